This is an optimization exercise on Yosys and OpenROAD, whose aim is small area, not a production implementation. The RTL was checked by simulation tests, not by an equivalence proof against the original design. Runs are listed by start time; runs that overlapped did not see each other's results, and the first one shown may already differ from the original design. Not every run is shown, and edits may drop behaviour that the tests do not exercise. Power is estimated from default activity; no workload was simulated.

==> flow/design.v <==
module hdlc_txcont (
  input      TXclk,
  input      ce,
  input      rst_n,
  input      TXEN,
  output reg enable,
  output reg BackendEnable,
  input      abortedTrans,
  input      inProgress,
  input      ValidFrame,
  output reg Frame,
  input      AbortFrame,
  output reg AbortTrans
);
  reg [3:0] a_counter;
  reg       a_state;
  reg [2:0] f_state;
  reg [4:0] f_counter;
  always @(posedge TXclk or negedge rst_n) begin
    if (!rst_n) begin
      AbortTrans <= 1'b0;
      a_counter  <= 4'd0;
      enable     <= 1'b1;
      a_state    <= 1'b0;
    end else if (ce) begin
      if (TXEN) begin
        case (a_state)
          1'b0: begin
            if (abortedTrans || AbortFrame) begin
              a_state   <= 1'b1;
              a_counter <= 4'd0;
            end
            AbortTrans <= 1'b0;
          end
          1'b1: begin
            if (a_counter == 4'd8) begin
              a_counter <= 4'd0;
              if (!abortedTrans && !AbortFrame) begin
                a_state    <= 1'b0;
                AbortTrans <= 1'b0;
              end else begin
                AbortTrans <= 1'b1;
              end
            end else begin
              a_counter <= a_counter + 4'd1;
            end
          end
        endcase
      end
      enable <= TXEN;
    end
  end
  always @(posedge TXclk or negedge rst_n) begin
    if (!rst_n) begin
      Frame         <= 1'b0;
      f_state       <= 3'b000;
      f_counter     <= 5'd0;
      BackendEnable <= 1'b0;
    end else if (ce && TXEN) begin
      case (f_state)
        3'b000: begin
          Frame <= 1'b0;
          if (ValidFrame) begin
            f_state       <= 3'b001;
            BackendEnable <= 1'b1;
          end else begin
            BackendEnable <= 1'b0;
          end
          f_counter <= 5'd0;
        end
        3'b001: begin
          if (f_counter > 5'd1 && !inProgress) begin
            f_state <= 3'b010;
            Frame   <= 1'b1;
          end else begin
            Frame <= 1'b0;
          end
          if (!inProgress) f_counter <= f_counter + 5'd1;
          BackendEnable <= 1'b1;
        end
        3'b010: begin
          Frame <= 1'b1;
          if (!ValidFrame) begin
            f_state       <= 3'b011;
            BackendEnable <= 1'b0;
          end else begin
            BackendEnable <= 1'b1;
          end
          f_counter <= 5'd0;
        end
        3'b011: begin
          if (f_counter > 5'd2 && !inProgress) f_state <= 3'b100;
          Frame <= 1'b1;
          if (!inProgress) f_counter <= f_counter + 5'd1;
          BackendEnable <= 1'b0;
        end
        3'b100: begin
          if (f_counter == 5'd10) begin
            f_counter <= 5'd0;
            f_state   <= 3'b000;
            Frame     <= 1'b0;
          end else begin
            f_counter <= f_counter + 5'd1;
            Frame     <= 1'b1;
          end
          BackendEnable <= 1'b0;
        end
        default: ;
      endcase
    end
  end
endmodule
module hdlc_zeroins (
  input            TxClk,
  input            ce,
  input            rst_n,
  input            enable,
  output reg       inProgress,
  input            BackendEnable,
  output reg       abortedTrans,
  input            ValidFrame,
  input            Writebyte,
  output reg       rdy,
  output reg       TXD,
  input      [7:0] Data
);
  reg [7:0]  data_reg;
  reg        flag;
  reg        delay_TX;
  reg [15:0] tmp_reg;
  reg [3:0]  counter;
  reg        b_state;
  reg [15:0] tmp_n;
  reg [3:0]  cnt_n;
  reg        ones;
  always @(posedge TxClk or negedge rst_n) begin
    if (!rst_n) begin
      tmp_reg    <= 16'h0000;
      counter    <= 4'd0;
      flag       <= 1'b1;
      TXD        <= 1'b1;
      delay_TX   <= 1'b1;
      inProgress <= 1'b0;
    end else if (ce && enable) begin
      ones = &tmp_reg[4:0];
      delay_TX <= tmp_reg[0];
      TXD      <= delay_TX;
      tmp_n = tmp_reg;
      cnt_n = counter;
      if (ones) begin
        tmp_n[4:0] = {1'b0, tmp_reg[4:1]};
      end else begin
        tmp_n = {1'b0, tmp_reg[15:1]};
        cnt_n = counter + 4'd1;
      end
      if (cnt_n == 4'd8) begin
        cnt_n = 4'd0;
        flag       <= 1'b1;
        inProgress <= 1'b0;
        tmp_n[15:8] = data_reg;
      end else begin
        inProgress <= 1'b1;
        flag       <= 1'b0;
      end
      tmp_reg <= tmp_n;
      counter <= cnt_n;
    end
  end
  always @(posedge TxClk or negedge rst_n) begin
    if (!rst_n) begin
      b_state      <= 1'b0;
      data_reg     <= 8'h00;
      rdy          <= 1'b0;
      abortedTrans <= 1'b0;
    end else if (ce && enable) begin
      if (BackendEnable) begin
        case (b_state)
          1'b0: begin
            if (flag) begin
              b_state  <= 1'b1;
              rdy      <= 1'b1;
              data_reg <= 8'h00;
            end
          end
          1'b1: begin
            if (Writebyte) begin
              b_state  <= 1'b0;
              rdy      <= 1'b0;
              data_reg <= Data;
            end else if (flag) begin
              b_state      <= 1'b0;
              rdy          <= 1'b0;
              data_reg     <= 8'h00;
              abortedTrans <= 1'b1;
            end
          end
        endcase
      end else begin
        rdy          <= 1'b0;
        b_state      <= 1'b0;
        abortedTrans <= 1'b0;
      end
    end
  end
endmodule
module hdlc_flagins (
  input      TXclk,
  input      ce,
  input      rst_n,
  output reg TX,
  input      TXEN,
  input      TXD,
  input      AbortFrame,
  input      Frame
);
  reg [7:0] transmit_reg;
  reg       state;
  always @(posedge TXclk or negedge rst_n) begin
    if (!rst_n) begin
      transmit_reg <= 8'hFF;
      state        <= 1'b0;
      TX           <= 1'b1;
    end else if (ce) begin
      if (TXEN) begin
      case (state)
        1'b0: begin
          TX <= transmit_reg[0];
          if (Frame && !AbortFrame) begin
            state        <= 1'b1;
            transmit_reg <= 8'b01111110;
          end else begin
            transmit_reg <= {1'b1, transmit_reg[7:1]};
          end
        end
        1'b1: begin
          TX <= transmit_reg[0];
          if (AbortFrame) begin
            transmit_reg <= 8'b11111110;
            state        <= 1'b0;
          end else if (!Frame) begin
            transmit_reg <= 8'b01111110;
            state        <= 1'b0;
          end else begin
            transmit_reg <= {TXD, transmit_reg[7:1]};
          end
        end
      endcase
      end else begin
        TX <= 1'b1;
      end
    end
  end
endmodule
module hdlc_txchannel (
  input        TxClk,
  input        TxClkEn,
  input        rst_n,
  input        TXEN,
  output       Tx,
  input        ValidFrame,
  input        AbortFrame,
  output       AbortedTrans,
  input        WriteByte,
  output       rdy,
  input  [7:0] TxData
);
  wire TXD_i, enable_i, abortedTrans_i, AbortTrans_i, Frame_i, inProgress_i, BackendEnable_i;
  assign AbortedTrans = abortedTrans_i;
  hdlc_flagins FlagMachine (
    .TXclk(TxClk), .ce(TxClkEn), .rst_n(rst_n), .TX(Tx), .TXEN(TXEN), .TXD(TXD_i),
    .AbortFrame(AbortTrans_i), .Frame(Frame_i));
  hdlc_zeroins BackendMachine (
    .TxClk(TxClk), .ce(TxClkEn), .rst_n(rst_n), .enable(TXEN), .inProgress(inProgress_i),
    .BackendEnable(BackendEnable_i), .abortedTrans(abortedTrans_i),
    .ValidFrame(ValidFrame), .Writebyte(WriteByte), .rdy(rdy), .TXD(TXD_i),
    .Data(TxData));
  hdlc_txcont Txcontroller (
    .TXclk(TxClk), .ce(TxClkEn), .rst_n(rst_n), .TXEN(TXEN), .enable(enable_i),
    .BackendEnable(BackendEnable_i), .abortedTrans(abortedTrans_i),
    .inProgress(inProgress_i), .ValidFrame(ValidFrame), .Frame(Frame_i),
    .AbortFrame(AbortFrame), .AbortTrans(AbortTrans_i));
endmodule
module hdlc_rxcont (
  input      RxClk,
  input      ce,
  input      rst,
  input      RxEn,
  output reg AbortedFrame,
  input      Abort,
  input      FlagDetect,
  output reg ValidFrame,
  output reg FrameError,
  input      aval,
  output reg initzero,
  output reg enable
);
  reg [2:0] counter;
  reg [2:0] FlagCounter;
  reg       FrameStatus;
  reg       FlagInit;
  reg [7:0] FrameStatusReg;
  reg [2:0] fc_n;
  reg       fs_n;
  reg       fi_n;
  always @(posedge RxClk or negedge rst) begin
    if (!rst) begin
      enable         <= 1'b0;
      FrameStatus    <= 1'b0;
      ValidFrame     <= 1'b0;
      AbortedFrame   <= 1'b0;
      counter        <= 3'd0;
      FlagInit       <= 1'b0;
      initzero       <= 1'b0;
      FrameStatusReg <= 8'h00;
      FrameError     <= 1'b0;
      FlagCounter    <= 3'd0;
    end else if (ce) begin
      fc_n = FlagCounter;
      fs_n = FrameStatus;
      fi_n = FlagInit;
      if (FlagDetect) begin
        fi_n = 1'b1;
        fs_n = 1'b0;
        fc_n = 3'd0;
        AbortedFrame <= 1'b0;
      end
      if (fi_n) begin
        if (fc_n == 3'd7) begin
          fs_n = 1'b1;
          fc_n = 3'd0;
          initzero <= 1'b1;
          fi_n = 1'b0;
        end else begin
          fc_n = fc_n + 3'd1;
          initzero <= 1'b0;
        end
      end else begin
        initzero <= 1'b0;
      end
      if (Abort) begin
        fs_n = 1'b0;
        AbortedFrame <= 1'b1;
      end
      ValidFrame     <= FrameStatusReg[0];
      FrameStatusReg <= {fs_n, FrameStatusReg[7:1]};
      if (RxEn) begin
        if (fs_n) begin
          if (aval) begin
            enable     <= 1'b1;
            counter    <= 3'd0;
            FrameError <= 1'b0;
          end else begin
            if (counter == 3'd5) begin
              enable     <= 1'b0;
              counter    <= 3'd0;
              FrameError <= 1'b1;
            end else begin
              enable     <= 1'b1;
              counter    <= counter + 3'd1;
              FrameError <= 1'b0;
            end
          end
        end else begin
          FrameError <= 1'b0;
          enable     <= 1'b0;
        end
      end else begin
        FrameError <= 1'b0;
        enable     <= 1'b0;
      end
      FlagCounter <= fc_n;
      FrameStatus <= fs_n;
      FlagInit    <= fi_n;
    end
  end
endmodule
module hdlc_zerodetect (
  input            ValidFrame,
  input            Readbyte,
  output reg       aval,
  input            enable,
  output reg       rdy,
  input            rst,
  input            StartofFrame,
  input            RxClk,
  input            ce,
  input            RxD,
  output reg [7:0] RxData
);
  reg [7:0] DataRegister;
  reg       flag;
  reg [7:0] tempRegister;
  reg [2:0] counter;
  reg [5:0] checkreg;
  reg       status;
  reg       rdy_var;
  reg [7:0] tr_n;
  reg [2:0] cnt_n;
  reg [5:0] cr_n;
  reg       zd;
  reg       st_n;
  reg       rv_n;
  always @(posedge RxClk or negedge rst) begin
    if (!rst) begin
      counter      <= 3'd0;
      tempRegister <= 8'h00;
      DataRegister <= 8'h00;
      flag         <= 1'b0;
      checkreg     <= 6'd0;
    end else if (ce && enable) begin
      tr_n  = tempRegister;
      cnt_n = counter;
      if (!StartofFrame) begin
        cr_n = {RxD, checkreg[5:1]};
        tr_n[cnt_n] = RxD;
      end else begin
        cr_n = {RxD, 5'b00000};
        cnt_n = 3'd0;
        tr_n[0] = RxD;
      end
      zd = !cr_n[5] && (&cr_n[4:0]);
      if (zd) begin
        flag <= 1'b0;
      end else begin
        if (cnt_n == 3'd7) begin
          DataRegister <= tr_n;
          cnt_n = 3'd0;
          flag <= 1'b1;
        end else begin
          cnt_n = cnt_n + 3'd1;
          flag <= 1'b0;
        end
      end
      tempRegister <= tr_n;
      counter      <= cnt_n;
      checkreg     <= cr_n;
    end
  end
  always @(posedge RxClk or negedge rst) begin
    if (!rst) begin
      RxData  <= 8'h00;
      status  <= 1'b0;
      aval    <= 1'b1;
      rdy_var <= 1'b0;
      rdy     <= 1'b0;
    end else if (ce) begin
      st_n = status;
      rv_n = rdy_var;
      if (enable && flag) begin
        st_n = 1'b1;
        RxData <= DataRegister;
        rv_n = 1'b1;
      end
      if (Readbyte) begin
        st_n = 1'b0;
        rv_n = 1'b0;
      end
      rdy <= rv_n;
      if (!ValidFrame) aval <= 1'b1;
      else             aval <= !st_n;
      status  <= st_n;
      rdy_var <= rv_n;
    end
  end
endmodule
module hdlc_flagdetect (
  input      Rxclk,
  input      ce,
  input      rst,
  output reg FlagDetect,
  output reg Abort,
  input      RxEn,
  output reg RXEn_O,
  output reg RXD,
  input      RX
);
  reg [7:0] ShiftReg;
  reg [7:0] Enable_Reg;
  always @(posedge Rxclk or negedge rst) begin
    if (!rst) begin
      FlagDetect <= 1'b0;
      Abort      <= 1'b0;
      RXD        <= 1'b0;
      ShiftReg   <= 8'h00;
      RXEn_O     <= 1'b1;
      Enable_Reg <= 8'hFF;
    end else if (ce) begin
      FlagDetect <= !ShiftReg[0] && (&ShiftReg[6:1]) && !ShiftReg[7];
      Abort      <= !ShiftReg[0] && (&ShiftReg[7:1]);
      ShiftReg   <= {RX, ShiftReg[7:1]};
      RXD        <= ShiftReg[0];
      RXEn_O     <= Enable_Reg[0];
      Enable_Reg <= {RxEn, Enable_Reg[7:1]};
    end
  end
endmodule
module hdlc_rxchannel (
  input        Rxclk,
  input        RxClkEn,
  input        rst,
  input        Rx,
  output [7:0] RxData,
  output       ValidFrame,
  output       FrameError,
  output       AbortSignal,
  input        Readbyte,
  output       rdy,
  input        RxEn
);
  wire RxD_i, enable_i, aval_i, FlagDetect_i, Abort_i, initzero_i, rxen_i, ValidFrame_i;
  assign ValidFrame = ValidFrame_i;
  hdlc_rxcont Controller (
    .RxClk(Rxclk), .ce(RxClkEn), .rst(rst), .RxEn(rxen_i), .AbortedFrame(AbortSignal),
    .Abort(Abort_i), .FlagDetect(FlagDetect_i), .ValidFrame(ValidFrame_i),
    .FrameError(FrameError), .aval(aval_i), .initzero(initzero_i),
    .enable(enable_i));
  hdlc_zerodetect zero_backend (
    .ValidFrame(ValidFrame_i), .Readbyte(Readbyte), .aval(aval_i),
    .enable(enable_i), .rdy(rdy), .rst(rst), .StartofFrame(initzero_i),
    .RxClk(Rxclk), .ce(RxClkEn), .RxD(RxD_i), .RxData(RxData));
  hdlc_flagdetect flag_detect (
    .Rxclk(Rxclk), .ce(RxClkEn), .rst(rst), .FlagDetect(FlagDetect_i), .Abort(Abort_i),
    .RxEn(RxEn), .RXEn_O(rxen_i), .RXD(RxD_i), .RX(Rx));
endmodule
module hdlc_txsync (
  input            rst_n,
  input            clk_D1,
  input            ce_D1,
  input            clk_D2,
  input            rdy_D1,
  output reg       rdy_D2,
  output reg       ack,
  output     [7:0] TXD_D1,
  input      [7:0] TXD_D2,
  output reg       ValidFrame_D1,
  input            ValidFrame_D2,
  input            AbortedTrans_D1,
  output reg       AbortedTrans_D2,
  output reg       AbortFrame_D1,
  input            AbortFrame_D2,
  output reg       WriteByte_D1,
  input            WriteByte_D2
);
  reg rdy_ff, wr_ff, ack_i, ack_ff, af_ff, vf_ff, at_ff;
  assign TXD_D1 = TXD_D2;
  always @(posedge clk_D2 or negedge rst_n)
    if (!rst_n) begin
      rdy_ff <= 1'b0; rdy_D2 <= 1'b0;
    end else begin
      rdy_D2 <= rdy_ff; rdy_ff <= rdy_D1;
    end
  always @(posedge clk_D1 or negedge rst_n)
    if (!rst_n) begin
      wr_ff <= 1'b0; WriteByte_D1 <= 1'b0; ack_i <= 1'b0;
    end else if (ce_D1) begin
      ack_i <= wr_ff; WriteByte_D1 <= wr_ff; wr_ff <= WriteByte_D2;
    end
  always @(posedge clk_D2 or negedge rst_n)
    if (!rst_n) begin
      ack_ff <= 1'b0; ack <= 1'b0;
    end else begin
      ack <= ack_ff; ack_ff <= ack_i;
    end
  always @(posedge clk_D1 or negedge rst_n)
    if (!rst_n) begin
      af_ff <= 1'b0; AbortFrame_D1 <= 1'b0;
    end else if (ce_D1) begin
      AbortFrame_D1 <= af_ff; af_ff <= AbortFrame_D2;
    end
  always @(posedge clk_D1 or negedge rst_n)
    if (!rst_n) begin
      vf_ff <= 1'b0; ValidFrame_D1 <= 1'b0;
    end else if (ce_D1) begin
      ValidFrame_D1 <= vf_ff; vf_ff <= ValidFrame_D2;
    end
  always @(posedge clk_D2 or negedge rst_n)
    if (!rst_n) begin
      at_ff <= 1'b0; AbortedTrans_D2 <= 1'b0;
    end else begin
      AbortedTrans_D2 <= at_ff; at_ff <= AbortedTrans_D1;
    end
endmodule
module hdlc_rxsync (
  input            rst_n,
  input            clk_D1,
  input            ce_D1,
  input            clk_D2,
  input            rdy_D1,
  output reg       rdy_D2,
  input      [7:0] RXD_D1,
  output     [7:0] RXD_D2,
  input            ValidFrame_D1,
  output reg       ValidFrame_D2,
  input            AbortSignal_D1,
  output reg       AbortSignal_D2,
  input            FrameError_D1,
  output reg       FrameError_D2,
  output reg       ReadByte_D1,
  input            ReadByte_D2
);
  reg rdy_ff, rd_ff, vf_ff, ab_ff, fe_ff;
  assign RXD_D2 = RXD_D1;
  always @(posedge clk_D2 or negedge rst_n)
    if (!rst_n) begin
      rdy_ff <= 1'b0; rdy_D2 <= 1'b0;
    end else begin
      rdy_D2 <= rdy_ff; rdy_ff <= rdy_D1;
    end
  always @(posedge clk_D1 or negedge rst_n)
    if (!rst_n) begin
      rd_ff <= 1'b0; ReadByte_D1 <= 1'b0;
    end else if (ce_D1) begin
      ReadByte_D1 <= rd_ff; rd_ff <= ReadByte_D2;
    end
  always @(posedge clk_D2 or negedge rst_n)
    if (!rst_n) begin
      vf_ff <= 1'b0; ValidFrame_D2 <= 1'b0;
    end else begin
      ValidFrame_D2 <= vf_ff; vf_ff <= ValidFrame_D1;
    end
  always @(posedge clk_D2 or negedge rst_n)
    if (!rst_n) begin
      ab_ff <= 1'b0; AbortSignal_D2 <= 1'b0;
    end else begin
      AbortSignal_D2 <= ab_ff; ab_ff <= AbortSignal_D1;
    end
  always @(posedge clk_D2 or negedge rst_n)
    if (!rst_n) begin
      fe_ff <= 1'b0; FrameError_D2 <= 1'b0;
    end else begin
      FrameError_D2 <= fe_ff; fe_ff <= FrameError_D1;
    end
endmodule
module hdlc_spmem #(
  parameter ADD_WIDTH   = 7,
  parameter WIDTH       = 8,
  parameter DEFAULT_OUT = 1'b1
) (
  input                      clk,
  input                      reset,
  input      [ADD_WIDTH-1:0] add,
  input      [WIDTH-1:0]     Data_In,
  output reg [WIDTH-1:0]     Data_Out,
  input                      WR
);
  reg [WIDTH-1:0] data [0:(1<<ADD_WIDTH)-1];
  integer i;
  always @(posedge clk or negedge reset) begin
    if (!reset) begin
      Data_Out <= {WIDTH{DEFAULT_OUT}};
      for (i = 0; i < (1<<ADD_WIDTH); i = i + 1) data[i] <= {WIDTH{1'b0}};
    end else if (!WR) begin
      data[add] <= Data_In;
      Data_Out  <= {WIDTH{DEFAULT_OUT}};
    end else begin
      Data_Out  <= data[add];
    end
  end
endmodule
module hdlc_txbuff #(
  parameter ADD_WIDTH = 7
) (
  input        TxClk,
  input        rst_n,
  input        RdBuff,
  input        Wr,
  output reg   TxDataAvail,
  input        TxEnable,
  output reg   TxDone,
  output [7:0] TxDataOutBuff,
  input  [7:0] TxDataInBuff,
  output       Full
);
  localparam IDLE_typ = 2'd0, WRITE_typ = 2'd1, READ_typ = 2'd2;
  localparam [ADD_WIDTH-1:0] MAX_ADDRESS = {ADD_WIDTH{1'b1}};
  reg                 WR_i;
  wire [ADD_WIDTH-1:0] Address;
  reg  [1:0]          p_state, n_state;
  reg  [ADD_WIDTH-1:0] FrameSize;
  reg                 load_FrSize, en_Count, rst_count;
  reg  [ADD_WIDTH-1:0] Count;
  hdlc_spmem #(.ADD_WIDTH(ADD_WIDTH), .WIDTH(8), .DEFAULT_OUT(1'b0)) Spmem_core (
    .clk(TxClk), .reset(rst_n), .add(Address), .Data_In(TxDataInBuff),
    .Data_Out(TxDataOutBuff), .WR(WR_i));
  assign Full    = (Address == MAX_ADDRESS);
  assign Address = Count;
  always @(posedge TxClk or negedge rst_n)
    if (!rst_n)          Count <= {ADD_WIDTH{1'b0}};
    else if (rst_count)  Count <= {ADD_WIDTH{1'b0}};
    else if (en_Count)   Count <= Count + 1'b1;
  always @(posedge TxClk or negedge rst_n)
    if (!rst_n)           FrameSize <= {ADD_WIDTH{1'b0}};
    else if (load_FrSize) FrameSize <= Address;
  always @(posedge TxClk or negedge rst_n)
    if (!rst_n) p_state <= IDLE_typ;
    else        p_state <= n_state;
  always @(*) begin
    case (p_state)
      IDLE_typ: begin
        TxDone      = 1'b1;
        TxDataAvail = 1'b0;
        load_FrSize = 1'b0;
        WR_i        = !Wr;
        if (Wr) begin
          n_state   = WRITE_typ;
          en_Count  = 1'b1;
          rst_count = 1'b0;
        end else begin
          n_state   = IDLE_typ;
          en_Count  = 1'b0;
          rst_count = 1'b1;
        end
      end
      WRITE_typ: begin
        TxDone      = 1'b0;
        TxDataAvail = 1'b0;
        WR_i        = !Wr;
        en_Count    = Wr;
        if (TxEnable || (Address == MAX_ADDRESS)) begin
          n_state     = READ_typ;
          load_FrSize = 1'b1;
          rst_count   = 1'b1;
        end else begin
          n_state     = WRITE_typ;
          load_FrSize = 1'b0;
          rst_count   = 1'b0;
        end
      end
      READ_typ: begin
        WR_i        = 1'b1;
        en_Count    = RdBuff;
        load_FrSize = 1'b0;
        TxDataAvail = 1'b1;
        if (Address == FrameSize) begin
          TxDone    = 1'b1;
          n_state   = IDLE_typ;
          rst_count = 1'b1;
        end else begin
          TxDone    = 1'b0;
          n_state   = READ_typ;
          rst_count = 1'b0;
        end
      end
      default: begin
        WR_i        = 1'b1;
        en_Count    = 1'b0;
        load_FrSize = 1'b0;
        TxDataAvail = 1'b0;
        TxDone      = 1'b0;
        rst_count   = 1'b1;
        n_state     = p_state;
      end
    endcase
  end
endmodule
module hdlc_rxbuff #(
  parameter FCS_TYPE  = 2,
  parameter ADD_WIDTH = 7
) (
  input                      Clk,
  input                      rst_n,
  input      [7:0]           DataBuff,
  input                      EOF,
  input                      WrBuff,
  output reg [ADD_WIDTH-1:0] FrameSize,
  output reg                 RxRdy,
  output     [7:0]           RxDataBuffOut,
  output reg                 Overflow,
  input                      Rd
);
  localparam IDLE_st = 2'd0, WRITE_st = 2'd1, READ_st = 2'd2;
  localparam [ADD_WIDTH-1:0] MAX_ADDRESS = {ADD_WIDTH{1'b1}};
  reg                  load_FrSize, en_Count, rst_count, WR_i;
  reg  [ADD_WIDTH-1:0] Count;
  wire [ADD_WIDTH-1:0] Address;
  reg  [ADD_WIDTH-1:0] FrameSize_i;
  reg                  Overflow_i, RxRdy_i;
  reg  [1:0]           p_state, n_state;
  assign Address = Count;
  always @(posedge Clk or negedge rst_n)
    if (!rst_n)          Count <= {ADD_WIDTH{1'b0}};
    else if (rst_count)  Count <= {ADD_WIDTH{1'b0}};
    else if (en_Count)   Count <= Count + 1'b1;
  always @(posedge Clk or negedge rst_n)
    if (!rst_n) begin
      FrameSize   <= {ADD_WIDTH{1'b0}};
      FrameSize_i <= {ADD_WIDTH{1'b0}};
    end else if (load_FrSize) begin
      FrameSize   <= Address - FCS_TYPE;
      FrameSize_i <= Address - FCS_TYPE;
    end
  always @(posedge Clk or negedge rst_n)
    if (!rst_n) begin
      p_state  <= IDLE_st;
      Overflow <= 1'b0;
      RxRdy    <= 1'b0;
    end else begin
      p_state  <= n_state;
      Overflow <= Overflow_i;
      RxRdy    <= RxRdy_i;
    end
  always @(*) begin
    case (p_state)
      WRITE_st: begin
        Overflow_i = (Address == MAX_ADDRESS);
        WR_i       = !WrBuff;
        en_Count   = WrBuff;
        if (EOF || (Address == MAX_ADDRESS)) begin
          RxRdy_i     = 1'b1;
          n_state     = READ_st;
          load_FrSize = 1'b1;
          rst_count   = 1'b1;
        end else begin
          RxRdy_i     = 1'b0;
          n_state     = WRITE_st;
          load_FrSize = 1'b0;
          rst_count   = 1'b0;
        end
      end
      READ_st: begin
        WR_i        = 1'b1;
        en_Count    = Rd;
        load_FrSize = 1'b0;
        if (Address == FrameSize_i) begin
          Overflow_i = 1'b0;
          RxRdy_i    = 1'b0;
          n_state    = IDLE_st;
          rst_count  = 1'b1;
        end else begin
          if (WrBuff) begin
            Overflow_i = 1'b1;
            n_state    = WRITE_st;
            rst_count  = 1'b1;
          end else begin
            Overflow_i = 1'b0;
            n_state    = READ_st;
            rst_count  = 1'b0;
          end
          RxRdy_i = 1'b1;
        end
      end
      default: begin   
        RxRdy_i     = 1'b0;
        load_FrSize = 1'b0;
        WR_i        = !WrBuff;
        Overflow_i  = 1'b0;
        if (WrBuff) begin
          n_state   = WRITE_st;
          en_Count  = 1'b1;
          rst_count = 1'b0;
        end else begin
          n_state   = IDLE_st;
          en_Count  = 1'b0;
          rst_count = 1'b1;
        end
      end
    endcase
  end
  hdlc_spmem #(.ADD_WIDTH(ADD_WIDTH), .WIDTH(8), .DEFAULT_OUT(1'b1)) Buff (
    .clk(Clk), .reset(rst_n), .add(Address), .Data_In(DataBuff),
    .Data_Out(RxDataBuffOut), .WR(WR_i));
endmodule
module hdlc_crc16_d8 (
  input  [7:0]  D,
  input  [15:0] C,
  output [15:0] N
);
  assign N[0]  = D[4] ^ D[0] ^ C[8]  ^ C[12];
  assign N[1]  = D[5] ^ D[1] ^ C[9]  ^ C[13];
  assign N[2]  = D[6] ^ D[2] ^ C[10] ^ C[14];
  assign N[3]  = D[7] ^ D[3] ^ C[11] ^ C[15];
  assign N[4]  = D[4] ^ C[12];
  assign N[5]  = D[5] ^ D[4] ^ D[0] ^ C[8] ^ C[12] ^ C[13];
  assign N[6]  = D[6] ^ D[5] ^ D[1] ^ C[9] ^ C[13] ^ C[14];
  assign N[7]  = D[7] ^ D[6] ^ D[2] ^ C[10] ^ C[14] ^ C[15];
  assign N[8]  = D[7] ^ D[3] ^ C[0] ^ C[11] ^ C[15];
  assign N[9]  = D[4] ^ C[1] ^ C[12];
  assign N[10] = D[5] ^ C[2] ^ C[13];
  assign N[11] = D[6] ^ C[3] ^ C[14];
  assign N[12] = D[7] ^ D[4] ^ D[0] ^ C[4] ^ C[8] ^ C[12] ^ C[15];
  assign N[13] = D[5] ^ D[1] ^ C[5] ^ C[9] ^ C[13];
  assign N[14] = D[6] ^ D[2] ^ C[6] ^ C[10] ^ C[14];
  assign N[15] = D[7] ^ D[3] ^ C[7] ^ C[11] ^ C[15];
endmodule
module hdlc_txfcs (
  input            TxClk,
  input            rst_n,
  input            FCSen,
  output reg       ValidFrame,
  output reg       WriteByte,
  input            rdy,
  input            ack,
  output reg [7:0] TxData,
  input            TxDataAvail,
  output reg       RdBuff,
  input      [7:0] TxDataBuff
);
  localparam IDLE_st = 4'd0, READ_st = 4'd1, WRITE_st = 4'd2, WAIT_st = 4'd3,
             SETZ1_st = 4'd4, WRITEZ1_st = 4'd5, SETZ2_st = 4'd6, WAIT2_st = 4'd7,
             WAIT_STATE1_st = 4'd8, WAIT_STATE2_st = 4'd9, WAIT_STATE3_st = 4'd10;
  reg [15:0] FCS_reg;
  reg [3:0]  state;
  wire [15:0] crc_data, crc_ones;
  hdlc_crc16_d8 crc_d (.D(TxDataBuff), .C(FCS_reg), .N(crc_data));
  hdlc_crc16_d8 crc_f (.D(8'hFF),      .C(FCS_reg), .N(crc_ones));
  always @(posedge TxClk or negedge rst_n) begin
    if (!rst_n) begin
      FCS_reg    <= 16'hFFFF;
      ValidFrame <= 1'b0;
      WriteByte  <= 1'b0;
      TxData     <= 8'h00;
      RdBuff     <= 1'b0;
      state      <= IDLE_st;
    end else begin
      case (state)
        IDLE_st: begin
          FCS_reg    <= 16'hFFFF;
          ValidFrame <= TxDataAvail;
          WriteByte  <= 1'b0;
          TxData     <= 8'h00;
          if (rdy) begin
            state  <= READ_st;
            RdBuff <= 1'b1;
          end else begin
            state  <= IDLE_st;
            RdBuff <= 1'b0;
          end
        end
        READ_st: begin
          FCS_reg    <= crc_data;
          ValidFrame <= 1'b1;
          WriteByte  <= 1'b1;
          TxData     <= TxDataBuff;
          RdBuff     <= 1'b0;
          state      <= WAIT_STATE1_st;
        end
        WAIT_STATE1_st: begin
          if (!rdy) state <= WAIT_st;
        end
        WAIT_st: begin
          ValidFrame <= 1'b1;
          WriteByte  <= 1'b0;
          if (TxDataAvail) begin
            TxData <= TxDataBuff;
            if (rdy) begin
              RdBuff <= 1'b1;
              state  <= READ_st;
            end else begin
              RdBuff <= 1'b0;
              state  <= WAIT_st;
            end
          end else begin
            TxData <= 8'hFF;
            RdBuff <= 1'b0;
            if (FCSen) begin
              FCS_reg <= crc_ones;
              state   <= SETZ1_st;
            end else begin
              FCS_reg <= 16'hFFFF;
              state   <= IDLE_st;
            end
          end
        end
        SETZ1_st: begin
          FCS_reg    <= crc_ones;
          ValidFrame <= 1'b1;
          WriteByte  <= 1'b0;
          TxData     <= 8'hFF;
          RdBuff     <= 1'b0;
          state      <= SETZ2_st;
        end
        SETZ2_st: begin
          ValidFrame <= 1'b1;
          RdBuff     <= 1'b0;
          if (rdy) begin
            WriteByte <= 1'b1;
            TxData    <= ~{FCS_reg[8], FCS_reg[9], FCS_reg[10], FCS_reg[11],
                           FCS_reg[12], FCS_reg[13], FCS_reg[14], FCS_reg[15]};
            state     <= WAIT_STATE2_st;
          end else begin
            TxData    <= 8'hFF;
            WriteByte <= 1'b0;
            state     <= SETZ2_st;
          end
        end
        WAIT_STATE2_st: begin
          if (!rdy) state <= WAIT2_st;
        end
        WAIT2_st: begin
          ValidFrame <= 1'b1;
          RdBuff     <= 1'b0;
          if (rdy) begin
            WriteByte <= 1'b1;
            TxData    <= ~{FCS_reg[0], FCS_reg[1], FCS_reg[2], FCS_reg[3],
                           FCS_reg[4], FCS_reg[5], FCS_reg[6], FCS_reg[7]};
            state     <= WAIT_STATE3_st;
          end else begin
            TxData    <= 8'hFF;
            WriteByte <= 1'b0;
            state     <= WAIT2_st;
          end
        end
        WAIT_STATE3_st: begin
          if (!rdy) state <= IDLE_st;
        end
        default: ;
      endcase
    end
  end
endmodule
module hdlc_rxfcs #(
  parameter FCS_TYPE = 2
) (
  input            clk,
  input            rst_n,
  input      [7:0] RxD,
  input            ValidFrame,
  input            rdy,
  output reg       Readbyte,
  output reg [7:0] DataBuff,
  output reg       WrBuff,
  output reg       EOF,
  input            FCSen,
  output reg       FCSerr
);
  localparam IDLE_st = 2'd0, RUN_st = 2'd1, READ_st = 2'd2, EOF_st = 2'd3;
  reg [1:0]  p_state, n_state;
  reg [15:0] FCS_reg, FCS_value;
  reg        WrBuff_i, EOF_i;
  wire [15:0] crc_next;
  hdlc_crc16_d8 crc (.D(RxD), .C(FCS_reg), .N(crc_next));
  always @(posedge clk or negedge rst_n) begin
    if (!rst_n) begin
      p_state  <= IDLE_st;
      FCS_reg  <= 16'hFFFF;
      WrBuff   <= 1'b0;
      DataBuff <= 8'hFF;
      EOF      <= 1'b0;
    end else begin
      p_state  <= n_state;
      FCS_reg  <= FCS_value;
      DataBuff <= RxD;
      WrBuff   <= WrBuff_i;
      EOF      <= EOF_i;
    end
  end
  always @(*) begin
    case (p_state)
      IDLE_st: begin
        FCSerr    = 1'b0;
        WrBuff_i  = 1'b0;
        FCS_value = 16'hFFFF;
        Readbyte  = 1'b0;
        EOF_i     = 1'b0;
        n_state   = ValidFrame ? RUN_st : IDLE_st;
      end
      RUN_st: begin
        FCSerr    = 1'b0;
        WrBuff_i  = 1'b0;
        Readbyte  = 1'b0;
        FCS_value = FCS_reg;
        if (ValidFrame) begin
          EOF_i   = 1'b0;
          n_state = rdy ? READ_st : RUN_st;
        end else begin
          n_state = EOF_st;
          EOF_i   = 1'b1;
        end
      end
      EOF_st: begin
        n_state   = IDLE_st;
        Readbyte  = 1'b0;
        WrBuff_i  = 1'b0;
        FCSerr    = FCSen && (FCS_reg != 16'h1D0F);
        FCS_value = 16'hFFFF;
        EOF_i     = 1'b0;
      end
      default: begin   
        FCSerr = 1'b0;
        EOF_i  = 1'b0;
        if (rdy) begin
          n_state   = READ_st;
          FCS_value = FCS_reg;
          WrBuff_i  = 1'b0;
          Readbyte  = 1'b1;
        end else begin
          n_state   = RUN_st;
          FCS_value = crc_next;
          WrBuff_i  = 1'b1;
          Readbyte  = 1'b0;
        end
      end
    endcase
  end
endmodule
module hdlc_wb_if #(
  parameter ADD_WIDTH = 7
) (
  input                  CLK_I,
  input                  RST_I,
  output reg             ACK_O,
  input      [2:0]       ADR_I,
  input                  CYC_I,
  input      [31:0]      DAT_I,
  output reg [31:0]      DAT_O,
  output reg             RTY_O,
  input                  STB_I,
  input                  WE_I,
  output reg             TAG0_O,
  output reg             TAG1_O,
  output reg             TxEnable,
  input                  TxDone,
  output reg [7:0]       TxDataInBuff,
  output reg             Txwr,
  input                  TxAborted,
  output reg             TxAbort,
  input                  TxOverflow,
  output reg             TxFCSen,
  input  [ADD_WIDTH-1:0] RxFrameSize,
  input                  RxRdy,
  input      [7:0]       RxDataBuffOut,
  input                  RxOverflow,
  input                  RxFrameError,
  input                  RxFCSErr,
  output reg             RxRd,
  input                  RxAbort
);
  reg        ack_0, ack_1, ack_2, ack_3, ack_4;
  reg [31:0] DATO_0, DATO_1, DATO_2, DATO_3, DATO_4;
  reg        en_0, en_1, en_2, en_3, en_4;
  reg [2:0]  counter;
  reg        rst_count;
  always @(posedge CLK_I) begin
    RTY_O <= 1'b0;
    if (RST_I) begin
      ACK_O     <= 1'b0;
      DAT_O     <= 32'h0;
      TAG0_O    <= 1'b0;
      TAG1_O    <= 1'b0;
      en_0      <= 1'b0;
      en_1      <= 1'b0;
      en_2      <= 1'b0;
      en_3      <= 1'b0;
      en_4      <= 1'b0;
      rst_count <= 1'b1;
    end else begin
      TAG0_O <= TxDone;
      TAG1_O <= RxRdy;
      if (CYC_I && STB_I) begin
        case (ADR_I)
          3'b000: begin
            ACK_O <= ack_0; DAT_O <= DATO_0;
            en_0 <= 1'b1; en_1 <= 1'b0; en_2 <= 1'b0; en_3 <= 1'b0; en_4 <= 1'b0;
            rst_count <= 1'b1;
          end
          3'b001: begin
            ACK_O <= ack_1; DAT_O <= DATO_1;
            en_0 <= 1'b0; en_1 <= !ack_1; en_2 <= 1'b0; en_3 <= 1'b0; en_4 <= 1'b0;
            rst_count <= (counter == 3'd4);
          end
          3'b010: begin
            ACK_O <= ack_2; DAT_O <= DATO_2;
            en_0 <= 1'b0; en_1 <= 1'b0; en_2 <= 1'b1; en_3 <= 1'b0; en_4 <= 1'b0;
          end
          3'b011: begin
            ACK_O <= ack_3; DAT_O <= DATO_3;
            en_0 <= 1'b0; en_1 <= 1'b0; en_2 <= 1'b0; en_3 <= !ack_3; en_4 <= 1'b0;
            rst_count <= (counter == 3'd7);
          end
          3'b100: begin
            ACK_O <= ack_4; DAT_O <= DATO_4;
            en_0 <= 1'b0; en_1 <= 1'b0; en_2 <= 1'b0; en_3 <= 1'b0; en_4 <= 1'b1;
          end
          default: begin
            DAT_O <= 32'h0; ACK_O <= 1'b1;
            en_0 <= 1'b0; en_1 <= 1'b0; en_2 <= 1'b0; en_3 <= 1'b0; en_4 <= 1'b0;
          end
        endcase
      end else begin
        DAT_O <= 32'h0;
        ACK_O <= 1'b0;
        en_0 <= 1'b0; en_1 <= 1'b0; en_2 <= 1'b0; en_3 <= 1'b0; en_4 <= 1'b0;
      end
    end
  end
  always @(posedge CLK_I) begin
    if (RST_I) begin
      ack_0    <= 1'b0;
      DATO_0   <= 32'h0;
      TxEnable <= 1'b0;
      TxAbort  <= 1'b0;
      TxFCSen  <= 1'b1;
    end else begin
      DATO_0 <= {24'h0, 3'b000, TxOverflow, TxAborted, 2'b00, TxDone};
      ack_0  <= en_0;
      if (en_0 && WE_I) begin
        TxEnable <= DAT_I[1];
        TxAbort  <= DAT_I[2];
        TxFCSen  <= DAT_I[5];
      end
    end
  end
  always @(posedge CLK_I) begin
    if (RST_I) begin
      ack_1        <= 1'b0;
      DATO_1       <= 32'h0;
      Txwr         <= 1'b0;
      TxDataInBuff <= 8'h00;
    end else begin
      DATO_1 <= 32'h0;
      if (WE_I && en_1) begin
        case (counter)
          3'd0: begin Txwr <= 1'b1; TxDataInBuff <= DAT_I[7:0];   ack_1 <= 1'b0; end
          3'd1: begin Txwr <= 1'b1; TxDataInBuff <= DAT_I[15:8];  ack_1 <= 1'b0; end
          3'd2: begin Txwr <= 1'b1; TxDataInBuff <= DAT_I[23:16]; ack_1 <= 1'b0; end
          3'd3: begin Txwr <= 1'b1; TxDataInBuff <= DAT_I[31:24]; ack_1 <= 1'b1; end
          default: begin Txwr <= 1'b0; TxDataInBuff <= 8'h00; ack_1 <= 1'b0; end
        endcase
      end else begin
        TxDataInBuff <= 8'h00;
        Txwr         <= 1'b0;
        ack_1        <= 1'b0;
      end
    end
  end
  always @(posedge CLK_I) begin
    if (RST_I) begin
      ack_2  <= 1'b0;
      DATO_2 <= 32'h0;
    end else begin
      DATO_2 <= {24'h0, 3'b000, RxOverflow, RxAbort, RxFrameError, RxFCSErr, RxRdy};
      ack_2  <= en_2;
    end
  end
  always @(posedge CLK_I) begin
    if (RST_I) begin
      ack_3  <= 1'b0;
      DATO_3 <= 32'h0;
      RxRd   <= 1'b0;
    end else begin
      if (en_3 && !WE_I) begin
        case (counter)
          3'd0: begin RxRd <= 1'b1; DATO_3 <= 32'h0; ack_3 <= 1'b0; end
          3'd1: begin RxRd <= 1'b1; DATO_3 <= {RxDataBuffOut, DATO_3[31:8]}; ack_3 <= 1'b0; end
          3'd2: begin RxRd <= 1'b1; DATO_3 <= {RxDataBuffOut, DATO_3[31:8]}; ack_3 <= 1'b0; end
          3'd3: begin RxRd <= 1'b0; DATO_3 <= {RxDataBuffOut, DATO_3[31:8]}; ack_3 <= 1'b0; end
          3'd4: begin RxRd <= 1'b0; DATO_3 <= {RxDataBuffOut, DATO_3[31:8]}; ack_3 <= 1'b0; end
          3'd5: begin RxRd <= 1'b0; DATO_3 <= {RxDataBuffOut, DATO_3[31:8]}; ack_3 <= 1'b1; end
          default: begin RxRd <= 1'b0; DATO_3 <= 32'h0; ack_3 <= 1'b0; end
        endcase
      end else begin
        DATO_3 <= 32'h0;
        RxRd   <= 1'b0;
        ack_3  <= 1'b0;
      end
    end
  end
  always @(posedge CLK_I) begin
    if (RST_I) begin
      ack_4  <= 1'b0;
      DATO_4 <= 32'h0;
    end else begin
      DATO_4 <= {24'h0, 1'b0, RxFrameSize};
      ack_4  <= en_4;
    end
  end
  always @(posedge CLK_I) begin
    if (rst_count)             counter <= 3'd0;
    else if (en_1 || en_3)     counter <= counter + 3'd1;
    else                       counter <= 3'd0;
  end
endmodule
module hdlc #(
  parameter FCS_TYPE  = 2,
  parameter ADD_WIDTH = 7
) (
  output        Tx,
  input         Rx,
  input         TxClkEn,
  input         RxClkEn,
  input         TxEN,
  input         RxEn,
  input         RST_I,
  input         CLK_I,
  input  [2:0]  ADR_I,
  output [31:0] DAT_O,
  input  [31:0] DAT_I,
  input         WE_I,
  input         STB_I,
  output        ACK_O,
  input         CYC_I,
  output        RTY_O,
  output        TAG0_O,
  output        TAG1_O
);
  wire rst_n = !RST_I;
  wire       Tx_rdy_D1, Tx_rdy_D2, Tx_ack;
  wire [7:0] TXD_D1, TXD_D2;
  wire       Tx_ValidFrame_D1, Tx_ValidFrame_D2;
  wire       Tx_AbortedTrans_D1, Tx_AbortedTrans_D2;
  wire       Tx_AbortFrame_D1, Tx_AbortFrame_D2;
  wire       Tx_WriteByte_D1, Tx_WriteByte_D2;
  wire       Rx_ValidFrame_D1, Rx_ValidFrame_D2;
  wire [7:0] RxD_D1, RxD_D2;
  wire       Rx_FrameError_D1, Rx_FrameError_D2;
  wire       Rx_AbortSignal_D1, Rx_AbortSignal_D2;
  wire       Rx_Readbyte_D1, Rx_Readbyte_D2;
  wire       Rx_rdy_D1, Rx_rdy_D2;
  wire       TxDataAvail, Tx_RdBuff, TxDone, TxEnable, Tx_Full;
  wire [7:0] TxDataInBuff, TxDataOutBuff;
  wire       Tx_Wr_Buff;
  wire       FCSen;
  wire                 Rx_WrBuff, Rx_EOF;
  wire [ADD_WIDTH-1:0] Rx_FrameSize;
  wire [7:0]           Rx_DataBuff;
  wire                 Rx_Buff_Overflow, Rx_FCSerr;
  wire [7:0]           RxDataBuffOut;
  wire                 Rx_Rd_Buff, RxRdy_int;
  hdlc_wb_if #(.ADD_WIDTH(ADD_WIDTH)) WB_host (
    .CLK_I(CLK_I), .RST_I(RST_I), .ACK_O(ACK_O), .ADR_I(ADR_I), .CYC_I(CYC_I),
    .DAT_I(DAT_I), .DAT_O(DAT_O), .RTY_O(RTY_O), .STB_I(STB_I), .WE_I(WE_I),
    .TAG0_O(TAG0_O), .TAG1_O(TAG1_O),
    .TxEnable(TxEnable), .TxDone(TxDone), .TxDataInBuff(TxDataInBuff),
    .Txwr(Tx_Wr_Buff), .TxAborted(Tx_AbortedTrans_D2), .TxAbort(Tx_AbortFrame_D2),
    .TxOverflow(Tx_Full), .TxFCSen(FCSen),
    .RxFrameSize(Rx_FrameSize), .RxRdy(RxRdy_int), .RxDataBuffOut(RxDataBuffOut),
    .RxOverflow(Rx_Buff_Overflow), .RxFrameError(Rx_FrameError_D2),
    .RxFCSErr(Rx_FCSerr), .RxRd(Rx_Rd_Buff), .RxAbort(Rx_AbortSignal_D2));
  hdlc_txsync TxSynch (
    .rst_n(rst_n), .clk_D1(CLK_I), .ce_D1(TxClkEn), .clk_D2(CLK_I),
    .rdy_D1(Tx_rdy_D1), .rdy_D2(Tx_rdy_D2), .ack(Tx_ack),
    .TXD_D1(TXD_D1), .TXD_D2(TXD_D2),
    .ValidFrame_D1(Tx_ValidFrame_D1), .ValidFrame_D2(Tx_ValidFrame_D2),
    .AbortedTrans_D1(Tx_AbortedTrans_D1), .AbortedTrans_D2(Tx_AbortedTrans_D2),
    .AbortFrame_D1(Tx_AbortFrame_D1), .AbortFrame_D2(Tx_AbortFrame_D2),
    .WriteByte_D1(Tx_WriteByte_D1), .WriteByte_D2(Tx_WriteByte_D2));
  hdlc_txbuff #(.ADD_WIDTH(ADD_WIDTH)) TxBuff (
    .TxClk(CLK_I), .rst_n(rst_n), .RdBuff(Tx_RdBuff), .Wr(Tx_Wr_Buff),
    .TxDataAvail(TxDataAvail), .TxEnable(TxEnable), .TxDone(TxDone),
    .TxDataOutBuff(TxDataOutBuff), .TxDataInBuff(TxDataInBuff), .Full(Tx_Full));
  hdlc_txfcs TxFCS (
    .TxClk(CLK_I), .rst_n(rst_n), .FCSen(FCSen),
    .ValidFrame(Tx_ValidFrame_D2), .WriteByte(Tx_WriteByte_D2),
    .rdy(Tx_rdy_D2), .ack(Tx_ack), .TxData(TXD_D2),
    .TxDataAvail(TxDataAvail), .RdBuff(Tx_RdBuff), .TxDataBuff(TxDataOutBuff));
  hdlc_txchannel TxCore (
    .TxClk(CLK_I), .TxClkEn(TxClkEn), .rst_n(rst_n), .TXEN(TxEN), .Tx(Tx),
    .ValidFrame(Tx_ValidFrame_D1), .AbortFrame(Tx_AbortFrame_D1),
    .AbortedTrans(Tx_AbortedTrans_D1), .WriteByte(Tx_WriteByte_D1),
    .rdy(Tx_rdy_D1), .TxData(TXD_D1));
  hdlc_rxchannel RxChannel (
    .Rxclk(CLK_I), .RxClkEn(RxClkEn), .rst(rst_n), .Rx(Rx), .RxData(RxD_D1),
    .ValidFrame(Rx_ValidFrame_D1), .FrameError(Rx_FrameError_D1),
    .AbortSignal(Rx_AbortSignal_D1), .Readbyte(Rx_Readbyte_D1),
    .rdy(Rx_rdy_D1), .RxEn(RxEn));
  hdlc_rxsync RxSynch (
    .rst_n(rst_n), .clk_D1(CLK_I), .ce_D1(RxClkEn), .clk_D2(CLK_I),
    .rdy_D1(Rx_rdy_D1), .rdy_D2(Rx_rdy_D2),
    .RXD_D1(RxD_D1), .RXD_D2(RxD_D2),
    .ValidFrame_D1(Rx_ValidFrame_D1), .ValidFrame_D2(Rx_ValidFrame_D2),
    .AbortSignal_D1(Rx_AbortSignal_D1), .AbortSignal_D2(Rx_AbortSignal_D2),
    .FrameError_D1(Rx_FrameError_D1), .FrameError_D2(Rx_FrameError_D2),
    .ReadByte_D1(Rx_Readbyte_D1), .ReadByte_D2(Rx_Readbyte_D2));
  hdlc_rxbuff #(.FCS_TYPE(FCS_TYPE), .ADD_WIDTH(ADD_WIDTH)) RxBuff (
    .Clk(CLK_I), .rst_n(rst_n), .DataBuff(Rx_DataBuff), .EOF(Rx_EOF),
    .WrBuff(Rx_WrBuff), .FrameSize(Rx_FrameSize), .RxRdy(RxRdy_int),
    .RxDataBuffOut(RxDataBuffOut), .Overflow(Rx_Buff_Overflow), .Rd(Rx_Rd_Buff));
  hdlc_rxfcs #(.FCS_TYPE(FCS_TYPE)) RxFCS (
    .clk(CLK_I), .rst_n(rst_n), .RxD(RxD_D2), .ValidFrame(Rx_ValidFrame_D2),
    .rdy(Rx_rdy_D2), .Readbyte(Rx_Readbyte_D2), .DataBuff(Rx_DataBuff),
    .WrBuff(Rx_WrBuff), .EOF(Rx_EOF), .FCSen(FCSen), .FCSerr(Rx_FCSerr));
endmodule
==> flow/run.sh <==
#!/bin/bash
# synth_recipe.tcl (not shown) runs the flow's synth.tcl, then flattens the netlist and writes it again
# the make line also repeats each setting of config.mk as NAME=value (left out here)
make -C /OpenROAD-flow-scripts/flow DESIGN_CONFIG=/design/flow/config.mk WORK_HOME=/design/flow/orfs CLKGATE_MAP_FILE= SYNTH_SCRIPT=/design/flow/synth_recipe.tcl finish
==> flow/config.mk <==
export PLATFORM = sky130hd
export DESIGN_NAME = hdlc
export DESIGN_NICKNAME = hdlc
export VERILOG_FILES = /design/flow/design.v
export SDC_FILE = /design/flow/constraint.sdc
export NUM_CORES = 4
export LEC_CHECK = 0
export CAP_MARGIN = 20
export CORE_MARGIN = 2
export CORE_UTILIZATION = 40
export PLACE_DENSITY = 0.6
export SLEW_MARGIN = 20
==> flow/constraint.sdc <==
create_clock -name core_clock -period 10.0 [get_ports {CLK_I}]
set_input_delay 2.0000 -clock core_clock [delete_from_list [all_inputs] [get_ports {CLK_I}]]
set_output_delay 2.0000 -clock core_clock [all_outputs]
set_load 0.01 [all_outputs]
==> results of run 1 <==
cells in the final DEF (no fill, tap or decap), drive strengths merged, types with 27 or more instances in the layout:
cell | netlist | layout
dfstp | 70 | 70
nor4 | 85 | 85
xor2 | 37 | 37
nor2 | 375 | 375
and3 | 136 | 136
nand4 | 161 | 161
nor3 | 196 | 196
dfxtp | 107 | 107
nand2 | 410 | 410
buf | 86 | 450
xnor2 | 59 | 59
a22oi | 668 | 668
clkbuf | 509 | 411
and2 | 112 | 112
dfrtp | 2244 | 2244
nand3 | 252 | 252
inv | 56 | 72
o21ai | 106 | 106
a2111oi | 40 | 40
a32oi | 106 | 106
a21oi | 118 | 118
ha | 41 | 41
a22o | 45 | 45
clkinv | 0 | 48
nor2b | 38 | 38
clkdlybuf4s50 | 0 | 79
mux2 | 2103 | 2103
a31oi | 27 | 27
final cells by class:
type	count	area (sq um)
inverters	56	214
well taps	3552	4440
fillers	24100	144000
clock buffers	411	8160
clock inverters	74	771
multi-input cells	5488	45500
flip-flops and latches	2421	60200
repair buffers	529	4340
diodes	18	45.0
kinds of logic after synthesis:
group / Yosys count / synth area share, %
AO/OA/AOI/OAI: 1297 / 8.93
XOR/XNOR: 96 / 0.782
adder cells (fa/ha/maj): 41 / 0.477
buffers and inverters: 651 / 2.43
flip-flops: 2421 / 55.9
multiplexers: 2129 / 22.3
other: 1 / 0.00349
AND/OR/NAND/NOR: 1924 / 9.19
power by group:
group          internal, mW  total (mW)  switching, mW
combinational         0.496        1.35          0.852
sequential             10.1        10.4          0.281
clock                  5.86        10.2           4.38
worst max-delay path: stages, from the launching register on:
cell and delay (ns):
dfrtp_2 0.45, buf_4 0.54, and3b_2 0.52, buf_4 0.36, buf_4 0.32, nand2_1 0.32, o22ai_1 0.21, or3_1 0.51
or4_1 0.56, nor4_1 1.01, a311oi_1 0.21
layer usage:
| layer | wire length [um] | global-route usage (%) | vias up | share of wire [%] |
|---|---|---|---|---|
| li1 | - | - | 32200 | - |
| met1 | 200000 | 49.1 | 44100 | 39 |
| met2 | 203000 | 50.1 | 5910 | 40 |
| met3 | 68200 | 13.4 | 1489 | 13 |
| met4 | 37200 | 21.3 | 14 | 7.3 |
| met5 | 232 | 0.369 | - | 0.046 |
path summary, 6_finish.rpt:
check / depth (start not counted) / slack (ns) / end / from
max: 10 / 4.75 / TxBuff.Spmem_core.Data_Out[5] / TxBuff.Count[6]
min: 0 / 0.35 / TxSynch.rdy_D2 / TxSynch.rdy_ff
max reg2reg: 10 / 4.75 / TxBuff.Spmem_core.Data_Out[5] / TxBuff.Count[6]
min reg2reg: 0 / 0.35 / TxSynch.rdy_D2 / TxSynch.rdy_ff
max in group asynchronous: 4 / 5.39 / RxBuff.Buff.data[97][6] / RST_I
min in group asynchronous: 2 / 2.30 / TxFCS.TxData[2] / RST_I
per-stage QoR:
| step | instances | instance area (sq um) | setup WS, ns | utilization, % |
|---|---|---|---|---|
| finish | 12500 | 124000 | 4.75 | 46.2 |
| global route | 12500 | 124000 | 4.84 | 46.2 |
| CTS | 12500 | 124000 | 4.98 | 46.2 |
| detailed placement | 12000 | 115000 | 4.29 | 42.8 |
| global placement | 12000 | 115000 | 4.37 | 42.8 |
| floorplan | 8560 | 108000 | -29.70 | - |
==> results.sh, run 1 <==
export IMPL_grt_first_pass_wirelength_um=688000
export IMPL_core_area_sq_mm=0.268
export IMPL_synth_warnings=17
export IMPL_p_total_mw=22.0
export IMPL_max_slew_margin_pct=12.5
export IMPL_synth_most_common_cell="dfrtp_1"
export IMPL_yosysSeqAreaShare_pct=55.9
export IMPL_synth_seq_cells=2421
export IMPL_syn_inst=8560
export IMPL_whs_ns=0.350
export IMPL_crit_fanout=44
export IMPL_vias_per_cell=6.67
export IMPL_worst_pin_slew_ns=1.31
export IMPL_netlist_top_cells_area="dfrtp_1 52%, mux2_2 22%, a22oi_1 4.6%, dfxtp_1 2.0%, clkbuf_1 1.8%"
export IMPL_synth_area_leader_cell="dfrtp_1"
export IMPL_cts_tree="yes"
export IMPL_period_share_pct=52.5
export IMPL_status="no timing/DRC/antenna violations"
export IMPL_drt_iter0_markers=12300
export IMPL_area_delta_synth_final_pct=15.0
export IMPL_die_area_sq_mm=0.273
export IMPL_dr_pass1_iters=8
export IMPL_fp_row_count=190
export IMPL_pin_count=82
export IMPL_cts_hold_buf=0
export IMPL_clk_transition_reported_paths_ns=0.06
export IMPL_synth_edf_count=0
export IMPL_clockBufferDepth=4
export IMPL_num_nets_final=8858
export IMPL_die_h_um=523
export IMPL_post_route_min_period_ns=5.25
export IMPL_htree_levels=5
export IMPL_ys_flop_type="dfrtp_1"
export IMPL_synth_top_area_share_pct=52.2
export IMPL_dr_total_vias=83800
export IMPL_avgSynthCellArea_sq_um=12.6
export IMPL_final_hold_viol_count=0
export IMPL_critPathKind="flop to flop"
export IMPL_grt_usage_pct=36.5
export IMPL_end_kind="flop"
export IMPL_ir_drop_uv=126
export IMPL_antenna_found_initial=42
export IMPL_finalSetupViolations=0
export IMPL_cap_violations=0
export IMPL_tns_ns=0
export IMPL_drt_total_wl_um=509000
export IMPL_grt_max_degree=160
export IMPL_fmax_mhz=191
export IMPL_finalMaxSlewViolations=0
export IMPL_gp_congestion=1.06
export IMPL_drive_gt1_share_pct=36.0
export IMPL_synth_area_sq_mm=0.108
export IMPL_worstSkewPairLatency_ns=0.93
export IMPL_start_kind="flop"
export IMPL_cts_sinks=2421
export IMPL_drc=0
export IMPL_port_buffers=80
export IMPL_grt_pass1_vias=80800
export IMPL_grt_ovfl_total=0
export IMPL_cts_resized=0
export IMPL_clock_skew_ns=0.0631
export IMPL_numCtsBuffers=276
export IMPL_cp_arrival_ns=6.00
export IMPL_dieWidth_um=523
export IMPL_yosys_top_cells_count="2244 x dfrtp_1, 2103 x mux2_2, 665 x a22oi_1"
export IMPL_initial_core_util_pct=40.2
export IMPL_synthArstFlopShare_pct=95.6
export IMPL_antenna_left=0
export IMPL_routedWlPerCell_um=40.5
export IMPL_cellPowerDensity_mw_per_mm2=178
export IMPL_dp_hpwl_um=347000
export IMPL_ys_types=86
export IMPL_rsz0062_at_grt="no"
export IMPL_cts_root_buf="clkbuf_16"
export IMPL_post_cts_setup_buffers=0
export IMPL_leakage_nw=58.8
export IMPL_required_ns=10.75
export IMPL_hold_class="flop to flop"
==> run 2: changes to the inputs <==
--- a/flow/design.v
+++ b/flow/design.v
@@ -636,2 +636,3 @@
   parameter WIDTH       = 8,
+  parameter DEPTH       = 1 << ADD_WIDTH,
   parameter DEFAULT_OUT = 1'b1
@@ -645,14 +646,20 @@
 );
-  reg [WIDTH-1:0] data [0:(1<<ADD_WIDTH)-1];
-  integer i;
+  reg [WIDTH-1:0] data [0:DEPTH-1];
+  reg [ADD_WIDTH:0] used;    
+  always @(posedge clk)
+    if (!WR) data[add] <= Data_In;
+  always @(posedge clk or negedge reset)
+    if (!reset)
+      used <= {(ADD_WIDTH+1){1'b0}};
+    else if (!WR && ({1'b0, add} == used))
+      used <= used + 1'b1;
   always @(posedge clk or negedge reset) begin
-    if (!reset) begin
+    if (!reset)
       Data_Out <= {WIDTH{DEFAULT_OUT}};
-      for (i = 0; i < (1<<ADD_WIDTH); i = i + 1) data[i] <= {WIDTH{1'b0}};
-    end else if (!WR) begin
-      data[add] <= Data_In;
-      Data_Out  <= {WIDTH{DEFAULT_OUT}};
-    end else begin
-      Data_Out  <= data[add];
-    end
+    else if (!WR)
+      Data_Out <= {WIDTH{DEFAULT_OUT}};
+    else if ({1'b0, add} < used)
+      Data_Out <= data[add];
+    else
+      Data_Out <= {WIDTH{1'b0}};
   end
@@ -858,3 +865,3 @@
   end
-  hdlc_spmem #(.ADD_WIDTH(ADD_WIDTH), .WIDTH(8), .DEFAULT_OUT(1'b1)) Buff (
+  hdlc_spmem #(.ADD_WIDTH(ADD_WIDTH), .WIDTH(8), .DEPTH((1<<ADD_WIDTH)-1), .DEFAULT_OUT(1'b1)) Buff (
     .clk(Clk), .reset(rst_n), .add(Address), .Data_In(DataBuff),
==> results.sh, run 2 <==
export IMPL_layout_commonest_cell="edfxtp_1"
export IMPL_mostFrequentLayoutCells="2040 x edfxtp_1, 485 x mux2i_1, 435 x nor2_1"
export IMPL_avgSynthCellArea_sq_um=16.5
export IMPL_end_kind="flop"
export IMPL_cellPowerDensity_mw_per_mm2=202
export IMPL_cts_resized=0
export IMPL_yosys_top_cells_count="2040 x edfxtp_1, 485 x mux2i_1, 435 x nor2_1"
export IMPL_antenna_left=0
export IMPL_required_ns=10.76
export IMPL_min_to="RxSynch.rdy_D2"
export IMPL_ir_drop_uv=201
export IMPL_synth_seq_cells=2429
export IMPL_area_delta_synth_final_pct=12.4
export IMPL_cts_tree="yes"
export IMPL_antenna_found_initial=8
export IMPL_netlist_top_cells_area="edfxtp_1 64%, dfrtp_1 5.5%, mux2i_1 5.0%, mux4_2 4.9%, dfxtp_1 2.2%"
export IMPL_period_share_pct=47.5
export IMPL_grt_pass1_vias=52400
export IMPL_routedWlPerCell_um=27.6
export IMPL_holdCritStartpoint="RxSynch.rdy_ff"
export IMPL_core_area_sq_mm=0.240
export IMPL_drt_total_wl_um=257000
export IMPL_synth_top_area_share_pct=63.6
export IMPL_synth_area_sq_mm=0.0963
export IMPL_drive_gt1_share_pct=14.8
export IMPL_leakage_nw=34.2
export IMPL_cap_violations=0
export IMPL_largest_reg_flops=1024
export IMPL_r2r_end="RxBuff.Buff.Data_Out[2]"
export IMPL_grt_usage_pct=20.6
export IMPL_fp_row_count=180
export IMPL_port_buffers=80
export IMPL_start_kind="flop"
export IMPL_grt_max_degree=156
export IMPL_worst_pin_slew_ns=1.19
export IMPL_drt_iter0_markers=6451
export IMPL_pin_count=82
export IMPL_cts_hold_buf=0
export IMPL_fmax_mhz=210
export IMPL_clk_transition_reported_paths_ns=0.06
export IMPL_cts_sinks=2429
export IMPL_status="no timing/DRC/antenna violations"
export IMPL_finalMaxSlewViolations=0
export IMPL_syn_inst=5827
export IMPL_dr_total_vias=54000
export IMPL_synth_warnings=15
export IMPL_r2r_start="RxBuff.Count[0]"
export IMPL_yosysSeqAreaShare_pct=73.3
export IMPL_vias_per_cell=5.80
export IMPL_htree_levels=4
export IMPL_rsz0062_at_grt="no"
export IMPL_r2r_slack_ns=5.25
export IMPL_dp_hpwl_um=157000
export IMPL_critPathKind="flop to flop"
export IMPL_max_slew_margin_pct=20.0
export IMPL_initial_core_util_pct=40.1
export IMPL_hold_class="flop to flop"
export IMPL_die_area_sq_mm=0.245
export IMPL_worstSkewPairLatency_ns=0.88
export IMPL_post_route_min_period_ns=4.75
export IMPL_die_h_um=495
export IMPL_cts_root_buf="clkbuf_16"
export IMPL_ys_types=86
export IMPL_numCtsBuffers=233
export IMPL_grt_ovfl_total=0
export IMPL_dieWidth_um=495
export IMPL_synthArstFlopShare_pct=11.6
export IMPL_ys_flop_type="edfxtp_1"
export IMPL_crit_fanout=44
export IMPL_num_nets_final=6014
export IMPL_synth_area_leader_cell="edfxtp_1"
export IMPL_post_cts_setup_buffers=0
export IMPL_cp_arrival_ns=5.52
export IMPL_tns_ns=0
export IMPL_clockBufferDepth=3
export IMPL_grt_first_pass_wirelength_um=371000
export IMPL_synth_most_common_cell="edfxtp_1"
export IMPL_dr_pass1_iters=6
export IMPL_reg2regPathDepth=9
export IMPL_whs_ns=0.349
export IMPL_nFillCells=20500
export IMPL_synth_edf_count=2040
export IMPL_drc=0
export IMPL_worstHoldPathCells=0
export IMPL_gp_congestion=0.862
export IMPL_finalSetupViolations=0
export IMPL_clock_skew_ns=0.0289
export IMPL_final_hold_viol_count=0
run 2: changes by cell type after synthesis, sizes merged, moves of 145 or more:
cell    change
nand4     -145
nand3     -202
mux2     -1986
o22ai     +183
dfrtp    -2032
edfxtp   +2040
a22oi     -586
nor3      -147
mux2i     +460
mux4      +207
clkbuf    -370
run 2: power by group:
| group | internal [mW] | switching (mW) |
|---|---|---|
| Sequential | 11.2 | 0.358 |
| Combinational | 0.568 | 0.746 |
| Clock | 5.17 | 3.81 |
| Total | 16.9 | 4.91 |
run 2: critical path: stages (launching register included):
cell and delay (ns):
dfrtp_4 0.94, buf_4 0.78, or4b_1 0.75, buf_4 0.43
o22ai_1 0.14, or4_1 0.49, o31ai_1 0.53, o2111ai_1 0.20
a21oi_1 0.17, o221ai_1 0.14
run 2: worst max-delay path by stage:
stage	from	to	slack (ns)	cells past startpoint
3_5_place_dp	RST_I	RxChannel.flag_detect.ShiftReg[7]	4.68	6
4_1_cts	RxBuff.Count[0]	RxBuff.Buff.Data_Out[2]	5.18	9
5_1_grt	RxBuff.Count[0]	RxBuff.Buff.Data_Out[2]	5.00	9
3_3_place_gp	RST_I	RxChannel.flag_detect.ShiftReg[7]	4.76	6
2_1_floorplan	RST_I	WB_host.DAT_O[11]	2.14	5
6_report	RxBuff.Count[0]	RxBuff.Buff.Data_Out[2]	5.25	9
run 2: per-stage QoR:
step           utilization, %  instances  setup slack, ns  area [sq um]  power (mW)
4_1_cts                  45.1       9302             5.18        108000        22.0
5_1_grt                  45.1       9304             5.00        108000        22.5
2_1_floorplan               -       5827             2.14         96300        12.6
6_report                 45.1       9305             5.25        108000        21.9
3_5_place_dp             41.9       8865             4.68        100000        13.1
3_3_place_gp             41.8       8864             4.76        100000        13.0
run 2: per-layer routing:
metal	part of all wire [%]	track usage, %
met1	43	30.1
met2	46	31.5
met3	8.7	3.93
met4	2.8	6.12
met5	0	0
run 2: layout make-up:
class / instances / area [sq um] / share of cell area, %
inverters: 69 / 263 / 0.243
clock inverters: 139 / 1450 / 1.34
repair buffers: 189 / 1670 / 1.54
well taps: 3185 / 3990 / 3.68
diodes: 3 / 7.51 / 0.00694
flip-flops and latches: 2429 / 70600 / 65.3
clock buffers: 298 / 6320 / 5.84
multi-input cells: 2993 / 23900 / 22.1
run 2: cell families after synthesis:
logic type,after synthesis,synth area share (%)
buffers and inverters,405,2.07
adder cells (fa/ha/maj),54,0.702
AO/OA/AOI/OAI,923,6.53
multiplexers,810,11.3
flip-flops,2429,73.3
other,1,0.00390
XOR/XNOR,101,0.919
AND/OR/NAND/NOR,1104,5.22
==> run 3: changes to the inputs <==
==> flow/design.v (replaced) <==
module hdlc_rd3 (
  input  [2:0] s,
  input  [7:0] d0, d1, d2,
  output [7:0] y
);
  assign y = ~((d0 & {8{s[0]}}) | (d1 & {8{s[1]}}) | (d2 & {8{s[2]}}));
endmodule
module hdlc_spmem #(
  parameter DEPTH       = 128,
  parameter DEFAULT_OUT = 1'b1
) (
  input            clk,
  input            rst,
  input      [6:0] add,
  input      [7:0] Data_In,
  output reg [7:0] Data_Out,
  input            WR
);
  localparam NG = (DEPTH + 2) / 3;
  reg  [7:0]      used;             
  wire [3*NG-1:0] sel;              
  wire [8*3*NG-1:0] q;              
  wire [8*NG-1:0] y;                
  reg  [7:0]      rd;
  integer i;
  genvar g;
  generate
    for (g = 0; g < 3*NG; g = g + 1) begin : row
      if (g < DEPTH) begin : m
        reg [7:0] data;
        assign sel[g] = (add == g);
        always @(posedge clk)
          if (!WR && sel[g]) data <= Data_In;
        assign q[8*g +: 8] = data;
      end else begin : e
        assign sel[g] = 1'b0;
        assign q[8*g +: 8] = 8'h00;
      end
    end
    for (g = 0; g < NG; g = g + 1) begin : grp
      hdlc_rd3 rd3 (.s(sel[3*g +: 3]), .d0(q[8*(3*g) +: 8]), .d1(q[8*(3*g+1) +: 8]),
                    .d2(q[8*(3*g+2) +: 8]), .y(y[8*g +: 8]));
    end
  endgenerate
  always @(*) begin
    rd = 8'h00;
    for (i = 0; i < NG; i = i + 1)
      rd = rd | ~y[8*i +: 8];
  end
  always @(posedge clk or posedge rst)
    if (rst)
      used <= 8'd0;
    else if (!WR && ({1'b0, add} == used))
      used <= used + 1'b1;
  always @(posedge clk or posedge rst) begin
    if (rst)
      Data_Out <= {8{DEFAULT_OUT}};
    else if (!WR)
      Data_Out <= {8{DEFAULT_OUT}};
    else if ({1'b0, add} < used)
      Data_Out <= rd;
    else
      Data_Out <= 8'h00;
  end
endmodule
module hdlc #(
  parameter FCS_TYPE  = 2,
  parameter ADD_WIDTH = 7
) (
  output reg    Tx,
  input         Rx,
  input         TxClkEn,
  input         RxClkEn,
  input         TxEN,
  input         RxEn,
  input         RST_I,
  input         CLK_I,
  input  [2:0]  ADR_I,
  output reg [31:0] DAT_O,
  input  [31:0] DAT_I,
  input         WE_I,
  input         STB_I,
  output reg    ACK_O,
  input         CYC_I,
  output        RTY_O,
  output reg    TAG0_O,
  output reg    TAG1_O
);
  localparam [6:0] MAX_ADDRESS = 7'h7F;
  assign RTY_O = 1'b0;
  reg        ack_0, ack_1, ack_2, ack_3, ack_4;
  reg  [4:0] DATO_0;    
  reg  [4:0] DATO_2;
  reg [31:0] DATO_3;
  reg  [6:0] DATO_4;
  reg        en_0, en_1, en_2, en_3, en_4;
  reg  [2:0] wb_counter;
  reg        rst_count;
  reg        TxEnable, TxAbort, TxFCSen;
  reg  [7:0] TxDataInBuff;
  reg        Txwr;
  reg        RxRd;
  wire       TxDone, Tx_Full, Tx_AbortedTrans_D2;
  wire [6:0] Rx_FrameSize;
  wire       RxRdy_int, Rx_Buff_Overflow, Rx_FrameError_D2, Rx_FCSerr, Rx_AbortSignal_D2;
  wire [7:0] RxDataBuffOut;
  always @(posedge CLK_I) begin
    if (RST_I) begin
      ACK_O     <= 1'b0;
      DAT_O     <= 32'h0;
      TAG0_O    <= 1'b0;
      TAG1_O    <= 1'b0;
      en_0      <= 1'b0;
      en_1      <= 1'b0;
      en_2      <= 1'b0;
      en_3      <= 1'b0;
      en_4      <= 1'b0;
      rst_count <= 1'b1;
    end else begin
      TAG0_O <= TxDone;
      TAG1_O <= RxRdy_int;
      if (CYC_I && STB_I) begin
        case (ADR_I)
          3'b000: begin
            ACK_O <= ack_0; DAT_O <= {24'h0, 3'b000, DATO_0};
            en_0 <= 1'b1; en_1 <= 1'b0; en_2 <= 1'b0; en_3 <= 1'b0; en_4 <= 1'b0;
            rst_count <= 1'b1;
          end
          3'b001: begin
            ACK_O <= ack_1; DAT_O <= 32'h0;
            en_0 <= 1'b0; en_1 <= !ack_1; en_2 <= 1'b0; en_3 <= 1'b0; en_4 <= 1'b0;
            rst_count <= (wb_counter == 3'd4);
          end
          3'b010: begin
            ACK_O <= ack_2; DAT_O <= {24'h0, 3'b000, DATO_2};
            en_0 <= 1'b0; en_1 <= 1'b0; en_2 <= 1'b1; en_3 <= 1'b0; en_4 <= 1'b0;
          end
          3'b011: begin
            ACK_O <= ack_3; DAT_O <= DATO_3;
            en_0 <= 1'b0; en_1 <= 1'b0; en_2 <= 1'b0; en_3 <= !ack_3; en_4 <= 1'b0;
            rst_count <= (wb_counter == 3'd7);
          end
          3'b100: begin
            ACK_O <= ack_4; DAT_O <= {24'h0, 1'b0, DATO_4};
            en_0 <= 1'b0; en_1 <= 1'b0; en_2 <= 1'b0; en_3 <= 1'b0; en_4 <= 1'b1;
          end
          default: begin
            DAT_O <= 32'h0; ACK_O <= 1'b1;
            en_0 <= 1'b0; en_1 <= 1'b0; en_2 <= 1'b0; en_3 <= 1'b0; en_4 <= 1'b0;
          end
        endcase
      end else begin
        DAT_O <= 32'h0;
        ACK_O <= 1'b0;
        en_0 <= 1'b0; en_1 <= 1'b0; en_2 <= 1'b0; en_3 <= 1'b0; en_4 <= 1'b0;
      end
    end
  end
  always @(posedge CLK_I) begin
    if (RST_I) begin
      ack_0    <= 1'b0;
      DATO_0   <= 5'h0;
      TxEnable <= 1'b0;
      TxAbort  <= 1'b0;
      TxFCSen  <= 1'b1;
    end else begin
      DATO_0 <= {Tx_Full, Tx_AbortedTrans_D2, 2'b00, TxDone};
      ack_0  <= en_0;
      if (en_0 && WE_I) begin
        TxEnable <= DAT_I[1];
        TxAbort  <= DAT_I[2];
        TxFCSen  <= DAT_I[5];
      end
    end
  end
  always @(posedge CLK_I) begin
    if (RST_I) begin
      ack_1        <= 1'b0;
      Txwr         <= 1'b0;
      TxDataInBuff <= 8'h00;
    end else begin
      if (WE_I && en_1) begin
        case (wb_counter)
          3'd0: begin Txwr <= 1'b1; TxDataInBuff <= DAT_I[7:0];   ack_1 <= 1'b0; end
          3'd1: begin Txwr <= 1'b1; TxDataInBuff <= DAT_I[15:8];  ack_1 <= 1'b0; end
          3'd2: begin Txwr <= 1'b1; TxDataInBuff <= DAT_I[23:16]; ack_1 <= 1'b0; end
          3'd3: begin Txwr <= 1'b1; TxDataInBuff <= DAT_I[31:24]; ack_1 <= 1'b1; end
          default: begin Txwr <= 1'b0; TxDataInBuff <= 8'h00; ack_1 <= 1'b0; end
        endcase
      end else begin
        TxDataInBuff <= 8'h00;
        Txwr         <= 1'b0;
        ack_1        <= 1'b0;
      end
    end
  end
  always @(posedge CLK_I) begin
    if (RST_I) begin
      ack_2  <= 1'b0;
      DATO_2 <= 5'h0;
    end else begin
      DATO_2 <= {Rx_Buff_Overflow, Rx_AbortSignal_D2, Rx_FrameError_D2, Rx_FCSerr, RxRdy_int};
      ack_2  <= en_2;
    end
  end
  always @(posedge CLK_I) begin
    if (RST_I) begin
      ack_3  <= 1'b0;
      DATO_3 <= 32'h0;
      RxRd   <= 1'b0;
    end else begin
      if (en_3 && !WE_I) begin
        case (wb_counter)
          3'd0: begin RxRd <= 1'b1; DATO_3 <= 32'h0; ack_3 <= 1'b0; end
          3'd1: begin RxRd <= 1'b1; DATO_3 <= {RxDataBuffOut, DATO_3[31:8]}; ack_3 <= 1'b0; end
          3'd2: begin RxRd <= 1'b1; DATO_3 <= {RxDataBuffOut, DATO_3[31:8]}; ack_3 <= 1'b0; end
          3'd3: begin RxRd <= 1'b0; DATO_3 <= {RxDataBuffOut, DATO_3[31:8]}; ack_3 <= 1'b0; end
          3'd4: begin RxRd <= 1'b0; DATO_3 <= {RxDataBuffOut, DATO_3[31:8]}; ack_3 <= 1'b0; end
          3'd5: begin RxRd <= 1'b0; DATO_3 <= {RxDataBuffOut, DATO_3[31:8]}; ack_3 <= 1'b1; end
          default: begin RxRd <= 1'b0; DATO_3 <= 32'h0; ack_3 <= 1'b0; end
        endcase
      end else begin
        DATO_3 <= 32'h0;
        RxRd   <= 1'b0;
        ack_3  <= 1'b0;
      end
    end
  end
  always @(posedge CLK_I) begin
    if (RST_I) begin
      ack_4  <= 1'b0;
      DATO_4 <= 7'h0;
    end else begin
      DATO_4 <= Rx_FrameSize;
      ack_4  <= en_4;
    end
  end
  always @(posedge CLK_I) begin
    if (rst_count)             wb_counter <= 3'd0;
    else if (en_1 || en_3)     wb_counter <= wb_counter + 3'd1;
    else                       wb_counter <= 3'd0;
  end
  wire       Tx_rdy_D1;            
  wire       Tx_AbortedTrans_D1;   
  reg        Tx_WriteByte_D2;      
  reg        Tx_ValidFrame_D2;     
  reg  [7:0] TXD;                  
  reg ts_rdy_ff, Tx_rdy_D2, ts_wr_ff, Tx_WriteByte_D1, ts_ack_i, ts_ack_ff, Tx_ack;
  reg ts_af_ff, Tx_AbortFrame_D1, ts_vf_ff, Tx_ValidFrame_D1, ts_at_ff;
  reg Tx_AbortedTrans_D2_r;
  assign Tx_AbortedTrans_D2 = Tx_AbortedTrans_D2_r;
  always @(posedge CLK_I or posedge RST_I)
    if (RST_I) begin
      ts_rdy_ff <= 1'b0; Tx_rdy_D2 <= 1'b0;
      ts_ack_ff <= 1'b0; Tx_ack <= 1'b0;
      ts_at_ff <= 1'b0; Tx_AbortedTrans_D2_r <= 1'b0;
    end else begin
      Tx_rdy_D2 <= ts_rdy_ff; ts_rdy_ff <= Tx_rdy_D1;
      Tx_ack <= ts_ack_ff; ts_ack_ff <= ts_ack_i;
      Tx_AbortedTrans_D2_r <= ts_at_ff; ts_at_ff <= Tx_AbortedTrans_D1;
    end
  always @(posedge CLK_I or posedge RST_I)
    if (RST_I) begin
      ts_wr_ff <= 1'b0; Tx_WriteByte_D1 <= 1'b0; ts_ack_i <= 1'b0;
      ts_af_ff <= 1'b0; Tx_AbortFrame_D1 <= 1'b0;
      ts_vf_ff <= 1'b0; Tx_ValidFrame_D1 <= 1'b0;
    end else if (TxClkEn) begin
      ts_ack_i <= ts_wr_ff; Tx_WriteByte_D1 <= ts_wr_ff; ts_wr_ff <= Tx_WriteByte_D2;
      Tx_AbortFrame_D1 <= ts_af_ff; ts_af_ff <= TxAbort;
      Tx_ValidFrame_D1 <= ts_vf_ff; ts_vf_ff <= Tx_ValidFrame_D2;
    end
  localparam TB_IDLE = 2'd0, TB_WRITE = 2'd1, TB_READ = 2'd2;
  reg  [1:0] tb_p_state, tb_n_state;
  reg  [6:0] tb_FrameSize, tb_Count;
  reg        tb_WR_i, tb_load_FrSize, tb_en_Count, tb_rst_count;
  reg        TxDataAvail, tb_TxDone;
  reg        Tx_RdBuff;    
  wire [7:0] TxDataOutBuff;
  assign TxDone  = tb_TxDone;
  assign Tx_Full = (tb_Count == MAX_ADDRESS);
  always @(posedge CLK_I or posedge RST_I)
    if (RST_I)             tb_Count <= 7'd0;
    else if (tb_rst_count) tb_Count <= 7'd0;
    else if (tb_en_Count)  tb_Count <= tb_Count + 1'b1;
  always @(posedge CLK_I or posedge RST_I)
    if (RST_I)               tb_FrameSize <= 7'd0;
    else if (tb_load_FrSize) tb_FrameSize <= tb_Count;
  always @(posedge CLK_I or posedge RST_I)
    if (RST_I) tb_p_state <= TB_IDLE;
    else       tb_p_state <= tb_n_state;
  always @(*) begin
    case (tb_p_state)
      TB_IDLE: begin
        tb_TxDone      = 1'b1;
        TxDataAvail    = 1'b0;
        tb_load_FrSize = 1'b0;
        tb_WR_i        = !Txwr;
        if (Txwr) begin
          tb_n_state   = TB_WRITE;
          tb_en_Count  = 1'b1;
          tb_rst_count = 1'b0;
        end else begin
          tb_n_state   = TB_IDLE;
          tb_en_Count  = 1'b0;
          tb_rst_count = 1'b1;
        end
      end
      TB_WRITE: begin
        tb_TxDone   = 1'b0;
        TxDataAvail = 1'b0;
        tb_WR_i     = !Txwr;
        tb_en_Count = Txwr;
        if (TxEnable || (tb_Count == MAX_ADDRESS)) begin
          tb_n_state     = TB_READ;
          tb_load_FrSize = 1'b1;
          tb_rst_count   = 1'b1;
        end else begin
          tb_n_state     = TB_WRITE;
          tb_load_FrSize = 1'b0;
          tb_rst_count   = 1'b0;
        end
      end
      TB_READ: begin
        tb_WR_i        = 1'b1;
        tb_en_Count    = Tx_RdBuff;
        tb_load_FrSize = 1'b0;
        TxDataAvail    = 1'b1;
        if (tb_Count == tb_FrameSize) begin
          tb_TxDone    = 1'b1;
          tb_n_state   = TB_IDLE;
          tb_rst_count = 1'b1;
        end else begin
          tb_TxDone    = 1'b0;
          tb_n_state   = TB_READ;
          tb_rst_count = 1'b0;
        end
      end
      default: begin
        tb_WR_i        = 1'b1;
        tb_en_Count    = 1'b0;
        tb_load_FrSize = 1'b0;
        TxDataAvail    = 1'b0;
        tb_TxDone      = 1'b0;
        tb_rst_count   = 1'b1;
        tb_n_state     = tb_p_state;
      end
    endcase
  end
  hdlc_spmem #(.DEPTH(128), .DEFAULT_OUT(1'b0)) TxMem (
    .clk(CLK_I), .rst(RST_I), .add(tb_Count), .Data_In(TxDataInBuff),
    .Data_Out(TxDataOutBuff), .WR(tb_WR_i));
  localparam TF_IDLE = 4'd0, TF_READ = 4'd1, TF_WRITE = 4'd2, TF_WAIT = 4'd3,
             TF_SETZ1 = 4'd4, TF_WRITEZ1 = 4'd5, TF_SETZ2 = 4'd6, TF_WAIT2 = 4'd7,
             TF_WAIT_STATE1 = 4'd8, TF_WAIT_STATE2 = 4'd9, TF_WAIT_STATE3 = 4'd10;
  reg [15:0] tf_FCS;
  reg [3:0]  tf_state;
  wire [15:0] tf_crc_data = crc16_d8(TxDataOutBuff, tf_FCS);
  wire [15:0] tf_crc_ones = crc16_d8(8'hFF, tf_FCS);
  always @(posedge CLK_I or posedge RST_I) begin
    if (RST_I) begin
      tf_FCS           <= 16'hFFFF;
      Tx_ValidFrame_D2 <= 1'b0;
      Tx_WriteByte_D2  <= 1'b0;
      TXD              <= 8'h00;
      Tx_RdBuff        <= 1'b0;
      tf_state         <= TF_IDLE;
    end else begin
      case (tf_state)
        TF_IDLE: begin
          tf_FCS           <= 16'hFFFF;
          Tx_ValidFrame_D2 <= TxDataAvail;
          Tx_WriteByte_D2  <= 1'b0;
          TXD              <= 8'h00;
          if (Tx_rdy_D2) begin
            tf_state  <= TF_READ;
            Tx_RdBuff <= 1'b1;
          end else begin
            tf_state  <= TF_IDLE;
            Tx_RdBuff <= 1'b0;
          end
        end
        TF_READ: begin
          tf_FCS           <= tf_crc_data;
          Tx_ValidFrame_D2 <= 1'b1;
          Tx_WriteByte_D2  <= 1'b1;
          TXD              <= TxDataOutBuff;
          Tx_RdBuff        <= 1'b0;
          tf_state         <= TF_WAIT_STATE1;
        end
        TF_WAIT_STATE1: begin
          if (!Tx_rdy_D2) tf_state <= TF_WAIT;
        end
        TF_WAIT: begin
          Tx_ValidFrame_D2 <= 1'b1;
          Tx_WriteByte_D2  <= 1'b0;
          if (TxDataAvail) begin
            TXD <= TxDataOutBuff;
            if (Tx_rdy_D2) begin
              Tx_RdBuff <= 1'b1;
              tf_state  <= TF_READ;
            end else begin
              Tx_RdBuff <= 1'b0;
              tf_state  <= TF_WAIT;
            end
          end else begin
            TXD       <= 8'hFF;
            Tx_RdBuff <= 1'b0;
            if (TxFCSen) begin
              tf_FCS   <= tf_crc_ones;
              tf_state <= TF_SETZ1;
            end else begin
              tf_FCS   <= 16'hFFFF;
              tf_state <= TF_IDLE;
            end
          end
        end
        TF_SETZ1: begin
          tf_FCS           <= tf_crc_ones;
          Tx_ValidFrame_D2 <= 1'b1;
          Tx_WriteByte_D2  <= 1'b0;
          TXD              <= 8'hFF;
          Tx_RdBuff        <= 1'b0;
          tf_state         <= TF_SETZ2;
        end
        TF_SETZ2: begin
          Tx_ValidFrame_D2 <= 1'b1;
          Tx_RdBuff        <= 1'b0;
          if (Tx_rdy_D2) begin
            Tx_WriteByte_D2 <= 1'b1;
            TXD <= ~{tf_FCS[8], tf_FCS[9], tf_FCS[10], tf_FCS[11],
                     tf_FCS[12], tf_FCS[13], tf_FCS[14], tf_FCS[15]};
            tf_state <= TF_WAIT_STATE2;
          end else begin
            TXD             <= 8'hFF;
            Tx_WriteByte_D2 <= 1'b0;
            tf_state        <= TF_SETZ2;
          end
        end
        TF_WAIT_STATE2: begin
          if (!Tx_rdy_D2) tf_state <= TF_WAIT2;
        end
        TF_WAIT2: begin
          Tx_ValidFrame_D2 <= 1'b1;
          Tx_RdBuff        <= 1'b0;
          if (Tx_rdy_D2) begin
            Tx_WriteByte_D2 <= 1'b1;
            TXD <= ~{tf_FCS[0], tf_FCS[1], tf_FCS[2], tf_FCS[3],
                     tf_FCS[4], tf_FCS[5], tf_FCS[6], tf_FCS[7]};
            tf_state <= TF_WAIT_STATE3;
          end else begin
            TXD             <= 8'hFF;
            Tx_WriteByte_D2 <= 1'b0;
            tf_state        <= TF_WAIT2;
          end
        end
        TF_WAIT_STATE3: begin
          if (!Tx_rdy_D2) tf_state <= TF_IDLE;
        end
        default: ;
      endcase
    end
  end
  reg [3:0] tc_a_counter;
  reg       tc_a_state;
  reg [2:0] tc_f_state;
  reg [4:0] tc_f_counter;
  reg       tc_enable;        
  reg       tc_BackendEnable, tc_Frame, tc_AbortTrans;
  reg       zi_inProgress;
  always @(posedge CLK_I or posedge RST_I) begin
    if (RST_I) begin
      tc_AbortTrans <= 1'b0;
      tc_a_counter  <= 4'd0;
      tc_enable     <= 1'b1;
      tc_a_state    <= 1'b0;
    end else if (TxClkEn) begin
      if (TxEN) begin
        case (tc_a_state)
          1'b0: begin
            if (Tx_AbortedTrans_D1 || Tx_AbortFrame_D1) begin
              tc_a_state   <= 1'b1;
              tc_a_counter <= 4'd0;
            end
            tc_AbortTrans <= 1'b0;
          end
          1'b1: begin
            if (tc_a_counter == 4'd8) begin
              tc_a_counter <= 4'd0;
              if (!Tx_AbortedTrans_D1 && !Tx_AbortFrame_D1) begin
                tc_a_state    <= 1'b0;
                tc_AbortTrans <= 1'b0;
              end else begin
                tc_AbortTrans <= 1'b1;
              end
            end else begin
              tc_a_counter <= tc_a_counter + 4'd1;
            end
          end
        endcase
      end
      tc_enable <= TxEN;
    end
  end
  always @(posedge CLK_I or posedge RST_I) begin
    if (RST_I) begin
      tc_Frame         <= 1'b0;
      tc_f_state       <= 3'b000;
      tc_f_counter     <= 5'd0;
      tc_BackendEnable <= 1'b0;
    end else if (TxClkEn && TxEN) begin
      case (tc_f_state)
        3'b000: begin
          tc_Frame <= 1'b0;
          if (Tx_ValidFrame_D1) begin
            tc_f_state       <= 3'b001;
            tc_BackendEnable <= 1'b1;
          end else begin
            tc_BackendEnable <= 1'b0;
          end
          tc_f_counter <= 5'd0;
        end
        3'b001: begin
          if (tc_f_counter > 5'd1 && !zi_inProgress) begin
            tc_f_state <= 3'b010;
            tc_Frame   <= 1'b1;
          end else begin
            tc_Frame <= 1'b0;
          end
          if (!zi_inProgress) tc_f_counter <= tc_f_counter + 5'd1;
          tc_BackendEnable <= 1'b1;
        end
        3'b010: begin
          tc_Frame <= 1'b1;
          if (!Tx_ValidFrame_D1) begin
            tc_f_state       <= 3'b011;
            tc_BackendEnable <= 1'b0;
          end else begin
            tc_BackendEnable <= 1'b1;
          end
          tc_f_counter <= 5'd0;
        end
        3'b011: begin
          if (tc_f_counter > 5'd2 && !zi_inProgress) tc_f_state <= 3'b100;
          tc_Frame <= 1'b1;
          if (!zi_inProgress) tc_f_counter <= tc_f_counter + 5'd1;
          tc_BackendEnable <= 1'b0;
        end
        3'b100: begin
          if (tc_f_counter == 5'd10) begin
            tc_f_counter <= 5'd0;
            tc_f_state   <= 3'b000;
            tc_Frame     <= 1'b0;
          end else begin
            tc_f_counter <= tc_f_counter + 5'd1;
            tc_Frame     <= 1'b1;
          end
          tc_BackendEnable <= 1'b0;
        end
        default: ;
      endcase
    end
  end
  reg [7:0]  zi_data_reg;
  reg        zi_flag, zi_delay_TX, zi_TXD;
  reg [15:0] zi_tmp_reg;
  reg [3:0]  zi_counter;
  reg        zi_b_state, zi_rdy, zi_abortedTrans;
  reg [15:0] zi_tmp_n;
  reg [3:0]  zi_cnt_n;
  reg        zi_ones;
  assign Tx_rdy_D1          = zi_rdy;
  assign Tx_AbortedTrans_D1 = zi_abortedTrans;
  always @(posedge CLK_I or posedge RST_I) begin
    if (RST_I) begin
      zi_tmp_reg    <= 16'h0000;
      zi_counter    <= 4'd0;
      zi_flag       <= 1'b1;
      zi_TXD        <= 1'b1;
      zi_delay_TX   <= 1'b1;
      zi_inProgress <= 1'b0;
    end else if (TxClkEn && TxEN) begin
      zi_ones = &zi_tmp_reg[4:0];
      zi_delay_TX <= zi_tmp_reg[0];
      zi_TXD      <= zi_delay_TX;
      zi_tmp_n = zi_tmp_reg;
      zi_cnt_n = zi_counter;
      if (zi_ones) begin
        zi_tmp_n[4:0] = {1'b0, zi_tmp_reg[4:1]};
      end else begin
        zi_tmp_n = {1'b0, zi_tmp_reg[15:1]};
        zi_cnt_n = zi_counter + 4'd1;
      end
      if (zi_cnt_n == 4'd8) begin
        zi_cnt_n = 4'd0;
        zi_flag       <= 1'b1;
        zi_inProgress <= 1'b0;
        zi_tmp_n[15:8] = zi_data_reg;
      end else begin
        zi_inProgress <= 1'b1;
        zi_flag       <= 1'b0;
      end
      zi_tmp_reg <= zi_tmp_n;
      zi_counter <= zi_cnt_n;
    end
  end
  always @(posedge CLK_I or posedge RST_I) begin
    if (RST_I) begin
      zi_b_state      <= 1'b0;
      zi_data_reg     <= 8'h00;
      zi_rdy          <= 1'b0;
      zi_abortedTrans <= 1'b0;
    end else if (TxClkEn && TxEN) begin
      if (tc_BackendEnable) begin
        case (zi_b_state)
          1'b0: begin
            if (zi_flag) begin
              zi_b_state  <= 1'b1;
              zi_rdy      <= 1'b1;
              zi_data_reg <= 8'h00;
            end
          end
          1'b1: begin
            if (Tx_WriteByte_D1) begin
              zi_b_state  <= 1'b0;
              zi_rdy      <= 1'b0;
              zi_data_reg <= TXD;
            end else if (zi_flag) begin
              zi_b_state      <= 1'b0;
              zi_rdy          <= 1'b0;
              zi_data_reg     <= 8'h00;
              zi_abortedTrans <= 1'b1;
            end
          end
        endcase
      end else begin
        zi_rdy          <= 1'b0;
        zi_b_state      <= 1'b0;
        zi_abortedTrans <= 1'b0;
      end
    end
  end
  reg [7:0] fi_transmit_reg;
  reg       fi_state;
  always @(posedge CLK_I or posedge RST_I) begin
    if (RST_I) begin
      fi_transmit_reg <= 8'hFF;
      fi_state        <= 1'b0;
      Tx              <= 1'b1;
    end else if (TxClkEn) begin
      if (TxEN) begin
        case (fi_state)
          1'b0: begin
            Tx <= fi_transmit_reg[0];
            if (tc_Frame && !tc_AbortTrans) begin
              fi_state        <= 1'b1;
              fi_transmit_reg <= 8'b01111110;
            end else begin
              fi_transmit_reg <= {1'b1, fi_transmit_reg[7:1]};
            end
          end
          1'b1: begin
            Tx <= fi_transmit_reg[0];
            if (tc_AbortTrans) begin
              fi_transmit_reg <= 8'b11111110;
              fi_state        <= 1'b0;
            end else if (!tc_Frame) begin
              fi_transmit_reg <= 8'b01111110;
              fi_state        <= 1'b0;
            end else begin
              fi_transmit_reg <= {zi_TXD, fi_transmit_reg[7:1]};
            end
          end
        endcase
      end else begin
        Tx <= 1'b1;
      end
    end
  end
  reg       fd_FlagDetect, fd_Abort, fd_RXD, fd_RXEn_O;
  reg [7:0] fd_ShiftReg, fd_Enable_Reg;
  always @(posedge CLK_I or posedge RST_I) begin
    if (RST_I) begin
      fd_FlagDetect <= 1'b0;
      fd_Abort      <= 1'b0;
      fd_RXD        <= 1'b0;
      fd_ShiftReg   <= 8'h00;
      fd_RXEn_O     <= 1'b1;
      fd_Enable_Reg <= 8'hFF;
    end else if (RxClkEn) begin
      fd_FlagDetect <= !fd_ShiftReg[0] && (&fd_ShiftReg[6:1]) && !fd_ShiftReg[7];
      fd_Abort      <= !fd_ShiftReg[0] && (&fd_ShiftReg[7:1]);
      fd_ShiftReg   <= {Rx, fd_ShiftReg[7:1]};
      fd_RXD        <= fd_ShiftReg[0];
      fd_RXEn_O     <= fd_Enable_Reg[0];
      fd_Enable_Reg <= {RxEn, fd_Enable_Reg[7:1]};
    end
  end
  reg [2:0] rc_counter, rc_FlagCounter;
  reg       rc_FrameStatus, rc_FlagInit;
  reg [7:0] rc_FrameStatusReg;
  reg       rc_enable, rc_initzero, Rx_ValidFrame_D1, Rx_FrameError_D1, Rx_AbortSignal_D1;
  reg [2:0] rc_fc_n;
  reg       rc_fs_n, rc_fi_n;
  reg       zd_aval;
  always @(posedge CLK_I or posedge RST_I) begin
    if (RST_I) begin
      rc_enable         <= 1'b0;
      rc_FrameStatus    <= 1'b0;
      Rx_ValidFrame_D1  <= 1'b0;
      Rx_AbortSignal_D1 <= 1'b0;
      rc_counter        <= 3'd0;
      rc_FlagInit       <= 1'b0;
      rc_initzero       <= 1'b0;
      rc_FrameStatusReg <= 8'h00;
      Rx_FrameError_D1  <= 1'b0;
      rc_FlagCounter    <= 3'd0;
    end else if (RxClkEn) begin
      rc_fc_n = rc_FlagCounter;
      rc_fs_n = rc_FrameStatus;
      rc_fi_n = rc_FlagInit;
      if (fd_FlagDetect) begin
        rc_fi_n = 1'b1;
        rc_fs_n = 1'b0;
        rc_fc_n = 3'd0;
        Rx_AbortSignal_D1 <= 1'b0;
      end
      if (rc_fi_n) begin
        if (rc_fc_n == 3'd7) begin
          rc_fs_n = 1'b1;
          rc_fc_n = 3'd0;
          rc_initzero <= 1'b1;
          rc_fi_n = 1'b0;
        end else begin
          rc_fc_n = rc_fc_n + 3'd1;
          rc_initzero <= 1'b0;
        end
      end else begin
        rc_initzero <= 1'b0;
      end
      if (fd_Abort) begin
        rc_fs_n = 1'b0;
        Rx_AbortSignal_D1 <= 1'b1;
      end
      Rx_ValidFrame_D1  <= rc_FrameStatusReg[0];
      rc_FrameStatusReg <= {rc_fs_n, rc_FrameStatusReg[7:1]};
      if (fd_RXEn_O) begin
        if (rc_fs_n) begin
          if (zd_aval) begin
            rc_enable        <= 1'b1;
            rc_counter       <= 3'd0;
            Rx_FrameError_D1 <= 1'b0;
          end else begin
            if (rc_counter == 3'd5) begin
              rc_enable        <= 1'b0;
              rc_counter       <= 3'd0;
              Rx_FrameError_D1 <= 1'b1;
            end else begin
              rc_enable        <= 1'b1;
              rc_counter       <= rc_counter + 3'd1;
              Rx_FrameError_D1 <= 1'b0;
            end
          end
        end else begin
          Rx_FrameError_D1 <= 1'b0;
          rc_enable        <= 1'b0;
        end
      end else begin
        Rx_FrameError_D1 <= 1'b0;
        rc_enable        <= 1'b0;
      end
      rc_FlagCounter <= rc_fc_n;
      rc_FrameStatus <= rc_fs_n;
      rc_FlagInit    <= rc_fi_n;
    end
  end
  reg [7:0] zd_DataRegister, zd_tempRegister, RxD;
  reg       zd_flag, zd_status, zd_rdy_var, Rx_rdy_D1;
  reg [2:0] zd_counter;
  reg [5:0] zd_checkreg;
  reg [7:0] zd_tr_n;
  reg [2:0] zd_cnt_n;
  reg [5:0] zd_cr_n;
  reg       zd_zd, zd_st_n, zd_rv_n;
  reg       Rx_Readbyte_D1;
  always @(posedge CLK_I or posedge RST_I) begin
    if (RST_I) begin
      zd_counter      <= 3'd0;
      zd_tempRegister <= 8'h00;
      zd_DataRegister <= 8'h00;
      zd_flag         <= 1'b0;
      zd_checkreg     <= 6'd0;
    end else if (RxClkEn && rc_enable) begin
      zd_tr_n  = zd_tempRegister;
      zd_cnt_n = zd_counter;
      if (!rc_initzero) begin
        zd_cr_n = {fd_RXD, zd_checkreg[5:1]};
        zd_tr_n[zd_cnt_n] = fd_RXD;
      end else begin
        zd_cr_n = {fd_RXD, 5'b00000};
        zd_cnt_n = 3'd0;
        zd_tr_n[0] = fd_RXD;
      end
      zd_zd = !zd_cr_n[5] && (&zd_cr_n[4:0]);
      if (zd_zd) begin
        zd_flag <= 1'b0;
      end else begin
        if (zd_cnt_n == 3'd7) begin
          zd_DataRegister <= zd_tr_n;
          zd_cnt_n = 3'd0;
          zd_flag <= 1'b1;
        end else begin
          zd_cnt_n = zd_cnt_n + 3'd1;
          zd_flag <= 1'b0;
        end
      end
      zd_tempRegister <= zd_tr_n;
      zd_counter      <= zd_cnt_n;
      zd_checkreg     <= zd_cr_n;
    end
  end
  always @(posedge CLK_I or posedge RST_I) begin
    if (RST_I) begin
      RxD        <= 8'h00;
      zd_status  <= 1'b0;
      zd_aval    <= 1'b1;
      zd_rdy_var <= 1'b0;
      Rx_rdy_D1  <= 1'b0;
    end else if (RxClkEn) begin
      zd_st_n = zd_status;
      zd_rv_n = zd_rdy_var;
      if (rc_enable && zd_flag) begin
        zd_st_n = 1'b1;
        RxD <= zd_DataRegister;
        zd_rv_n = 1'b1;
      end
      if (Rx_Readbyte_D1) begin
        zd_st_n = 1'b0;
        zd_rv_n = 1'b0;
      end
      Rx_rdy_D1 <= zd_rv_n;
      if (!Rx_ValidFrame_D1) zd_aval <= 1'b1;
      else                   zd_aval <= !zd_st_n;
      zd_status  <= zd_st_n;
      zd_rdy_var <= zd_rv_n;
    end
  end
  reg rs_rdy_ff, Rx_rdy_D2, rs_rd_ff, rs_vf_ff, Rx_ValidFrame_D2, rs_ab_ff, rs_fe_ff;
  reg Rx_AbortSignal_D2_r, Rx_FrameError_D2_r;
  reg Rx_Readbyte_D2;    
  assign Rx_AbortSignal_D2 = Rx_AbortSignal_D2_r;
  assign Rx_FrameError_D2  = Rx_FrameError_D2_r;
  always @(posedge CLK_I or posedge RST_I)
    if (RST_I) begin
      rs_rdy_ff <= 1'b0; Rx_rdy_D2 <= 1'b0;
      rs_vf_ff <= 1'b0; Rx_ValidFrame_D2 <= 1'b0;
      rs_ab_ff <= 1'b0; Rx_AbortSignal_D2_r <= 1'b0;
      rs_fe_ff <= 1'b0; Rx_FrameError_D2_r <= 1'b0;
    end else begin
      Rx_rdy_D2 <= rs_rdy_ff; rs_rdy_ff <= Rx_rdy_D1;
      Rx_ValidFrame_D2 <= rs_vf_ff; rs_vf_ff <= Rx_ValidFrame_D1;
      Rx_AbortSignal_D2_r <= rs_ab_ff; rs_ab_ff <= Rx_AbortSignal_D1;
      Rx_FrameError_D2_r <= rs_fe_ff; rs_fe_ff <= Rx_FrameError_D1;
    end
  always @(posedge CLK_I or posedge RST_I)
    if (RST_I) begin
      rs_rd_ff <= 1'b0; Rx_Readbyte_D1 <= 1'b0;
    end else if (RxClkEn) begin
      Rx_Readbyte_D1 <= rs_rd_ff; rs_rd_ff <= Rx_Readbyte_D2;
    end
  localparam RF_IDLE = 2'd0, RF_RUN = 2'd1, RF_READ = 2'd2, RF_EOF = 2'd3;
  reg [1:0]  rf_p_state, rf_n_state;
  reg [15:0] rf_FCS, rf_FCS_value;
  reg        rf_WrBuff_i, rf_EOF_i, rf_FCSerr;
  reg [7:0]  Rx_DataBuff;
  reg        Rx_WrBuff, Rx_EOF;
  wire [15:0] rf_crc_next = crc16_d8(RxD, rf_FCS);
  assign Rx_FCSerr = rf_FCSerr;
  always @(posedge CLK_I or posedge RST_I) begin
    if (RST_I) begin
      rf_p_state  <= RF_IDLE;
      rf_FCS      <= 16'hFFFF;
      Rx_WrBuff   <= 1'b0;
      Rx_DataBuff <= 8'hFF;
      Rx_EOF      <= 1'b0;
    end else begin
      rf_p_state  <= rf_n_state;
      rf_FCS      <= rf_FCS_value;
      Rx_DataBuff <= RxD;
      Rx_WrBuff   <= rf_WrBuff_i;
      Rx_EOF      <= rf_EOF_i;
    end
  end
  always @(*) begin
    case (rf_p_state)
      RF_IDLE: begin
        rf_FCSerr      = 1'b0;
        rf_WrBuff_i    = 1'b0;
        rf_FCS_value   = 16'hFFFF;
        Rx_Readbyte_D2 = 1'b0;
        rf_EOF_i       = 1'b0;
        rf_n_state     = Rx_ValidFrame_D2 ? RF_RUN : RF_IDLE;
      end
      RF_RUN: begin
        rf_FCSerr      = 1'b0;
        rf_WrBuff_i    = 1'b0;
        Rx_Readbyte_D2 = 1'b0;
        rf_FCS_value   = rf_FCS;
        if (Rx_ValidFrame_D2) begin
          rf_EOF_i   = 1'b0;
          rf_n_state = Rx_rdy_D2 ? RF_READ : RF_RUN;
        end else begin
          rf_n_state = RF_EOF;
          rf_EOF_i   = 1'b1;
        end
      end
      RF_EOF: begin
        rf_n_state     = RF_IDLE;
        Rx_Readbyte_D2 = 1'b0;
        rf_WrBuff_i    = 1'b0;
        rf_FCSerr      = TxFCSen && (rf_FCS != 16'h1D0F);
        rf_FCS_value   = 16'hFFFF;
        rf_EOF_i       = 1'b0;
      end
      default: begin   
        rf_FCSerr = 1'b0;
        rf_EOF_i  = 1'b0;
        if (Rx_rdy_D2) begin
          rf_n_state     = RF_READ;
          rf_FCS_value   = rf_FCS;
          rf_WrBuff_i    = 1'b0;
          Rx_Readbyte_D2 = 1'b1;
        end else begin
          rf_n_state     = RF_RUN;
          rf_FCS_value   = rf_crc_next;
          rf_WrBuff_i    = 1'b1;
          Rx_Readbyte_D2 = 1'b0;
        end
      end
    endcase
  end
  localparam RB_IDLE = 2'd0, RB_WRITE = 2'd1, RB_READ = 2'd2;
  reg  [6:0] rb_Count, rb_FrameSize;
  reg  [1:0] rb_p_state, rb_n_state;
  reg        rb_load_FrSize, rb_en_Count, rb_rst_count, rb_WR_i;
  reg        rb_Overflow_i, rb_RxRdy_i, rb_Overflow, rb_RxRdy;
  assign Rx_FrameSize     = rb_FrameSize;
  assign RxRdy_int        = rb_RxRdy;
  assign Rx_Buff_Overflow = rb_Overflow;
  always @(posedge CLK_I or posedge RST_I)
    if (RST_I)             rb_Count <= 7'd0;
    else if (rb_rst_count) rb_Count <= 7'd0;
    else if (rb_en_Count)  rb_Count <= rb_Count + 1'b1;
  always @(posedge CLK_I or posedge RST_I)
    if (RST_I)               rb_FrameSize <= 7'd0;
    else if (rb_load_FrSize) rb_FrameSize <= rb_Count - FCS_TYPE;
  always @(posedge CLK_I or posedge RST_I)
    if (RST_I) begin
      rb_p_state  <= RB_IDLE;
      rb_Overflow <= 1'b0;
      rb_RxRdy    <= 1'b0;
    end else begin
      rb_p_state  <= rb_n_state;
      rb_Overflow <= rb_Overflow_i;
      rb_RxRdy    <= rb_RxRdy_i;
    end
  always @(*) begin
    case (rb_p_state)
      RB_WRITE: begin
        rb_Overflow_i = (rb_Count == MAX_ADDRESS);
        rb_WR_i       = !Rx_WrBuff;
        rb_en_Count   = Rx_WrBuff;
        if (Rx_EOF || (rb_Count == MAX_ADDRESS)) begin
          rb_RxRdy_i     = 1'b1;
          rb_n_state     = RB_READ;
          rb_load_FrSize = 1'b1;
          rb_rst_count   = 1'b1;
        end else begin
          rb_RxRdy_i     = 1'b0;
          rb_n_state     = RB_WRITE;
          rb_load_FrSize = 1'b0;
          rb_rst_count   = 1'b0;
        end
      end
      RB_READ: begin
        rb_WR_i        = 1'b1;
        rb_en_Count    = RxRd;
        rb_load_FrSize = 1'b0;
        if (rb_Count == rb_FrameSize) begin
          rb_Overflow_i = 1'b0;
          rb_RxRdy_i    = 1'b0;
          rb_n_state    = RB_IDLE;
          rb_rst_count  = 1'b1;
        end else begin
          if (Rx_WrBuff) begin
            rb_Overflow_i = 1'b1;
            rb_n_state    = RB_WRITE;
            rb_rst_count  = 1'b1;
          end else begin
            rb_Overflow_i = 1'b0;
            rb_n_state    = RB_READ;
            rb_rst_count  = 1'b0;
          end
          rb_RxRdy_i = 1'b1;
        end
      end
      default: begin   
        rb_RxRdy_i     = 1'b0;
        rb_load_FrSize = 1'b0;
        rb_WR_i        = !Rx_WrBuff;
        rb_Overflow_i  = 1'b0;
        if (Rx_WrBuff) begin
          rb_n_state   = RB_WRITE;
          rb_en_Count  = 1'b1;
          rb_rst_count = 1'b0;
        end else begin
          rb_n_state   = RB_IDLE;
          rb_en_Count  = 1'b0;
          rb_rst_count = 1'b1;
        end
      end
    endcase
  end
  hdlc_spmem #(.DEPTH(127), .DEFAULT_OUT(1'b1)) RxMem (
    .clk(CLK_I), .rst(RST_I), .add(rb_Count), .Data_In(Rx_DataBuff),
    .Data_Out(RxDataBuffOut), .WR(rb_WR_i));
  function [15:0] crc16_d8(input [7:0] D, input [15:0] C);
    begin
      crc16_d8[0]  = D[4] ^ D[0] ^ C[8]  ^ C[12];
      crc16_d8[1]  = D[5] ^ D[1] ^ C[9]  ^ C[13];
      crc16_d8[2]  = D[6] ^ D[2] ^ C[10] ^ C[14];
      crc16_d8[3]  = D[7] ^ D[3] ^ C[11] ^ C[15];
      crc16_d8[4]  = D[4] ^ C[12];
      crc16_d8[5]  = D[5] ^ D[4] ^ D[0] ^ C[8] ^ C[12] ^ C[13];
      crc16_d8[6]  = D[6] ^ D[5] ^ D[1] ^ C[9] ^ C[13] ^ C[14];
      crc16_d8[7]  = D[7] ^ D[6] ^ D[2] ^ C[10] ^ C[14] ^ C[15];
      crc16_d8[8]  = D[7] ^ D[3] ^ C[0] ^ C[11] ^ C[15];
      crc16_d8[9]  = D[4] ^ C[1] ^ C[12];
      crc16_d8[10] = D[5] ^ C[2] ^ C[13];
      crc16_d8[11] = D[6] ^ C[3] ^ C[14];
      crc16_d8[12] = D[7] ^ D[4] ^ D[0] ^ C[4] ^ C[8] ^ C[12] ^ C[15];
      crc16_d8[13] = D[5] ^ D[1] ^ C[5] ^ C[9] ^ C[13];
      crc16_d8[14] = D[6] ^ D[2] ^ C[6] ^ C[10] ^ C[14];
      crc16_d8[15] = D[7] ^ D[3] ^ C[7] ^ C[11] ^ C[15];
    end
  endfunction
endmodule
--- a/flow/config.mk
+++ b/flow/config.mk
@@ -12 +12,3 @@
 export SLEW_MARGIN = 20
+export SYNTH_HIERARCHICAL = 1
+export SYNTH_MINIMUM_KEEP_SIZE = 0
==> results.sh, run 3 <==
export IMPL_nFillCells=19200
export IMPL_reg2regPathDepth=9
export IMPL_grt_max_degree=95
export IMPL_status="no timing/DRC/antenna violations"
export IMPL_slowest_delay_ns=0.95
export IMPL_hold_class="flop to flop"
export IMPL_clk_transition_reported_paths_ns=0.06
export IMPL_design_area_sq_mm=0.102
export IMPL_finalMaxSlewViolations=0
export IMPL_slowest_stage="nor4_1"
export IMPL_cap_violations=0
export IMPL_clockBufferDepth=3
export IMPL_end_kind="flop"
export IMPL_p_switching_mw=4.43
export IMPL_required_ns=10.70
export IMPL_synth_top_area_share_pct=67.7
export IMPL_leakage_nw=33.2
export IMPL_antenna_found_initial=6
export IMPL_dp_hpwl_um=141000
export IMPL_clockPowerShare_pct=41.4
export IMPL_drt_total_wl_um=225000
export IMPL_synth_edf_count=2040
export IMPL_synth_area_sq_mm=0.0905
export IMPL_max_slew_margin_pct=27.4
export IMPL_p_int_mw=16.3
export IMPL_grt_pass1_vias=50500
export IMPL_fmax_mhz=226
export IMPL_finalSetupViolations=0
export IMPL_synth_area_leader_cell="edfxtp_1"
export IMPL_period_share_pct=44.2
export IMPL_antenna_left=0
export IMPL_largest_reg_flops=1024
export IMPL_clock_skew_ns=0.0546
export IMPL_seq_power_share_pct=54.5
export IMPL_tns_ns=0
export IMPL_avgSynthCellArea_sq_um=16.6
export IMPL_dr_total_vias=51500
export IMPL_port_buffers=80
export IMPL_routedWlPerCell_um=25.9
export IMPL_rsz0062_at_grt="no"
export IMPL_worstHoldPathCells=0
export IMPL_cts_sinks=2429
export IMPL_holdCritStartpoint="rs_ab_ff"
export IMPL_crit_fanout=14
export IMPL_r2r_slack_ns=5.58
export IMPL_core_area_sq_mm=0.225
export IMPL_initial_core_util_pct=40.2
export IMPL_synth_seq_cells=2429
export IMPL_area_delta_synth_final_pct=12.2
export IMPL_syn_inst=5437
export IMPL_dieWidth_um=480
export IMPL_htree_levels=4
export IMPL_dr_pass1_iters=14
export IMPL_drt_iter0_markers=7608
export IMPL_die_area_sq_mm=0.230
export IMPL_drc=0
export IMPL_post_cts_setup_buffers=0
export IMPL_ir_drop_uv=179
export IMPL_start_kind="flop"
export IMPL_synthArstFlopShare_pct=11.6
export IMPL_layout_commonest_cell="edfxtp_1"
export IMPL_mostFrequentLayoutCells="2040 x edfxtp_1, 696 x a222oi_1, 581 x nor2_1"
export IMPL_cp_arrival_ns=5.12
export IMPL_min_to="Rx_AbortSignal_D2_r"
export IMPL_switching_share_pct=21.4
export IMPL_r2r_end="TxMem.Data_Out[6]"
export IMPL_synth_most_common_cell="edfxtp_1"
export IMPL_top_register="TxMem.row.m.data"
export IMPL_worstSkewPairLatency_ns=0.87
export IMPL_grt_ovfl_total=0
export IMPL_vias_per_cell=5.93
export IMPL_biggestRegsByFlops="TxMem.row.m.data x1024, RxMem.row.m.data x1016"
export IMPL_cts_tree="yes"
export IMPL_num_nets_final=5594
export IMPL_gp_congestion=0.831
export IMPL_ys_flop_type="edfxtp_1"
export IMPL_fp_row_count=174
export IMPL_numCtsBuffers=227
export IMPL_die_h_um=480
export IMPL_crit_start="tb_Count[3]"
export IMPL_drive_gt1_share_pct=11.0
export IMPL_final_hold_viol_count=0
export IMPL_regArea_sq_mm=0.0706
export IMPL_worst_pin_slew_ns=1.09
export IMPL_post_route_min_period_ns=4.42
export IMPL_cts_resized=0
export IMPL_dpl_instance_area_sq_mm=0.0940
export IMPL_critPathKind="flop to flop"
export IMPL_cts_hold_buf=0
export IMPL_grt_usage_pct=19.1
export IMPL_cp_cell_sequence="nor2_1, nand2_1, buf_4, nor2_1, a222oi_1, nand4_1, nor4_1, and3_1, nor3_1"
export IMPL_power_frac_comb_pct=4.1
export IMPL_cellPowerDensity_mw_per_mm2=204
export IMPL_r2r_start="tb_Count[3]"
export IMPL_yosys_top_cells_count="2040 x edfxtp_1, 696 x a222oi_1, 581 x nor2_1"
export IMPL_netlist_top_cells_area="edfxtp_1 68%, a222oi_1 7.7%, dfrtp_1 5.9%, nor2_1 2.4%, dfxtp_1 2.4%"
export IMPL_pin_count=82
export IMPL_grt_first_pass_wirelength_um=332000
export IMPL_ys_types=82
export IMPL_cp_common_cell="nor2_1"
export IMPL_cts_root_buf="clkbuf_16"
export IMPL_multiInputGateArea_sq_mm=0.0182
export IMPL_synth_warnings=9
export IMPL_yosysSeqAreaShare_pct=78.0
run 3: cell types whose count changed after synthesis, sizes merged, moves of 147 or more:
cell	change
mux4	-208
a222oi	+684
clkbuf	+147
nand4	+172
mux2i	-467
o22ai	-201
nor2	+191
run 3: power by group through the flow:
stage,clock (mW),sequential [mW],combinational [mW]
finish,8.58,11.3,0.849
global route,9.08,11.3,0.950
CTS,8.69,11.3,0.853
detailed placement,0,11.5,0.849
global placement,0,11.5,0.825
floorplan,0,11.4,0.665
run 3: Yosys stat by module, one instance, submodules excluded, a selection:
module / copies in the design / flip-flops and latches
hdlc_rd3: 86 / 0
hdlc: 1 / 357
run 3: area by class of cell:
class / count / area share (%)
Timing Repair Buffer: 145 / 1.28
Inverter: 66 / 0.251
Sequential cell: 2429 / 69.6
Multi-Input combinational cell: 2630 / 17.9
Clock inverter: 113 / 1.05
Clock buffer: 305 / 6.28
Tap cell: 2992 / 3.69
Antenna cell: 3 / 0.00740
run 3: critical path: cells and delay by family, from the launching register on:
kind	cells	cell delay (ns)
AND/OR/NAND/NOR	7	2.53
flip-flops	1	0.66
AO/OA/AOI/OAI	1	0.70
buffers and inverters	1	0.35
run 3: per-stage QoR:
step                util (%)  setup slack, ns  instances  total power [mW]  hold WS, ns
floorplan                  -             3.72       5462              12.1        0.331
global placement        41.8             5.45       8258              12.3        0.333
detailed placement      41.8             5.39       8260              12.3        0.346
CTS                     45.1             5.56       8678              20.8        0.352
global route            45.1             5.55       8683              21.3        0.367
finish                  45.1             5.58       8683              20.7        0.341
run 3: how the worst max path moves through the flow:
stage	cells past startpoint	endpoint
after floorplan	5	DAT_O[12]
after global placement	5	DAT_O[16]
after detailed placement	5	DAT_O[10]
after CTS	9	TxMem.Data_Out[1]
after global routing	9	TxMem.Data_Out[1]
final	9	TxMem.Data_Out[6]
run 3: cell families after synthesis:
group	count (synthesis)	synth area share [%]
DFF	2429	78.0
and+or+nand+nor	1350	7.33
AOI/OAI and AO/OA	1027	10.0
buffers and inverters	403	2.08
xor gates and xnor gates	100	0.968
muxes	75	0.909
adders and majority gates	50	0.691
other	3	0.0124
run 3: per-layer routing:
metal / vias to the layer above / global-route usage, % / share of wire, %
met1: 26500 / 25.9 / 41
met4: 4 / 6.21 / 2.9
li1: 22500 / - / -
met2: 2169 / 31.4 / 49
met3: 369 / 3.06 / 7.4
met5: - / 0 / 0.0098
==> run 4: changes to the inputs <==
--- a/flow/design.v
+++ b/flow/design.v
@@ -25,2 +25,3 @@
   integer i;
+  wire [7:0] wd = WR ? rd : Data_In;
   genvar g;
@@ -32,3 +33,3 @@
         always @(posedge clk)
-          if (!WR && sel[g]) data <= Data_In;
+          if (sel[g]) data <= wd;
         assign q[8*g +: 8] = data;
@@ -106,2 +107,14 @@
   wire [7:0] RxDataBuffOut;
+  reg        rd3_acc;    
+  reg  [7:0] DAT_O_lo;
+  always @(*) DAT_O = {DATO_3[31:8] & {24{rd3_acc}}, DAT_O_lo};
+  always @(posedge CLK_I) begin
+    case (ADR_I)
+      3'b000:  DAT_O_lo <= {3'b000, DATO_0};
+      3'b010:  DAT_O_lo <= {3'b000, DATO_2};
+      3'b011:  DAT_O_lo <= DATO_3[7:0];
+      3'b100:  DAT_O_lo <= {1'b0, DATO_4};
+      default: DAT_O_lo <= 8'h00;
+    endcase
+  end
   always @(posedge CLK_I) begin
@@ -109,3 +122,3 @@
       ACK_O     <= 1'b0;
-      DAT_O     <= 32'h0;
+      rd3_acc   <= 1'b0;
       TAG0_O    <= 1'b0;
@@ -119,4 +132,5 @@
     end else begin
-      TAG0_O <= TxDone;
-      TAG1_O <= RxRdy_int;
+      TAG0_O  <= TxDone;
+      TAG1_O  <= RxRdy_int;
+      rd3_acc <= CYC_I && STB_I && (ADR_I == 3'b011);
       if (CYC_I && STB_I) begin
@@ -124,3 +138,3 @@
           3'b000: begin
-            ACK_O <= ack_0; DAT_O <= {24'h0, 3'b000, DATO_0};
+            ACK_O <= ack_0;
             en_0 <= 1'b1; en_1 <= 1'b0; en_2 <= 1'b0; en_3 <= 1'b0; en_4 <= 1'b0;
@@ -129,3 +143,3 @@
           3'b001: begin
-            ACK_O <= ack_1; DAT_O <= 32'h0;
+            ACK_O <= ack_1;
             en_0 <= 1'b0; en_1 <= !ack_1; en_2 <= 1'b0; en_3 <= 1'b0; en_4 <= 1'b0;
@@ -134,3 +148,3 @@
           3'b010: begin
-            ACK_O <= ack_2; DAT_O <= {24'h0, 3'b000, DATO_2};
+            ACK_O <= ack_2;
             en_0 <= 1'b0; en_1 <= 1'b0; en_2 <= 1'b1; en_3 <= 1'b0; en_4 <= 1'b0;
@@ -138,3 +152,3 @@
           3'b011: begin
-            ACK_O <= ack_3; DAT_O <= DATO_3;
+            ACK_O <= ack_3;
             en_0 <= 1'b0; en_1 <= 1'b0; en_2 <= 1'b0; en_3 <= !ack_3; en_4 <= 1'b0;
@@ -143,3 +157,3 @@
           3'b100: begin
-            ACK_O <= ack_4; DAT_O <= {24'h0, 1'b0, DATO_4};
+            ACK_O <= ack_4;
             en_0 <= 1'b0; en_1 <= 1'b0; en_2 <= 1'b0; en_3 <= 1'b0; en_4 <= 1'b1;
@@ -147,3 +161,3 @@
           default: begin
-            DAT_O <= 32'h0; ACK_O <= 1'b1;
+            ACK_O <= 1'b1;
             en_0 <= 1'b0; en_1 <= 1'b0; en_2 <= 1'b0; en_3 <= 1'b0; en_4 <= 1'b0;
@@ -152,3 +166,2 @@
       end else begin
-        DAT_O <= 32'h0;
         ACK_O <= 1'b0;
@@ -158,2 +171,3 @@
   end
+  always @(posedge CLK_I) DATO_0 <= {Tx_Full, Tx_AbortedTrans_D2, 2'b00, TxDone};
   always @(posedge CLK_I) begin
@@ -161,3 +175,2 @@
       ack_0    <= 1'b0;
-      DATO_0   <= 5'h0;
       TxEnable <= 1'b0;
@@ -166,3 +179,2 @@
     end else begin
-      DATO_0 <= {Tx_Full, Tx_AbortedTrans_D2, 2'b00, TxDone};
       ack_0  <= en_0;
@@ -175,54 +187,22 @@
   end
+  always @(posedge CLK_I) TxDataInBuff <= DAT_I[8*wb_counter[1:0] +: 8];
   always @(posedge CLK_I) begin
     if (RST_I) begin
-      ack_1        <= 1'b0;
-      Txwr         <= 1'b0;
-      TxDataInBuff <= 8'h00;
+      ack_1 <= 1'b0;
+      Txwr  <= 1'b0;
     end else begin
-      if (WE_I && en_1) begin
-        case (wb_counter)
-          3'd0: begin Txwr <= 1'b1; TxDataInBuff <= DAT_I[7:0];   ack_1 <= 1'b0; end
-          3'd1: begin Txwr <= 1'b1; TxDataInBuff <= DAT_I[15:8];  ack_1 <= 1'b0; end
-          3'd2: begin Txwr <= 1'b1; TxDataInBuff <= DAT_I[23:16]; ack_1 <= 1'b0; end
-          3'd3: begin Txwr <= 1'b1; TxDataInBuff <= DAT_I[31:24]; ack_1 <= 1'b1; end
-          default: begin Txwr <= 1'b0; TxDataInBuff <= 8'h00; ack_1 <= 1'b0; end
-        endcase
-      end else begin
-        TxDataInBuff <= 8'h00;
-        Txwr         <= 1'b0;
-        ack_1        <= 1'b0;
-      end
+      Txwr  <= WE_I && en_1 && !wb_counter[2];
+      ack_1 <= WE_I && en_1 && (wb_counter == 3'd3);
     end
   end
+  always @(posedge CLK_I) DATO_2 <= {Rx_Buff_Overflow, Rx_AbortSignal_D2, Rx_FrameError_D2, Rx_FCSerr, RxRdy_int};
   always @(posedge CLK_I) begin
-    if (RST_I) begin
-      ack_2  <= 1'b0;
-      DATO_2 <= 5'h0;
-    end else begin
-      DATO_2 <= {Rx_Buff_Overflow, Rx_AbortSignal_D2, Rx_FrameError_D2, Rx_FCSerr, RxRdy_int};
-      ack_2  <= en_2;
-    end
+    if (RST_I) ack_2 <= 1'b0;
+    else       ack_2 <= en_2;
   end
   always @(posedge CLK_I) begin
-    if (RST_I) begin
-      ack_3  <= 1'b0;
+    if (en_3 && !WE_I && (wb_counter != 3'd0) && (wb_counter <= 3'd5))
+      DATO_3 <= {RxDataBuffOut, DATO_3[31:8]};
+    else if (!ack_3)
       DATO_3 <= 32'h0;
-      RxRd   <= 1'b0;
-    end else begin
-      if (en_3 && !WE_I) begin
-        case (wb_counter)
-          3'd0: begin RxRd <= 1'b1; DATO_3 <= 32'h0; ack_3 <= 1'b0; end
-          3'd1: begin RxRd <= 1'b1; DATO_3 <= {RxDataBuffOut, DATO_3[31:8]}; ack_3 <= 1'b0; end
-          3'd2: begin RxRd <= 1'b1; DATO_3 <= {RxDataBuffOut, DATO_3[31:8]}; ack_3 <= 1'b0; end
-          3'd3: begin RxRd <= 1'b0; DATO_3 <= {RxDataBuffOut, DATO_3[31:8]}; ack_3 <= 1'b0; end
-          3'd4: begin RxRd <= 1'b0; DATO_3 <= {RxDataBuffOut, DATO_3[31:8]}; ack_3 <= 1'b0; end
-          3'd5: begin RxRd <= 1'b0; DATO_3 <= {RxDataBuffOut, DATO_3[31:8]}; ack_3 <= 1'b1; end
-          default: begin RxRd <= 1'b0; DATO_3 <= 32'h0; ack_3 <= 1'b0; end
-        endcase
-      end else begin
-        DATO_3 <= 32'h0;
-        RxRd   <= 1'b0;
-        ack_3  <= 1'b0;
-      end
-    end
   end
@@ -230,9 +210,14 @@
     if (RST_I) begin
-      ack_4  <= 1'b0;
-      DATO_4 <= 7'h0;
+      ack_3 <= 1'b0;
+      RxRd  <= 1'b0;
     end else begin
-      DATO_4 <= Rx_FrameSize;
-      ack_4  <= en_4;
+      RxRd  <= en_3 && !WE_I && (wb_counter <= 3'd2);
+      ack_3 <= en_3 && !WE_I && (wb_counter == 3'd5);
     end
   end
+  always @(posedge CLK_I) DATO_4 <= Rx_FrameSize;
+  always @(posedge CLK_I) begin
+    if (RST_I) ack_4 <= 1'b0;
+    else       ack_4 <= en_4;
+  end
   always @(posedge CLK_I) begin
--- a/flow/config.mk
+++ b/flow/config.mk
@@ -9,4 +9,7 @@
 export CORE_MARGIN = 2
-export CORE_UTILIZATION = 40
-export PLACE_DENSITY = 0.6
+export CORE_UTILIZATION = 60
+export CTS_BUF_LIST = sky130_fd_sc_hd__clkbuf_16
+export CTS_CLUSTER_DIAMETER = 60
+export CTS_CLUSTER_SIZE = 30
+export PLACE_DENSITY = 0.8
 export SLEW_MARGIN = 20
==> results.sh, run 4 <==
export IMPL_cts_tree="yes"
export IMPL_antenna_found_initial=7
export IMPL_synth_area_sq_mm=0.0889
export IMPL_cts_root_buf="clkbuf_16"
export IMPL_top_register="TxMem.row.m.data"
export IMPL_p_int_mw=15.4
export IMPL_met1_usage_pct=35.3
export IMPL_yosys_top_cells_count="2072 x edfxtp_1, 688 x a222oi_1, 387 x nor2_1"
export IMPL_p_switching_mw=4.87
export IMPL_final_hold_viol_count=0
export IMPL_cts_hold_buf=0
export IMPL_seq_power_share_pct=59.6
export IMPL_rsz0062_at_grt="no"
export IMPL_fp_row_count=141
export IMPL_tns_ns=0
export IMPL_clockPowerShare_pct=31.7
export IMPL_use_met3_pct=4.53
export IMPL_synthArstFlopShare_pct=11.7
export IMPL_numCtsBuffers=130
export IMPL_hold_class="flop to flop"
export IMPL_end_kind="flop"
export IMPL_cellPowerDensity_mw_per_mm2=206
export IMPL_top_usage_layer="met2"
export IMPL_largest_reg_flops=1024
export IMPL_slowest_delay_ns=0.98
export IMPL_layout_commonest_cell="edfxtp_1"
export IMPL_mostFrequentLayoutCells="2072 x edfxtp_1, 688 x a222oi_1, 370 x nor2_1"
export IMPL_whs_ns=0.342
export IMPL_grt_ovfl_total=0
export IMPL_leakage_nw=31.9
export IMPL_gp_congestion=0.864
export IMPL_synth_seq_cells=2408
export IMPL_synth_top_area_share_pct=70.0
export IMPL_grt_usage_pct=26.1
export IMPL_crit_fanout=105
export IMPL_dp_hpwl_um=122000
export IMPL_final_util_pct=66.7
export IMPL_synth_most_common_cell="edfxtp_1"
export IMPL_slowest_stage="nor4_1"
export IMPL_ys_flop_type="edfxtp_1"
export IMPL_dr_pass1_iters=13
export IMPL_finalSetupViolations=0
export IMPL_drc=0
export IMPL_cts_sinks=2408
export IMPL_htree_levels=4
export IMPL_path_delay_family="simple AND/OR/NAND/NOR gates"
export IMPL_syn_inst=5077
export IMPL_required_ns=10.36
export IMPL_die_h_um=389
export IMPL_start_kind="flop"
export IMPL_clock_skew_ns=0.0587
export IMPL_grt_use_met2_pct=41.5
export IMPL_netlist_top_cells_area="edfxtp_1 70%, a222oi_1 7.8%, dfrtp_1 6.0%, dfstp_2 2.1%, nor2_1 1.6%"
export IMPL_cp_cell_sequence="nor2_1, nand2_1, nor2_1, buf_4, a222oi_1, nand4_1, nor4_1, and3_1, nor2_4, buf_4"
export IMPL_fmax_mhz=190
export IMPL_num_nets_final=5440
export IMPL_ys_types=85
export IMPL_nFillCells=9099
export IMPL_finalMaxSlewViolations=0
export IMPL_initial_core_util_pct=60.3
export IMPL_avgSynthCellArea_sq_um=17.5
export IMPL_post_cts_setup_buffers=0
export IMPL_max_slew_margin_pct=15.5
export IMPL_synth_area_leader_cell="edfxtp_1"
export IMPL_grt_max_degree=129
export IMPL_clk_transition_reported_paths_ns=0.09
export IMPL_vias_per_cell=6.83
export IMPL_post_route_min_period_ns=5.26
export IMPL_synth_warnings=9
export IMPL_area_delta_synth_final_pct=10.5
export IMPL_pin_count=82
export IMPL_clockBufferDepth=3
export IMPL_p_total_mw=20.2
export IMPL_drive_gt1_share_pct=13.3
export IMPL_yosysSeqAreaShare_pct=79.3
export IMPL_worst_pin_slew_ns=1.26
export IMPL_antenna_left=0
export IMPL_routedWlPerCell_um=27.0
export IMPL_dr_total_vias=50400
export IMPL_critPathKind="flop to flop"
export IMPL_cap_violations=0
export IMPL_drt_total_wl_um=200000
export IMPL_grt_first_pass_wirelength_um=301000
export IMPL_drt_iter0_markers=9049
export IMPL_worstPathBufferInverterCount=2
export IMPL_status="no timing/DRC/antenna violations"
export IMPL_period_share_pct=52.6
export IMPL_ir_drop_uv=252
export IMPL_die_area_sq_mm=0.151
export IMPL_worstSkewPairLatency_ns=0.81
export IMPL_switching_share_pct=24.1
export IMPL_port_buffers=80
export IMPL_grt_pass1_vias=48900
export IMPL_cts_resized=0
export IMPL_synth_edf_count=2072
export IMPL_core_area_sq_mm=0.147
export IMPL_power_frac_comb_pct=8.6
export IMPL_cp_arrival_ns=5.62
export IMPL_biggestRegsByFlops="TxMem.row.m.data x1024, RxMem.row.m.data x1016, DATO_3 x32"
export IMPL_dieWidth_um=389
[run 4: cell types whose count changed in the layout (fill, tap and decap cells not counted), sizes merged, moves of 18 or more]
cell    change
dfxtp      -53
clkinv     -50
clkbuf    -168
o21ai      +20
nor2b      -18
inv        +38
nor2      -244
buf       +232
edfxtp     +32
[run 4: worst register-to-register path, delay by kind of cell (launching register included)]
kind	cells	cell delay (ns)
compound gates	1	0.76
flops	1	0.67
simple gates	7	2.60
buf+inv	2	0.74
[run 4: layout make-up]
cell class / count / area (sq um) / share of cell area (%)
Tap cell: 1930 / 2410 / 2.46
Timing Repair Buffer: 378 / 3110 / 3.17
Clock buffer: 137 / 3430 / 3.49
Multi-Input combinational cell: 2360 / 17200 / 17.5
Sequential cell: 2408 / 70400 / 71.7
Inverter: 67 / 259 / 0.264
Antenna cell: 1 / 2.50 / 0.00255
Clock inverter: 99 / 1370 / 1.40
[run 4: power groups by stage]
stage	Sequential, mW	Combinational (mW)	Clock (mW)
after floorplan	12.3	1.04	0
after global placement	12.3	1.58	0
after detailed placement	12.3	1.71	0
after CTS	12.1	1.72	6.47
after global routing	12.1	1.91	6.80
final	12.1	1.75	6.42
[run 4: kinds of logic after synthesis]
kind of cell / count (synthesis) / share of synthesized area, %
other: 3 / 0.0127
muxes: 80 / 1.11
and+or+nand+nor: 1080 / 6.03
buffers and inverters: 334 / 1.75
AOI/OAI and AO/OA: 1014 / 10.0
xor gates and xnor gates: 108 / 1.07
adders and majority gates: 50 / 0.704
DFF: 2408 / 79.3
[run 4: per-layer routing]
metal	vias to the layer above	wire, um
li1	21700	-
met1	25200	74400
met2	2971	95300
met3	499	19000
met4	4	10800
met5	-	33
[run 4: per-stage QoR]
step           area (sq um)  cells  worst slack [ns]
3_5_place_dp          93400   7140              4.75
2_1_floorplan         88900   5102              1.17
3_3_place_gp          93300   7137              5.08
6_report              98200   7380              4.74
4_1_cts               98200   7376              4.72
5_1_grt               98200   7379              4.69
[run 4: modules after synthesis, one instance, submodules excluded, excerpt]
| module | cells inside | flops+latches | copies in the design | cell area [sq um] |
|---|---|---|---|---|
| hdlc | 1417 | 336 | 1 | 15200 |
| hdlc_rd3 | 10 | 0 | 86 | 90.1 |
[run 4: worst paths after layout]
check / from / endpoint / slack, ns / depth (start not counted)
min in group asynchronous: RST_I / tc_f_counter[4] / 2.16 / 2
max: rb_Count[3] / RxMem.row[51].m.data[6] / 4.74 / 10
min reg2reg: Rx_FrameError_D2_r / DATO_2[2] / 0.34 / 0
max in group asynchronous: RST_I / zd_checkreg[3] / 6.44 / 3
min: Rx_FrameError_D2_r / DATO_2[2] / 0.34 / 0
max reg2reg: rb_Count[3] / RxMem.row[51].m.data[6] / 4.74 / 10
==> run 5: changes to the inputs <==
--- a/flow/design.v
+++ b/flow/design.v
@@ -55,6 +55,4 @@
       used <= used + 1'b1;
-  always @(posedge clk or posedge rst) begin
-    if (rst)
-      Data_Out <= {8{DEFAULT_OUT}};
-    else if (!WR)
+  always @(posedge clk) begin
+    if (!WR)
       Data_Out <= {8{DEFAULT_OUT}};
@@ -269,5 +267,4 @@
     else if (tb_en_Count)  tb_Count <= tb_Count + 1'b1;
-  always @(posedge CLK_I or posedge RST_I)
-    if (RST_I)               tb_FrameSize <= 7'd0;
-    else if (tb_load_FrSize) tb_FrameSize <= tb_Count;
+  always @(posedge CLK_I)
+    if (tb_load_FrSize) tb_FrameSize <= tb_Count;
   always @(posedge CLK_I or posedge RST_I)
@@ -343,8 +340,53 @@
   wire [15:0] tf_crc_ones = crc16_d8(8'hFF, tf_FCS);
+  reg [15:0] tf_FCS_n;
+  reg [7:0]  TXD_n;
+  always @(*) begin
+    tf_FCS_n = tf_FCS;
+    TXD_n    = TXD;
+    case (tf_state)
+      TF_IDLE: begin
+        tf_FCS_n = 16'hFFFF;
+        TXD_n    = 8'h00;
+      end
+      TF_READ: begin
+        tf_FCS_n = tf_crc_data;
+        TXD_n    = TxDataOutBuff;
+      end
+      TF_WAIT: begin
+        if (TxDataAvail) begin
+          TXD_n = TxDataOutBuff;
+        end else begin
+          TXD_n    = 8'hFF;
+          tf_FCS_n = TxFCSen ? tf_crc_ones : 16'hFFFF;
+        end
+      end
+      TF_SETZ1: begin
+        tf_FCS_n = tf_crc_ones;
+        TXD_n    = 8'hFF;
+      end
+      TF_SETZ2: begin
+        if (Tx_rdy_D2)
+          TXD_n = ~{tf_FCS[8], tf_FCS[9], tf_FCS[10], tf_FCS[11],
+                    tf_FCS[12], tf_FCS[13], tf_FCS[14], tf_FCS[15]};
+        else
+          TXD_n = 8'hFF;
+      end
+      TF_WAIT2: begin
+        if (Tx_rdy_D2)
+          TXD_n = ~{tf_FCS[0], tf_FCS[1], tf_FCS[2], tf_FCS[3],
+                    tf_FCS[4], tf_FCS[5], tf_FCS[6], tf_FCS[7]};
+        else
+          TXD_n = 8'hFF;
+      end
+      default: ;
+    endcase
+  end
+  always @(posedge CLK_I) begin
+    tf_FCS <= tf_FCS_n;
+    TXD    <= TXD_n;
+  end
   always @(posedge CLK_I or posedge RST_I) begin
     if (RST_I) begin
-      tf_FCS           <= 16'hFFFF;
       Tx_ValidFrame_D2 <= 1'b0;
       Tx_WriteByte_D2  <= 1'b0;
-      TXD              <= 8'h00;
       Tx_RdBuff        <= 1'b0;
@@ -354,6 +396,4 @@
         TF_IDLE: begin
-          tf_FCS           <= 16'hFFFF;
           Tx_ValidFrame_D2 <= TxDataAvail;
           Tx_WriteByte_D2  <= 1'b0;
-          TXD              <= 8'h00;
           if (Tx_rdy_D2) begin
@@ -367,6 +407,4 @@
         TF_READ: begin
-          tf_FCS           <= tf_crc_data;
           Tx_ValidFrame_D2 <= 1'b1;
           Tx_WriteByte_D2  <= 1'b1;
-          TXD              <= TxDataOutBuff;
           Tx_RdBuff        <= 1'b0;
@@ -381,3 +419,2 @@
           if (TxDataAvail) begin
-            TXD <= TxDataOutBuff;
             if (Tx_rdy_D2) begin
@@ -390,9 +427,6 @@
           end else begin
-            TXD       <= 8'hFF;
             Tx_RdBuff <= 1'b0;
             if (TxFCSen) begin
-              tf_FCS   <= tf_crc_ones;
               tf_state <= TF_SETZ1;
             end else begin
-              tf_FCS   <= 16'hFFFF;
               tf_state <= TF_IDLE;
@@ -402,6 +436,4 @@
         TF_SETZ1: begin
-          tf_FCS           <= tf_crc_ones;
           Tx_ValidFrame_D2 <= 1'b1;
           Tx_WriteByte_D2  <= 1'b0;
-          TXD              <= 8'hFF;
           Tx_RdBuff        <= 1'b0;
@@ -414,7 +446,4 @@
             Tx_WriteByte_D2 <= 1'b1;
-            TXD <= ~{tf_FCS[8], tf_FCS[9], tf_FCS[10], tf_FCS[11],
-                     tf_FCS[12], tf_FCS[13], tf_FCS[14], tf_FCS[15]};
             tf_state <= TF_WAIT_STATE2;
           end else begin
-            TXD             <= 8'hFF;
             Tx_WriteByte_D2 <= 1'b0;
@@ -431,7 +460,4 @@
             Tx_WriteByte_D2 <= 1'b1;
-            TXD <= ~{tf_FCS[0], tf_FCS[1], tf_FCS[2], tf_FCS[3],
-                     tf_FCS[4], tf_FCS[5], tf_FCS[6], tf_FCS[7]};
             tf_state <= TF_WAIT_STATE3;
           end else begin
-            TXD             <= 8'hFF;
             Tx_WriteByte_D2 <= 1'b0;
@@ -764,3 +790,2 @@
   reg [5:0] zd_checkreg;
-  reg [7:0] zd_tr_n;
   reg [2:0] zd_cnt_n;
@@ -769,2 +794,9 @@
   reg       Rx_Readbyte_D1;
+  wire [2:0] zd_cnt_cur     = rc_initzero ? 3'd0 : zd_counter;
+  wire [5:0] zd_checkreg_n  = rc_initzero ? {fd_RXD, 5'b00000} : {fd_RXD, zd_checkreg[5:1]};
+  reg  [7:0] zd_tr_cur;
+  always @(*) begin
+    zd_tr_cur = zd_tempRegister;
+    zd_tr_cur[zd_cnt_cur] = fd_RXD;
+  end
   always @(posedge CLK_I or posedge RST_I) begin
@@ -772,4 +804,2 @@
       zd_counter      <= 3'd0;
-      zd_tempRegister <= 8'h00;
-      zd_DataRegister <= 8'h00;
       zd_flag         <= 1'b0;
@@ -777,3 +807,2 @@
     end else if (RxClkEn && rc_enable) begin
-      zd_tr_n  = zd_tempRegister;
       zd_cnt_n = zd_counter;
@@ -781,3 +810,2 @@
         zd_cr_n = {fd_RXD, zd_checkreg[5:1]};
-        zd_tr_n[zd_cnt_n] = fd_RXD;
       end else begin
@@ -785,3 +813,2 @@
         zd_cnt_n = 3'd0;
-        zd_tr_n[0] = fd_RXD;
       end
@@ -792,3 +819,2 @@
         if (zd_cnt_n == 3'd7) begin
-          zd_DataRegister <= zd_tr_n;
           zd_cnt_n = 3'd0;
@@ -800,3 +826,2 @@
       end
-      zd_tempRegister <= zd_tr_n;
       zd_counter      <= zd_cnt_n;
@@ -805,5 +830,12 @@
   end
+  always @(posedge CLK_I)
+    if (RxClkEn && rc_enable) begin
+      zd_tempRegister <= zd_tr_cur;
+      if (!(!zd_checkreg_n[5] && (&zd_checkreg_n[4:0])) && (zd_cnt_cur == 3'd7))
+        zd_DataRegister <= zd_tr_cur;
+    end
+  always @(posedge CLK_I)
+    if (RxClkEn && rc_enable && zd_flag) RxD <= zd_DataRegister;
   always @(posedge CLK_I or posedge RST_I) begin
     if (RST_I) begin
-      RxD        <= 8'h00;
       zd_status  <= 1'b0;
@@ -817,3 +849,2 @@
         zd_st_n = 1'b1;
-        RxD <= zd_DataRegister;
         zd_rv_n = 1'b1;
@@ -862,2 +893,6 @@
   assign Rx_FCSerr = rf_FCSerr;
+  always @(posedge CLK_I) begin
+    rf_FCS      <= rf_FCS_value;
+    Rx_DataBuff <= RxD;
+  end
   always @(posedge CLK_I or posedge RST_I) begin
@@ -865,5 +900,3 @@
       rf_p_state  <= RF_IDLE;
-      rf_FCS      <= 16'hFFFF;
       Rx_WrBuff   <= 1'b0;
-      Rx_DataBuff <= 8'hFF;
       Rx_EOF      <= 1'b0;
@@ -871,4 +904,2 @@
       rf_p_state  <= rf_n_state;
-      rf_FCS      <= rf_FCS_value;
-      Rx_DataBuff <= RxD;
       Rx_WrBuff   <= rf_WrBuff_i;
==> flow/flow/run.sh (new file) <==
#!/bin/bash
# The standard layout (standard.sh, with the standard synthesis), with
# three knobs changed through make variables:
#  - the buffers that synthesis (ABC) inserted are removed at floorplan, so
#    that the resizer buffers only the nets that need it;
#  - ports are buffered with the smallest buffer;
#  - the clock tree uses clkbuf_16 sink clusters of up to 30 flip-flops
#    within 60 um, and no dummy loads.
# The make output goes to flow_make.log; each ORFS step writes its own log
# under orfs/logs/.
set -euo pipefail
cd "$(dirname "$0")/.."
bash standard.sh \
  REMOVE_ABC_BUFFERS=1 \
  "BUFFER_PORTS_ARGS=-buffer_cell sky130_fd_sc_hd__buf_1" \
  "CTS_ARGS=-sink_clustering_enable -repair_clock_nets -sink_clustering_size 30 -sink_clustering_max_diameter 60 -buf_list sky130_fd_sc_hd__clkbuf_16 -dont_use_dummy_load" \
  finish > flow_make.log 2>&1
==> flow/standard.sh (new file) <==
#!/bin/bash
# synth_recipe.tcl (not shown) runs the flow's synth.tcl, then flattens the netlist and writes it again
# the make line also repeats each setting of config.mk as NAME=value (left out here)
make -C /OpenROAD-flow-scripts/flow DESIGN_CONFIG=/design/flow/config.mk WORK_HOME=/design/flow/orfs CLKGATE_MAP_FILE= SYNTH_SCRIPT=/design/flow/synth_recipe.tcl "${@:-finish}"
==> flow/config.mk (replaced) <==
export PLATFORM = sky130hd
export DESIGN_NAME = hdlc
export DESIGN_NICKNAME = hdlc
export VERILOG_FILES = /design/flow/design.v
export SDC_FILE = /design/flow/constraint.sdc
export NUM_CORES = 4
export LEC_CHECK = 0
export CAP_MARGIN = 10
export CORE_MARGIN = 2
export CORE_UTILIZATION = 60
export GPL_TIMING_DRIVEN = 0
export PLACE_DENSITY = 0.8
export SLEW_MARGIN = 10
export SYNTH_HIERARCHICAL = 1
export SYNTH_MINIMUM_KEEP_SIZE = 0
removed: flow/run.sh
==> results.sh, run 5 <==
export IMPL_vias_per_cell=6.91
export IMPL_cellPowerDensity_mw_per_mm2=195
export IMPL_drive_gt1_share_pct=9.05
export IMPL_diodes=0
export IMPL_port_buffers=80
export IMPL_drt_iter0_markers=7923
export IMPL_post_cts_setup_buffers=0
export IMPL_slowest_delay_ns=1.24
export IMPL_grt_max_degree=123
export IMPL_synth_area_sq_mm=0.0884
export IMPL_die_area_sq_mm=0.150
export IMPL_path_delay_family="simple AND/OR/NAND/NOR gates"
export IMPL_biggestRegsByFlops="TxMem.row.m.data x1024, RxMem.row.m.data x1016, DATO_3 x32"
export IMPL_tns_ns=0
export IMPL_ys_types=90
export IMPL_worstHoldPathCells=0
export IMPL_die_h_um=388
export IMPL_synth_edf_count=2143
export IMPL_synth_top_area_share_pct=72.8
export IMPL_worstPathBufferInverterCount=2
export IMPL_grt_first_pass_wirelength_um=273000
export IMPL_cap_violations=0
export IMPL_cts_root_buf="clkbuf_16"
export IMPL_dieWidth_um=388
export IMPL_mostFrequentLayoutCells="2143 x edfxtp_1, 688 x a222oi_1, 215 x nor2_1"
export IMPL_worst_pin_slew_ns=1.29
export IMPL_reg2regPathDepth=10
export IMPL_slowest_stage="nor2_1"
export IMPL_htree_levels=3
export IMPL_synth_seq_cells=2408
export IMPL_grt_usage_pct=23.3
export IMPL_ys_flop_type="edfxtp_1"
export IMPL_nFillCells=9386
export IMPL_cts_hold_buf=0
export IMPL_finalSetupViolations=0
export IMPL_cp_cell_sequence="nor2b_1, nand3_1, nor2_1, a222oi_1, nand4_1, nor4_1, and3_1, nor2_4, buf_16, buf_12"
export IMPL_synth_area_leader_cell="edfxtp_1"
export IMPL_crit_fanout=44
export IMPL_post_route_min_period_ns=5.63
export IMPL_cts_sinks=2408
export IMPL_clockBufferDepth=3
export IMPL_initial_core_util_pct=60.6
export IMPL_final_hold_viol_count=0
export IMPL_dr_pass1_iters=11
export IMPL_antenna_left=0
export IMPL_grt_ovfl_total=0
export IMPL_cts_tree="yes"
export IMPL_leakage_nw=29.4
export IMPL_yosys_top_cells_count="2143 x edfxtp_1, 688 x a222oi_1, 338 x nor2_1"
export IMPL_worstSkewPairLatency_ns=0.83
export IMPL_synthArstFlopShare_pct=7.77
export IMPL_syn_inst=4949
export IMPL_core_area_sq_mm=0.146
export IMPL_max_slew_margin_pct=13.8
export IMPL_multiInputGateArea_sq_mm=0.0168
export IMPL_largest_reg_flops=1024
export IMPL_fin_ws_ns=4.37
export IMPL_period_share_pct=56.3
export IMPL_status="no timing/DRC/antenna violations"
export IMPL_regArea_sq_mm=0.0706
export IMPL_cts_resized=0
export IMPL_cp_depth=10
export IMPL_pin_count=82
export IMPL_routedWlPerCell_um=26.1
export IMPL_avgSynthCellArea_sq_um=17.9
export IMPL_gp_congestion=0.827
export IMPL_synth_most_common_cell="edfxtp_1"
export IMPL_finalMaxSlewViolations=0
export IMPL_dr_total_vias=47800
export IMPL_yosysSeqAreaShare_pct=79.9
export IMPL_grt_pass1_vias=45700
export IMPL_num_nets_final=5089
export IMPL_rsz0062_at_grt="no"
export IMPL_required_ns=10.51
export IMPL_top_register="TxMem.row.m.data"
export IMPL_netlist_top_cells_area="edfxtp_1 73%, a222oi_1 7.8%, dfrtp_1 4.7%, dfxtp_1 1.8%, nor2_1 1.4%"
export IMPL_fp_row_count=140
export IMPL_hold_class="flop to flop"
export IMPL_synth_warnings=9
export IMPL_dp_hpwl_um=114000
export IMPL_start_kind="flop"
export IMPL_end_kind="flop"
export IMPL_numCtsBuffers=115
export IMPL_antenna_found_initial=6
export IMPL_ir_drop_uv=227
export IMPL_area_delta_synth_final_pct=7.07
export IMPL_drc=0
export IMPL_drt_total_wl_um=180000
export IMPL_clock_skew_ns=0.182
export IMPL_fmax_mhz=178
export IMPL_layout_commonest_cell="edfxtp_1"
export IMPL_cp_arrival_ns=6.14
export IMPL_pre_cts_ws_ns=4.66
export IMPL_clk_transition_reported_paths_ns=0.08
export IMPL_critPathKind="flop to flop"
-- run 5: metrics by stage --
stage               util [%]  cells  power, mW  hold slack (ns)  instance area [sq um]
floorplan                  -   4717       13.1            0.324                  87200
CTS                     64.5   6883       18.5            0.300                  94100
detailed placement      62.5   6768       13.8            0.332                  91300
global placement        61.6   6714       13.6            0.327                  89900
finish                  64.9   6909       18.5            0.301                  94600
global route            64.9   6909       19.0            0.312                  94600
-- run 5: layer usage --
layer	track usage, %	wire, um	vias to the layer above
met4	8.67	7460	4
met5	0	23	-
met3	4.01	15600	377
met1	32.3	69600	24200
li1	-	-	20800
met2	37.7	87800	2396
-- run 5: area by class of cell --
type / instances / area share [%]
clock buffers: 115 / 3.04
repair buffers: 160 / 1.78
flip-flops and latches: 2408 / 74.6
inverters: 64 / 0.262
multi-input cells: 2245 / 17.8
well taps: 1917 / 2.53
-- run 5: modules after synthesis, one instance, submodules excluded, a selection --
module	times used	cells	flip-flops and latches
hdlc	1	1286	336
hdlc_rd3	86	10	0
-- run 5: worst paths after layout --
check | from | endpoint | slack, ns
worst max-delay path | rb_Count[3] | RxMem.row[85].m.data[2] | 4.37
min in group asynchronous | RST_I | TxMem.used[7] | 1.63
max in group asynchronous | RST_I | tc_f_state[2] | 7.42
worst max register to register | rb_Count[3] | RxMem.row[85].m.data[2] | 4.37
worst min-delay path | ts_at_ff | Tx_AbortedTrans_D2_r | 0.30
worst min register to register | ts_at_ff | Tx_AbortedTrans_D2_r | 0.30
-- run 5: logic make-up after synthesis --
family                   synth area share, %
flip-flops                              79.9
other                                 0.0127
AO/OA/AOI/OAI                           9.81
buffers and inverters                   1.75
AND/OR/NAND/NOR                         5.93
adder cells (fa/ha/maj)                0.708
XOR/XNOR                                1.04
multiplexers                           0.856
-- run 5: worst reg2reg max path, cell delays in order (launching register included) --
cell      delay [ns]
dfrtp_1         0.76
nor2b_1         0.37
nand3_1         0.75
nor2_1          1.24
a222oi_1        0.31
nand4_1         0.34
nor4_1          0.17
and3_1          0.33
nor2_4          0.60
buf_16          0.27
buf_12          0.23
-- run 5: report_power, final --
| part | internal (mW) | leakage (nW) | switching [mW] |
|---|---|---|---|
| sequential | 11.7 | 22.0 | 0.170 |
| combinational | 0.562 | 5.98 | 1.16 |
| clock | 2.04 | 1.42 | 2.79 |
==> run 6: changes to the inputs <==
--- a/flow/design.v
+++ b/flow/design.v
@@ -7,2 +7,10 @@
 endmodule
+module hdlc_wsel (
+  input        WR,
+  input  [7:0] rd,
+  input  [7:0] Data_In,
+  output [7:0] wd
+);
+  assign wd = WR ? rd : Data_In;
+endmodule
 module hdlc_spmem #(
@@ -25,3 +33,4 @@
   integer i;
-  wire [7:0] wd = WR ? rd : Data_In;
+  localparam NW = 4;
+  wire [8*NW-1:0] wd;
   genvar g;
@@ -33,3 +42,3 @@
         always @(posedge clk)
-          if (sel[g]) data <= wd;
+          if (sel[g]) data <= wd[8*(g*NW/DEPTH) +: 8];
         assign q[8*g +: 8] = data;
@@ -40,2 +49,5 @@
     end
+    for (g = 0; g < NW; g = g + 1) begin : wsel
+      hdlc_wsel ws (.WR(WR), .rd(rd), .Data_In(Data_In), .wd(wd[8*g +: 8]));
+    end
     for (g = 0; g < NG; g = g + 1) begin : grp
==> results.sh, run 6 <==
export IMPL_status="no timing/DRC/antenna violations"
export IMPL_grt_max_degree=94
export IMPL_drt_total_wl_um=192000
export IMPL_tns_ns=0
export IMPL_finalSetupViolations=0
export IMPL_dr_pass1_iters=11
export IMPL_cts_hold_buf=0
export IMPL_cts_root_buf="clkbuf_16"
export IMPL_die_h_um=390
export IMPL_yosys_top_cells_count="2143 x edfxtp_1, 688 x a222oi_1, 335 x nor2_1"
export IMPL_top_register="TxMem.row.m.data"
export IMPL_fp_row_count=141
export IMPL_rsz0062_at_grt="no"
export IMPL_synth_area_sq_mm=0.0893
export IMPL_antenna_found_initial=16
export IMPL_post_route_min_period_ns=5.62
export IMPL_period_share_pct=56.2
export IMPL_synth_seq_cells=2408
export IMPL_synth_most_common_cell="edfxtp_1"
export IMPL_area_delta_synth_final_pct=5.78
export IMPL_htree_levels=3
export IMPL_yosysSeqAreaShare_pct=79.1
export IMPL_initial_core_util_pct=60.5
export IMPL_slowest_delay_ns=0.97
export IMPL_mostFrequentLayoutCells="2143 x edfxtp_1, 688 x a222oi_1, 217 x nor2_1"
export IMPL_hold_class="flop to flop"
export IMPL_cp_cell_sequence="nor2_1, nand2_1, nor2_1, a222oi_1, nand4_1, nor4_1, nand3_1, mux2_4"
export IMPL_cellPowerDensity_mw_per_mm2=197
export IMPL_critPathKind="flop to flop"
export IMPL_dieWidth_um=390
export IMPL_leakage_nw=27.0
export IMPL_grt_ovfl_total=0
export IMPL_end_kind="flop"
export IMPL_required_ns=10.37
export IMPL_final_hold_viol_count=0
export IMPL_cts_tree="yes"
export IMPL_routedWlPerCell_um=27.7
export IMPL_crit_fanout=32
export IMPL_slowest_stage="nor4_1"
export IMPL_clock_skew_ns=0.151
export IMPL_layout_commonest_cell="edfxtp_1"
export IMPL_path_delay_family="simple AND/OR/NAND/NOR gates"
export IMPL_dp_hpwl_um=121000
export IMPL_cts_resized=0
export IMPL_grt_usage_pct=24.7
export IMPL_drt_iter0_markers=8954
export IMPL_synth_edf_count=2143
export IMPL_worstPathBufferInverterCount=0
export IMPL_grt_first_pass_wirelength_um=285000
export IMPL_antenna_left=0
export IMPL_netlist_top_cells_area="edfxtp_1 72%, a222oi_1 7.7%, dfrtp_1 4.6%, dfxtp_1 1.7%, nor2_1 1.4%"
export IMPL_ir_drop_uv=168
export IMPL_synth_warnings=9
export IMPL_drc=0
export IMPL_cp_common_cell="nor2_1"
export IMPL_drive_gt1_share_pct=8.74
export IMPL_gp_congestion=0.885
export IMPL_synthArstFlopShare_pct=7.77
export IMPL_die_area_sq_mm=0.152
export IMPL_start_kind="flop"
export IMPL_numCtsBuffers=120
export IMPL_whs_ns=0.353
export IMPL_core_area_sq_mm=0.148
export IMPL_dr_total_vias=48700
export IMPL_biggestRegsByFlops="TxMem.row.m.data x1024, RxMem.row.m.data x1016, DATO_3 x32"
export IMPL_worstSkewPairLatency_ns=0.83
export IMPL_ys_flop_type="edfxtp_1"
export IMPL_synth_area_leader_cell="edfxtp_1"
export IMPL_clockBufferDepth=3
export IMPL_largest_reg_flops=1024
export IMPL_synth_top_area_share_pct=72.1
export IMPL_max_slew_margin_pct=13.7
export IMPL_avgSynthCellArea_sq_um=17.9
export IMPL_ys_types=85
export IMPL_pin_count=82
export IMPL_worst_pin_slew_ns=1.29
export IMPL_clk_transition_reported_paths_ns=0.08
export IMPL_fmax_mhz=178
export IMPL_num_nets_final=5083
export IMPL_finalMaxSlewViolations=0
export IMPL_port_buffers=80
export IMPL_p_total_mw=18.6
export IMPL_cts_sinks=2408
export IMPL_cp_arrival_ns=6.00
export IMPL_syn_inst=4990
export IMPL_cap_violations=0
export IMPL_grt_pass1_vias=45600
export IMPL_post_cts_setup_buffers=0
export IMPL_vias_per_cell=7.04
## run 6: cell types whose count changed in the layout (fill, tap and decap cells not counted), moves of 8 or more
cell	change
mux2_4	+64
buf_12	-33
nor2_2	-18
nand3_1	+17
nor3_1	-16
buf_16	-13
nand4_1	-9
a21oi_4	-8
inv_1	+8
nor2_4	-8
nor3b_1	+8
o31ai_1	+8
## run 6: power by group
part	internal (mW)	switching [mW]
clock	2.12	2.84
sequential	11.8	0.175
combinational	0.454	1.24
## run 6: cells by family after synthesis
group / share of synthesized area, %
AOI/OAI and AO/OA: 9.72
other: 0.0126
xor gates and xnor gates: 1.03
muxes: 1.92
adders and majority gates: 0.701
buffers and inverters: 1.82
DFF: 79.1
and+or+nand+nor: 5.68
## run 6: path summary, 6_finish.rpt
| path | startpoint | endpoint | slack [ns] | cells past startpoint |
|---|---|---|---|---|
| max | tb_Count[1] | TxMem.row[56].m.data[1] | 4.38 | 8 |
| min | rs_rdy_ff | Rx_rdy_D2 | 0.35 | 0 |
| max reg2reg | tb_Count[1] | TxMem.row[56].m.data[1] | 4.38 | 8 |
| min reg2reg | rs_rdy_ff | Rx_rdy_D2 | 0.35 | 0 |
| max in group asynchronous | RST_I | fd_Enable_Reg[0] | 7.20 | 3 |
| min in group asynchronous | RST_I | RxMem.used[4] | 1.71 | 2 |
## run 6: modules after synthesis, one instance, submodules excluded, excerpt
module / cells / flops+latches / cell area, sq um
hdlc_rd3: 10 / 0 / 90.1
hdlc: 1286 / 336 / 14700
hdlc_wsel: 9 / 0 / 131
## run 6: final cells by class
class | instances | area, sq um
sequential | 2408 | 70600
fill | 9581 | 53200
multi-input combinational | 2275 | 17500
clock buffer | 120 | 3000
tap | 1930 | 2410
timing repair buffer | 112 | 646
inverter | 71 | 274
antenna | 3 | 7.51
## run 6: per-stage QoR
step | util (%) | setup WS (ns) | std cells | instance area (sq um)
6_report | 63.9 | 4.38 | 6919 | 94400
5_1_grt | 63.9 | 4.32 | 6916 | 94400
4_1_cts | 63.6 | 4.83 | 6893 | 93900
3_5_place_dp | 61.6 | 4.89 | 6773 | 90900
3_3_place_gp | 61.4 | 0.523 | 6764 | 90700
2_1_floorplan | - | 3.19 | 4754 | 88000
## run 6: layer usage
layer  share of wire, %  track usage (%)
met1                 39             36.8
met4                2.8             6.36
met3                 13             5.82
met5              0.046                0
met2                 46             37.3
==> run 7: changes to the inputs <==
--- a/flow/design.v
+++ b/flow/design.v
@@ -102,4 +102,4 @@
   reg        ack_0, ack_1, ack_2, ack_3, ack_4;
-  reg  [4:0] DATO_0;    
-  reg  [4:0] DATO_2;
+  reg  [4:1] DATO_0;    
+  reg  [4:1] DATO_2;    
   reg [31:0] DATO_3;
@@ -122,4 +122,4 @@
     case (ADR_I)
-      3'b000:  DAT_O_lo <= {3'b000, DATO_0};
-      3'b010:  DAT_O_lo <= {3'b000, DATO_2};
+      3'b000:  DAT_O_lo <= {3'b000, DATO_0[4:1], TAG0_O};
+      3'b010:  DAT_O_lo <= {3'b000, DATO_2[4:1], TAG1_O};
       3'b011:  DAT_O_lo <= DATO_3[7:0];
@@ -181,3 +181,3 @@
   end
-  always @(posedge CLK_I) DATO_0 <= {Tx_Full, Tx_AbortedTrans_D2, 2'b00, TxDone};
+  always @(posedge CLK_I) DATO_0[4:1] <= {Tx_Full, Tx_AbortedTrans_D2, 2'b00};
   always @(posedge CLK_I) begin
@@ -207,3 +207,3 @@
   end
-  always @(posedge CLK_I) DATO_2 <= {Rx_Buff_Overflow, Rx_AbortSignal_D2, Rx_FrameError_D2, Rx_FCSerr, RxRdy_int};
+  always @(posedge CLK_I) DATO_2[4:1] <= {Rx_Buff_Overflow, Rx_AbortSignal_D2, Rx_FrameError_D2, Rx_FCSerr};
   always @(posedge CLK_I) begin
==> flow/flow/run.sh (replaced) <==
#!/bin/bash
# The standard layout (standard.sh, with the standard synthesis), with
# three knobs changed through make variables:
#  - the buffers that synthesis (ABC) inserted are removed at floorplan, so
#    that the resizer buffers only the nets that need it;
#  - ports are buffered with the smallest buffer;
#  - the clock tree uses clkbuf_16 sink clusters of up to 26 flip-flops
#    within 80 um, and no dummy loads.
# The make output goes to flow_make.log; each ORFS step writes its own log
# under orfs/logs/.
set -euo pipefail
cd "$(dirname "$0")/.."
bash standard.sh \
  REMOVE_ABC_BUFFERS=1 \
  "BUFFER_PORTS_ARGS=-buffer_cell sky130_fd_sc_hd__buf_1" \
  "CTS_ARGS=-sink_clustering_enable -repair_clock_nets -sink_clustering_size 26 -sink_clustering_max_diameter 80 -buf_list sky130_fd_sc_hd__clkbuf_16 -dont_use_dummy_load" \
  finish > flow_make.log 2>&1
==> results.sh, run 7 <==
export IMPL_synth_compound_area_share_pct=9.74
export IMPL_crit_start="rb_Count[4]"
export IMPL_cts_tree="yes"
export IMPL_clock_skew_ns=0.116
export IMPL_fmax_mhz=188
export IMPL_finalMaxSlewViolations=0
export IMPL_synth_top_area_share_pct=72.1
export IMPL_post_cts_setup_buffers=0
export IMPL_grt_usage_pct=24.5
export IMPL_num_nets_final=5073
export IMPL_cap_violations=0
export IMPL_grt_pass1_vias=45300
export IMPL_synth_most_common_cell="edfxtp_1"
export IMPL_yosysSeqAreaShare_pct=79.1
export IMPL_max_slew_margin_pct=11.5
export IMPL_clockPowerShare_pct=25.9
export IMPL_nFillCells=9540
export IMPL_layout_commonest_cell="edfxtp_1"
export IMPL_ys_flop_type="edfxtp_1"
export IMPL_hold_class="flop to flop"
export IMPL_tns_ns=0
export IMPL_dr_pass1_iters=14
export IMPL_grt_ovfl_total=0
export IMPL_cts_root_buf="clkbuf_16"
export IMPL_drt_iter0_markers=7778
export IMPL_p_switching_mw=4.22
export IMPL_die_area_sq_mm=0.152
export IMPL_post_route_min_period_ns=5.31
export IMPL_drive_gt1_share_pct=8.76
export IMPL_ir_drop_uv=162
export IMPL_antenna_found_initial=10
export IMPL_area_delta_synth_final_pct=5.54
export IMPL_grt_use_met2_pct=36.9
export IMPL_cts_sinks=2406
export IMPL_p_int_mw=14.1
export IMPL_grt_first_pass_wirelength_um=282000
export IMPL_htree_levels=3
export IMPL_switching_share_pct=23.0
export IMPL_avgSynthCellArea_sq_um=17.9
export IMPL_status="no timing/DRC/antenna violations"
export IMPL_core_area_sq_mm=0.148
export IMPL_synth_simple_area_share_pct=5.66
export IMPL_synth_top_family_by_area="compound AO/OA/AOI/OAI gates"
export IMPL_antenna_left=0
export IMPL_mostFrequentLayoutCells="2143 x edfxtp_1, 688 x a222oi_1, 204 x nor2_1"
export IMPL_cp_arrival_ns=5.72
export IMPL_crit_fanout=32
export IMPL_fp_row_count=141
export IMPL_muxShareOfSynthArea_pct=1.91
export IMPL_syn_inst=4989
export IMPL_power_frac_comb_pct=9.2
export IMPL_leakage_nw=26.9
export IMPL_synthArstFlopShare_pct=7.77
export IMPL_met1_usage_pct=36.7
export IMPL_worst_pin_slew_ns=1.32
export IMPL_top_register="TxMem.row.m.data"
export IMPL_synth_warnings=9
export IMPL_cts_hold_buf=0
export IMPL_worstSkewPairLatency_ns=0.78
export IMPL_synth_seq_cells=2406
export IMPL_vias_per_cell=7.07
export IMPL_routedWlPerCell_um=27.5
export IMPL_cellPowerDensity_mw_per_mm2=195
export IMPL_p_total_mw=18.4
export IMPL_period_share_pct=53.1
export IMPL_dp_hpwl_um=121000
export IMPL_r2r_start="rb_Count[4]"
export IMPL_pin_count=82
export IMPL_top_usage_layer="met2"
export IMPL_synth_fa_ha_area_share_pct=0.701
export IMPL_pre_cts_ws_ns=4.72
export IMPL_yosys_top_cells_count="2143 x edfxtp_1, 688 x a222oi_1, 333 x nor2_1"
export IMPL_synth_xor_area_share_pct=1.03
export IMPL_drt_total_wl_um=190000
export IMPL_rsz0062_at_grt="no"
export IMPL_synth_edf_count=2143
export IMPL_grt_max_degree=92
export IMPL_required_ns=10.41
export IMPL_use_met3_pct=4.52
export IMPL_numCtsBuffers=109
export IMPL_critPathKind="flop to flop"
export IMPL_ys_types=84
export IMPL_dr_total_vias=48900
export IMPL_seq_power_share_pct=65.0
export IMPL_port_buffers=80
export IMPL_synth_area_sq_mm=0.0892
export IMPL_drc=0
export IMPL_initial_core_util_pct=60.4
export IMPL_finalSetupViolations=0
export IMPL_synth_area_leader_cell="edfxtp_1"
export IMPL_start_kind="flop"
export IMPL_clockBufferDepth=3
export IMPL_netlist_top_cells_area="edfxtp_1 72%, a222oi_1 7.7%, dfrtp_1 4.6%, dfxtp_1 1.7%, nor2_1 1.4%"
export IMPL_gp_congestion=0.876
export IMPL_biggestRegsByFlops="TxMem.row.m.data x1024, RxMem.row.m.data x1016, DATO_3 x32"
export IMPL_fin_ws_ns=4.69
export IMPL_die_h_um=390
export IMPL_final_hold_viol_count=0
export IMPL_clk_transition_reported_paths_ns=0.10
export IMPL_end_kind="flop"
export IMPL_cts_resized=0
export IMPL_holdCritStartpoint="en_4"
export IMPL_dieWidth_um=390
export IMPL_largest_reg_flops=1024
[run 7: changes by cell type after synthesis, moves of 3 or more]
| cell | delta |
|---|---|
| nor3_1 | -6 |
| o221ai_1 | -4 |
| nand3_1 | -3 |
| inv_1 | +4 |
| nand3b_1 | +3 |
| o2bb2ai_1 | +3 |
| a31oi_1 | -6 |
| a221o_1 | +8 |
| nand2_1 | +7 |
[run 7: area by class of cell]
type / instances / area [sq um] / share of cell area, %
Clock buffer: 109 / 2730 / 2.90
Sequential cell: 2406 / 70600 / 74.9
Inverter: 75 / 289 / 0.307
Multi-Input combinational cell: 2271 / 17500 / 18.5
Timing Repair Buffer: 115 / 688 / 0.731
Tap cell: 1930 / 2410 / 2.56
Antenna cell: 3 / 7.51 / 0.00797
[run 7: worst max-delay path, cell delays in order (launching register included)]
cell and delay, ns:
dfrtp_1 0.71, nand3_1 0.92, nor2_1 0.53, a222oi_1 0.92, nand4_1 0.27, nor4_1 0.73
and3_1 0.36, inv_1 0.11, mux2_4 0.41
[run 7: final timing paths]
path / endpoint / slack (ns) / depth (start not counted)
max in group asynchronous: fd_Enable_Reg[1] / 7.19 / 3
worst max register to register: RxMem.row[45].m.data[3] / 4.69 / 8
worst min-delay path: ack_4 / 0.34 / 1
worst min register to register: ack_4 / 0.34 / 1
min in group asynchronous: TxMem.used[1] / 1.70 / 2
worst max-delay path: RxMem.row[45].m.data[3] / 4.69 / 8
[run 7: kinds of logic after synthesis]
kind of cell,Yosys count
flip-flops,2406
AND/OR/NAND/NOR,1010
AO/OA/AOI/OAI,956
buffers and inverters,337
multiplexers,122
XOR/XNOR,105
adder cells (fa/ha/maj),50
other,3
[run 7: modules after synthesis (local to each module, per instance), a selection]
module	copies in the design	area, sq um	flip-flops and latches	cells inside
hdlc_wsel	8	131	0	9
hdlc_rd3	86	90.1	0	10
hdlc	1	14700	334	1285
[run 7: power by group through the flow]
stage / sequential (mW) / clock, mW / combinational [mW]
6_report: 11.9 / 4.75 / 1.69
5_1_grt: 12.0 / 5.06 / 1.84
4_1_cts: 11.9 / 4.76 / 1.68
3_5_place_dp: 12.1 / 0 / 1.67
3_3_place_gp: 12.1 / 0 / 1.55
2_1_floorplan: 12.1 / 0 / 1.05
[run 7: per-stage QoR]
step	hold WS [ns]	cell area [sq um]	std cells	utilization (%)
floorplan	0.324	88000	4752	-
global placement	0.331	90700	6762	61.4
detailed placement	0.336	90900	6773	61.6
CTS	0.346	93700	6882	63.4
global route	0.343	94200	6906	63.8
finish	0.345	94200	6909	63.8
[run 7: per-layer routing]
metal	vias up	routed length, um
met5	-	48
met4	8	6070
met3	317	22600
met2	2962	86900
met1	24800	74300
li1	20800	-
==> run 8: changes to the inputs <==
--- a/flow/design.v
+++ b/flow/design.v
@@ -350,4 +350,5 @@
   reg [3:0]  tf_state;
-  wire [15:0] tf_crc_data = crc16_d8(TxDataOutBuff, tf_FCS);
-  wire [15:0] tf_crc_ones = crc16_d8(8'hFF, tf_FCS);
+  wire [15:0] tf_crc      = crc16_d8((tf_state == TF_READ) ? TxDataOutBuff : 8'hFF, tf_FCS);
+  wire [15:0] tf_crc_data = tf_crc;
+  wire [15:0] tf_crc_ones = tf_crc;
   reg [15:0] tf_FCS_n;
==> results.sh, run 8 <==
export IMPL_dpl_instance_area_sq_mm=0.0908
export IMPL_synth_top_family_by_area="compound AO/OA/AOI/OAI gates"
export IMPL_worstHoldPathCells=0
export IMPL_use_met3_pct=5.08
export IMPL_whs_ns=0.338
export IMPL_core_area_sq_mm=0.148
export IMPL_dp_cells=6767
export IMPL_synth_xor_area_share_pct=0.969
export IMPL_synth_fa_ha_area_share_pct=0.702
export IMPL_area_delta_synth_final_pct=5.55
export IMPL_hold_class="flop to flop"
export IMPL_yosysSeqAreaShare_pct=79.2
export IMPL_muxShareOfSynthArea_pct=1.95
export IMPL_clockBufferDepth=3
export IMPL_port_buffers=80
export IMPL_cts_hold_buf=0
export IMPL_final_util_pct=63.7
export IMPL_netlist_top_cells_area="edfxtp_1 72%, a222oi_1 7.7%, dfrtp_1 4.6%, dfxtp_1 1.7%, nor2_1 1.4%"
export IMPL_synth_warnings=9
export IMPL_gp_congestion=0.884
export IMPL_finalMaxSlewViolations=0
export IMPL_routedWlPerCell_um=27.7
export IMPL_final_hold_viol_count=0
export IMPL_crit_fanout=32
export IMPL_grt_first_pass_wirelength_um=285000
export IMPL_initial_core_util_pct=60.3
export IMPL_clock_skew_ns=0.120
export IMPL_synth_simple_area_share_pct=5.81
export IMPL_synth_compound_area_share_pct=9.54
export IMPL_synth_area_leader_cell="edfxtp_1"
export IMPL_dr_pass1_iters=15
export IMPL_worstSkewPairLatency_ns=0.80
export IMPL_cts_tree="yes"
export IMPL_post_route_min_period_ns=5.96
export IMPL_top_usage_layer="met2"
export IMPL_ys_types=81
export IMPL_mostFrequentLayoutCells="2143 x edfxtp_1, 688 x a222oi_1, 223 x nor2_1"
export IMPL_numCtsBuffers=108
export IMPL_grt_pass1_vias=45500
export IMPL_synth_top_area_share_pct=72.2
export IMPL_finalSetupViolations=0
export IMPL_fin_ws_ns=4.04
export IMPL_drc=0
export IMPL_period_share_pct=59.6
export IMPL_grt_max_degree=98
export IMPL_r2r_end="TxMem.row[6].m.data[0]"
export IMPL_drt_total_wl_um=192000
export IMPL_end_kind="flop"
export IMPL_grt_ovfl_total=0
export IMPL_clk_transition_reported_paths_ns=0.10
export IMPL_r2r_start="tb_Count[2]"
export IMPL_worst_pin_slew_ns=1.39
export IMPL_largest_reg_flops=1024
export IMPL_yosys_top_cells_count="2143 x edfxtp_1, 688 x a222oi_1, 342 x nor2_1"
export IMPL_ir_drop_uv=221
export IMPL_grt_use_met2_pct=39.0
export IMPL_required_ns=10.43
export IMPL_cap_violations=0
export IMPL_die_h_um=389
export IMPL_dieWidth_um=389
export IMPL_status="no timing/DRC/antenna violations"
export IMPL_synth_seq_cells=2406
export IMPL_layout_commonest_cell="edfxtp_1"
export IMPL_drt_iter0_markers=8114
export IMPL_met1_usage_pct=34.6
export IMPL_dr_total_vias=48300
export IMPL_biggestRegsByFlops="TxMem.row.m.data x1024, RxMem.row.m.data x1016, DATO_3 x32"
export IMPL_grt_usage_pct=24.8
export IMPL_synth_area_sq_mm=0.0891
export IMPL_synthArstFlopShare_pct=7.77
export IMPL_cts_resized=0
export IMPL_synth_edf_count=2143
export IMPL_antenna_left=0
export IMPL_avgSynthCellArea_sq_um=17.9
export IMPL_top_register="TxMem.row.m.data"
export IMPL_p_total_mw=18.6
export IMPL_syn_inst=4982
export IMPL_pin_count=82
export IMPL_rsz0062_at_grt="no"
export IMPL_cts_root_buf="clkbuf_16"
export IMPL_critPathKind="flop to flop"
export IMPL_fp_row_count=141
export IMPL_synth_most_common_cell="edfxtp_1"
export IMPL_cellPowerDensity_mw_per_mm2=198
export IMPL_post_cts_setup_buffers=0
export IMPL_max_slew_margin_pct=6.18
export IMPL_fmax_mhz=168
export IMPL_die_area_sq_mm=0.152
export IMPL_r2r_slack_ns=4.04
export IMPL_htree_levels=3
export IMPL_vias_per_cell=7.00
export IMPL_antenna_found_initial=4
export IMPL_holdCritStartpoint="Rx_AbortSignal_D2_r"
export IMPL_cts_sinks=2406
export IMPL_start_kind="flop"
export IMPL_drive_gt1_share_pct=8.82
export IMPL_ys_flop_type="edfxtp_1"
export IMPL_instances_no_fill=6906
export IMPL_dp_hpwl_um=120000
export IMPL_leakage_nw=26.9
export IMPL_num_nets_final=5072
export IMPL_cp_arrival_ns=6.39
export IMPL_pre_cts_ws_ns=4.64
export IMPL_min_to="DATO_2[3]"
export IMPL_reg2regPathDepth=8
export IMPL_design_area_sq_mm=0.0940
export IMPL_tns_ns=0
-- run 8: cell types whose count changed in the layout (fill, tap and decap cells not counted), sizes merged, moves of 5 or more --
cell and delta:
a21oi -5, o211ai -9, nor2 +10, o221ai -6
xor2 -10, nand2 +7, o21ai +12
-- run 8: power breakdown --
part,switching [mW],leakage [nW],internal [mW]
logic,1.29,6.40,0.524
clock network,2.80,1.33,1.93
registers,0.292,19.1,11.8
total,4.38,26.9,14.3
-- run 8: final cells by class --
| class | instances | area, sq um |
|---|---|---|
| antenna | 1 | 2.50 |
| clock buffer | 108 | 2700 |
| fill | 9552 | 53600 |
| inverter | 74 | 285 |
| multi-input combinational | 2269 | 17300 |
| sequential | 2406 | 70600 |
| tap | 1930 | 2410 |
| timing repair buffer | 118 | 707 |
-- run 8: how the worst max path moves through the flow --
stage	to	slack, ns	startpoint
2_1_floorplan	Rx_AbortSignal_D1	3.37	RST_I
3_3_place_gp	ACK_O	0.61	RST_I
6_report	TxMem.row[6].m.data[0]	4.04	tb_Count[2]
3_5_place_dp	TxMem.row[49].m.data[6]	4.64	tb_Count[2]
5_1_grt	TxMem.row[6].m.data[0]	4.21	tb_Count[3]
4_1_cts	TxMem.row[4].m.data[6]	4.57	tb_Count[2]
-- run 8: worst max-delay path: stages, from the launching register on --
cell      delay, ns
dfrtp_1        0.66
nor2_1         0.17
nand3_1        0.80
nor2_1         0.57
a222oi_1       0.57
nand4_1        0.33
nor4_1         1.19
nand3_1        0.65
mux2_4         0.63
-- run 8: kinds of logic (layout without fill, tap and decap cells) --
kind of cell | after synthesis | count (layout)
mux | 126 | 126
other cells | 3 | 29
flops | 2406 | 2406
xor+xnor | 97 | 97
simple gates | 1032 | 1032
fa+ha+maj | 50 | 50
compound gates | 936 | 936
buf+inv | 332 | 300
-- run 8: modules after synthesis (local to each module, per instance), a selection --
| module | cells | cell area, sq um | flip-flops and latches | copies in the design |
|---|---|---|---|---|
| hdlc_rd3 | 10 | 90.1 | 0 | 86 |
| hdlc | 1274 | 14500 | 334 | 1 |
| hdlc_wsel | 9 | 131 | 0 | 8 |
-- run 8: per-layer routing --
metal  vias to the layer above  share of wire [%]
met5                         -              0.010
met4                         2                4.2
met3                       411                 11
met2                      2688                 47
met1                     24400                 38
li1                      20800                  -
==> run 9: changes to the inputs <==
--- a/flow/design.v
+++ b/flow/design.v
@@ -9,2 +9,3 @@
   input        WR,
+  input        WR_n,    
   input  [7:0] rd,
@@ -13,3 +14,3 @@
 );
-  assign wd = WR ? rd : Data_In;
+  assign wd = (rd & {8{WR}}) | (Data_In & {8{WR_n}});
 endmodule
@@ -50,3 +51,3 @@
     for (g = 0; g < NW; g = g + 1) begin : wsel
-      hdlc_wsel ws (.WR(WR), .rd(rd), .Data_In(Data_In), .wd(wd[8*g +: 8]));
+      hdlc_wsel ws (.WR(WR), .WR_n(!WR), .rd(rd), .Data_In(Data_In), .wd(wd[8*g +: 8]));
     end
==> results.sh, run 9 <==
export IMPL_status="no timing/DRC/antenna violations"
export IMPL_num_nets_final=5057
export IMPL_clockBufferDepth=3
export IMPL_die_area_sq_mm=0.151
export IMPL_cts_sinks=2406
export IMPL_grt_max_degree=93
export IMPL_drt_iter0_markers=8617
export IMPL_largest_reg_flops=1024
export IMPL_pin_count=82
export IMPL_dieWidth_um=389
export IMPL_dr_total_vias=48700
export IMPL_cts_hold_buf=0
export IMPL_finalMaxSlewViolations=0
export IMPL_die_h_um=389
export IMPL_synth_area_leader_cell="edfxtp_1"
export IMPL_slowest_delay_ns=1.15
export IMPL_worst_pin_slew_ns=1.33
export IMPL_p_total_mw=19.3
export IMPL_initial_core_util_pct=60.3
export IMPL_routedWlPerCell_um=27.7
export IMPL_synthArstFlopShare_pct=7.77
export IMPL_synth_warnings=9
export IMPL_hold_class="flop to flop"
export IMPL_cts_tree="yes"
export IMPL_synth_top_area_share_pct=72.4
export IMPL_clk_transition_reported_paths_ns=0.10
export IMPL_drt_total_wl_um=191000
export IMPL_synth_most_common_cell="edfxtp_1"
export IMPL_biggestRegsByFlops="TxMem.row.m.data x1024, RxMem.row.m.data x1016, DATO_3 x32"
export IMPL_grt_ovfl_total=0
export IMPL_ys_types=82
export IMPL_yosysSeqAreaShare_pct=79.4
export IMPL_end_kind="flop"
export IMPL_required_ns=10.29
export IMPL_mostFrequentLayoutCells="2143 x edfxtp_1, 688 x a222oi_1, 199 x nor2_1"
export IMPL_grt_pass1_vias=45000
export IMPL_antenna_found_initial=6
export IMPL_layout_commonest_cell="edfxtp_1"
export IMPL_crit_fanout=32
export IMPL_final_util_pct=63.5
export IMPL_ir_drop_uv=209
export IMPL_numCtsBuffers=107
export IMPL_antenna_left=0
export IMPL_htree_levels=3
export IMPL_period_share_pct=61.8
export IMPL_top_register="TxMem.row.m.data"
export IMPL_cp_cell_sequence="nor2b_1, nand3_1, nor2_1, a222oi_1, nand4_1, nor4_1, nand3_1, a22o_1"
export IMPL_synth_area_sq_mm=0.0889
export IMPL_netlist_top_cells_area="edfxtp_1 72%, a222oi_1 7.7%, dfrtp_1 4.6%, dfxtp_1 1.7%, nor2_1 1.4%"
export IMPL_cts_root_buf="clkbuf_16"
export IMPL_cap_violations=0
export IMPL_drc=0
export IMPL_max_slew_margin_pct=10.8
export IMPL_finalSetupViolations=0
export IMPL_grt_first_pass_wirelength_um=282000
export IMPL_clock_skew_ns=0.140
export IMPL_fp_row_count=141
export IMPL_leakage_nw=26.6
export IMPL_vias_per_cell=7.06
export IMPL_start_kind="flop"
export IMPL_fmax_mhz=162
export IMPL_instances_no_fill=6894
export IMPL_core_area_sq_mm=0.147
export IMPL_ys_flop_type="edfxtp_1"
export IMPL_post_cts_setup_buffers=0
export IMPL_post_route_min_period_ns=6.18
export IMPL_dp_hpwl_um=120000
export IMPL_cts_resized=0
export IMPL_gp_congestion=0.882
export IMPL_nFillCells=9623
export IMPL_synth_seq_cells=2406
export IMPL_port_buffers=80
export IMPL_grt_usage_pct=24.6
export IMPL_cp_arrival_ns=6.48
export IMPL_rsz0062_at_grt="no"
export IMPL_yosys_top_cells_count="2143 x edfxtp_1, 688 x a222oi_1, 333 x nor2_1"
export IMPL_avgSynthCellArea_sq_um=17.8
export IMPL_tns_ns=0
export IMPL_cp_common_cell="nand3_1"
export IMPL_dr_pass1_iters=11
export IMPL_area_delta_synth_final_pct=5.32
export IMPL_cellPowerDensity_mw_per_mm2=206
export IMPL_slowest_stage="nor4_1"
export IMPL_worstSkewPairLatency_ns=0.79
export IMPL_dp_cells=6767
export IMPL_syn_inst=4993
export IMPL_whs_ns=0.354
export IMPL_synth_edf_count=2143
export IMPL_drive_gt1_share_pct=7.94
export IMPL_critPathKind="flop to flop"
export IMPL_final_hold_viol_count=0
-- run 9: changes by cell type after synthesis, moves of 9 or more --
cell,change
a22o_1,+64
buf_6,+10
nand2_1,-11
mux2_4,-64
nor2_1,-9
-- run 9: Yosys stat by module (local to each module, per instance), a selection --
module	cell area [sq um]	flops+latches
hdlc	14600	334
hdlc_wsel	92.6	0
hdlc_rd3	90.1	0
-- run 9: kinds of logic (layout without fill, tap and decap cells) --
group / after synthesis / in the layout / share of synthesized area (%)
other: 3 / 32 / 0.0127
multiplexers: 62 / 62 / 0.890
flip-flops: 2406 / 2406 / 79.4
adder cells (fa/ha/maj): 50 / 50 / 0.704
AO/OA/AOI/OAI: 999 / 999 / 10.2
XOR/XNOR: 96 / 96 / 0.978
AND/OR/NAND/NOR: 1031 / 1031 / 5.87
buffers and inverters: 346 / 288 / 1.95
-- run 9: area by class of cell --
class                   count  area, sq um  area share [%]
repair buffers            104          556           0.593
inverters                  77          297           0.317
multi-input cells        2266        17100            18.2
flip-flops and latches   2406        70600            75.4
clock buffers             107         2680            2.86
diodes                      4         10.0          0.0107
well taps                1930         2410            2.58
-- run 9: through the flow --
| stage | worst slack [ns] | instance area [sq um] |
|---|---|---|
| 2_1_floorplan | 3.18 | 87500 |
| 3_3_place_gp | 0.515 | 90300 |
| 3_5_place_dp | 4.17 | 90400 |
| 4_1_cts | 4.09 | 93100 |
| 5_1_grt | 3.97 | 93600 |
| 6_report | 3.82 | 93600 |
-- run 9: metal layers --
| layer | GRT usage, % | up-vias | part of all wire [%] |
|---|---|---|---|
| li1 | - | 20800 | - |
| met1 | 37.3 | 24500 | 39 |
| met2 | 36.5 | 3020 | 46 |
| met3 | 4.98 | 343 | 12 |
| met4 | 7.55 | 2 | 2.9 |
| met5 | 0 | - | 0.028 |
-- run 9: power by group --
group | total (mW) | internal, mW | switching (mW)
registers | 12.4 | 12.1 | 0.329
clock network | 4.72 | 1.91 | 2.81
logic | 2.17 | 0.599 | 1.57
total | 19.3 | 14.6 | 4.71
-- run 9: worst max-delay path: cells and delay by family (launching register included) --
kind | cells | cell delay, ns
DFF | 1 | 0.58
AOI/OAI and AO/OA | 2 | 1.50
and+or+nand+nor | 6 | 3.62
-- run 9: worst paths after layout --
kind                            cells past startpoint        start                        to  slack [ns]
worst max register to register                      8  tb_Count[3]  TxMem.row[113].m.data[4]        3.82
max in group asynchronous                           3        RST_I             zd_counter[1]        7.26
worst min register to register                      0    ts_rdy_ff                 Tx_rdy_D2        0.35
min in group asynchronous                           2        RST_I             RxMem.used[3]        1.68
worst min-delay path                                0    ts_rdy_ff                 Tx_rdy_D2        0.35
worst max-delay path                                8  tb_Count[3]  TxMem.row[113].m.data[4]        3.82
==> run 10: changes to the inputs <==
==> flow/flow/run.sh (replaced) <==
#!/bin/bash
# The standard layout (standard.sh, with the standard synthesis), with
# three knobs changed through make variables:
#  - the buffers that synthesis (ABC) inserted are removed at floorplan, so
#    that the resizer buffers only the nets that need it;
#  - ports are buffered with the smallest buffer;
#  - the clock tree uses clkbuf_16 sink clusters of up to 28 flip-flops
#    within 90 um, and no dummy loads.
# The make output goes to flow_make.log; each ORFS step writes its own log
# under orfs/logs/.
set -euo pipefail
cd "$(dirname "$0")/.."
bash standard.sh \
  REMOVE_ABC_BUFFERS=1 \
  "BUFFER_PORTS_ARGS=-buffer_cell sky130_fd_sc_hd__buf_1" \
  "CTS_ARGS=-sink_clustering_enable -repair_clock_nets -sink_clustering_size 28 -sink_clustering_max_diameter 90 -buf_list sky130_fd_sc_hd__clkbuf_16 -dont_use_dummy_load" \
  finish > flow_make.log 2>&1
--- a/flow/config.mk
+++ b/flow/config.mk
@@ -7,3 +7,3 @@
 export LEC_CHECK = 0
-export CAP_MARGIN = 10
+export CAP_MARGIN = 5
 export CORE_MARGIN = 2
@@ -12,3 +12,3 @@
 export PLACE_DENSITY = 0.8
-export SLEW_MARGIN = 10
+export SLEW_MARGIN = 5
 export SYNTH_HIERARCHICAL = 1
==> results.sh, run 10 <==
export IMPL_status="no timing/DRC/antenna violations"
export IMPL_largest_reg_flops=1024
export IMPL_slowest_delay_ns=1.11
export IMPL_end_kind="flop"
export IMPL_tns_ns=0
export IMPL_worstSkewPairLatency_ns=0.78
export IMPL_grt_use_met2_pct=36.5
export IMPL_post_cts_setup_buffers=0
export IMPL_post_route_min_period_ns=6.21
export IMPL_fmax_mhz=161
export IMPL_synth_warnings=9
export IMPL_avgSynthCellArea_sq_um=17.8
export IMPL_grt_first_pass_wirelength_um=281000
export IMPL_die_area_sq_mm=0.151
export IMPL_cts_tree="yes"
export IMPL_use_met3_pct=4.76
export IMPL_cp_cell_sequence="nor2b_1, nand3_1, nor2_1, a222oi_1, nand4_1, nor4_1, nand3_1, a22o_1"
export IMPL_area_delta_synth_final_pct=4.86
export IMPL_routedWlPerCell_um=27.6
export IMPL_slowest_stage="nor4_1"
export IMPL_instances_no_fill=6893
export IMPL_yosys_top_cells_count="2143 x edfxtp_1, 688 x a222oi_1, 333 x nor2_1"
export IMPL_num_nets_final=5056
export IMPL_clockBufferDepth=3
export IMPL_drt_iter0_markers=8522
export IMPL_synthArstFlopShare_pct=7.77
export IMPL_synth_seq_cells=2406
export IMPL_period_share_pct=62.1
export IMPL_initial_core_util_pct=60.3
export IMPL_nFillCells=9669
export IMPL_worstPathBufferInverterCount=0
export IMPL_final_util_pct=63.2
export IMPL_mostFrequentLayoutCells="2143 x edfxtp_1, 688 x a222oi_1, 291 x nor2_1"
export IMPL_max_slew_margin_pct=10.1
export IMPL_leakage_nw=26.6
export IMPL_vias_per_cell=7.05
export IMPL_cp_arrival_ns=6.48
export IMPL_path_delay_family="simple AND/OR/NAND/NOR gates"
export IMPL_drt_total_wl_um=191000
export IMPL_finalSetupViolations=0
export IMPL_final_hold_viol_count=0
export IMPL_rsz0062_at_grt="no"
export IMPL_cts_resized=0
export IMPL_start_kind="flop"
export IMPL_grt_pass1_vias=44900
export IMPL_clock_skew_ns=0.115
export IMPL_layout_commonest_cell="edfxtp_1"
export IMPL_worst_pin_slew_ns=1.34
export IMPL_hold_class="flop to flop"
export IMPL_drc=0
export IMPL_dr_total_vias=48600
export IMPL_required_ns=10.27
export IMPL_synth_most_common_cell="edfxtp_1"
export IMPL_antenna_left=0
export IMPL_crit_fanout=32
export IMPL_core_area_sq_mm=0.147
export IMPL_synth_area_leader_cell="edfxtp_1"
export IMPL_grt_usage_pct=24.5
export IMPL_top_usage_layer="met1"
export IMPL_port_buffers=80
export IMPL_dp_cells=6766
export IMPL_top_register="TxMem.row.m.data"
export IMPL_biggestRegsByFlops="TxMem.row.m.data x1024, RxMem.row.m.data x1016, DATO_3 x32"
export IMPL_dieWidth_um=389
export IMPL_clk_transition_reported_paths_ns=0.10
export IMPL_ys_types=82
export IMPL_met1_usage_pct=37.1
export IMPL_cts_sinks=2406
export IMPL_synth_edf_count=2143
export IMPL_dr_pass1_iters=13
export IMPL_grt_max_degree=93
export IMPL_cap_violations=0
export IMPL_netlist_top_cells_area="edfxtp_1 72%, a222oi_1 7.7%, dfrtp_1 4.6%, dfxtp_1 1.7%, nor2_1 1.4%"
export IMPL_pin_count=82
export IMPL_antenna_found_initial=4
export IMPL_grt_ovfl_total=0
export IMPL_cellPowerDensity_mw_per_mm2=205
export IMPL_ir_drop_uv=225
export IMPL_cp_common_cell="nand3_1"
export IMPL_numCtsBuffers=98
export IMPL_synth_top_area_share_pct=72.4
export IMPL_finalMaxSlewViolations=0
export IMPL_cts_root_buf="clkbuf_16"
export IMPL_gp_congestion=0.882
export IMPL_synth_area_sq_mm=0.0889
export IMPL_drive_gt1_share_pct=5.75
export IMPL_htree_levels=3
export IMPL_yosysSeqAreaShare_pct=79.4
export IMPL_syn_inst=4993
export IMPL_die_h_um=389
export IMPL_cts_hold_buf=0
export IMPL_critPathKind="flop to flop"
export IMPL_ys_flop_type="edfxtp_1"
export IMPL_fp_row_count=141
export IMPL_dp_hpwl_um=120000
-- run 10: changes by cell type in the layout (fill, tap and decap cells not counted), sizes merged --
cell	previous run	this run
buf	104	109
clkbuf	107	101
-- run 10: power breakdown --
group / total, mW / switching [mW] / internal [mW]
sequential: 12.4 / 0.329 / 12.1
clock: 4.52 / 2.76 / 1.76
combinational: 2.17 / 1.58 / 0.590
-- run 10: final timing paths --
kind	start	slack [ns]	depth (start not counted)	to
setup / recovery	tb_Count[3]	3.79	8	TxMem.row[100].m.data[4]
hold / removal	rs_vf_ff	0.36	0	Rx_ValidFrame_D2
setup reg to reg	tb_Count[3]	3.79	8	TxMem.row[100].m.data[4]
hold reg to reg	rs_vf_ff	0.36	0	Rx_ValidFrame_D2
max in group asynchronous	RST_I	7.20	3	zd_aval
min in group asynchronous	RST_I	1.71	2	RxMem.used[2]
-- run 10: stage by stage --
step	cell area, sq um	setup WS, ns	hold slack [ns]	total power [mW]
floorplan	87500	3.18	0.324	13.9
global placement	90300	0.515	0.327	14.6
detailed placement	90400	4.20	0.341	14.8
CTS	92900	4.19	0.366	19.1
global route	93200	3.98	0.384	19.6
finish	93200	3.79	0.363	19.1
-- run 10: per-module statistics from Yosys (local to each module, per instance), a selection --
module,flops+latches,area (sq um),copies in the design,cells inside
hdlc,334,14600,1,1275
hdlc_wsel,0,92.6,8,10
hdlc_rd3,0,90.1,86,10
-- run 10: cell families after synthesis --
logic type / Yosys count / synth area share [%]
adders and majority gates: 50 / 0.704
xor gates and xnor gates: 96 / 0.978
buffers and inverters: 346 / 1.95
and+or+nand+nor: 1031 / 5.87
DFF: 2406 / 79.4
AOI/OAI and AO/OA: 999 / 10.2
muxes: 62 / 0.890
other: 3 / 0.0127
-- run 10: metal layers --
metal | wire length, um | up-vias
met5 | 0 | -
met3 | 23200 | 324
met2 | 86800 | 2962
li1 | - | 20800
met1 | 74600 | 24500
met4 | 5860 | 0
-- run 10: area by class of cell --
type / instances / area [sq um] / share of cell area [%]
antenna: 4 / 10.0 / 0.0107
clock buffer: 98 / 2450 / 2.63
inverter: 77 / 297 / 0.318
multi-input combinational: 2266 / 16800 / 18.0
sequential: 2406 / 70600 / 75.7
tap: 1930 / 2410 / 2.59
timing repair buffer: 112 / 641 / 0.687
-- run 10: worst register-to-register path, stage by stage (launching register included) --
cell,delay [ns]
dfrtp_1,0.66
nor2b_1,0.17
nand3_1,0.73
nor2_1,0.55
a222oi_1,0.64
nand4_1,0.28
nor4_1,1.11
nand3_1,0.73
a22o_1,0.87
==> run 11: changes to the inputs <==
--- a/flow/design.v
+++ b/flow/design.v
@@ -7,2 +7,9 @@
 endmodule
+module hdlc_rd1 (
+  input        s,
+  input  [7:0] d0,
+  output [7:0] y
+);
+  assign y = ~(d0 & {8{s}});
+endmodule
 module hdlc_wsel (
@@ -54,4 +61,8 @@
     for (g = 0; g < NG; g = g + 1) begin : grp
-      hdlc_rd3 rd3 (.s(sel[3*g +: 3]), .d0(q[8*(3*g) +: 8]), .d1(q[8*(3*g+1) +: 8]),
-                    .d2(q[8*(3*g+2) +: 8]), .y(y[8*g +: 8]));
+      if (DEPTH - 3*g >= 2) begin : s3
+        hdlc_rd3 rd3 (.s(sel[3*g +: 3]), .d0(q[8*(3*g) +: 8]), .d1(q[8*(3*g+1) +: 8]),
+                      .d2(q[8*(3*g+2) +: 8]), .y(y[8*g +: 8]));
+      end else begin : s1
+        hdlc_rd1 rd1 (.s(sel[3*g]), .d0(q[8*(3*g) +: 8]), .y(y[8*g +: 8]));
+      end
     end
==> flow/flow/run.sh (replaced) <==
#!/bin/bash
# The standard layout (standard.sh, with the standard synthesis), with
# three knobs changed through make variables:
#  - the buffers that synthesis (ABC) inserted are removed at floorplan, so
#    that the resizer buffers only the nets that need it;
#  - ports are buffered with the smallest buffer;
#  - the clock tree uses clkbuf_16 sink clusters of up to 26 flip-flops
#    within 80 um, and no dummy loads.
# The make output goes to flow_make.log; each ORFS step writes its own log
# under orfs/logs/.
set -euo pipefail
cd "$(dirname "$0")/.."
bash standard.sh \
  REMOVE_ABC_BUFFERS=1 \
  "BUFFER_PORTS_ARGS=-buffer_cell sky130_fd_sc_hd__buf_1" \
  "CTS_ARGS=-sink_clustering_enable -repair_clock_nets -sink_clustering_size 26 -sink_clustering_max_diameter 80 -buf_list sky130_fd_sc_hd__clkbuf_16 -dont_use_dummy_load" \
  finish > flow_make.log 2>&1
--- a/flow/config.mk
+++ b/flow/config.mk
@@ -7,3 +7,3 @@
 export LEC_CHECK = 0
-export CAP_MARGIN = 5
+export CAP_MARGIN = 10
 export CORE_MARGIN = 2
@@ -12,3 +12,3 @@
 export PLACE_DENSITY = 0.8
-export SLEW_MARGIN = 5
+export SLEW_MARGIN = 10
 export SYNTH_HIERARCHICAL = 1
==> results.sh, run 11 <==
export IMPL_r2r_end="TxMem.row[55].m.data[2]"
export IMPL_met1_usage_pct=34.9
export IMPL_die_area_sq_mm=0.151
export IMPL_vias_per_cell=7.06
export IMPL_worstHoldPathCells=0
export IMPL_clock_skew_ns=0.141
export IMPL_port_buffers=80
export IMPL_cap_violations=0
export IMPL_grt_ovfl_total=0
export IMPL_area_delta_synth_final_pct=5.39
export IMPL_critPathKind="flop to flop"
export IMPL_layout_commonest_cell="edfxtp_1"
export IMPL_synth_xor_area_share_pct=0.979
export IMPL_final_hold_viol_count=0
export IMPL_r2r_slack_ns=4.04
export IMPL_grt_max_degree=99
export IMPL_initial_core_util_pct=60.3
export IMPL_synth_compound_area_share_pct=10.1
export IMPL_tns_ns=0
export IMPL_cts_hold_buf=0
export IMPL_synth_area_sq_mm=0.0888
export IMPL_num_nets_final=5054
export IMPL_grt_use_met2_pct=38.7
export IMPL_start_kind="flop"
export IMPL_synth_top_family_by_area="compound AO/OA/AOI/OAI gates"
export IMPL_synthArstFlopShare_pct=7.77
export IMPL_fmax_mhz=168
export IMPL_cts_sinks=2406
export IMPL_ys_types=82
export IMPL_netlist_top_cells_area="edfxtp_1 72%, a222oi_1 7.7%, dfrtp_1 4.6%, dfxtp_1 1.7%, nor2_1 1.4%"
export IMPL_dp_hpwl_um=120000
export IMPL_die_h_um=389
export IMPL_synth_warnings=9
export IMPL_drc=0
export IMPL_dieWidth_um=389
export IMPL_top_usage_layer="met2"
export IMPL_yosys_top_cells_count="2143 x edfxtp_1, 680 x a222oi_1, 333 x nor2_1"
export IMPL_synth_seq_cells=2406
export IMPL_r2r_start="tb_Count[3]"
export IMPL_end_kind="flop"
export IMPL_numCtsBuffers=107
export IMPL_finalMaxSlewViolations=0
export IMPL_fin_ws_ns=4.04
export IMPL_gp_congestion=0.864
export IMPL_htree_levels=3
export IMPL_pre_cts_ws_ns=4.35
export IMPL_worst_pin_slew_ns=1.32
export IMPL_grt_first_pass_wirelength_um=284000
export IMPL_drt_iter0_markers=8733
export IMPL_crit_fanout=32
export IMPL_cp_cell_sequence="nor2_1, nand3_1, nor2_1, a222oi_1, nand4_1, nor4_1, nand3_1, a22o_1"
export IMPL_dr_pass1_iters=9
export IMPL_required_ns=10.23
export IMPL_mostFrequentLayoutCells="2143 x edfxtp_1, 680 x a222oi_1, 207 x nor2_1"
export IMPL_cellPowerDensity_mw_per_mm2=211
export IMPL_fp_row_count=141
export IMPL_yosysSeqAreaShare_pct=79.5
export IMPL_synth_most_common_cell="edfxtp_1"
export IMPL_biggestRegsByFlops="TxMem.row.m.data x1024, RxMem.row.m.data x1016, DATO_3 x32"
export IMPL_synth_top_area_share_pct=72.4
export IMPL_clk_transition_reported_paths_ns=0.10
export IMPL_reg2regPathDepth=8
export IMPL_muxShareOfSynthArea_pct=0.890
export IMPL_largest_reg_flops=1024
export IMPL_synth_simple_area_share_pct=5.91
export IMPL_worstSkewPairLatency_ns=0.79
export IMPL_synth_fa_ha_area_share_pct=0.704
export IMPL_finalSetupViolations=0
export IMPL_core_area_sq_mm=0.147
export IMPL_max_slew_margin_pct=12.3
export IMPL_rsz0062_at_grt="no"
export IMPL_cp_arrival_ns=6.19
export IMPL_use_met3_pct=5.19
export IMPL_slowest_delay_ns=1.00
export IMPL_synth_area_leader_cell="edfxtp_1"
export IMPL_avgSynthCellArea_sq_um=17.8
export IMPL_grt_pass1_vias=45600
export IMPL_status="no timing/DRC/antenna violations"
export IMPL_p_total_mw=19.7
export IMPL_synth_edf_count=2143
export IMPL_syn_inst=4991
export IMPL_leakage_nw=27.1
export IMPL_drt_total_wl_um=192000
export IMPL_nFillCells=9540
export IMPL_top_register="TxMem.row.m.data"
export IMPL_grt_usage_pct=24.7
export IMPL_ir_drop_uv=282
export IMPL_ys_flop_type="edfxtp_1"
export IMPL_hold_class="flop to flop"
export IMPL_clockBufferDepth=3
export IMPL_routedWlPerCell_um=27.8
export IMPL_antenna_found_initial=5
export IMPL_period_share_pct=59.6
export IMPL_min_to="Tx_rdy_D2"
export IMPL_pin_count=82
export IMPL_drive_gt1_share_pct=7.99
export IMPL_dr_total_vias=48600
export IMPL_holdCritStartpoint="ts_rdy_ff"
export IMPL_post_cts_setup_buffers=0
export IMPL_slowest_stage="nor4_1"
export IMPL_antenna_left=0
export IMPL_cts_root_buf="clkbuf_16"
export IMPL_post_route_min_period_ns=5.96
export IMPL_cts_tree="yes"
export IMPL_cts_resized=0
## run 11: cell types whose count changed after synthesis, sizes merged
cell    delta
nand2      +8
buf        +1
conb       -1
clkbuf     -2
a222oi     -8
## run 11: where the power goes
| group | switching (mW) | internal, mW | total [mW] |
|---|---|---|---|
| registers | 0.348 | 12.3 | 12.6 |
| logic | 1.76 | 0.629 | 2.39 |
| clock network | 2.82 | 1.91 | 4.72 |
## run 11: worst max-delay path by stage
stage | endpoint | from | depth (start not counted)
floorplan | en_1 | RST_I | 3
global placement | en_1 | RST_I | 4
detailed placement | RxMem.row[60].m.data[4] | rb_Count[0] | 10
CTS | RxMem.row[50].m.data[0] | rb_Count[0] | 10
global route | RxMem.row[42].m.data[3] | rb_Count[4] | 8
finish | TxMem.row[55].m.data[2] | tb_Count[3] | 8
## run 11: logic make-up after synthesis
kind of cell / count (synthesis)
flops: 2406
simple gates: 1039
buf+inv: 345
fa+ha+maj: 50
compound gates: 991
xor+xnor: 96
mux: 62
other cells: 2
## run 11: per-stage QoR
stage / hold slack [ns] / std cells / util, % / area (sq um)
3_5_place_dp: 0.327 / 6749 / 61.3 / 90300
4_1_cts: 0.286 / 6856 / 63.1 / 93000
2_1_floorplan: 0.324 / 4731 / - / 87400
6_report: 0.278 / 6890 / 63.5 / 93600
5_1_grt: 0.296 / 6887 / 63.5 / 93600
3_3_place_gp: 0.326 / 6741 / 61.2 / 90100
## run 11: layout make-up
cell class | instances | area, sq um | share of cell area, %
sequential | 2406 | 70600 | 75.4
multi-input combinational | 2248 | 16900 | 18.1
clock buffer | 107 | 2680 | 2.86
tap | 1930 | 2410 | 2.58
timing repair buffer | 119 | 711 | 0.759
inverter | 77 | 297 | 0.317
antenna | 3 | 7.51 | 0.00802
## run 11: per-layer routing
metal / part of all wire (%) / up-vias / wire, um
met1: 38 / 24600 / 72300
met5: 0.0052 / - / 10
met2: 47 / 2793 / 89900
met4: 3.8 / 2 / 7320
met3: 12 / 394 / 22200
li1: - / 20800 / -
## run 11: per-module statistics from Yosys, one instance, submodules excluded, excerpt
module	flip-flops and latches	cells inside	copies in the design
hdlc	334	1275	1
hdlc_rd1	0	9	1
hdlc_rd3	0	10	85
hdlc_wsel	0	10	8
## run 11: critical path, delay by kind of cell, from the launching register on
family           cells  cell delay (ns)
flip-flops           1             0.65
AND/OR/NAND/NOR      6             3.39
AO/OA/AOI/OAI        2             1.34
==> run 12: changes to the inputs <==
==> flow/flow/run.sh (replaced) <==
#!/bin/bash
# The standard layout (standard.sh, with the standard synthesis), with
# three knobs changed through make variables:
#  - the buffers that synthesis (ABC) inserted are removed at floorplan, so
#    that the resizer buffers only the nets that need it;
#  - ports are buffered with the smallest buffer;
#  - the clock tree uses clkbuf_16 sink clusters of up to 28 flip-flops
#    within 90 um, and no dummy loads.
# The make output goes to flow_make.log; each ORFS step writes its own log
# under orfs/logs/.
set -euo pipefail
cd "$(dirname "$0")/.."
bash standard.sh \
  REMOVE_ABC_BUFFERS=1 \
  "BUFFER_PORTS_ARGS=-buffer_cell sky130_fd_sc_hd__buf_1" \
  "CTS_ARGS=-sink_clustering_enable -repair_clock_nets -sink_clustering_size 28 -sink_clustering_max_diameter 90 -buf_list sky130_fd_sc_hd__clkbuf_16 -dont_use_dummy_load" \
  finish > flow_make.log 2>&1
--- a/flow/config.mk
+++ b/flow/config.mk
@@ -7,3 +7,3 @@
 export LEC_CHECK = 0
-export CAP_MARGIN = 10
+export CAP_MARGIN = 5
 export CORE_MARGIN = 2
@@ -12,3 +12,3 @@
 export PLACE_DENSITY = 0.8
-export SLEW_MARGIN = 10
+export SLEW_MARGIN = 5
 export SYNTH_HIERARCHICAL = 1
==> results.sh, run 12 <==
export IMPL_ir_drop_uv=337
export IMPL_final_hold_viol_count=0
export IMPL_status="no timing/DRC/antenna violations"
export IMPL_pin_count=82
export IMPL_worst_pin_slew_ns=1.37
export IMPL_dieWidth_um=389
export IMPL_synth_area_leader_cell="edfxtp_1"
export IMPL_instances_no_fill=6859
export IMPL_fmax_mhz=165
export IMPL_grt_ovfl_total=0
export IMPL_synth_top_area_share_pct=72.4
export IMPL_biggestRegsByFlops="TxMem.row.m.data x1024, RxMem.row.m.data x1016, DATO_3 x32"
export IMPL_end_kind="flop"
export IMPL_clockBufferDepth=3
export IMPL_drt_iter0_markers=8692
export IMPL_mostFrequentLayoutCells="2143 x edfxtp_1, 680 x a222oi_1, 296 x nor2_1"
export IMPL_period_share_pct=60.5
export IMPL_vias_per_cell=7.05
export IMPL_yosys_top_cells_count="2143 x edfxtp_1, 680 x a222oi_1, 333 x nor2_1"
export IMPL_fp_row_count=141
export IMPL_drive_gt1_share_pct=5.36
export IMPL_rsz0062_at_grt="no"
export IMPL_tns_ns=0
export IMPL_num_nets_final=5023
export IMPL_core_area_sq_mm=0.147
export IMPL_nFillCells=9595
export IMPL_cap_violations=0
export IMPL_die_area_sq_mm=0.151
export IMPL_required_ns=10.22
export IMPL_synth_edf_count=2143
export IMPL_post_route_min_period_ns=6.05
export IMPL_power_frac_comb_pct=12.1
export IMPL_dr_pass1_iters=12
export IMPL_port_buffers=80
export IMPL_cts_resized=0
export IMPL_leakage_nw=26.9
export IMPL_synthArstFlopShare_pct=7.77
export IMPL_worstSkewPairLatency_ns=0.79
export IMPL_whs_ns=0.353
export IMPL_dp_hpwl_um=120000
export IMPL_avgSynthCellArea_sq_um=17.8
export IMPL_synth_area_sq_mm=0.0888
export IMPL_finalSetupViolations=0
export IMPL_synth_warnings=9
export IMPL_cts_hold_buf=0
export IMPL_top_register="TxMem.row.m.data"
export IMPL_routedWlPerCell_um=27.8
export IMPL_antenna_found_initial=6
export IMPL_initial_core_util_pct=60.3
export IMPL_grt_pass1_vias=45200
export IMPL_clock_skew_ns=0.130
export IMPL_max_slew_margin_pct=8.28
export IMPL_post_cts_setup_buffers=0
export IMPL_drt_total_wl_um=191000
export IMPL_grt_first_pass_wirelength_um=282000
export IMPL_finalMaxSlewViolations=0
export IMPL_antenna_left=0
export IMPL_clockPowerShare_pct=23.2
export IMPL_yosysSeqAreaShare_pct=79.5
export IMPL_numCtsBuffers=97
export IMPL_seq_power_share_pct=64.8
export IMPL_layout_commonest_cell="edfxtp_1"
export IMPL_dr_total_vias=48400
export IMPL_area_delta_synth_final_pct=4.61
export IMPL_ys_flop_type="edfxtp_1"
export IMPL_synth_seq_cells=2406
export IMPL_switching_share_pct=24.9
export IMPL_grt_max_degree=99
export IMPL_synth_most_common_cell="edfxtp_1"
export IMPL_crit_fanout=32
export IMPL_cts_sinks=2406
export IMPL_gp_congestion=0.864
export IMPL_dp_cells=6746
export IMPL_ys_types=82
export IMPL_netlist_top_cells_area="edfxtp_1 72%, a222oi_1 7.7%, dfrtp_1 4.6%, dfxtp_1 1.7%, nor2_1 1.4%"
export IMPL_critPathKind="flop to flop"
export IMPL_hold_class="flop to flop"
export IMPL_cts_tree="yes"
export IMPL_largest_reg_flops=1024
export IMPL_clk_transition_reported_paths_ns=0.10
export IMPL_cts_root_buf="clkbuf_16"
export IMPL_drc=0
export IMPL_start_kind="flop"
export IMPL_grt_usage_pct=24.6
export IMPL_cp_arrival_ns=6.27
export IMPL_cellPowerDensity_mw_per_mm2=210
export IMPL_htree_levels=3
export IMPL_syn_inst=4991
export IMPL_p_switching_mw=4.86
export IMPL_die_h_um=389
export IMPL_p_int_mw=14.6
==> run 12: cell counts after synthesis <==
Identical to the previous run, type by type.
==> run 12: kinds of logic (layout without fill, tap and decap cells) <==
family	count (synthesis)	in the layout	synth area share [%]
compound gates	991	991	10.1
simple gates	1039	1039	5.91
buf+inv	345	272	1.95
flops	2406	2406	79.5
fa+ha+maj	50	50	0.704
mux	62	62	0.890
xor+xnor	96	96	0.979
other cells	2	13	0.00845
==> run 12: worst paths after layout <==
check	from	to	slack [ns]	cells after the start
setup / recovery	tb_Count[3]	TxMem.row[55].m.data[2]	3.95	8
hold / removal	Rx_FrameError_D2_r	DATO_2[2]	0.35	0
setup reg to reg	tb_Count[3]	TxMem.row[55].m.data[2]	3.95	8
hold reg to reg	Rx_FrameError_D2_r	DATO_2[2]	0.35	0
max in group asynchronous	RST_I	fd_Enable_Reg[1]	7.15	3
min in group asynchronous	RST_I	RxMem.used[2]	1.72	2
==> run 12: modules after synthesis (local to each module, per instance), a selection <==
module     copies in the design  area, sq um
hdlc                          1        14600
hdlc_wsel                     8         92.6
hdlc_rd1                      1         35.0
hdlc_rd3                     85         90.1
==> run 12: area by class of cell <==
class	instances	area [sq um]	area share, %
multi-input combinational	2248	16700	18.0
antenna	3	7.51	0.00808
inverter	77	297	0.319
clock buffer	97	2430	2.61
sequential	2406	70600	76.0
tap	1930	2410	2.60
timing repair buffer	98	513	0.552
==> run 12: metal layers <==
metal	up-vias	share of wire (%)	GRT usage (%)
met5	-	0.039	0
met4	6	3.6	8.65
met3	371	12	5.03
met2	2784	47	38.2
met1	24500	38	35.2
li1	20700	-	-
==> run 12: power by group through the flow <==
stage | registers (mW) | logic (mW) | clock network [mW]
2_1_floorplan | 12.7 | 1.50 | 0
3_3_place_gp | 12.8 | 2.18 | 0
3_5_place_dp | 12.8 | 2.35 | 0
4_1_cts | 12.6 | 2.35 | 4.52
5_1_grt | 12.7 | 2.58 | 4.82
6_report | 12.6 | 2.36 | 4.51
==> run 12: through the flow <==
| stage | area, sq um | total power, mW | setup WS (ns) | util [%] |
|---|---|---|---|---|
| detailed placement | 90300 | 15.2 | 4.26 | 61.3 |
| global route | 92900 | 20.1 | 3.97 | 63.1 |
| finish | 92900 | 19.5 | 3.95 | 63.1 |
| CTS | 92700 | 19.5 | 4.18 | 62.9 |
| global placement | 90100 | 15.0 | 0.446 | 61.2 |
| floorplan | 87400 | 14.2 | 3.18 | - |
==> run 12: worst max-delay path: stages, from the launching register on <==
cell	delay (ns)
dfrtp_1	0.68
nor2_1	0.20
nand2_1	0.80
nor2_1	0.53
a222oi_1	0.58
nand4_1	0.32
nor4_1	0.98
nand3_1	0.56
a22o_1	0.78

re-timing with driven ports:
Ports are ideal in the flow. The routed layouts listed here were re-timed in OpenROAD.
Step 1 (the two cells are an assumption about what drives the block):
set clk [get_ports {CLK_I}]
set_driving_cell -lib_cell sky130_fd_sc_hd__clkbuf_16 $clk
set_driving_cell -lib_cell sky130_fd_sc_hd__buf_2 [delete_from_list [all_inputs] $clk]
Step 2 also shifts input and output timing later by t, the mid clock arrival at the registers, as if the neighbouring blocks saw the same clock.
Slacks: ideal ports / drivers / drivers and shift; pairs: ideal ports / drivers.
run	t (ns)	setup WS [ns]	hold slack, ns	worst setup path at the end	cell pins on the clock port's net
run 1	1.001	4.752 / 4.752 / 4.456	0.350 / 0.350 / 0.350	input, reset recovery	1
run 2	0.951	5.246 / 5.246 / 5.106	0.349 / 0.349 / 0.349	input, reset recovery	1
run 3	0.932	5.581 / 5.581 / 5.548	0.341 / 0.341 / 0.341	input to register	1
run 4	0.871	4.744 / 4.744 / 4.744	0.342 / 0.342 / 0.342	register to register	1
run 5	0.819	4.367 / 4.367 / 4.367	0.301 / 0.301 / 0.301	register to register	1
run 6	0.847	4.379 / 4.379 / 4.379	0.353 / 0.353 / 0.353	register to register	1
run 7	0.810	4.691 / 4.691 / 4.691	0.345 / 0.345 / 0.345	register to register	1
run 8	0.823	4.039 / 4.039 / 4.039	0.338 / 0.338 / 0.338	register to register	1
run 9	0.806	3.816 / 3.816 / 3.816	0.354 / 0.354 / 0.354	register to register	1
run 10	0.808	3.795 / 3.795 / 3.795	0.363 / 0.363 / 0.363	register to register	1
run 11	0.810	4.044 / 4.044 / 4.044	0.278 / 0.278 / 0.278	register to register	1
run 12	0.808	3.953 / 3.953 / 3.953	0.353 / 0.353 / 0.353	register to register	1
After both steps setup and hold are still met in every run listed. For run 1, which loses most, drivers alone change the setup slack by 0.000 ns; drivers and shift together by -0.296 ns. The worst setup slack also covers recovery checks on asynchronous resets.
